Source: an optimization exercise on an open RTL-to-GDS flow (aim: small area and a short achievable clock period). Production flows keep margins and buffers that such runs may drop.
Function was checked by simulation only, so behaviour that the tests miss may differ from the original.
Order is by start time. A run may have started before the one above it ended, and the first run may already hold edits.
Not every run is shown, and edits may drop behaviour that the tests do not exercise.
Power is estimated from default activity; no workload was simulated.

### flow/run.sh
#!/bin/bash
# synth_recipe.tcl (not shown) runs the flow's synth.tcl, then flattens the netlist and writes it again
# the make line also repeats each setting of config.mk as NAME=value (left out here)
make -C /OpenROAD-flow-scripts/flow DESIGN_CONFIG=/design/flow/config.mk WORK_HOME=/design/flow/orfs CLKGATE_MAP_FILE= SYNTH_SCRIPT=/design/flow/synth_recipe.tcl finish
### flow/design.v
module ALU(
    input [31:0] A,
    input [31:0] B,
    input [3:0] ALUOp,
    output reg [31:0] Result,
    output logic Zero,
    output logic negative
);
typedef enum logic[3:0] { ADD= 4'b0010,
                          SUB = 4'b0110,
                          SLT = 4'b0111,
                          XOR = 4'b1100,
                          AND_ = 4'b0000,
                          OR_ = 4'b0001,
                          SLL = 4'b1000,
                          SRL = 4'b1001,
                          SRA = 4'b1010   } operation;
assign Zero = A-B == 0;  
assign negative = Result[31];  
always @(*) begin
    case (ALUOp)
        ADD: Result = (A) + (B);  
        SUB: Result = $signed(A) - $signed(B);  
        SLT: Result = $signed(A) < $signed(B)?1'b1:1'b0;  
        XOR: Result = A ^ B;  
        AND_: Result = A & B;  
        OR_: Result = (A | B);  
        SLL: Result = A << B[4:0];  
        SRL: Result = A >> B[4:0];  
        SRA: Result = $signed(A) >>> B[4:0];  
        default: Result = 32'h00000000;  
    endcase
end
endmodule
module sign_extend(
    input [11:0] offset_load,input [11:0] offset_store,input [12:0] offset_branch, input [1:0] ctrl_sign_extend,
    output reg [31:0] out
);
    always @(*) begin
        case (ctrl_sign_extend)
            2'b00: out = {{20{offset_load[11]}}, offset_load};  
            2'b01: out = {{20{offset_store[11]}}, offset_store};  
            2'b10: out = {{19{offset_branch[12]}}, offset_branch};  
            default: out = 32'h00000000;  
        endcase
    end
endmodule
module Control_Unit(opcode,branch,mem_read,mem_to_register,ALU_op,mem_write,ALU_src,Reg_write,ctrl_sign_extend);
typedef enum logic[6:0] {R_format=7'h33,I_format_load=7'h03 ,S_format=7'h23,B_format=7'h63 ,I_format=7'h13 } op_code;
output reg Reg_write,mem_write,mem_read,mem_to_register,ALU_src,branch;
output reg [1:0] ALU_op, ctrl_sign_extend;
input [6:0] opcode;
always @(*) begin
    case (opcode)
        R_format:begin     
            ALU_src=0;
            mem_to_register=0;
            Reg_write=1;
            mem_read=0;
            mem_write=0;
            branch=0;
            ALU_op=2'b10;
            ctrl_sign_extend=2'b00;  
        end
        I_format:begin     
            ALU_src=1;
            mem_to_register=0;
            Reg_write=1;
            mem_read=0;
            mem_write=0;
            branch=0;
            ALU_op=2'b11;
            ctrl_sign_extend=2'b00;  
        end
        I_format_load:begin      
            ALU_src=1;
            mem_to_register=1;
            Reg_write=1;
            mem_read=1;
            mem_write=0;
            branch=0;
            ALU_op=2'b11;
            ctrl_sign_extend=2'b00;  
        end
        S_format:begin    
            ALU_src=1;
            mem_to_register=1'b0;
            Reg_write=0;
            mem_read=0;
            mem_write=1;
            branch=0;
            ALU_op=2'b00;
            ctrl_sign_extend=2'b01;  
        end
        B_format:begin   
            ALU_src=0;
            mem_to_register=1'b0;
            Reg_write=0;
            mem_read=0;
            mem_write=0;
            branch=1;
            ALU_op=2'b01;
            ctrl_sign_extend=2'b10;  
        end
        default:begin
            ALU_src=1'b0;
            mem_to_register=1'b0;
            Reg_write=1'b0;
            mem_read=1'b0;
            mem_write=1'b0;
            branch=1'b0;
            ALU_op=2'b00;
            ctrl_sign_extend=2'b00;
        end
    endcase
end
endmodule
module ALU_ctrl_unit (
    input  logic [1:0] alu_op,
    input  logic [2:0] funct3,
    input  logic [6:0] funct7,
    output logic [3:0] alu_ctrl_lines
);
    typedef enum logic [9:0] {
        ADD_R = 10'b0000000000,
        SUB_R = 10'b0100000000,
        SLL_R = 10'b0000000001,
        SLT_R = 10'b0000000010,
        XOR_R = 10'b0000000100,
        SRL_R = 10'b0000000101,
        SRA_R = 10'b0100000101,
        OR_R  = 10'b0000000110,
        AND_R = 10'b0000000111
    } R_format;
    typedef enum logic[2:0] { 
        ADD_I = 3'b000,
        SLL_I = 3'b001,
        SLT_I = 3'b010,
        SRA_I = 3'b011,
        XOR_I = 3'b100,
        SRL_I = 3'b101,
        OR_I  = 3'b110,
        AND_I = 3'b111
     } I_format;
    logic [9:0] funct_total;
    assign funct_total = {funct7, funct3};
    always_comb begin
        case (alu_op)
            2'b00: alu_ctrl_lines = 4'b0010;  
            2'b01: alu_ctrl_lines = 4'b0110;  
            2'b10: begin                      
                case (funct_total)
                    ADD_R: alu_ctrl_lines = 4'b0010;
                    SUB_R: alu_ctrl_lines = 4'b0110;
                    SLT_R: alu_ctrl_lines = 4'b0111;
                    XOR_R: alu_ctrl_lines = 4'b1100;
                    AND_R: alu_ctrl_lines = 4'b0000;
                    OR_R : alu_ctrl_lines = 4'b0001;
                    SLL_R: alu_ctrl_lines = 4'b1000;
                    SRL_R: alu_ctrl_lines = 4'b1001;
                    SRA_R: alu_ctrl_lines = 4'b1010;
                    default: alu_ctrl_lines = 4'b1111;  
                endcase
            end
            2'b11: begin
                case (funct3)
                    ADD_I: alu_ctrl_lines = 4'b0010;  
                    SLL_I: alu_ctrl_lines = 4'b1000;  
                    SLT_I: alu_ctrl_lines = 4'b0111;  
                    SRA_I: alu_ctrl_lines = 4'b1010;  
                    XOR_I: alu_ctrl_lines = 4'b1100;  
                    SRL_I: alu_ctrl_lines = (funct7[5]) ? 4'b1010 : 4'b1001;  
                    OR_I : alu_ctrl_lines = 4'b0001;  
                    AND_I: alu_ctrl_lines = 4'b0000;  
                    default: alu_ctrl_lines = 4'b1111;  
                endcase
            end
            default: alu_ctrl_lines = 4'b1111;
        endcase
    end
endmodule
module branch_control(
    input  logic B_format,
    input  logic Zero,
    input  logic negative,
    input logic [2:0] funct3,
    output logic branch
);
    always_comb begin
        case (funct3)
            3'b000: branch = B_format && Zero;  
            3'b001: branch = B_format && !Zero;  
            3'b100: branch = B_format && negative;  
            3'b101: branch = B_format && !negative;  
            default: branch = 1'b0;  
        endcase
    end
endmodule
module data_forwarding_unit(
    input logic [31:0] current_instruction,EX_MEM_instruction, MEM_WB_instruction,
    input logic Reg_write_EX_MEM, Reg_write_MEM_WB,
    output logic [1:0] ctrl_alu_src1, ctrl_alu_src2,
    output logic [1:0] sw_ctrl
);
    reg [4:0] rd_ex_mem, rd_mem_wb;
    reg [4:0] rs1, rs2;
    reg sw_flag;
    assign rs1 = current_instruction[19:15];  
    assign rs2 = current_instruction[24:20];  
    assign rd_ex_mem = EX_MEM_instruction[11:7];  
    assign rd_mem_wb = MEM_WB_instruction[11:7];  
    assign sw_flag = (current_instruction[6:0] == 7'b0100011);  
    always_comb begin
        if (Reg_write_EX_MEM && (rd_ex_mem != 0) && (rd_ex_mem == rs1)) begin
            ctrl_alu_src1 = 2'b01;  
        end else if (Reg_write_MEM_WB && (rd_mem_wb != 0) && (rd_mem_wb == rs1)) begin
            ctrl_alu_src1 = 2'b10;  
        end else begin
            ctrl_alu_src1 = 2'b00;  
        end
        if (Reg_write_EX_MEM && (rd_ex_mem != 0) && (rd_ex_mem == rs2)) begin
            ctrl_alu_src2 = 2'b01;  
        end else if (Reg_write_MEM_WB && (rd_mem_wb != 0) && (rd_mem_wb == rs2)) begin
            ctrl_alu_src2 = 2'b10;  
        end else begin
            ctrl_alu_src2 = 2'b00;  
        end
        if (sw_flag && (rd_ex_mem != 0) && EX_MEM_instruction[6:0]==7'b0000011) begin 
            sw_ctrl = 2'b11;  
        end else if (sw_flag && (rd_ex_mem != 0) && (rd_ex_mem == rs2)) begin
            sw_ctrl = 2'b01;  
        end else if (sw_flag && (rd_mem_wb != 0) && (rd_mem_wb == rs2)) begin
            sw_ctrl = 2'b10;  
        end else begin
            sw_ctrl = 2'b00;  
        end
    end
endmodule
module hazard_detection_unit(
    input logic [6:0] opcode,  
    input logic Mem_read_EX_MEM, 
    input logic [4:0] rd_ex_mem,
    input logic [4:0] rs1, rs2,
    output logic stall
);
    always_comb begin
        if (opcode == 7'b0100011) begin  
            stall = 1'b0;  
        end else if (Mem_read_EX_MEM  && ((rd_ex_mem == rs1) || (rd_ex_mem == rs2))) begin
            stall = 1'b1;  
        end else begin
            stall = 1'b0;  
        end
    end
endmodule
module branch_predictor(
    input logic branch,
    input logic Zero,
    output logic flush
);
    always_comb begin
        if (branch && Zero) begin
            flush = 1'b1;  
        end else begin
            flush = 1'b0;  
        end
    end
endmodule
module Register_file(
    input clk,
    input rst,
    input [4:0] read_reg1,
    input [4:0] read_reg2,
    input [4:0] write_reg,
    input [31:0] write_data,
    input reg_write,
    output reg [31:0] read_data1,
    output reg [31:0] read_data2
);
    reg [31:0] registers [31:0];  
    always @(posedge clk or posedge rst) begin
        if (rst) begin
            integer i;
            for (i = 0; i < 32; i = i + 1) begin
                registers[i] <= i;
            end
        end else if (reg_write && write_reg != 5'b00000) begin
            registers[write_reg] <= write_data;
        end
    end
    always @(*) begin
        read_data1 = (read_reg1 != 5'b00000) ? registers[read_reg1] : 32'h00000000;
        read_data2 = (read_reg2 != 5'b00000) ? registers[read_reg2] : 32'h00000000;
    end
endmodule
module PC_updater (
    input  logic        clk,
    input  logic        rst,
    input  logic        branch,
    input  logic        stall,
    input  logic [31:0] branch_offset,  
    output logic [31:0] PC
);
    reg [31:0] PC_4,PC_reg,PC_reg2,branched_PC,branched_PC_reg;
    assign PC_4=PC+ 32'h00000004;  
    assign branched_PC = PC_reg2 + branch_offset;  
    always_ff @(posedge clk or posedge rst) begin
        if (rst)
            PC <= 32'h00000000;
        else begin
                if (stall) begin
                    PC<=PC;
                end else if (branch) begin
                    PC <= branched_PC_reg;  
                end else begin
                    PC <= PC_4;  
                end
            end
    end
    always_ff @(posedge clk) begin
        PC_reg <= PC;  
        PC_reg2 <= PC_reg;  
        branched_PC_reg <= branched_PC;  
    end
endmodule
module Risc_V(
    input  logic        clk,
    input  logic        rst,
    output logic [31:0] imem_addr,
    input  logic [31:0] imem_data,
    output logic [31:0] dmem_addr,
    output logic [31:0] dmem_wdata,
    output logic        dmem_we,
    output logic        dmem_re,
    input  logic [31:0] dmem_rdata,
    output logic        wb_we,
    output logic [4:0]  wb_rd,
    output logic [31:0] wb_data
);
    wire branch, mem_read, ALU_src, mem_write;
    wire [31:0] address, instruction;
    wire [1:0] ctrl_sign_extend, ALUOp_ctrl;
    wire [4:0] read_reg1, read_reg2, write_reg;
    wire [31:0] write_data_reg, read_data1, read_data2;
    wire [31:0] A, B, Result;
    wire [3:0] ALUOp,ALU_opcode;
    wire Zero;
        wire [11:0] offset_load_Iformat, offset_store;
    wire [12:0] offset_branch;
    wire [31:0] sign_extended_out;
    reg [31:0] sign_extended_out2,read_data1_reg,read_data2_reg,read_data2_reg2;  
    reg branch1,branch2,branch3,Zero2;  
    reg negative1, negative2;  
    wire [31:0] write_data, read_data;
    reg [31:0] instruction_reg,instruction_reg2, instruction_reg3,instruction_reg4;  
    reg [4:0] write_reg1, write_reg2,write_reg3;  
    reg reg_write1, reg_write2, reg_write3, reg_write4;  
    reg mem_to_register1, mem_to_register2, mem_to_register3, mem_to_register4;  
    reg [1:0] ALUOp_ctrl1, ALUOp_ctrl2;  
    reg ALU_src1, ALU_src2;  
    reg [31:0] Result2, Result3,read_data_reg;  
    reg mem_read1,mem_read2,mem_read3, mem_write1,mem_write2,mem_write3;  
    wire [1:0] ctrl_alu_src1, ctrl_alu_src2;
    wire [1:0]sw_source_ctrl;
    wire stall,branch4;
    Control_Unit control_unit_inst (
        .opcode(instruction_reg[6:0]),
        .branch(branch1),
        .mem_read(mem_read1),
        .mem_to_register(mem_to_register1),
        .ALU_op(ALUOp_ctrl1),
        .mem_write(mem_write1),
        .ALU_src(ALU_src1),
        .Reg_write(reg_write1),
        .ctrl_sign_extend(ctrl_sign_extend)
    );
    wire [31:0] PC;
    PC_updater pc_updater_inst (
        .clk(clk),
        .rst(rst),
        .stall(stall),
        .branch(branch4),  
        .branch_offset(sign_extended_out2),  
        .PC(PC)
    );
    branch_control branch_control_inst (
        .B_format(branch3),  
        .Zero(Zero2),  
        .negative(negative2),  
        .funct3(instruction_reg3[14:12]),  
        .branch(branch4)  
    );
    assign imem_addr = PC;
    assign instruction = imem_data;
    assign read_reg1 = instruction_reg[19:15];  
    assign read_reg2 = instruction_reg[24:20];  
    assign write_reg = write_reg3;  
    assign write_data_reg =(mem_to_register4) ? read_data_reg : Result3 ;  
    Register_file reg_file_inst (
        .clk(clk),
        .rst(rst),
        .read_reg1(read_reg1),
        .read_reg2(read_reg2),
        .write_reg(write_reg),
        .write_data(write_data_reg),
        .reg_write(reg_write4), 
        .read_data1(read_data1),
        .read_data2(read_data2)
    );
    ALU_ctrl_unit alu_ctrl_unit_inst (
        .alu_op(ALUOp_ctrl2),  
        .funct3(instruction_reg2[14:12]),  
        .funct7(instruction_reg2[31:25]),  
        .alu_ctrl_lines(ALUOp)  
    );
    wire [31:0] B_stage1;
    assign A = (ctrl_alu_src1 == 2'b10) ? write_data_reg : (ctrl_alu_src1 == 2'b01) ? Result2 : read_data1_reg;  
    assign B_stage1 = (ctrl_alu_src2 == 2'b10) ? write_data_reg : (ctrl_alu_src2 == 2'b01) ? Result2 : read_data2_reg;
    assign B = (ALU_src2) ? sign_extended_out2 : B_stage1; 
    assign ALU_opcode = ALUOp;  
    ALU alu_inst (
        .A(A),
        .B(B),
        .ALUOp(ALU_opcode),
        .Result(Result),
        .Zero(Zero),
        .negative(negative1)  
    );
    assign offset_load_Iformat = instruction_reg[31:20];  
    assign offset_store = {instruction_reg[31:25],instruction_reg[11:7]};  
    assign offset_branch = {instruction_reg[31],instruction_reg[7],instruction_reg[30:25],instruction_reg[11:8],1'b0};  
    sign_extend sign_extend_inst (
        .offset_load(offset_load_Iformat),
        .offset_store(offset_store),
        .offset_branch(offset_branch),
        .ctrl_sign_extend(ctrl_sign_extend), 
        .out(sign_extended_out)
    );
    wire [31:0] sw_source_data;
    assign sw_source_data = (sw_source_ctrl == 2'b11)?read_data:(sw_source_ctrl == 2'b10) ? write_data_reg : 
                            (sw_source_ctrl == 2'b01) ? Result2 : read_data2_reg;
    assign write_data = read_data2_reg2;  
    assign address = Result2;  
    assign dmem_addr = address;
    assign dmem_wdata = write_data;
    assign dmem_we = mem_write3;
    assign dmem_re = mem_read3;
    assign read_data = dmem_rdata;
    assign wb_we = reg_write4;
    assign wb_rd = write_reg;
    assign wb_data = write_data_reg;
    data_forwarding_unit data_forwarding_unit_inst (
        .current_instruction(instruction_reg2),  
        .EX_MEM_instruction(instruction_reg3),  
        .MEM_WB_instruction(instruction_reg4),  
        .Reg_write_EX_MEM(reg_write3),  
        .Reg_write_MEM_WB(reg_write4),  
        .ctrl_alu_src1(ctrl_alu_src1),  
        .ctrl_alu_src2(ctrl_alu_src2),  
        .sw_ctrl(sw_source_ctrl)  
    );
    hazard_detection_unit hazard_detection_unit_inst (
        .opcode(instruction_reg[6:0]),  
        .Mem_read_EX_MEM(mem_read2),  
        .rd_ex_mem(instruction_reg2[11:7]),  
        .rs1(instruction_reg[19:15]),  
        .rs2(instruction_reg[24:20]),  
        .stall(stall)  
    );
    wire flush;
    branch_predictor branch_predictor_inst (
        .branch(branch3),  
        .Zero(Zero2),  
        .flush(flush)  
    );
    always @(posedge clk or posedge rst) begin
      if (rst) begin
        instruction_reg  <= 32'b0;
        reg_write2       <= 1'b0;
        mem_to_register2 <= 1'b0;
        ALUOp_ctrl2      <= 2'b00;
        ALU_src2         <= 1'b0;
        branch2          <= 1'b0;
        mem_read2        <= 1'b0;
        mem_write2       <= 1'b0;
      end else begin
        instruction_reg  <= (stall ) ? instruction_reg: (flush)? 0 : instruction;
        reg_write2       <= (stall || flush)? 0:reg_write1;  
        mem_to_register2 <= (stall ) ? mem_to_register2: (flush)? 0:mem_to_register1;  
        ALUOp_ctrl2      <= (stall ) ? ALUOp_ctrl2: (flush)? 0:ALUOp_ctrl1;  
        ALU_src2         <= (stall ) ? ALU_src2: (flush)? 0: ALU_src1;  
        branch2          <= (stall || flush)? 0: branch1;  
        mem_read2        <= (stall || flush)? 0:mem_read1;  
        mem_write2 <= (stall || flush)? 0:mem_write1;  
      end
    end
    always @(posedge clk or posedge rst) begin
      if (rst) begin
        instruction_reg2 <= 32'b0;
        reg_write3       <= 1'b0;
        mem_to_register3 <= 1'b0;
        branch3          <= 1'b0;
        mem_read3        <= 1'b0;
      end else begin
        instruction_reg2 <= flush ? 32'b0 : instruction_reg;  
        reg_write3 <= flush ? 0 : reg_write2;  
        mem_to_register3 <= flush ? 0 : mem_to_register2;  
        branch3 <= flush ? 0 : branch2;  
        mem_read3 <= flush ? 0 : mem_read2;  
      end
    end
    always @(posedge clk or posedge rst) begin
      if (rst) begin
        instruction_reg3 <= 32'b0;
        instruction_reg4 <= 32'b0;
        reg_write4       <= 1'b0;
        mem_to_register4 <= 1'b0;
        Zero2            <= 1'b0;
        negative2        <= 1'b0;
        mem_write3       <= 1'b0;
      end else begin
        instruction_reg3 <= instruction_reg2;  
        instruction_reg4 <= instruction_reg3;  
        reg_write4 <= reg_write3;  
        mem_to_register4 <= mem_to_register3;  
        Zero2 <= Zero;  
        negative2 <= negative1;  
        mem_write3 <= mem_write2;  
      end
    end
    always @(posedge clk) begin
        write_reg1 <= instruction_reg[11:7];  
        write_reg2 <= write_reg1;  
        write_reg3 <= write_reg2;  
        sign_extended_out2 <= sign_extended_out;  
        read_data1_reg <= read_data1;  
        read_data2_reg <= read_data2;  
        read_data2_reg2 <= sw_source_data;  
        read_data_reg<= read_data;  
        Result2 <= Result;  
        Result3 <= Result2;  
    end
endmodule
### flow/constraint.sdc
create_clock -name core_clock -period 8.0 [get_ports {clk}]
set_input_delay 1.6000 -clock core_clock [delete_from_list [all_inputs] [get_ports {clk}]]
set_output_delay 1.6000 -clock core_clock [all_outputs]
set_load 0.01 [all_outputs]
### flow/config.mk
export PLATFORM = sky130hd
export DESIGN_NAME = Risc_V
export DESIGN_NICKNAME = Risc_V
export VERILOG_FILES = /design/flow/design.v
export SDC_FILE = /design/flow/constraint.sdc
export NUM_CORES = 4
export LEC_CHECK = 0
export CAP_MARGIN = 20
export CORE_MARGIN = 2
export CORE_UTILIZATION = 40
export SLEW_MARGIN = 20
==> results of run 1 <==
logic make-up after synthesis:
group | Yosys count | share of synthesized area
DFF | 1441 | 0.483
muxes | 250 | 0.0362
xor gates and xnor gates | 101 | 0.0124
AOI/OAI and AO/OA | 2834 | 0.256
adders and majority gates | 133 | 0.0235
buffers and inverters | 833 | 0.0458
and+or+nand+nor | 2339 | 0.143
per-layer routing:
layer  vias to the layer above  GRT usage
met4                        29      0.271
met1                     33700      0.472
met5                         -     0.0161
met2                      5614      0.566
li1                      28700          -
met3                      1780      0.139
final cells by class:
type                    count  share of cell area
inverters                 154             0.00714
multi-input cells        5657               0.422
clock buffers             220              0.0564
clock inverters            72              0.0120
diodes                     18            0.000548
repair buffers            401              0.0453
well taps                2355              0.0359
flip-flops and latches   1441               0.421
critical path: cells and delay by family (launching register included):
family                     cells  cell delay (ns)
DFF                            1             0.44
buffers and inverters          1             0.14
adders and majority gates      2             0.87
AOI/OAI and AO/OA              6             2.49
and+or+nand+nor                9             2.80
stage by stage:
stage / power [W] / setup TNS (ns)
after floorplan: 0.00914 / -9838.35
after global placement: 0.0101 / 0
after detailed placement: 0.0101 / 0
after CTS: 0.0179 / 0
after global routing: 0.0184 / 0
final: 0.0179 / 0
power groups by stage:
stage,combinational [W],sequential (W),clock [W]
2_1_floorplan,0.00120,0.00794,0
3_3_place_gp,0.00201,0.00806,0
3_5_place_dp,0.00203,0.00807,0
4_1_cts,0.00204,0.00793,0.00793
5_1_grt,0.00221,0.00797,0.00823
6_report,0.00210,0.00795,0.00790
cell usage in the layout (no fill, tap or decap), types with 166 or more instances in the layout:
| cell type | synthesis | routed |
|---|---|---|
| nand3_1 | 187 | 186 |
| o21ai_0 | 709 | 709 |
| a22o_1 | 166 | 166 |
| dfrtp_1 | 1045 | 1044 |
| a21oi_1 | 756 | 756 |
| clkdlybuf4s50_1 | 0 | 201 |
| dfxtp_1 | 316 | 316 |
| nand2_1 | 824 | 813 |
| a221oi_1 | 175 | 175 |
| nor2_1 | 868 | 792 |
| a22oi_1 | 593 | 593 |
| buf_4 | 8 | 186 |
| mux2i_1 | 210 | 178 |
worst max path at each step:
stage                                    start             end
final                      instruction_reg3[7]           Zero2
after floorplan                            rst  ALUOp_ctrl2[0]
after global routing      instruction_reg4[11]       negative2
after detailed placement   instruction_reg3[7]           Zero2
after CTS                  instruction_reg3[7]           Zero2
after global placement     instruction_reg3[7]           Zero2
==> metrics.md, run 1 <==
| Metric | Value |
|---|---|
| Syn Std Cell Area | `0.0716 mm2` |
| CTS tree | `yes` |
| # fillers | `17,000` |
| First-iteration detailed-routing DRC count | `12,300` |
| Slowest stage cell, crit path | `a2111oi_0` |
| Worst R2R Start | `instruction_reg3[7]` |
| Fraction of layout instances using a drive strength above 1 | `0.0957` |
| Metal3 WL | `47.5 mm` |
| CORE AREA | `0.178 mm2` |
| Post-synthesis cell count | `7,931` |
| Vias in the first global route | `65,700` |
| Most frequent cells after synthesis | `dfrtp_1, nor2_1, nand2_1, a21oi_1, o21ai_0` |
| First drt pass iteration count | `13` |
| Fin Hold WS | `0.321 ns` |
| Reg power frac | `0.443` |
| Dominant cells by area after synthesis | `dfrtp_1, dfxtp_1, a22oi_1` |
| Highest metal used | `met5` |
| Max FFs per register | `992` |
| Max cap viols | `0` |
| Via count | `69,800` |
| Max incr delay on CP | `0.83 ns` |
| Final Hold Fails | `0` |
| Most frequent cell after synthesis | `dfrtp_1` |
| # setup viols final | `0` |
| Post-Place Cells | `10,000` |
| Synth Warn # | `19` |
| Post-route cell area | `0.0821 mm2` |
| Worst Hold Class | `reg2reg` |
| Clock insertion delay at the later pin of the skew report | `0.84 ns` |
| Setup Skew | `0.0576 ns` |
| Synth Register Bits | `1,441` |
| Post-synth top flop | `dfrtp_1` |
| Clock power share | `0.440` |
| Wire length on met1 | `131 mm` |
| Full die area | `0.182 mm2` |
| Largest fanout on the critical path | `13` |
| Worst R2R Path Depth | `18` |
| Area Growth Syn to Fin | `14.8%` |
| Nets | `8,009` |
| FF+latch area | `0.0346 mm2` |
| Power per Cell Area | `219 mW/mm2` |
| Final Non-Filler Cells | `10,300` |
| DR DRC count | `0` |
| Num CTS Buffers | `156` |
| Post-route ant nets | `0` |
| Worst-margin pin slew | `1.30 ns` |
| Slew HR | `0.134` |
| CP Cell Sequence | `or4_4 -> o211a_1 -> and3_2 -> o21ai_1 -> inv_1 -> ha_1 -> fa_1 -> nand2b_1 -> a221oi_1 -> o211ai_1 -> or4_1 -> a2111oi_0 -> nand4_1 -> nor3_1 -> nand4_1 -> a2111oi_0 -> nand4_1 -> nor4_1` |
| Min Tclk post-route | `6.84 ns` |
| Seq/Total Area, Yosys | `0.483` |
| Combinational share of power | `0.117` |
| Leakage | `34.6 nW` |
| RSZ-0062 raised after global routing | `false` |
| Startpoint types | `register` |
| Min-Delay Path Depth | `0` |
| CP arrival | `7.54 ns` |
| Switching Fraction | `0.278` |
| R2r endpoint | `Zero2` |
| Post-cts resize count | `0` |
| Root buf cell | `clkbuf_16` |
| Synth area leader | `dfrtp_1` |
| Syn_nets | `8,129` |
| Cts hold-fix bufs | `0` |
| Synth Area per Inst | `9.02 um2` |
| Chip Height | `427 um` |
| Die width | `427 um` |
| EDFF count, synth | `0` |
| Post-synth ARST share | `0.781` |
| First-pass GRT wire length | `502 mm` |
| Final worst slack | `1.16 ns` |
| # Post-CTS Setup Buffers | `0` |
| Clock Sink Count | `1,441` |
| Switch Pwr | `0.00498 W` |
| Fmax achieved | `0.146 GHz` |
| Req. time, crit path | `8.70 ns` |
| Finished Core Util | `0.461` |
| PortBufs | `201` |
| CTS max path bufs | `3` |
| WHS Endpoint | `pc_updater_inst.PC_reg2[11]` |
| Post-Place Worst Slack | `1.27 ns` |
| Hold Startpoint | `pc_updater_inst.PC_reg[11]` |
| Yosys cell types | `102` |
| Status | `complete, no violations` |
| CP Class | `reg2reg` |
| Clock transition at path regs | `0.06 ns` |
| CP Capture Type | `register` |
| Via density per instance | `6.77` |
| Yosys top cell area share | `0.365` |
| Metal2 WL | `152 mm` |
| Max Slew Vio Count | `0` |
| Mean routed wirelength per cell | `35.0 um` |
| Rows | `155` |
| Max VDD drop | `230 uV` |
| Total gr overflow | `0` |
| Total Routing Usage GR | `0.387` |
| Initial Util | `0.402` |
| Pint | `0.0130 W` |
| Crit path top cell by count | `nand4_1` |
| Placed Area | `0.0764 mm2` |
| Routability cong. | `1.03` |
| Largest net degree at the start of global routing | `149` |
| Placed wire-length estimate | `215 mm` |
| Initial antenna violation count | `21` |
| Area of the multi-input gates | `0.0346 mm2` |
| # IOs | `202` |
| Period utilization | `0.855` |
| Drt total wl | `361 mm` |
| Worst reg-to-reg setup slack | `1.16 ns` |
| CTS H-Tree Depth | `4` |
==> run 2: changes to the inputs <==
==> flow/design.v (replaced) <==
module ALU(
    input  logic [31:0] A,
    input  logic [31:0] B,
    input  logic [8:0]  op,
    input  logic        sub,       
    output logic [31:0] Result,
    output logic        Zero,
    output logic        negative
);
    logic [31:0] sum, shl, shr;
    logic        lt;
    assign sum = A + (B ^ {32{sub}}) + {31'b0, sub};
    assign lt  = (A[31] ^ B[31]) ? A[31] : sum[31];
    assign shl = A << B[4:0];
    assign shr = $signed({op[8] & A[31], A}) >>> B[4:0];
    assign Result = {32{op[0] | op[1]}} & sum
                  | {32{op[2]}}         & {31'b0, lt}
                  | {32{op[3]}}         & (A ^ B)
                  | {32{op[4]}}         & (A & B)
                  | {32{op[5]}}         & (A | B)
                  | {32{op[6]}}         & shl
                  | {32{op[7] | op[8]}} & shr;
    assign Zero     = (A == B);
    assign negative = Result[31];
endmodule
module Control_Unit(
    input  logic [6:0] opcode,
    output logic       branch,
    output logic       mem_read,
    output logic       mem_to_register,
    output logic [1:0] ALU_op,
    output logic       mem_write,
    output logic       ALU_src,
    output logic       Reg_write,
    output logic       is_store
);
    logic r, i, l, s, b;
    assign r = (opcode == 7'h33);
    assign i = (opcode == 7'h13);
    assign l = (opcode == 7'h03);
    assign s = (opcode == 7'h23);
    assign b = (opcode == 7'h63);
    assign branch          = b;
    assign mem_read        = l;
    assign mem_to_register = l;
    assign mem_write       = s;
    assign ALU_src         = i | l | s;
    assign Reg_write       = r | i | l;
    assign ALU_op          = {r | i | l, i | l | b};
    assign is_store        = s;
endmodule
module ALU_ctrl_unit (
    input  logic [1:0] alu_op,
    input  logic [2:0] funct3,
    input  logic [6:0] funct7,
    output logic [8:0] op
);
    always_comb begin
        op = 9'b0;
        case (alu_op)
            2'b00: op[0] = 1'b1;
            2'b01: op[1] = 1'b1;
            2'b10: begin
                if (funct7 == 7'h00)
                    case (funct3)
                        3'b000: op[0] = 1'b1;
                        3'b001: op[6] = 1'b1;
                        3'b010: op[2] = 1'b1;
                        3'b100: op[3] = 1'b1;
                        3'b101: op[7] = 1'b1;
                        3'b110: op[5] = 1'b1;
                        3'b111: op[4] = 1'b1;
                        default: ;
                    endcase
                else if (funct7 == 7'h20)
                    case (funct3)
                        3'b000: op[1] = 1'b1;
                        3'b101: op[8] = 1'b1;
                        default: ;
                    endcase
            end
            default: begin
                case (funct3)
                    3'b000: op[0] = 1'b1;
                    3'b001: op[6] = 1'b1;
                    3'b010: op[2] = 1'b1;
                    3'b011: op[8] = 1'b1;
                    3'b100: op[3] = 1'b1;
                    3'b101: if (funct7[5]) op[8] = 1'b1; else op[7] = 1'b1;
                    3'b110: op[5] = 1'b1;
                    3'b111: op[4] = 1'b1;
                endcase
            end
        endcase
    end
endmodule
module Register_file(
    input  logic        clk,
    input  logic        rst,
    input  logic [4:0]  read_reg1,
    input  logic [4:0]  read_reg2,
    input  logic [4:0]  write_reg,
    input  logic [31:0] write_data,
    input  logic        reg_write,
    output logic [31:0] read_data1,
    output logic [31:0] read_data2
);
    logic [31:0] t1 [1:31];
    logic [31:0] t2 [1:31];
    genvar g;
    generate
        for (g = 1; g < 32; g = g + 1) begin : r
            logic [31:0] q;
            logic        v;
            logic        s1, s2;
            always_ff @(posedge clk)
                if (reg_write && write_reg == g) q <= write_data;
            always_ff @(posedge clk or posedge rst)
                if (rst) v <= 1'b0;
                else if (reg_write && write_reg == g) v <= 1'b1;
            assign s1 = (read_reg1 == g);
            assign s2 = (read_reg2 == g);
            assign t1[g] = {32{s1 & v}} & q | {32{s1 & ~v}} & 32'(g);
            assign t2[g] = {32{s2 & v}} & q | {32{s2 & ~v}} & 32'(g);
        end
    endgenerate
    always_comb begin
        read_data1 = 32'b0;
        read_data2 = 32'b0;
        for (int i = 1; i < 32; i = i + 1) begin
            read_data1 = read_data1 | t1[i];
            read_data2 = read_data2 | t2[i];
        end
    end
endmodule
module Risc_V(
    input  logic        clk,
    input  logic        rst,
    output logic [31:0] imem_addr,
    input  logic [31:0] imem_data,
    output logic [31:0] dmem_addr,
    output logic [31:0] dmem_wdata,
    output logic        dmem_we,
    output logic        dmem_re,
    input  logic [31:0] dmem_rdata,
    output logic        wb_we,
    output logic [4:0]  wb_rd,
    output logic [31:0] wb_data
);
    logic [31:1] pc, pc_d1, pc_d2;
    logic [31:0] ir1;
    logic        rw2, mtr2, src2, br2, mr2, mw2, ld2;
    logic [1:0]  aluop2;
    logic [4:0]  rd2;
    logic [2:0]  f3_2;
    logic [8:0]  op2;
    logic        sub2;
    logic        fa_mem, fa_wb, fb_mem, fb_wb;
    logic [1:0]  sws2;
    logic [31:0] imm2, rs1v, rs2v;
    logic        rw3, mtr3, br3, mr3, mw3, z3, n3;
    logic [4:0]  rd3;
    logic [2:0]  f3_3;
    logic [31:0] res3, st3;
    logic [31:1] bpc;
    logic        rw4;
    logic [4:0]  rd4;
    logic [31:0] wd4;
    logic       br1, mr1, mtr1, mw1, src1, rw1, st1;
    logic [1:0] aluop1;
    Control_Unit control_unit_inst (
        .opcode(ir1[6:0]), .branch(br1), .mem_read(mr1), .mem_to_register(mtr1),
        .ALU_op(aluop1), .mem_write(mw1), .ALU_src(src1), .Reg_write(rw1),
        .is_store(st1)
    );
    logic [4:0] rs1, rs2, rd1;
    assign rs1 = ir1[19:15];
    assign rs2 = ir1[24:20];
    assign rd1 = ir1[11:7];
    logic [31:0] imm1;
    assign imm1 = st1 ? {{20{ir1[31]}}, ir1[31:25], ir1[11:7]} :
                  br1 ? {{19{ir1[31]}}, ir1[31], ir1[7], ir1[30:25], ir1[11:8], 1'b0} :
                        {{20{ir1[31]}}, ir1[31:20]};
    logic flush, stall, taken;
    assign flush = br3 & z3;
    assign stall = ~st1 & mr2 & ((rd2 == rs1) | (rd2 == rs2));
    logic [31:0] rf1, rf2;
    Register_file reg_file_inst (
        .clk(clk), .rst(rst),
        .read_reg1(rs1), .read_reg2(rs2),
        .write_reg(rd4), .write_data(wd4), .reg_write(rw4),
        .read_data1(rf1), .read_data2(rf2)
    );
    logic [1:0] aluop2_n;
    logic [8:0] op_n;
    assign aluop2_n = stall ? aluop2 : (flush ? 2'b00 : aluop1);
    ALU_ctrl_unit alu_ctrl_unit_inst (
        .alu_op(aluop2_n),
        .funct3(flush ? 3'b0 : ir1[14:12]),
        .funct7(flush ? 7'b0 : ir1[31:25]),
        .op(op_n)
    );
    logic w3, w4;                         
    assign w3 = rw2 & (rd2 != 5'd0);
    assign w4 = rw3 & (rd3 != 5'd0);
    logic fa_mem_n, fa_wb_n, fb_mem_n, fb_wb_n;
    assign fa_mem_n = ~flush & w3 & (rd2 == rs1);
    assign fa_wb_n  = ~flush & w4 & (rd3 == rs1);
    assign fb_mem_n = ~flush & w3 & (rd2 == rs2);
    assign fb_wb_n  = ~flush & w4 & (rd3 == rs2);
    logic [1:0] sws_n;
    always_comb begin
        if (flush | ~st1)                          sws_n = 2'b00;
        else if (ld2 & (rd2 != 5'd0))              sws_n = 2'b11;
        else if ((rd2 != 5'd0) & (rd2 == rs2))     sws_n = 2'b01;
        else if ((rd3 != 5'd0) & (rd3 == rs2))     sws_n = 2'b10;
        else                                       sws_n = 2'b00;
    end
    logic [31:0] A, B, Bf, result;
    logic        zero, negative;
    assign A  = fa_mem ? res3 : fa_wb ? wd4 : rs1v;
    assign Bf = fb_mem ? res3 : fb_wb ? wd4 : rs2v;
    assign B  = src2 ? imm2 : Bf;
    ALU alu_inst (
        .A(A), .B(B), .op(op2), .sub(sub2),
        .Result(result), .Zero(zero), .negative(negative)
    );
    logic [31:0] st_n;
    assign st_n = (sws2 == 2'b11) ? dmem_rdata :
                  (sws2 == 2'b10) ? wd4 :
                  (sws2 == 2'b01) ? res3 : rs2v;
    always_comb begin
        case (f3_3)
            3'b000:  taken = br3 & z3;
            3'b001:  taken = br3 & ~z3;
            3'b100:  taken = br3 & n3;
            3'b101:  taken = br3 & ~n3;
            default: taken = 1'b0;
        endcase
    end
    assign imem_addr  = {pc, 1'b0};
    assign dmem_addr  = res3;
    assign dmem_wdata = st3;
    assign dmem_we    = mw3;
    assign dmem_re    = mr3;
    assign wb_we      = rw4;
    assign wb_rd      = rd4;
    assign wb_data    = wd4;
    always_ff @(posedge clk or posedge rst) begin
        if (rst) pc <= 31'b0;
        else if (!stall) pc <= taken ? bpc : {pc[31:2] + 30'd1, pc[1]};
    end
    always_ff @(posedge clk) begin
        pc_d1 <= pc;
        pc_d2 <= pc_d1;
        bpc   <= pc_d2 + imm2[31:1];
        imm2  <= imm1;
        rs1v  <= rf1;
        rs2v  <= rf2;
        res3  <= result;
        st3   <= st_n;
        wd4   <= mtr3 ? dmem_rdata : res3;
    end
    always_ff @(posedge clk or posedge rst) begin
        if (rst) begin
            ir1 <= 32'b0;
            rw2 <= 1'b0; mtr2 <= 1'b0; src2 <= 1'b0; br2 <= 1'b0;
            mr2 <= 1'b0; mw2 <= 1'b0; ld2 <= 1'b0; aluop2 <= 2'b00;
            rd2 <= 5'd0; f3_2 <= 3'd0;
            op2 <= 9'b1; sub2 <= 1'b0;
            fa_mem <= 1'b0; fa_wb <= 1'b0; fb_mem <= 1'b0; fb_wb <= 1'b0;
            sws2 <= 2'b00;
            rw3 <= 1'b0; mtr3 <= 1'b0; br3 <= 1'b0; mr3 <= 1'b0; mw3 <= 1'b0;
            z3 <= 1'b0; n3 <= 1'b0; rd3 <= 5'd0; f3_3 <= 3'd0;
            rw4 <= 1'b0; rd4 <= 5'd0;
        end else begin
            if (!stall) ir1 <= flush ? 32'b0 : imem_data;
            rw2 <= ~stall & ~flush & rw1;
            br2 <= ~stall & ~flush & br1;
            mr2 <= ~stall & ~flush & mr1;
            mw2 <= ~stall & ~flush & mw1;
            if (!stall) begin
                mtr2 <= ~flush & mtr1;
                src2 <= ~flush & src1;
            end
            aluop2 <= aluop2_n;
            ld2  <= ~flush & mr1;
            rd2  <= flush ? 5'd0 : rd1;
            f3_2 <= flush ? 3'd0 : ir1[14:12];
            op2  <= op_n;
            sub2 <= op_n[1] | op_n[2];
            fa_mem <= fa_mem_n; fa_wb <= fa_wb_n;
            fb_mem <= fb_mem_n; fb_wb <= fb_wb_n;
            sws2 <= sws_n;
            rw3  <= ~flush & rw2;
            mtr3 <= ~flush & mtr2;
            br3  <= ~flush & br2;
            mr3  <= ~flush & mr2;
            mw3  <= mw2;
            z3   <= zero;
            n3   <= negative;
            rd3  <= rd2;
            f3_3 <= f3_2;
            rw4 <= rw3;
            rd4 <= rd3;
        end
    end
endmodule
==> metrics.md, run 2 <==
| Metric | Value |
|---|---|
| Yosys top cell area share | `0.463 (+0.0976)` |
| Placed Area | `0.0690 mm2 (-9.6%)` |
| Final Non-Filler Cells | `7,613 (-26%)` |
| First-pass GRT wire length | `414 mm (-17%)` |
| Initial antenna violation count | `11 (-48%)` |
| Post-synth top flop | `edfxtp_1` |
| CP arrival | `6.13 ns (-1.41 ns)` |
| # fillers | `14,400 (-15%)` |
| Most frequent cells in the layout | `edfxtp_1, nand2_1, a22oi_1, dfxtp_1, a221oi_1` |
| CTS max path bufs | `3 (unchanged)` |
| Mean routed wirelength per cell | `40.3 um (+15%)` |
| EDFF count, synth | `992 (+992)` |
| Die width | `405 um (-5.1%)` |
| Total Routing Usage GR | `0.364 (-0.0231)` |
| Largest Register | `reg_file_inst.r.q` |
| Most frequent cells after synthesis | `edfxtp_1, nand2_1, a22oi_1, clkbuf_1, dfxtp_1` |
| Met2 usage | `0.491 (-0.0752)` |
| Setup Skew | `0.0711 ns (+0.0135 ns)` |
| Total gr overflow | `0 (unchanged)` |
| Leakage | `28.3 nW (-18%)` |
| Clock insertion delay at the later pin of the skew report | `0.83 ns (about the same)` |
| Area Growth Syn to Fin | `15.0%` |
| Post-synthesis cell count | `5,242 (-34%)` |
| Commonest non-fill, non-tap cell in the layout | `edfxtp_1` |
| Clock transition at path regs | `0.07 ns (about the same)` |
| Syn_nets | `5,440 (-33%)` |
| CP Capture Type | `register` |
| Max FFs per register | `992 (unchanged)` |
| Post-route cell area | `0.0740 mm2 (-9.9%)` |
| Final Hold Fails | `0 (unchanged)` |
| Largest net degree at the start of global routing | `89 (-40%)` |
| First-iteration detailed-routing DRC count | `12,900 (+4.9%)` |
| Syn Std Cell Area | `0.0643 mm2 (-10%)` |
| RSZ-0062 raised after global routing | `false` |
| Fraction of layout instances using a drive strength above 1 | `0.113 (+0.0171)` |
| # Post-CTS Setup Buffers | `0 (unchanged)` |
| Num CTS Buffers | `146 (-6.4%)` |
| PortBufs | `200 (-0.50%)` |
| Max cap viols | `0 (unchanged)` |
| Power per Cell Area | `225 mW/mm2 (+3.1%)` |
| Largest fanout on the critical path | `56 (+43)` |
| Yosys cell types | `82 (-20%)` |
| Synth Warn # | `5 (-14)` |
| Met3 Use GR | `0.149 (+0.00947)` |
| Req. time, crit path | `8.72 ns (+0.02 ns)` |
| Post-Place Cells | `7,336 (-27%)` |
| Min Tclk post-route | `5.40 ns (-1.44 ns)` |
| Worst Hold Class | `reg2reg` |
| Synth Register Bits | `1,406 (-2.4%)` |
| Status | `complete, no violations` |
| Root buf cell | `clkbuf_16` |
| Nets | `5,523 (-31%)` |
| CTS H-Tree Depth | `4 (unchanged)` |
| Max VDD drop | `195 uV (-15%)` |
| Drt total wl | `307 mm (-15%)` |
| Worst-margin pin slew | `1.22 ns (-0.0784 ns)` |
| First drt pass iteration count | `13 (unchanged)` |
| Setup TNS Final | `0 ns (unchanged)` |
| Post-route ant nets | `0 (unchanged)` |
| Dominant cells by area after synthesis | `edfxtp_1, dfxtp_1, dfrtp_1` |
| Fmax achieved | `0.185 GHz (+27%)` |
| Via density per instance | `7.16 (+5.8%)` |
| Startpoint types | `register` |
| CORE AREA | `0.160 mm2 (-10%)` |
| Cts hold-fix bufs | `0 (unchanged)` |
| CTS tree | `yes` |
| Period utilization | `0.676 (-0.180)` |
| Synth area leader | `edfxtp_1` |
| Synth Area per Inst | `12.3 um2 (+36%)` |
| FF+latch area | `0.0388 mm2 (+12%)` |
| Routability cong. | `0.963 (-6.7%)` |
| Clock Sink Count | `1,406 (-2.4%)` |
| Initial Util | `0.402 (about the same)` |
| Most frequent cell after synthesis | `edfxtp_1` |
| Met1 usage | `0.482 (+0.0107)` |
| Post-synth ARST share | `0.105 (-0.675)` |
| Chip Height | `405 um (-5.1%)` |
| DR DRC count | `0 (unchanged)` |
| Rows | `147 (-5.2%)` |
| Layer with the highest usage | `met2` |
| CP Class | `reg2reg` |
| Max Slew Vio Count | `0 (unchanged)` |
| Slew HR | `0.186 (+0.0523)` |
| Full die area | `0.164 mm2 (-10%)` |
| Post-cts resize count | `0 (unchanged)` |
| Via count | `54,500 (-22%)` |
| # setup viols final | `0 (unchanged)` |
| Seq/Total Area, Yosys | `0.603 (+0.120)` |
| Placed wire-length estimate | `168 mm (-22%)` |
| # IOs | `202 (unchanged)` |
| Vias in the first global route | `51,700 (-21%)` |
| Area of the multi-input gates | `0.0241 mm2 (-31%)` |
==> run 2: cell count changes in the layout (fill, tap and decap cells not counted), sizes merged, moves of 79 or more <==
cell    change
edfxtp    +992
dfrtp     -898
nor2      -679
o21ai     -574
a21oi     -557
nand2     -406
a22oi     -264
dfstp      -79
==> run 2: path summary, 6_finish.rpt <==
| kind | slack (ns) | cells after the start | end | startpoint |
|---|---|---|---|---|
| max | 2.60 | 17 | res3[26] | fb_wb |
| min | 0.32 | 0 | pc_d2[14] | pc_d1[14] |
| max reg2reg | 2.60 | 17 | res3[26] | fb_wb |
| min reg2reg | 0.32 | 0 | pc_d2[14] | pc_d1[14] |
| max in group asynchronous | 5.12 | 3 | sub2 | rst |
| min in group asynchronous | 1.38 | 2 | ir1[16] | rst |
==> run 2: through the flow <==
step	hold slack [ns]	util	power, W	setup WS (ns)
6_report	0.317	0.462	0.0167	2.60
5_1_grt	0.329	0.462	0.0171	2.24
4_1_cts	0.320	0.462	0.0166	2.64
3_5_place_dp	0.312	0.431	0.00974	2.69
3_3_place_gp	0.310	0.431	0.00974	2.65
2_1_floorplan	0.310	-	0.00910	2.42
==> run 2: kinds of logic (layout without fill, tap and decap cells) <==
kind of cell / after synthesis / in the layout / synth area share
adder cells (fa/ha/maj): 132 / 132 / 0.0259
buffers and inverters: 499 / 702 / 0.0296
AO/OA/AOI/OAI: 1582 / 1582 / 0.185
AND/OR/NAND/NOR: 1252 / 1252 / 0.0936
XOR/XNOR: 106 / 106 / 0.0144
other: 1 / 9 / 0.0000583
flip-flops: 1406 / 1406 / 0.603
multiplexers: 264 / 264 / 0.0483
==> run 2: report_power, final <==
group | switching [W] | internal (W) | leakage [nW]
registers | 0.000176 | 0.00805 | 14.9
logic | 0.000899 | 0.000511 | 11.0
clock network | 0.00315 | 0.00388 | 2.39
==> run 2: cell type report <==
class | count | area share
clock buffers | 185 | 0.0536
diodes | 8 | 0.000271
inverters | 92 | 0.00474
clock inverters | 83 | 0.0132
well taps | 2160 | 0.0365
repair buffers | 342 | 0.0415
flip-flops and latches | 1406 | 0.525
multi-input cells | 3337 | 0.325
==> run 2: critical path, cell delays in order (launching register included) <==
cell and delay [ns]:
dfrtp_2 0.49, buf_4 0.47, nor2b_1 0.10, a211oi_1 0.24, o31a_2 0.17, buf_4 0.53, xnor2_1 0.15, ha_1 0.37
and3_1 0.17, a221oi_1 0.58, o21ai_0 0.36, a2111oi_0 0.51, buf_4 0.22, o31ai_1 0.20, a221oi_1 0.40, xnor2_1 0.16
nand2_1 0.08, nand4_1 0.09
==> run 2: per-layer routing <==
metal | wire [um] | share of wire
met5 | 86 | 0.00028
met2 | 119000 | 0.39
met4 | 23900 | 0.078
met3 | 51800 | 0.17
met1 | 112000 | 0.36
==> run 3: changes to the inputs <==
--- a/flow/design.v
+++ b/flow/design.v
@@ -149,3 +149,3 @@
 );
-    logic [31:1] pc, pc_d1, pc_d2;
+    logic [31:1] pc, pc_d1, bpc_x;
     logic [31:0] ir1;
@@ -157,5 +157,4 @@
     logic        sub2;
-    logic        fa_mem, fa_wb, fb_mem, fb_wb;
-    logic [1:0]  sws2;
-    logic [31:0] imm2, rs1v, rs2v;
+    logic        fa_mem, b_mem, sw_ld, sw_mem;
+    logic [31:0] aop, bop, sdat;
     logic        rw3, mtr3, br3, mr3, mw3, z3, n3;
@@ -211,2 +210,6 @@
     logic [1:0] sws_n;
+    logic       src2_n;
+    logic [31:0] wd_n;                    
+    assign src2_n = stall ? src2 : (~flush & src1);
+    assign wd_n   = mtr3 ? dmem_rdata : res3;
     always_comb begin
@@ -218,7 +221,6 @@
     end
-    logic [31:0] A, B, Bf, result;
+    logic [31:0] A, B, result;
     logic        zero, negative;
-    assign A  = fa_mem ? res3 : fa_wb ? wd4 : rs1v;
-    assign Bf = fb_mem ? res3 : fb_wb ? wd4 : rs2v;
-    assign B  = src2 ? imm2 : Bf;
+    assign A = fa_mem ? res3 : aop;
+    assign B = b_mem  ? res3 : bop;
     ALU alu_inst (
@@ -228,5 +230,3 @@
     logic [31:0] st_n;
-    assign st_n = (sws2 == 2'b11) ? dmem_rdata :
-                  (sws2 == 2'b10) ? wd4 :
-                  (sws2 == 2'b01) ? res3 : rs2v;
+    assign st_n = sw_ld ? dmem_rdata : sw_mem ? res3 : sdat;
     always_comb begin
@@ -254,10 +254,10 @@
         pc_d1 <= pc;
-        pc_d2 <= pc_d1;
-        bpc   <= pc_d2 + imm2[31:1];
-        imm2  <= imm1;
-        rs1v  <= rf1;
-        rs2v  <= rf2;
+        bpc_x <= pc_d1 + imm1[31:1];
+        bpc   <= bpc_x;
+        aop   <= fa_wb_n ? wd_n : rf1;
+        bop   <= src2_n ? imm1 : fb_wb_n ? wd_n : rf2;
+        sdat  <= (sws_n == 2'b10) ? wd_n : rf2;
         res3  <= result;
         st3   <= st_n;
-        wd4   <= mtr3 ? dmem_rdata : res3;
+        wd4   <= wd_n;
     end
@@ -270,4 +270,3 @@
             op2 <= 9'b1; sub2 <= 1'b0;
-            fa_mem <= 1'b0; fa_wb <= 1'b0; fb_mem <= 1'b0; fb_wb <= 1'b0;
-            sws2 <= 2'b00;
+            fa_mem <= 1'b0; b_mem <= 1'b0; sw_ld <= 1'b0; sw_mem <= 1'b0;
             rw3 <= 1'b0; mtr3 <= 1'b0; br3 <= 1'b0; mr3 <= 1'b0; mw3 <= 1'b0;
@@ -281,6 +280,4 @@
             mw2 <= ~stall & ~flush & mw1;
-            if (!stall) begin
-                mtr2 <= ~flush & mtr1;
-                src2 <= ~flush & src1;
-            end
+            if (!stall) mtr2 <= ~flush & mtr1;
+            src2 <= src2_n;
             aluop2 <= aluop2_n;
@@ -291,5 +288,6 @@
             sub2 <= op_n[1] | op_n[2];
-            fa_mem <= fa_mem_n; fa_wb <= fa_wb_n;
-            fb_mem <= fb_mem_n; fb_wb <= fb_wb_n;
-            sws2 <= sws_n;
+            fa_mem <= fa_mem_n;
+            b_mem  <= ~src2_n & fb_mem_n;
+            sw_ld  <= (sws_n == 2'b11);
+            sw_mem <= (sws_n == 2'b01);
             rw3  <= ~flush & rw2;
--- a/flow/config.mk
+++ b/flow/config.mk
@@ -10,2 +10,3 @@
 export CORE_UTILIZATION = 40
+export SETUP_SLACK_MARGIN = 4.5
 export SLEW_MARGIN = 20
==> metrics.md, run 3 <==
| Metric | Value |
|---|---|
| Status | `complete, no violations` |
| Switching Fraction | `0.258 (+0.00478)` |
| CP Capture Type | `register` |
| First-pass GRT wire length | `427 mm (+3.0%)` |
| Total gr overflow | `0 (unchanged)` |
| Setup Skew | `0.0371 ns (-0.0340 ns)` |
| Max cap viols | `0 (unchanged)` |
| Fraction of layout instances using a drive strength above 1 | `0.174 (+0.0612)` |
| Post-Synth Adder-Cell Area | `0.0256 (-0.000259)` |
| Area fraction in compound gates after synthesis | `0.192 (+0.00681)` |
| Total Routing Usage GR | `0.371 (+0.00745)` |
| RSZ-0062 raised after global routing | `true` |
| Synth Area per Inst | `11.9 um2 (-3.0%)` |
| Slew HR | `0.168 (-0.0177)` |
| Mean routed wirelength per cell | `39.9 um (-1.0%)` |
| CORE AREA | `0.161 mm2 (+0.46%)` |
| CP Class | `reg2reg` |
| Min Tclk post-route | `3.65 ns (-1.75 ns)` |
| Max FFs per register | `992 (unchanged)` |
| Largest fanout on the critical path | `53 (-5.4%)` |
| Chip Height | `407 um (+0.50%)` |
| Power per Cell Area | `227 mW/mm2 (+0.81%)` |
| Dominant cells by area after synthesis | `edfxtp_1, dfxtp_1, dfrtp_1` |
| Via density per instance | `7.16 (about the same)` |
| Clock Sink Count | `1,423 (+1.2%)` |
| Worst-margin pin slew | `1.21 ns (-0.00821 ns)` |
| Max incr delay on CP | `0.55 ns (-0.03 ns)` |
| Initial Util | `0.404 (+0.00221)` |
| WHS Endpoint | `bpc[11]` |
| Via count | `57,200 (+5.0%)` |
| Yosys cell types | `83 (+1.2%)` |
| Clock insertion delay at the later pin of the skew report | `0.83 ns (about the same)` |
| Crit path top cell by count | `buf_4` |
| Largest Register | `reg_file_inst.r.q` |
| Period utilization | `0.456 (-0.219)` |
| CP Buf/Inv Count | `4 (+1)` |
| Synth Warn # | `5 (unchanged)` |
| Finished Core Util | `0.487 (+0.0253)` |
| Most frequent cell after synthesis | `edfxtp_1` |
| Vias in the first global route | `53,200 (+3.0%)` |
| Min-Delay Path Depth | `0 (unchanged)` |
| CP arrival | `4.33 ns (-1.80 ns)` |
| Clock transition at path regs | `0.06 ns (about the same)` |
| PortBufs | `200 (unchanged)` |
| Leakage | `28.3 nW (about the same)` |
| Max Slew Vio Count | `0 (unchanged)` |
| Worst R2R Path Depth | `12 (-5)` |
| Nets | `5,898 (+6.8%)` |
| Startpoint types | `register` |
| Mux contribution to synthesized area | `0.0374 (-0.0109)` |
| Reg power frac | `0.480 (-0.014)` |
| Combinational share of power | `0.102 (+0.017)` |
| Post-route ant nets | `0 (unchanged)` |
| CTS H-Tree Depth | `4 (unchanged)` |
| Num CTS Buffers | `150 (+2.7%)` |
| Fmax achieved | `0.274 GHz (+48%)` |
| Drt total wl | `319 mm (+3.9%)` |
| Switch Pwr | `0.00460 W (+8.8%)` |
| Initial antenna violation count | `19 (+8)` |
| Simple-Gate Fraction of Synth Area | `0.0998 (+0.00617)` |
| Rows | `147 (unchanged)` |
| Synth area leader | `edfxtp_1` |
| Worst Hold Class | `reg2reg` |
| Slowest stage cell, crit path | `a2111oi_0` |
| Top delay family on crit path | `compound AO/OA/AOI/OAI gates` |
| Commonest non-fill, non-tap cell in the layout | `edfxtp_1` |
| DR DRC count | `0 (unchanged)` |
| First drt pass iteration count | `14 (+1)` |
| # IOs | `202 (unchanged)` |
| Pint | `0.0132 W (+6.1%)` |
| Final Hold Fails | `0 (unchanged)` |
| Routability cong. | `1.02 (+5.8%)` |
| R2r endpoint | `res3[25]` |
| Seq/Total Area, Yosys | `0.602 (-0.000958)` |
| XOR/XNOR share of the synthesized area | `0.0129 (-0.00149)` |
| Root buf cell | `clkbuf_16` |
| Largest net degree at the start of global routing | `147 (+65%)` |
| Post-synth top flop | `edfxtp_1` |
| CTS tree | `yes` |
| Most frequent cells in the layout | `edfxtp_1, nand2_1, a22oi_1, o21ai_0, dfxtp_1` |
| Yosys top cell area share | `0.458 (-0.00464)` |
| EDFF count, synth | `992 (unchanged)` |
| Max VDD drop | `162 uV (-17%)` |
| Post-synth ARST share | `0.103 (-0.00266)` |
| Placed wire-length estimate | `183 mm (+9.2%)` |
| Synth Register Bits | `1,423 (+1.2%)` |
| First-iteration detailed-routing DRC count | `12,800 (-0.51%)` |
| Main combinational cell family by area after synthesis | `compound AO/OA/AOI/OAI gates` |
| Worst R2R Start | `b_mem` |
| Syn Std Cell Area | `0.0650 mm2 (+1.0%)` |
| Setup TNS Final | `0 ns (unchanged)` |
| Die width | `407 um (+0.50%)` |
| Req. time, crit path | `8.69 ns (-0.03 ns)` |
| Cts hold-fix bufs | `0 (unchanged)` |
| Most frequent cells after synthesis | `edfxtp_1, nand2_1, a22oi_1, clkbuf_1, dfxtp_1` |
| Full die area | `0.166 mm2 (+1.0%)` |
| Clock power share | `0.418 (-0.004)` |
| Hold Startpoint | `bpc_x[11]` |
| Syn_nets | `5,657 (+4.0%)` |
| Post-synthesis cell count | `5,459 (+4.1%)` |
| CP Cell Sequence | `buf_4 -> buf_4 -> mux2i_4 -> buf_4 -> clkbuf_8 -> mux2_2 -> nor2_1 -> a21oi_1 -> o21ai_0 -> a21oi_1 -> a2111oi_0 -> o211ai_1` |
| Worst reg-to-reg setup slack | `4.35 ns (+1.75 ns)` |
| Area Growth Syn to Fin | `20.6%` |
| # setup viols final | `0 (unchanged)` |
| CTS max path bufs | `3 (unchanged)` |
-- run 3: cell types whose count changed after synthesis, sizes merged, moves of 33 or more --
cell	previous run	this run
a31oi	14	49
o22ai	56	17
a221oi	245	212
a22o	233	194
o21ai	171	269
a22oi	329	393
nor2	191	237
a21oi	199	247
o21a	54	12
-- run 3: power groups by stage --
stage	clock network (W)	logic [W]	registers, W
2_1_floorplan	0	0.000799	0.00864
3_3_place_gp	0	0.00154	0.00867
3_5_place_dp	0	0.00155	0.00867
4_1_cts	0.00744	0.00166	0.00853
5_1_grt	0.00773	0.00191	0.00856
6_report	0.00744	0.00181	0.00854
-- run 3: timing repair --
item / 4_1_cts / 5_1_grt
cloned: 9 / 3
gates resized for setup: 329 / 218
buffers inserted: 43 / 63
setup endpoints to repair: 207 / 119
pin swaps: 17 / 57
-- run 3: per-layer routing --
metal,GRT usage,vias up,part of all wire
li1,-,22100,-
met1,0.448,27700,0.34
met2,0.540,5759,0.42
met3,0.158,1636,0.16
met4,0.240,18,0.085
met5,0.0167,-,0.0016
-- run 3: worst register-to-register path, stage by stage (launching register included) --
cell	delay (ns)
dfrtp_2	0.42
buf_4	0.16
buf_4	0.16
mux2i_4	0.29
buf_4	0.20
clkbuf_8	0.39
mux2_2	0.47
nor2_1	0.09
a21oi_1	0.05
o21ai_0	0.33
a21oi_1	0.25
a2111oi_0	0.56
o211ai_1	0.17
-- run 3: logic make-up (layout without fill, tap and decap cells) --
family	Yosys count	count (layout)
AO/OA/AOI/OAI	1714	1714
XOR/XNOR	96	96
adder cells (fa/ha/maj)	132	132
buffers and inverters	512	881
flip-flops	1423	1423
multiplexers	235	235
other	1	7
AND/OR/NAND/NOR	1346	1347
-- run 3: area by class of cell --
class,instances,area (um2)
tap,2160,2700
timing repair buffer,494,4740
antenna,6,15.0
inverter,106,408
clock inverter,85,1130
fill,14100,82500
sequential,1423,39300
clock buffer,196,4100
multi-input combinational,3525,26000
-- run 3: worst max-delay path by stage --
stage | start | to | slack, ns | cells past startpoint
6_report | b_mem | res3[25] | 4.35 | 12
4_1_cts | fa_mem | res3[30] | 4.35 | 15
3_5_place_dp | b_mem | res3[30] | 3.22 | 15
3_3_place_gp | b_mem | res3[30] | 3.32 | 15
2_1_floorplan | fa_mem | n3 | 4.44 | 15
5_1_grt | b_mem | res3[25] | 4.17 | 12
-- run 3: per-stage QoR --
step,area [um2],total power [W],hold WS (ns),instances,setup slack (ns)
2_1_floorplan,65100,0.00944,0.310,5459,4.44
3_3_place_gp,70000,0.0102,0.311,7588,3.32
3_5_place_dp,70000,0.0102,0.312,7589,3.22
4_1_cts,76800,0.0176,0.324,7922,4.35
5_1_grt,78400,0.0182,0.328,7990,4.17
6_report,78400,0.0178,0.323,7995,4.35
==> run 4: changes to the inputs <==
--- a/flow/config.mk
+++ b/flow/config.mk
@@ -9,4 +9,5 @@
 export CORE_MARGIN = 2
-export CORE_UTILIZATION = 40
+export CORE_UTILIZATION = 60
 export SETUP_SLACK_MARGIN = 4.5
 export SLEW_MARGIN = 20
+export TNS_END_PERCENT = 10
==> metrics.md, run 4 <==
| Metric | Value |
|---|---|
| First-iteration detailed-routing DRC count | `14,900 (+16%)` |
| Max cap viols | `0 (unchanged)` |
| Initial antenna violation count | `14 (-5)` |
| Final worst slack | `4.09 ns (-0.258 ns)` |
| Max Slew Vio Count | `0 (unchanged)` |
| Clock transition at path regs | `0.06 ns (about the same)` |
| Final Hold Fails | `0 (unchanged)` |
| Vias in the first global route | `53,200 (+0.041%)` |
| DR DRC count | `0 (unchanged)` |
| RSZ-0062 raised after global routing | `true` |
| Setup TNS Final | `0 ns (unchanged)` |
| Initial Util | `0.606 (+0.202)` |
| Synth area leader | `edfxtp_1` |
| CTS H-Tree Depth | `4 (unchanged)` |
| Syn Std Cell Area | `0.0650 mm2 (unchanged)` |
| Yosys cell types | `83 (unchanged)` |
| Die width | `333 um (-18%)` |
| # IOs | `202 (unchanged)` |
| Leakage | `27.8 nW (-1.7%)` |
| Most frequent cells after synthesis | `edfxtp_1, nand2_1, a22oi_1, clkbuf_1, dfxtp_1` |
| Rows | `120 (-18%)` |
| Synth Area per Inst | `11.9 um2 (unchanged)` |
| Placed Area | `0.0688 mm2 (-1.6%)` |
| Slew HR | `0.160 (-0.00806)` |
| Dominant cells by area after synthesis | `edfxtp_1, dfxtp_1, dfrtp_1` |
| Post-synthesis cell count | `5,459 (unchanged)` |
| Startpoint types | `register` |
| Largest fanout on the critical path | `21 (-60%)` |
| CP arrival | `4.54 ns (+0.21 ns)` |
| Most frequent cell after synthesis | `edfxtp_1` |
| Post-route cell area | `0.0762 mm2 (-2.9%)` |
| Worst Hold Class | `reg2reg` |
| Post-synth ARST share | `0.103 (unchanged)` |
| Via count | `58,600 (+2.4%)` |
| Fmax achieved | `0.256 GHz (-6.6%)` |
| Largest net degree at the start of global routing | `72 (-51%)` |
| CP Class | `reg2reg` |
| Min Tclk post-route | `3.91 ns (+0.258 ns)` |
| Cts hold-fix bufs | `0 (unchanged)` |
| Req. time, crit path | `8.63 ns (-0.06 ns)` |
| # fillers | `7,454 (-47%)` |
| Syn_nets | `5,657 (unchanged)` |
| Largest Register | `reg_file_inst.r.q` |
| Simple-Gate Fraction of Synth Area | `0.0998 (unchanged)` |
| Fin Hold WS | `0.304 ns (-0.0187 ns)` |
| Mux contribution to synthesized area | `0.0374 (unchanged)` |
| Mean routed wirelength per cell | `42.3 um (+6.0%)` |
| CORE AREA | `0.107 mm2 (-33%)` |
| Area fraction in compound gates after synthesis | `0.192 (unchanged)` |
| PortBufs | `200 (unchanged)` |
| Post-Place Worst Slack | `3.50 ns (+0.287 ns)` |
| CTS max path bufs | `3 (unchanged)` |
| Synth Register Bits | `1,423 (unchanged)` |
| Max FFs per register | `992 (unchanged)` |
| Worst-margin pin slew | `1.26 ns (+0.0468 ns)` |
| Post-route ant nets | `0 (unchanged)` |
| Power per Cell Area | `229 mW/mm2 (+0.88%)` |
| Drt total wl | `303 mm (-4.9%)` |
| Fraction of layout instances using a drive strength above 1 | `0.146 (-0.0282)` |
| Seq/Total Area, Yosys | `0.602 (unchanged)` |
| First drt pass iteration count | `22 (+8)` |
| Placed wire-length estimate | `172 mm (-6.0%)` |
| Clock Sink Count | `1,423 (unchanged)` |
| # setup viols final | `0 (unchanged)` |
| Synth Warn # | `5 (unchanged)` |
| Via density per instance | `8.17 (+14%)` |
| Yosys top cell area share | `0.458 (unchanged)` |
| CP Capture Type | `register` |
| Post-Synth Adder-Cell Area | `0.0256 (unchanged)` |
| Max VDD drop | `286 uV (+77%)` |
| Area Growth Syn to Fin | `17.2%` |
| First-pass GRT wire length | `410 mm (-3.8%)` |
| Setup Skew | `0.0580 ns (+0.0209 ns)` |
| Total Routing Usage GR | `0.529 (+0.158)` |
| Status | `complete, no violations` |
| Commonest non-fill, non-tap cell in the layout | `edfxtp_1` |
| Clock insertion delay at the later pin of the skew report | `0.81 ns (-0.02 ns)` |
| Num CTS Buffers | `145 (-3.3%)` |
| CTS tree | `yes` |
| XOR/XNOR share of the synthesized area | `0.0129 (unchanged)` |
| Nets | `5,838 (-1.0%)` |
| Post-synth top flop | `edfxtp_1` |
| Full die area | `0.111 mm2 (-33%)` |
| Period utilization | `0.488 (+0.0322)` |
| Finished Core Util | `0.710 (+0.223)` |
| Routability cong. | `1.03 (+1.5%)` |
| Total gr overflow | `0 (unchanged)` |
| Main combinational cell family by area after synthesis | `compound AO/OA/AOI/OAI gates` |
| Root buf cell | `clkbuf_16` |
| EDFF count, synth | `992 (unchanged)` |
| Most frequent cells in the layout | `edfxtp_1, nand2_1, a22oi_1, dfxtp_1, o21ai_0` |
| Chip Height | `333 um (-18%)` |
## run 4: cell counts after synthesis
Identical to the previous run, type by type.
## run 4: per-stage QoR
stage / power (W) / instances
floorplan: 0.00943 / 5459
finish: 0.0174 / 7175
detailed placement: 0.0102 / 6813
global route: 0.0178 / 7168
global placement: 0.0101 / 6812
CTS: 0.0173 / 7139
## run 4: path summary, 6_finish.rpt
kind                               start  endpoint  slack (ns)  cells after the start
min in group asynchronous            rst    pc[13]        1.09                      2
worst max-delay path             ir1[17]    aop[7]        4.09                      8
worst min register to register  bpc_x[4]    bpc[4]        0.30                      0
worst max register to register   ir1[17]    aop[7]        4.09                      8
max in group asynchronous            rst   ir1[18]        5.55                      3
worst min-delay path            bpc_x[4]    bpc[4]        0.30                      0
## run 4: layout make-up
class,count,area (um2),area share
Multi-Input combinational cell,3524,25400,0.333
Clock buffer,181,3980,0.0523
Inverter,106,405,0.00532
Clock inverter,89,1070,0.0141
Antenna cell,9,22.5,0.000296
Tap cell,1403,1760,0.0231
Timing Repair Buffer,440,4290,0.0563
Sequential cell,1423,39200,0.515
## run 4: logic make-up after synthesis
logic type / Yosys count
simple gates: 1346
mux: 235
other cells: 1
compound gates: 1714
flops: 1423
fa+ha+maj: 132
xor+xnor: 96
buf+inv: 512
## run 4: metal layers
metal  vias to the layer above  part of all wire  track usage
met2                      6863              0.39        0.727
met4                        39             0.097        0.359
met1                     27600              0.31        0.633
met5                         -            0.0023       0.0165
li1                      22000                 -            -
met3                      2158              0.20        0.290
## run 4: timing repair
item | 4_1_cts | 5_1_grt
setup buffers | 43 | 24
gates cloned | 13 | 0
hold endpoints to repair | 0 | 0
endpoints found under the setup margin | 200 | 196
pin swaps | 35 | 29
gates resized for setup | 218 | 93
## run 4: worst max-delay path, stage by stage, from the launching register on
cell and delay [ns]:
dfrtp_2 0.56, nor2_1 0.63, and4_2 0.78, buf_4 0.67, a22oi_1 0.23, nand4_1 0.17
a2111oi_0 0.08, nand4_1 0.14, o22a_1 0.48
## run 4: where the power goes
part / total [W] / leakage, nW / internal, W / switching (W)
Combinational: 0.00169 / 11.9 / 0.000650 / 0.00104
Clock: 0.00717 / 2.46 / 0.00405 / 0.00312
Sequential: 0.00859 / 13.5 / 0.00825 / 0.000334
Total: 0.0174 / 27.8 / 0.0130 / 0.00449
==> run 5: changes to the inputs <==
--- a/flow/design.v
+++ b/flow/design.v
@@ -2,3 +2,3 @@
     input  logic [31:0] A,
-    input  logic [31:0] B,
+    input  logic [31:0] B,         
     input  logic [8:0]  op,
@@ -9,6 +9,26 @@
 );
-    logic [31:0] sum, shl, shr;
+    logic [31:0] bx, p0, g0, sum, shl, shr;
     logic        lt;
-    assign sum = A + (B ^ {32{sub}}) + {31'b0, sub};
-    assign lt  = (A[31] ^ B[31]) ? A[31] : sum[31];
+    assign bx = B;
+    assign p0 = A ^ bx;
+    assign g0 = A & bx;
+    logic [32*6-1:0] G, P;
+    assign G[31:0] = {g0[31:1], g0[0] | (p0[0] & sub)};
+    assign P[31:0] = p0;
+    genvar l, i;
+    generate
+        for (l = 0; l < 5; l = l + 1) begin : lvl
+            for (i = 0; i < 32; i = i + 1) begin : bit_
+                if (i >= (1 << l)) begin : op_
+                    assign G[32*(l+1)+i] = G[32*l+i] | (P[32*l+i] & G[32*l+i-(1<<l)]);
+                    assign P[32*(l+1)+i] = P[32*l+i] & P[32*l+i-(1<<l)];
+                end else begin : pass
+                    assign G[32*(l+1)+i] = G[32*l+i];
+                    assign P[32*(l+1)+i] = P[32*l+i];
+                end
+            end
+        end
+    endgenerate
+    assign sum = p0 ^ {G[32*5+30 -: 31], sub};
+    assign lt  = (A[31] ^ B[31] ^ sub) ? A[31] : sum[31];
     assign shl = A << B[4:0];
@@ -17,8 +37,8 @@
                   | {32{op[2]}}         & {31'b0, lt}
-                  | {32{op[3]}}         & (A ^ B)
-                  | {32{op[4]}}         & (A & B)
-                  | {32{op[5]}}         & (A | B)
+                  | {32{op[3]}}         & p0
+                  | {32{op[4]}}         & g0
+                  | {32{op[5]}}         & (p0 | g0)
                   | {32{op[6]}}         & shl
                   | {32{op[7] | op[8]}} & shr;
-    assign Zero     = (A == B);
+    assign Zero     = sub ? (&p0) : ~(|p0);
     assign negative = Result[31];
@@ -157,3 +177,3 @@
     logic        sub2;
-    logic        fa_mem, b_mem, sw_ld, sw_mem;
+    logic        sw_ld, sw_mem;
     logic [31:0] aop, bop, sdat;
@@ -180,3 +200,2 @@
     assign imm1 = st1 ? {{20{ir1[31]}}, ir1[31:25], ir1[11:7]} :
-                  br1 ? {{19{ir1[31]}}, ir1[31], ir1[7], ir1[30:25], ir1[11:8], 1'b0} :
                         {{20{ir1[31]}}, ir1[31:20]};
@@ -194,2 +213,4 @@
     logic [8:0] op_n;
+    logic       sub_n;
+    assign sub_n = op_n[1] | op_n[2];
     assign aluop2_n = stall ? aluop2 : (flush ? 2'b00 : aluop1);
@@ -223,4 +244,4 @@
     logic        zero, negative;
-    assign A = fa_mem ? res3 : aop;
-    assign B = b_mem  ? res3 : bop;
+    assign A = aop;
+    assign B = bop;
     ALU alu_inst (
@@ -254,6 +275,6 @@
         pc_d1 <= pc;
-        bpc_x <= pc_d1 + imm1[31:1];
+        bpc_x <= pc_d1 + {{19{ir1[31]}}, ir1[31], ir1[7], ir1[30:25], ir1[11:8]};
         bpc   <= bpc_x;
-        aop   <= fa_wb_n ? wd_n : rf1;
-        bop   <= src2_n ? imm1 : fb_wb_n ? wd_n : rf2;
+        aop   <= fa_mem_n ? result : fa_wb_n ? wd_n : rf1;
+        bop   <= (src2_n ? imm1 : fb_mem_n ? result : fb_wb_n ? wd_n : rf2) ^ {32{sub_n}};
         sdat  <= (sws_n == 2'b10) ? wd_n : rf2;
@@ -270,3 +291,3 @@
             op2 <= 9'b1; sub2 <= 1'b0;
-            fa_mem <= 1'b0; b_mem <= 1'b0; sw_ld <= 1'b0; sw_mem <= 1'b0;
+            sw_ld <= 1'b0; sw_mem <= 1'b0;
             rw3 <= 1'b0; mtr3 <= 1'b0; br3 <= 1'b0; mr3 <= 1'b0; mw3 <= 1'b0;
@@ -287,5 +308,3 @@
             op2  <= op_n;
-            sub2 <= op_n[1] | op_n[2];
-            fa_mem <= fa_mem_n;
-            b_mem  <= ~src2_n & fb_mem_n;
+            sub2 <= sub_n;
             sw_ld  <= (sws_n == 2'b11);
--- a/flow/config.mk
+++ b/flow/config.mk
@@ -9,5 +9,6 @@
 export CORE_MARGIN = 2
-export CORE_UTILIZATION = 60
-export SETUP_SLACK_MARGIN = 4.5
+export CORE_UTILIZATION = 50
+export CTS_CLUSTER_DIAMETER = 100
+export CTS_CLUSTER_SIZE = 20
+export SETUP_SLACK_MARGIN = 5
 export SLEW_MARGIN = 20
-export TNS_END_PERCENT = 10
==> metrics.md, run 5 <==
| Metric | Value |
|---|---|
| Largest net degree at the start of global routing | `145 (+100%)` |
| Met3 Use GR | `0.287 (-0.00275)` |
| Req. time, crit path | `8.62 ns (about the same)` |
| Post-Place Cells | `6,962 (+2.2%)` |
| PortBufs | `200 (unchanged)` |
| CORE AREA | `0.130 mm2 (+21%)` |
| Slew HR | `0.188 (+0.0281)` |
| Synth Warn # | `5 (unchanged)` |
| Largest fanout on the critical path | `5 (-76%)` |
| Worst Hold Class | `reg2reg` |
| Placed wire-length estimate | `173 mm (+0.44%)` |
| CTS tree | `yes` |
| Power per Cell Area | `186 mW/mm2 (-19%)` |
| Num CTS Buffers | `82 (-43%)` |
| Syn_nets | `5,475 (-3.2%)` |
| CTS max path bufs | `3 (unchanged)` |
| Final Power | `0.0154 W (-12%)` |
| Root buf cell | `clkbuf_16` |
| Initial Util | `0.504 (-0.102)` |
| First-iteration detailed-routing DRC count | `14,900 (+0.067%)` |
| Period utilization | `0.443 (-0.0454)` |
| Largest Register | `reg_file_inst.r.q` |
| Yosys cell types | `88 (+6.0%)` |
| # IOs | `202 (unchanged)` |
| Syn Std Cell Area | `0.0654 mm2 (+0.57%)` |
| Synth Register Bits | `1,421 (-0.14%)` |
| Fmax achieved | `0.282 GHz (+10%)` |
| Full die area | `0.134 mm2 (+20%)` |
| Final Hold Fails | `0 (unchanged)` |
| Max Slew Vio Count | `0 (unchanged)` |
| Mean routed wirelength per cell | `46.0 um (+8.8%)` |
| Setup TNS Final | `0 ns (unchanged)` |
| Synth Area per Inst | `12.3 um2 (+3.5%)` |
| Total Routing Usage GR | `0.514 (-0.0155)` |
| Post-synthesis cell count | `5,306 (-2.8%)` |
| Clock insertion delay at the later pin of the skew report | `0.80 ns (about the same)` |
| Placed Area | `0.0693 mm2 (+0.74%)` |
| Leakage | `29.8 nW (+7.0%)` |
| Clock transition at path regs | `0.09 ns (+0.03 ns)` |
| Layer with the highest usage | `met2` |
| Via density per instance | `8.02 (-1.8%)` |
| Area Growth Syn to Fin | `26.6%` |
| DR DRC count | `0 (unchanged)` |
| Die width | `366 um (+9.7%)` |
| Status | `complete, no violations` |
| Most frequent cells after synthesis | `edfxtp_1, a22oi_1, nand2_1, clkbuf_1, dfxtp_1` |
| Max FFs per register | `992 (unchanged)` |
| CP Capture Type | `register` |
| Final Non-Filler Cells | `7,762 (+8.2%)` |
| Fin Hold WS | `0.331 ns (+0.0273 ns)` |
| Most frequent cells in the layout | `edfxtp_1, buf_4, a22oi_1, nand2_1, a22o_1` |
| Max VDD drop | `216 uV (-24%)` |
| Post-route ant nets | `0 (unchanged)` |
| Setup Skew | `0.101 ns (+0.0431 ns)` |
| Worst-margin pin slew | `1.22 ns (-0.0421 ns)` |
| Via count | `62,300 (+6.3%)` |
| First drt pass iteration count | `16 (-27%)` |
| Rows | `132 (+10%)` |
| RSZ-0062 raised after global routing | `true` |
| Clock Sink Count | `1,421 (-0.14%)` |
| # setup viols final | `0 (unchanged)` |
| Dominant cells by area after synthesis | `edfxtp_1, dfxtp_1, dfrtp_1` |
| Fraction of layout instances using a drive strength above 1 | `0.284 (+0.138)` |
| Commonest non-fill, non-tap cell in the layout | `edfxtp_1` |
| Vias in the first global route | `55,500 (+4.2%)` |
| Initial antenna violation count | `32 (+18)` |
| CTS H-Tree Depth | `3 (-1)` |
| Seq/Total Area, Yosys | `0.598 (-0.00416)` |
| CP Class | `reg2reg` |
| Max cap viols | `0 (unchanged)` |
| Total gr overflow | `0 (unchanged)` |
| EDFF count, synth | `992 (unchanged)` |
| Post-synth ARST share | `0.101 (-0.00126)` |
| Min Tclk post-route | `3.54 ns (-0.363 ns)` |
| CP arrival | `4.16 ns (-0.38 ns)` |
| Yosys top cell area share | `0.456 (-0.00258)` |
| Nets | `6,088 (+4.3%)` |
| Startpoint types | `register` |
| First-pass GRT wire length | `465 mm (+13%)` |
| Met2 usage | `0.700 (-0.0274)` |
| Routability cong. | `0.991 (-4.2%)` |
| Synth area leader | `edfxtp_1` |
| Drt total wl | `357 mm (+18%)` |
| Post-route cell area | `0.0827 mm2 (+8.6%)` |
| Post-synth top flop | `edfxtp_1` |
| # fillers | `9,885 (+33%)` |
| Most frequent cell after synthesis | `edfxtp_1` |
| Met1 usage | `0.592 (-0.0408)` |
| Chip Height | `366 um (+9.7%)` |
==> run 5: cell families (layout without fill, tap and decap cells) <==
| group | Yosys count | after routing | share of synthesized area |
|---|---|---|---|
| adders and majority gates | 103 | 103 | 0.0201 |
| AOI/OAI and AO/OA | 1704 | 1704 | 0.193 |
| xor gates and xnor gates | 98 | 98 | 0.0131 |
| muxes | 228 | 228 | 0.0483 |
| other | 1 | 41 | 0.0000574 |
| and+or+nand+nor | 1172 | 1194 | 0.0901 |
| buffers and inverters | 579 | 1231 | 0.0367 |
| DFF | 1421 | 1421 | 0.598 |
==> run 5: path summary, 6_finish.rpt <==
kind / from / endpoint / slack, ns / cells after the start
min in group asynchronous: rst / pc[29] / 1.46 / 3
max in group asynchronous: rst / ir1[23] / 5.81 / 3
hold / removal: bpc_x[4] / bpc[4] / 0.33 / 0
setup / recovery: sub2 / bop[26] / 4.46 / 18
setup reg to reg: sub2 / bop[26] / 4.46 / 18
hold reg to reg: bpc_x[4] / bpc[4] / 0.33 / 0
==> run 5: repair_timing <==
action / CTS / global route
gates resized for setup: 1142 / 308
hold buffers: 0 / 0
hold endpoints to repair: 0 / 0
cloned: 64 / 12
setup endpoints to repair: 290 / 144
setup buffers: 385 / 154
pin swaps: 181 / 184
==> run 5: final cells by class <==
cell class / count / area, um2 / share of cell area
sequential: 1421 / 39400 / 0.476
multi-input combinational: 3328 / 27300 / 0.330
timing repair buffer: 929 / 10600 / 0.128
clock buffer: 135 / 2310 / 0.0280
tap: 1742 / 2180 / 0.0263
inverter: 154 / 629 / 0.00761
clock inverter: 10 / 171 / 0.00207
antenna: 40 / 100 / 0.00121
timing repair inverter: 3 / 28.8 / 0.000348
==> run 5: per-layer routing <==
layer	part of all wire	vias to the layer above
met5	0.0040	-
met4	0.11	50
met3	0.18	2619
met2	0.39	7344
met1	0.32	29800
li1	-	22500
==> run 5: power breakdown <==
group / internal [W] / switching, W / total (W) / leakage (nW)
registers: 0.00826 / 0.000201 / 0.00846 / 13.4
clock network: 0.00205 / 0.00259 / 0.00464 / 1.19
logic: 0.000955 / 0.00135 / 0.00230 / 15.2
total: 0.0113 / 0.00414 / 0.0154 / 29.8
==> run 5: stage by stage <==
| stage | setup slack [ns] | utilization |
|---|---|---|
| 6_report | 4.46 | 0.638 |
| 5_1_grt | 4.38 | 0.637 |
| 4_1_cts | 4.58 | 0.615 |
| 3_5_place_dp | 3.33 | 0.535 |
| 3_3_place_gp | 3.40 | 0.535 |
| 2_1_floorplan | 4.60 | - |
==> run 5: critical path, stage by stage, from the launching register on <==
cell and delay, ns:
dfrtp_2 0.45, fa_2 0.36, inv_2 0.08, fa_2 0.24
nor2b_4 0.06, o31ai_4 0.17, a211oi_2 0.09, buf_4 0.16
o211ai_1 0.42, buf_4 0.22, a21oi_4 0.08, buf_4 0.18
buf_6 0.11, buf_6 0.11, o31ai_4 0.15, o211ai_1 0.19
nand2_1 0.12, a31oi_1 0.10, xnor2_1 0.15
==> run 6: changes to the inputs <==
--- a/flow/config.mk
+++ b/flow/config.mk
@@ -9,6 +9,6 @@
 export CORE_MARGIN = 2
-export CORE_UTILIZATION = 50
+export CORE_UTILIZATION = 40
 export CTS_CLUSTER_DIAMETER = 100
 export CTS_CLUSTER_SIZE = 20
-export SETUP_SLACK_MARGIN = 5
+export SETUP_SLACK_MARGIN = 4.8
 export SLEW_MARGIN = 20
==> metrics.md, run 6 <==
| Metric | Value |
|---|---|
| Initial antenna violation count | `27 (-16%)` |
| Post-synthesis cell count | `5,306 (unchanged)` |
| PortBufs | `200 (unchanged)` |
| Seq/Total Area, Yosys | `0.598 (unchanged)` |
| DR DRC count | `0 (unchanged)` |
| First-pass GRT wire length | `443 mm (-4.7%)` |
| Placed Area | `0.0698 mm2 (+0.66%)` |
| Period utilization | `0.455 (+0.0121)` |
| CTS max path bufs | `3 (unchanged)` |
| Clock insertion delay at the later pin of the skew report | `0.79 ns (about the same)` |
| Synth Warn # | `5 (unchanged)` |
| Largest net degree at the start of global routing | `67 (-54%)` |
| Largest Register | `reg_file_inst.r.q` |
| Via density per instance | `7.46 (-7.0%)` |
| Post-route ant nets | `0 (unchanged)` |
| Switch Pwr | `0.00404 W (-2.2%)` |
| Post-synth top flop | `edfxtp_1` |
| Worst Hold Class | `reg2reg` |
| Synth area leader | `edfxtp_1` |
| Max FFs per register | `992 (unchanged)` |
| Placed wire-length estimate | `171 mm (-1.2%)` |
| Power per Cell Area | `191 mW/mm2 (+2.6%)` |
| Dominant cells by area after synthesis | `edfxtp_1, dfxtp_1, dfrtp_1` |
| CP arrival | `4.27 ns (+0.11 ns)` |
| Most frequent cell after synthesis | `edfxtp_1` |
| Status | `complete, no violations` |
| Largest fanout on the critical path | `17 (+12)` |
| Area Growth Syn to Fin | `21.1%` |
| Syn_nets | `5,475 (unchanged)` |
| Cts hold-fix bufs | `0 (unchanged)` |
| Initial Util | `0.402 (-0.102)` |
| Worst-margin pin slew | `1.24 ns (+0.0261 ns)` |
| Req. time, crit path | `8.63 ns (about the same)` |
| Commonest non-fill, non-tap cell in the layout | `edfxtp_1` |
| Slew HR | `0.171 (-0.0174)` |
| # IOs | `202 (unchanged)` |
| Pint | `0.0111 W (-1.7%)` |
| Via count | `59,100 (-5.1%)` |
| Routability cong. | `1.04 (+5.5%)` |
| Total Routing Usage GR | `0.381 (-0.132)` |
| Rows | `148 (+12%)` |
| Combinational share of power | `0.131 (-0.018)` |
| Reg power frac | `0.562 (+0.012)` |
| Max cap viols | `0 (unchanged)` |
| # setup viols final | `0 (unchanged)` |
| Yosys cell types | `88 (unchanged)` |
| CP Capture Type | `register` |
| First-iteration detailed-routing DRC count | `14,000 (-5.8%)` |
| CORE AREA | `0.163 mm2 (+25%)` |
| Yosys top cell area share | `0.456 (unchanged)` |
| Fmax achieved | `0.275 GHz (-2.7%)` |
| Num CTS Buffers | `83 (+1.2%)` |
| Synth Area per Inst | `12.3 um2 (unchanged)` |
| Max Slew Vio Count | `0 (unchanged)` |
| Final Non-Filler Cells | `7,925 (+2.1%)` |
| Synth Register Bits | `1,421 (unchanged)` |
| Switching Fraction | `0.268 (-0.000976)` |
| CTS H-Tree Depth | `3 (unchanged)` |
| First drt pass iteration count | `13 (-3)` |
| Chip Height | `408 um (+12%)` |
| Max VDD drop | `168 uV (-22%)` |
| Startpoint types | `register` |
| Mean routed wirelength per cell | `43.1 um (-6.4%)` |
| Drt total wl | `341 mm (-4.4%)` |
| Final Hold Fails | `0 (unchanged)` |
| Syn Std Cell Area | `0.0654 mm2 (unchanged)` |
| Most frequent cells in the layout | `edfxtp_1, a22oi_1, nand2_1, buf_4, a22o_1` |
| Max incr delay on CP | `0.94 ns (+0.49 ns)` |
| Clock Sink Count | `1,421 (unchanged)` |
| RSZ-0062 raised after global routing | `true` |
| Full die area | `0.167 mm2 (+25%)` |
| CP Cell Sequence | `buf_4 -> nor4bb_4 -> and2_4 -> a221oi_2 -> nand4_1 -> or4b_4 -> nor2_2 -> a211oi_1 -> o22ai_1 -> xnor2_1` |
| Die width | `408 um (+12%)` |
| CP Class | `reg2reg` |
| Min Tclk post-route | `3.64 ns (+0.0965 ns)` |
| Post-synth ARST share | `0.101 (unchanged)` |
| Leakage | `28.1 nW (-5.7%)` |
| Nets | `5,818 (-4.4%)` |
| Most frequent cells after synthesis | `edfxtp_1, a22oi_1, nand2_1, clkbuf_1, dfxtp_1` |
| Clock transition at path regs | `0.09 ns (about the same)` |
| EDFF count, synth | `992 (unchanged)` |
| Root buf cell | `clkbuf_16` |
| Slowest stage cell, crit path | `nor4bb_4` |
| Vias in the first global route | `53,500 (-3.5%)` |
| CTS tree | `yes` |
| Setup Skew | `0.0721 ns (-0.0290 ns)` |
| Setup TNS Final | `0 ns (unchanged)` |
| Post-Place Cells | `7,399 (+6.3%)` |
| Fraction of layout instances using a drive strength above 1 | `0.218 (-0.0659)` |
| Total gr overflow | `0 (unchanged)` |
| Clock power share | `0.306 (+0.005)` |
| Post-route cell area | `0.0792 mm2 (-4.3%)` |
| Fin Hold WS | `0.324 ns (-0.00782 ns)` |
[run 6: cell counts after synthesis]
Identical to the previous run, type by type.
[run 6: area by class of cell]
| cell class | count | area, um2 |
|---|---|---|
| sequential | 1421 | 39400 |
| clock buffer | 137 | 2280 |
| timing repair buffer | 671 | 7690 |
| multi-input combinational | 3317 | 26200 |
| clock inverter | 13 | 229 |
| timing repair inverter | 1 | 11.3 |
| antenna | 36 | 90.1 |
| fill | 14300 | 83400 |
| tap | 2175 | 2720 |
| inverter | 154 | 617 |
[run 6: cells by family (layout without fill, tap and decap cells)]
| group | Yosys count | count (layout) | share of synthesized area |
|---|---|---|---|
| XOR/XNOR | 98 | 98 | 0.0131 |
| flip-flops | 1421 | 1421 | 0.598 |
| AO/OA/AOI/OAI | 1704 | 1704 | 0.193 |
| other | 1 | 37 | 0.0000574 |
| multiplexers | 228 | 228 | 0.0483 |
| buffers and inverters | 579 | 976 | 0.0367 |
| adder cells (fa/ha/maj) | 103 | 103 | 0.0201 |
| AND/OR/NAND/NOR | 1172 | 1183 | 0.0901 |
[run 6: final timing paths]
check | startpoint | end | slack, ns | depth (start not counted)
setup / recovery | ir1[24] | bop[0] | 4.36 | 10
setup reg to reg | ir1[24] | bop[0] | 4.36 | 10
hold / removal | bpc_x[27] | bpc[27] | 0.32 | 0
hold reg to reg | bpc_x[27] | bpc[27] | 0.32 | 0
min in group asynchronous | rst | mr3 | 1.24 | 2
max in group asynchronous | rst | pc[29] | 5.46 | 3
[run 6: critical path, delay by kind of cell, from the launching register on]
kind            cells  cell delay [ns]
simple gates        5             2.03
compound gates      3             0.61
buf+inv             1             0.18
xor+xnor            1             0.15
flops               1             0.54
[run 6: power by group through the flow]
stage	combinational, W	sequential [W]	clock, W
finish	0.00198	0.00850	0.00463
detailed placement	0.00146	0.00872	0
global placement	0.00146	0.00872	0
floorplan	0.000775	0.00867	0
CTS	0.00184	0.00849	0.00461
global route	0.00206	0.00852	0.00488
[run 6: timing repair]
item,in CTS,in global routing
cloned,35,17
resized for setup,724,222
pin swaps,64,108
buffers inserted,204,84
setup endpoints to repair,279,90
[run 6: per-stage QoR]
| stage | power [W] | util | setup slack [ns] |
|---|---|---|---|
| floorplan | 0.00944 | - | 4.60 |
| global placement | 0.0102 | 0.429 | 2.93 |
| detailed placement | 0.0102 | 0.429 | 2.87 |
| CTS | 0.0149 | 0.473 | 4.60 |
| global route | 0.0155 | 0.487 | 4.40 |
| finish | 0.0151 | 0.487 | 4.36 |
[run 6: per-layer routing]
| layer | up-vias | track usage | share of wire |
|---|---|---|---|
| met5 | - | 0.0141 | 0.0018 |
| met2 | 6577 | 0.542 | 0.40 |
| met1 | 28500 | 0.443 | 0.32 |
| met4 | 20 | 0.290 | 0.11 |
| li1 | 21900 | - | - |
| met3 | 2142 | 0.180 | 0.17 |
==> run 7: changes to the inputs <==
--- a/flow/design.v
+++ b/flow/design.v
@@ -202,4 +202,8 @@
     logic flush, stall, taken;
-    assign flush = br3 & z3;
-    assign stall = ~st1 & mr2 & ((rd2 == rs1) | (rd2 == rs2));
+    logic flush_q, stall_q;
+    assign flush = flush_q;               
+    assign stall = stall_q;               
+    logic stall_n;
+    assign stall_n = ~stall & ~flush & mr1 & (imem_data[6:0] != 7'h23) &
+                     ((rd1 == imem_data[19:15]) | (rd1 == imem_data[24:20]));
     logic [31:0] rf1, rf2;
@@ -295,3 +299,6 @@
             rw4 <= 1'b0; rd4 <= 5'd0;
+            stall_q <= 1'b0; flush_q <= 1'b0;
         end else begin
+            stall_q <= stall_n;
+            flush_q <= ~flush & br2 & zero;
             if (!stall) ir1 <= flush ? 32'b0 : imem_data;
==> metrics.md, run 7 <==
| Metric | Value |
|---|---|
| Max VDD drop | `213 uV (+27%)` |
| # IOs | `202 (unchanged)` |
| Initial antenna violation count | `32 (+19%)` |
| Max FFs per register | `992 (unchanged)` |
| CTS max path bufs | `3 (unchanged)` |
| Leakage | `29.5 nW (+5.0%)` |
| RSZ-0062 raised after global routing | `true` |
| Final Non-Filler Cells | `8,024 (+1.2%)` |
| CP Capture Type | `register` |
| Worst-margin pin slew | `1.23 ns (-0.0133 ns)` |
| Syn Std Cell Area | `0.0655 mm2 (+0.15%)` |
| CP Class | `reg2reg` |
| Yosys cell types | `88 (unchanged)` |
| Seq/Total Area, Yosys | `0.598 (about the same)` |
| Placed wire-length estimate | `187 mm (+9.3%)` |
| Post-Place Cells | `7,473 (+1.0%)` |
| Full die area | `0.167 mm2 (+0.15%)` |
| CTS tree | `yes` |
| Mean routed wirelength per cell | `43.9 um (+2.1%)` |
| Yosys top cell area share | `0.455 (-0.000671)` |
| Routability cong. | `1.04 (-0.90%)` |
| Most frequent cells in the layout | `edfxtp_1, a22oi_1, nand2_1, buf_4, dfxtp_1` |
| Chip Height | `409 um (about the same)` |
| Status | `complete, no violations` |
| CTS H-Tree Depth | `3 (unchanged)` |
| Largest net degree at the start of global routing | `84 (+25%)` |
| Via density per instance | `7.44 (-0.22%)` |
| Fmax achieved | `0.287 GHz (+4.3%)` |
| Clock transition at path regs | `0.09 ns (about the same)` |
| Fraction of layout instances using a drive strength above 1 | `0.228 (+0.0101)` |
| Post-synthesis cell count | `5,342 (+0.68%)` |
| Synth Area per Inst | `12.3 um2 (-0.53%)` |
| Startpoint types | `register` |
| First-iteration detailed-routing DRC count | `14,200 (+1.5%)` |
| Clock Sink Count | `1,423 (+0.14%)` |
| Period utilization | `0.436 (-0.0188)` |
| Vias in the first global route | `53,500 (+0.036%)` |
| Synth Register Bits | `1,423 (+0.14%)` |
| CP arrival | `4.12 ns (-0.15 ns)` |
| Most frequent cells after synthesis | `edfxtp_1, a22oi_1, nand2_1, clkbuf_1, dfxtp_1` |
| Die width | `409 um (about the same)` |
| Final Hold Fails | `0 (unchanged)` |
| Num CTS Buffers | `83 (unchanged)` |
| Worst R2R Path Depth | `10 (unchanged)` |
| Min-Delay Path Depth | `0 (unchanged)` |
| Clock insertion delay at the later pin of the skew report | `0.79 ns (about the same)` |
| EDFF count, synth | `992 (unchanged)` |
| Total gr overflow | `0 (unchanged)` |
| Hold Startpoint | `bpc_x[26]` |
| Max Slew Vio Count | `0 (unchanged)` |
| CORE AREA | `0.163 mm2 (unchanged)` |
| # setup viols final | `0 (unchanged)` |
| Largest fanout on the critical path | `7 (-10)` |
| Placed Area | `0.0702 mm2 (+0.57%)` |
| Dominant cells by area after synthesis | `edfxtp_1, dfxtp_1, a22oi_1` |
| Post-route ant nets | `0 (unchanged)` |
| Slew HR | `0.180 (+0.00889)` |
| Final Power | `0.0152 W (+0.78%)` |
| Root buf cell | `clkbuf_16` |
| Power per Cell Area | `190 mW/mm2 (-0.30%)` |
| Worst Hold Class | `reg2reg` |
| Min Tclk post-route | `3.49 ns (-0.151 ns)` |
| Initial Util | `0.403 (+0.000593)` |
| Post-route cell area | `0.0800 mm2 (+1.1%)` |
| Synth area leader | `edfxtp_1` |
| Most frequent cell after synthesis | `edfxtp_1` |
| WHS Endpoint | `bpc[26]` |
| Largest Register | `reg_file_inst.r.q` |
| Setup TNS Final | `0 ns (unchanged)` |
| Post-synth top flop | `edfxtp_1` |
| Post-Place Worst Slack | `3.35 ns (+0.475 ns)` |
| Worst reg-to-reg setup slack | `4.51 ns (+0.15 ns)` |
| First drt pass iteration count | `13 (unchanged)` |
| Drt total wl | `353 mm (+3.3%)` |
| Commonest non-fill, non-tap cell in the layout | `edfxtp_1` |
| PortBufs | `200 (unchanged)` |
| Synth Warn # | `5 (unchanged)` |
| Final worst slack | `4.51 ns (+0.151 ns)` |
| Via count | `59,700 (+1.0%)` |
| Syn_nets | `5,511 (+0.66%)` |
| Total Routing Usage GR | `0.393 (+0.0114)` |
| Worst R2R Start | `reg_file_inst.r[12].v` |
| Req. time, crit path | `8.63 ns (about the same)` |
| R2r endpoint | `bop[2]` |
| Rows | `148 (unchanged)` |
| First-pass GRT wire length | `454 mm (+2.5%)` |
| DR DRC count | `0 (unchanged)` |
| Setup Skew | `0.0828 ns (+0.0107 ns)` |
| Area Growth Syn to Fin | `22.3%` |
| Max cap viols | `0 (unchanged)` |
| Post-synth ARST share | `0.103 (+0.00126)` |
| Nets | `5,914 (+1.7%)` |
run 7: cell count changes in the layout (fill, tap and decap cells not counted), moves of 26 or more:
cell | before | now
a22oi_1 | 347 | 522
buf_4 | 291 | 320
o22ai_1 | 50 | 24
a22o_1 | 266 | 170
o21ai_0 | 218 | 148
nand2_1 | 296 | 342
mux2_2 | 43 | 81
nor3_1 | 38 | 64
a221oi_1 | 232 | 117
run 7: worst max path at each step:
stage	slack [ns]	depth (start not counted)	endpoint	from
after CTS	4.57	11	bop[2]	ir1[23]
after global placement	3.35	11	bop[2]	ir1[21]
final	4.51	10	bop[2]	reg_file_inst.r[12].v
after detailed placement	3.35	11	bop[2]	ir1[21]
after floorplan	4.57	1	aluop2[0]	rst
after global routing	4.54	10	bop[2]	reg_file_inst.r[18].v
run 7: report_power, final:
group          switching (W)  leakage, nW  internal (W)
Clock                0.00263         1.17       0.00200
Combinational        0.00126         15.0      0.000841
Sequential          0.000243         13.3       0.00826
Total                0.00413         29.5        0.0111
run 7: kinds of logic after synthesis:
logic type	after synthesis	synth area share
adder cells (fa/ha/maj)	103	0.0200
multiplexers	252	0.0526
flip-flops	1423	0.598
AND/OR/NAND/NOR	1327	0.103
XOR/XNOR	108	0.0145
other	1	0.0000573
AO/OA/AOI/OAI	1595	0.180
buffers and inverters	533	0.0317
run 7: timing repair:
| item | 4_1_cts | 5_1_grt |
|---|---|---|
| gates cloned | 30 | 22 |
| hold buffers | 0 | 0 |
| pin swaps | 70 | 111 |
| buffers inserted | 135 | 175 |
| resized for setup | 749 | 341 |
| endpoints found under the setup margin | 264 | 99 |
run 7: cell type report:
cell class,instances,area (um2)
inverters,129,544
repair buffers,714,8260
repair inverters,1,8.76
well taps,2175,2720
fillers,14300,82600
flip-flops and latches,1423,39400
diodes,37,92.6
clock inverters,13,189
clock buffers,139,2290
multi-input cells,3393,26600
run 7: metal layers:
metal / track usage / share of wire
met1: 0.494 / 0.34
met2: 0.536 / 0.39
met3: 0.170 / 0.17
met4: 0.281 / 0.10
met5: 0.00316 / 0.00066
run 7: worst max-delay path: stages (launching register included):
cell       delay (ns)
dfrtp_1          0.78
mux2i_1          0.27
a32oi_4          0.33
o2111ai_2        0.17
or4_4            0.45
or4_4            0.60
nor2_2           0.10
nor3_1           0.06
a211oi_2         0.18
a21oi_2          0.09
xnor2_4          0.31
run 7: per-stage QoR:
step                hold slack (ns)  utilization
floorplan                     0.310            -
global placement              0.311        0.432
finish                        0.330        0.492
detailed placement            0.312        0.432
CTS                           0.321        0.471
global route                  0.325        0.492
==> run 8: changes to the inputs <==
--- a/flow/config.mk
+++ b/flow/config.mk
@@ -14 +14,2 @@
 export SLEW_MARGIN = 20
+export TNS_END_PERCENT = 0
==> metrics.md, run 8 <==
| Metric | Value |
|---|---|
| CP Buf/Inv Count | `2 (+2)` |
| CORE AREA | `0.163 mm2 (unchanged)` |
| Initial Util | `0.403 (unchanged)` |
| Chip Height | `409 um (unchanged)` |
| CP arrival | `4.25 ns (+0.13 ns)` |
| Root buf cell | `clkbuf_16` |
| CP Class | `reg2reg` |
| Syn Std Cell Area | `0.0655 mm2 (unchanged)` |
| Final Power | `0.0150 W (-1.5%)` |
| Clock Sink Count | `1,423 (unchanged)` |
| Startpoint types | `register` |
| Period utilization | `0.452 (+0.0155)` |
| Cts hold-fix bufs | `0 (unchanged)` |
| CP Capture Type | `register` |
| Min-Delay Path Depth | `0 (unchanged)` |
| CTS tree | `yes` |
| Hold Startpoint | `bpc_x[8]` |
| Mux contribution to synthesized area | `0.0526 (unchanged)` |
| Drt total wl | `332 mm (-6.0%)` |
| First drt pass iteration count | `11 (-2)` |
| Slew HR | `0.156 (-0.0232)` |
| Worst-margin pin slew | `1.27 ns (+0.0348 ns)` |
| Post-synth ARST share | `0.103 (unchanged)` |
| Synth area leader | `edfxtp_1` |
| CP Cell Sequence | `buf_4 -> nor3b_4 -> and3_4 -> buf_6 -> a22o_1 -> a221oi_1 -> nand4_1 -> nor3_1 -> nand4_1 -> o21ai_0 -> a21oi_1` |
| # setup viols final | `0 (unchanged)` |
| Commonest non-fill, non-tap cell in the layout | `edfxtp_1` |
| Post-route ant nets | `0 (unchanged)` |
| Req. time, crit path | `8.63 ns (about the same)` |
| XOR/XNOR share of the synthesized area | `0.0145 (unchanged)` |
| Placed wire-length estimate | `189 mm (+1.3%)` |
| Initial antenna violation count | `18 (-44%)` |
| EDFF count, synth | `992 (unchanged)` |
| DR DRC count | `0 (unchanged)` |
| CTS max path bufs | `3 (unchanged)` |
| Post-Place Cells | `7,483 (+0.13%)` |
| Via count | `57,100 (-4.3%)` |
| Synth Register Bits | `1,423 (unchanged)` |
| Largest Register | `reg_file_inst.r.q` |
| Clock transition at path regs | `0.09 ns (about the same)` |
| Syn_nets | `5,511 (unchanged)` |
| R2r endpoint | `aop[4]` |
| Total Routing Usage GR | `0.377 (-0.0153)` |
| Top delay family on crit path | `simple AND/OR/NAND/NOR gates` |
| Area fraction in compound gates after synthesis | `0.180 (unchanged)` |
| Max Slew Vio Count | `0 (unchanged)` |
| Clock insertion delay at the later pin of the skew report | `0.78 ns (about the same)` |
| Slowest stage cell, crit path | `dfrtp_4` |
| Rows | `148 (unchanged)` |
| Worst reg-to-reg setup slack | `4.39 ns (-0.12 ns)` |
| Routability cong. | `1.04 (+0.77%)` |
| Max FFs per register | `992 (unchanged)` |
| Most frequent cells in the layout | `edfxtp_1, a22oi_1, nand2_1, dfxtp_1, nor2_1` |
| Synth Area per Inst | `12.3 um2 (unchanged)` |
| Power per Cell Area | `199 mW/mm2 (+4.5%)` |
| Dominant cells by area after synthesis | `edfxtp_1, dfxtp_1, a22oi_1` |
| WHS Endpoint | `bpc[8]` |
| Full die area | `0.167 mm2 (unchanged)` |
| Max cap viols | `0 (unchanged)` |
| Worst Hold Class | `reg2reg` |
| Max incr delay on CP | `0.60 ns (-0.18 ns)` |
| Seq/Total Area, Yosys | `0.598 (unchanged)` |
| First-iteration detailed-routing DRC count | `13,700 (-3.6%)` |
| Mean routed wirelength per cell | `42.8 um (-2.5%)` |
| Largest net degree at the start of global routing | `97 (+15%)` |
| Vias in the first global route | `52,600 (-1.7%)` |
| Crit path top cell by count | `nand4_1` |
| Post-synthesis cell count | `5,342 (unchanged)` |
| Post-synth top flop | `edfxtp_1` |
| Yosys top cell area share | `0.455 (unchanged)` |
| Num CTS Buffers | `83 (unchanged)` |
| Total gr overflow | `0 (unchanged)` |
| Leakage | `26.9 nW (-8.7%)` |
| Most frequent cell after synthesis | `edfxtp_1` |
| Setup TNS Final | `0 ns (unchanged)` |
| Most frequent cells after synthesis | `edfxtp_1, a22oi_1, nand2_1, clkbuf_1, dfxtp_1` |
| Max VDD drop | `151 uV (-29%)` |
| Nets | `5,654 (-4.4%)` |
| CTS H-Tree Depth | `3 (unchanged)` |
| Fmax achieved | `0.277 GHz (-3.4%)` |
| # IOs | `202 (unchanged)` |
| First-pass GRT wire length | `438 mm (-3.6%)` |
| # fillers | `14,700 (+2.5%)` |
| Fraction of layout instances using a drive strength above 1 | `0.158 (-0.0705)` |
| Largest fanout on the critical path | `24 (+17)` |
| Worst R2R Path Depth | `11 (+1)` |
| Setup Skew | `0.0912 ns (+0.00840 ns)` |
| Final Hold Fails | `0 (unchanged)` |
| Worst R2R Start | `ir1[19]` |
| Die width | `409 um (unchanged)` |
| RSZ-0062 raised after global routing | `true` |
| Post-Synth Adder-Cell Area | `0.0200 (unchanged)` |
| Synth Warn # | `5 (unchanged)` |
| Post-route cell area | `0.0754 mm2 (-5.8%)` |
| Status | `complete, no violations` |
| Placed Area | `0.0702 mm2 (about the same)` |
| Final Non-Filler Cells | `7,738 (-3.6%)` |
| Min Tclk post-route | `3.61 ns (+0.124 ns)` |
| Finished Core Util | `0.464 (-0.0283)` |
| Main combinational cell family by area after synthesis | `compound AO/OA/AOI/OAI gates` |
| Yosys cell types | `88 (unchanged)` |
| PortBufs | `200 (unchanged)` |
| Simple-Gate Fraction of Synth Area | `0.103 (unchanged)` |
| Area Growth Syn to Fin | `15.2%` |
| Via density per instance | `7.38 (-0.76%)` |
run 8: report_power, final:
group | internal [W] | total, W | switching [W]
logic | 0.000700 | 0.00184 | 0.00114
clock network | 0.00205 | 0.00464 | 0.00259
registers | 0.00826 | 0.00854 | 0.000280
total | 0.0110 | 0.0150 | 0.00401
run 8: worst max-delay path by stage:
| stage | slack [ns] | cells past startpoint | from | endpoint |
|---|---|---|---|---|
| floorplan | 4.57 | 1 | rst | aluop2[0] |
| global placement | 3.22 | 12 | bop[4] | aop[30] |
| detailed placement | 3.11 | 12 | bop[4] | aop[30] |
| CTS | 4.53 | 11 | ir1[21] | bop[10] |
| global route | 4.47 | 13 | bop[3] | bop[28] |
| finish | 4.39 | 11 | ir1[19] | aop[4] |
run 8: metal layers:
metal  vias up  GRT usage  wire length (um)
met4        13      0.244             30700
met1     27800      0.494            117000
met3      1748      0.145             55100
met2      6159      0.519            129000
met5         -    0.00546               179
li1      21500          -                 -
run 8: metrics by stage:
stage | worst slack [ns] | hold WS, ns
floorplan | 4.57 | 0.310
global placement | 3.22 | 0.310
detailed placement | 3.11 | 0.314
CTS | 4.53 | 0.334
global route | 4.47 | 0.337
finish | 4.39 | 0.331
run 8: area by class of cell:
type | count | area, um2 | share of cell area
Antenna cell | 11 | 27.5 | 0.000365
Clock buffer | 141 | 2350 | 0.0311
Clock inverter | 11 | 168 | 0.00222
Inverter | 129 | 515 | 0.00683
Multi-Input combinational cell | 3390 | 25600 | 0.339
Sequential cell | 1423 | 39300 | 0.521
Tap cell | 2175 | 2720 | 0.0361
Timing Repair Buffer | 458 | 4800 | 0.0636
run 8: cell families (layout without fill, tap and decap cells):
group	Yosys count	in the layout
multiplexers	252	252
flip-flops	1423	1423
buffers and inverters	533	739
adder cells (fa/ha/maj)	103	103
AO/OA/AOI/OAI	1595	1595
other	1	12
AND/OR/NAND/NOR	1327	1331
XOR/XNOR	108	108
run 8: worst register-to-register path, stage by stage, from the launching register on:
cell,delay (ns)
dfrtp_4,0.60
buf_4,0.19
nor3b_4,0.54
and3_4,0.51
buf_6,0.52
a22o_1,0.23
a221oi_1,0.06
nand4_1,0.13
nor3_1,0.06
nand4_1,0.22
o21ai_0,0.23
a21oi_1,0.20
run 8: timing repair:
| action | CTS | global route |
|---|---|---|
| cloned | 6 | 9 |
| buffers inserted | 26 | 50 |
| endpoints found under the setup margin | 259 | 233 |
| gates resized for setup | 322 | 200 |
| pin swaps | 22 | 46 |
==> run 9: changes to the inputs <==
--- a/flow/design.v
+++ b/flow/design.v
@@ -119,4 +119,6 @@
     input  logic        rst,
-    input  logic [4:0]  read_reg1,
-    input  logic [4:0]  read_reg2,
+    input  logic [3:0]  read_hi1,
+    input  logic [7:0]  read_lo1,
+    input  logic [3:0]  read_hi2,
+    input  logic [7:0]  read_lo2,
     input  logic [4:0]  write_reg,
@@ -140,4 +142,4 @@
                 else if (reg_write && write_reg == g) v <= 1'b1;
-            assign s1 = (read_reg1 == g);
-            assign s2 = (read_reg2 == g);
+            assign s1 = read_hi1[g / 8] & read_lo1[g % 8];
+            assign s2 = read_hi2[g / 8] & read_lo2[g % 8];
             assign t1[g] = {32{s1 & v}} & q | {32{s1 & ~v}} & 32'(g);
@@ -171,2 +173,4 @@
     logic [31:0] ir1;
+    logic [3:0]  r1hi, r2hi;              
+    logic [7:0]  r1lo, r2lo;
     logic        rw2, mtr2, src2, br2, mr2, mw2, ld2;
@@ -211,3 +215,3 @@
         .clk(clk), .rst(rst),
-        .read_reg1(rs1), .read_reg2(rs2),
+        .read_hi1(r1hi), .read_lo1(r1lo), .read_hi2(r2hi), .read_lo2(r2lo),
         .write_reg(rd4), .write_data(wd4), .reg_write(rw4),
@@ -291,2 +295,4 @@
             ir1 <= 32'b0;
+            r1hi <= 4'b0001; r1lo <= 8'b00000001;
+            r2hi <= 4'b0001; r2lo <= 8'b00000001;
             rw2 <= 1'b0; mtr2 <= 1'b0; src2 <= 1'b0; br2 <= 1'b0;
@@ -303,3 +309,9 @@
             flush_q <= ~flush & br2 & zero;
-            if (!stall) ir1 <= flush ? 32'b0 : imem_data;
+            if (!stall) begin
+                ir1  <= flush ? 32'b0 : imem_data;
+                r1hi <= flush ? 4'b0001 : 4'b0001 << imem_data[19:18];
+                r1lo <= flush ? 8'b00000001 : 8'b00000001 << imem_data[17:15];
+                r2hi <= flush ? 4'b0001 : 4'b0001 << imem_data[24:23];
+                r2lo <= flush ? 8'b00000001 : 8'b00000001 << imem_data[22:20];
+            end
             rw2 <= ~stall & ~flush & rw1;
==> metrics.md, run 9 <==
| Metric | Value |
|---|---|
| First-pass GRT wire length | `422 mm (-3.6%)` |
| Routability cong. | `1.02 (-2.5%)` |
| Setup Skew | `0.0462 ns (-0.0449 ns)` |
| Synth Register Bits | `1,447 (+1.7%)` |
| Total Routing Usage GR | `0.358 (-0.0196)` |
| Synth Warn # | `5 (unchanged)` |
| Post-route cell area | `0.0744 mm2 (-1.4%)` |
| Commonest non-fill, non-tap cell in the layout | `edfxtp_1` |
| Leakage | `26.0 nW (-3.4%)` |
| Dominant cells by area after synthesis | `edfxtp_1, dfxtp_1, dfrtp_1` |
| Post-synthesis cell count | `5,323 (-0.36%)` |
| Area fraction in compound gates after synthesis | `0.189 (+0.00874)` |
| CORE AREA | `0.165 mm2 (+1.2%)` |
| First drt pass iteration count | `10 (-1)` |
| Syn Std Cell Area | `0.0661 mm2 (+1.0%)` |
| Seq/Total Area, Yosys | `0.601 (+0.00317)` |
| Largest Register | `reg_file_inst.r.q` |
| Cts hold-fix bufs | `0 (unchanged)` |
| Fraction of layout instances using a drive strength above 1 | `0.121 (-0.0364)` |
| RSZ-0062 raised after global routing | `true` |
| Clock transition at path regs | `0.08 ns (about the same)` |
| Most frequent cells in the layout | `edfxtp_1, a22oi_1, dfxtp_1, nand2_1, a22o_1` |
| Placed Area | `0.0709 mm2 (+0.91%)` |
| Most frequent cell after synthesis | `edfxtp_1` |
| Synth area leader | `edfxtp_1` |
| Power per Cell Area | `204 mW/mm2 (+2.7%)` |
| Synth Area per Inst | `12.4 um2 (+1.4%)` |
| Worst R2R Start | `r1hi[2]` |
| Worst-margin pin slew | `1.20 ns (-0.0673 ns)` |
| CTS max path bufs | `3 (unchanged)` |
| Post-Place Cells | `7,469 (-0.19%)` |
| Via count | `55,700 (-2.6%)` |
| Most frequent cells after synthesis | `edfxtp_1, a22oi_1, clkbuf_1, dfxtp_1, nand2_1` |
| Simple-Gate Fraction of Synth Area | `0.0910 (-0.0117)` |
| Full die area | `0.169 mm2 (+1.0%)` |
| Rows | `149 (+0.68%)` |
| Min Tclk post-route | `3.92 ns (+0.303 ns)` |
| Finished Core Util | `0.452 (-0.0120)` |
| Drt total wl | `313 mm (-5.6%)` |
| CP arrival | `4.50 ns (+0.25 ns)` |
| CP startpoint | `r1hi[2]` |
| # IOs | `202 (unchanged)` |
| Die width | `411 um (+0.50%)` |
| PortBufs | `200 (unchanged)` |
| Setup TNS Final | `0 ns (unchanged)` |
| Final Power | `0.0152 W (+1.3%)` |
| Req. time, crit path | `8.58 ns (-0.05 ns)` |
| Max cap viols | `0 (unchanged)` |
| Via density per instance | `7.26 (-1.7%)` |
| Slew HR | `0.201 (+0.0448)` |
| Vias in the first global route | `52,000 (-1.2%)` |
| Hold Startpoint | `bpc_x[8]` |
| Yosys cell types | `92 (+4.5%)` |
| Placed wire-length estimate | `180 mm (-4.8%)` |
| Largest fanout on the critical path | `27 (+13%)` |
| CTS tree | `yes` |
| First-iteration detailed-routing DRC count | `12,100 (-12%)` |
| Post-Synth Adder-Cell Area | `0.0198 (-0.000201)` |
| Final Hold Fails | `0 (unchanged)` |
| Max FFs per register | `992 (unchanged)` |
| Startpoint types | `register` |
| Final Non-Filler Cells | `7,666 (-0.93%)` |
| Post-synth top flop | `edfxtp_1` |
| Mux contribution to synthesized area | `0.0542 (+0.00161)` |
| Syn_nets | `5,492 (-0.34%)` |
| Post-route ant nets | `0 (unchanged)` |
| Status | `complete, no violations` |
| DR DRC count | `0 (unchanged)` |
| Fmax achieved | `0.255 GHz (-7.7%)` |
| Largest net degree at the start of global routing | `86 (-11%)` |
| Yosys top cell area share | `0.451 (-0.00456)` |
| Mean routed wirelength per cell | `40.8 um (-4.8%)` |
| Root buf cell | `clkbuf_16` |
| Initial Util | `0.402 (-0.000945)` |
| Nets | `5,567 (-1.5%)` |
| Worst Hold Class | `reg2reg` |
| Post-synth ARST share | `0.117 (+0.0149)` |
| Total gr overflow | `0 (unchanged)` |
| Period utilization | `0.490 (+0.0379)` |
| Main combinational cell family by area after synthesis | `compound AO/OA/AOI/OAI gates` |
| Area Growth Syn to Fin | `12.5%` |
| Max VDD drop | `183 uV (+21%)` |
| Clock Sink Count | `1,447 (+1.7%)` |
| CP Class | `reg2reg` |
| Initial antenna violation count | `16 (-2)` |
| CTS H-Tree Depth | `3 (unchanged)` |
| CP Capture Type | `register` |
| XOR/XNOR share of the synthesized area | `0.0121 (-0.00240)` |
| Num CTS Buffers | `85 (+2.4%)` |
| Max Slew Vio Count | `0 (unchanged)` |
| # setup viols final | `0 (unchanged)` |
| EDFF count, synth | `992 (unchanged)` |
| Chip Height | `411 um (+0.50%)` |
| Clock insertion delay at the later pin of the skew report | `0.75 ns (-0.03 ns)` |
[run 9: cell types whose count changed in the layout (fill, tap and decap cells not counted), moves of 31 or more]
cell,before,now
nand4_1,91,139
dfrtp_1,114,156
a22oi_1,529,482
a221oi_1,146,213
nand2_1,345,255
a22o_1,171,233
o21ai_0,176,207
and3_1,64,26
[run 9: metal layers]
| metal | GRT usage | vias to the layer above | part of all wire |
|---|---|---|---|
| met4 | 0.219 | 16 | 0.080 |
| met2 | 0.528 | 5575 | 0.42 |
| met1 | 0.433 | 27100 | 0.34 |
| met3 | 0.153 | 1617 | 0.16 |
| met5 | 0 | - | 0.00039 |
| li1 | - | 21300 | - |
[run 9: path summary, 6_finish.rpt]
check,slack [ns],to,depth (start not counted)
min,0.33,bpc[8],0
max in group asynchronous,5.28,r2hi[2],3
min in group asynchronous,1.40,pc[12],2
max,4.08,aop[3],9
min reg2reg,0.33,bpc[8],0
max reg2reg,4.08,aop[3],9
[run 9: area by class of cell]
type                       instances  area, um2
multi-input combinational       3327      25000
fill                           14800      90200
timing repair buffer             391       3690
clock buffer                     142       2350
inverter                         145        557
sequential                      1447      39800
clock inverter                    16        236
tap                             2189       2740
antenna                            8       20.0
timing repair inverter             1       7.51
[run 9: report_power, final]
| part | leakage [nW] | internal [W] | switching, W |
|---|---|---|---|
| clock network | 1.22 | 0.00207 | 0.00269 |
| logic | 11.1 | 0.000665 | 0.00108 |
| registers | 13.7 | 0.00840 | 0.000299 |
[run 9: metrics by stage]
step	setup WS, ns	hold WS (ns)
after global placement	3.26	0.311
after global routing	4.15	0.337
after CTS	4.46	0.329
after detailed placement	3.31	0.312
after floorplan	4.24	0.310
final	4.08	0.332
[run 9: critical path: stages, from the launching register on]
cell and delay [ns]:
dfrtp_1 0.76, inv_1 0.22, nor3_4 0.67, buf_4 0.78, nand2_1 0.22, nand2_1 0.11
a221oi_1 0.09, nand4_1 0.28, o32ai_2 0.20, a21oi_1 0.42
[run 9: what timing repair did]
action / 4_1_cts / 5_1_grt
setup endpoints to repair: 273 / 263
resized for setup: 158 / 16
gates cloned: 4 / 0
pin swaps: 7 / 11
hold endpoints to repair: 0 / 0
buffers inserted: 15 / 12
[run 9: cells by family (layout without fill, tap and decap cells)]
family,after synthesis,in the layout
XOR/XNOR,91,91
multiplexers,251,251
buffers and inverters,549,695
flip-flops,1447,1447
AND/OR/NAND/NOR,1194,1194
AO/OA/AOI/OAI,1687,1687
adder cells (fa/ha/maj),103,103
other,1,9
==> run 10: changes to the inputs <==
--- a/flow/design.v
+++ b/flow/design.v
@@ -45,4 +45,11 @@
 endmodule
-module Control_Unit(
+module Opcode_decode(
     input  logic [6:0] opcode,
+    output logic [4:0] cls        
+);
+    assign cls = {opcode == 7'h63, opcode == 7'h23, opcode == 7'h03,
+                  opcode == 7'h13, opcode == 7'h33};
+endmodule
+module Control_Unit(
+    input  logic [4:0] cls,
     output logic       branch,
@@ -57,7 +64,3 @@
     logic r, i, l, s, b;
-    assign r = (opcode == 7'h33);
-    assign i = (opcode == 7'h13);
-    assign l = (opcode == 7'h03);
-    assign s = (opcode == 7'h23);
-    assign b = (opcode == 7'h63);
+    assign {b, s, l, i, r} = cls;
     assign branch          = b;
@@ -175,2 +178,3 @@
     logic [7:0]  r1lo, r2lo;
+    logic [4:0]  cls1;                    
     logic        rw2, mtr2, src2, br2, mr2, mw2, ld2;
@@ -191,2 +195,4 @@
     logic [31:0] wd4;
+    logic [4:0] cls0;
+    Opcode_decode opcode_decode_inst (.opcode(imem_data[6:0]), .cls(cls0));
     logic       br1, mr1, mtr1, mw1, src1, rw1, st1;
@@ -194,3 +200,3 @@
     Control_Unit control_unit_inst (
-        .opcode(ir1[6:0]), .branch(br1), .mem_read(mr1), .mem_to_register(mtr1),
+        .cls(cls1), .branch(br1), .mem_read(mr1), .mem_to_register(mtr1),
         .ALU_op(aluop1), .mem_write(mw1), .ALU_src(src1), .Reg_write(rw1),
@@ -210,3 +216,3 @@
     logic stall_n;
-    assign stall_n = ~stall & ~flush & mr1 & (imem_data[6:0] != 7'h23) &
+    assign stall_n = ~stall & ~flush & mr1 & ~cls0[3] &
                      ((rd1 == imem_data[19:15]) | (rd1 == imem_data[24:20]));
@@ -295,2 +301,3 @@
             ir1 <= 32'b0;
+            cls1 <= 5'b0;
             r1hi <= 4'b0001; r1lo <= 8'b00000001;
@@ -311,2 +318,3 @@
                 ir1  <= flush ? 32'b0 : imem_data;
+                cls1 <= flush ? 5'b0 : cls0;
                 r1hi <= flush ? 4'b0001 : 4'b0001 << imem_data[19:18];
--- a/flow/config.mk
+++ b/flow/config.mk
@@ -14,2 +14 @@
 export SLEW_MARGIN = 20
-export TNS_END_PERCENT = 0
==> metrics.md, run 10 <==
| Metric | Value |
|---|---|
| EDFF count, synth | `992 (unchanged)` |
| Yosys top cell area share | `0.450 (-0.000766)` |
| CTS H-Tree Depth | `3 (unchanged)` |
| Synth area leader | `edfxtp_1` |
| Yosys cell types | `99 (+7.6%)` |
| Via count | `57,900 (+4.1%)` |
| RSZ-0062 raised after global routing | `true` |
| Max Slew Vio Count | `0 (unchanged)` |
| Clock transition at path regs | `0.10 ns (+0.02 ns)` |
| Dominant cells by area after synthesis | `edfxtp_1, dfxtp_1, dfrtp_1` |
| Post-synth ARST share | `0.116 (-0.00122)` |
| Max incr delay on CP | `0.74 ns (-0.04 ns)` |
| First-pass GRT wire length | `431 mm (+2.2%)` |
| Finished Core Util | `0.471 (+0.0194)` |
| Vias in the first global route | `53,100 (+2.2%)` |
| Die width | `411 um (about the same)` |
| Power per Cell Area | `202 mW/mm2 (-0.94%)` |
| Top delay family on crit path | `simple AND/OR/NAND/NOR gates` |
| Most frequent cells after synthesis | `edfxtp_1, a22oi_1, clkbuf_1, nand2_1, dfxtp_1` |
| Worst R2R Start | `reg_file_inst.r[6].v` |
| CP Cell Sequence | `and3_4 -> buf_4 -> a22oi_1 -> nand4_1 -> or4_1 -> nor2_1 -> a211oi_2 -> a21o_1` |
| CP arrival | `4.14 ns (-0.36 ns)` |
| Rows | `149 (unchanged)` |
| Largest net degree at the start of global routing | `154 (+79%)` |
| First drt pass iteration count | `11 (+1)` |
| Initial Util | `0.402 (+0.000684)` |
| Post-route ant nets | `0 (unchanged)` |
| CTS tree | `yes` |
| Seq/Total Area, Yosys | `0.600 (-0.00178)` |
| Root buf cell | `clkbuf_16` |
| Syn_nets | `5,548 (+1.0%)` |
| CP Capture Type | `register` |
| CP Class | `reg2reg` |
| FF+latch area | `0.0400 mm2 (+0.45%)` |
| Synth Register Bits | `1,445 (-0.14%)` |
| Setup TNS Final | `0 ns (unchanged)` |
| Setup Skew | `0.0516 ns (+0.00540 ns)` |
| Req. time, crit path | `8.71 ns (+0.13 ns)` |
| Final worst slack | `4.58 ns (+0.493 ns)` |
| Status | `complete, no violations` |
| DR DRC count | `0 (unchanged)` |
| Post-route cell area | `0.0776 mm2 (+4.3%)` |
| Clock Sink Count | `1,445 (-0.14%)` |
| Largest fanout on the critical path | `21 (-22%)` |
| Via density per instance | `7.35 (+1.2%)` |
| Slew HR | `0.154 (-0.0470)` |
| Worst Hold Class | `reg2reg` |
| CTS max path bufs | `3 (unchanged)` |
| Placed wire-length estimate | `182 mm (+1.2%)` |
| # setup viols final | `0 (unchanged)` |
| Fraction of layout instances using a drive strength above 1 | `0.179 (+0.0575)` |
| Leakage | `27.7 nW (+6.4%)` |
| Area of the multi-input gates | `0.0258 mm2 (+3.1%)` |
| R2r endpoint | `aop[30]` |
| Commonest non-fill, non-tap cell in the layout | `edfxtp_1` |
| Drt total wl | `327 mm (+4.5%)` |
| Placed Area | `0.0710 mm2 (+0.13%)` |
| PortBufs | `200 (unchanged)` |
| First-iteration detailed-routing DRC count | `12,700 (+4.8%)` |
| Syn Std Cell Area | `0.0662 mm2 (+0.17%)` |
| Area Growth Syn to Fin | `17.2%` |
| Worst reg-to-reg setup slack | `4.58 ns (+0.49 ns)` |
| Routability cong. | `0.978 (-3.9%)` |
| Most frequent cell after synthesis | `edfxtp_1` |
| Crit path depth | `8 (-1)` |
| Post-synthesis cell count | `5,379 (+1.1%)` |
| Final Hold Fails | `0 (unchanged)` |
| Mean routed wirelength per cell | `41.5 um (+1.6%)` |
| Total Routing Usage GR | `0.365 (+0.00724)` |
| Post-synth top flop | `edfxtp_1` |
| CP startpoint | `reg_file_inst.r[6].v` |
| Most frequent cells in the layout | `edfxtp_1, a22oi_1, nand2_1, buf_4, a22o_1` |
| WHS Endpoint | `bpc[10]` |
| Initial antenna violation count | `13 (-3)` |
| Clock insertion delay at the later pin of the skew report | `0.77 ns (+0.02 ns)` |
| Max cap viols | `0 (unchanged)` |
| Num CTS Buffers | `84 (-1.2%)` |
| CORE AREA | `0.165 mm2 (unchanged)` |
| Fmax achieved | `0.292 GHz (+14%)` |
| # IOs | `202 (unchanged)` |
| Min-Delay Path Depth | `0 (unchanged)` |
| Largest Register | `reg_file_inst.r.q` |
| CP Buf/Inv Count | `1 (-1)` |
| Hold Startpoint | `bpc_x[10]` |
| Total gr overflow | `0 (unchanged)` |
| Startpoint types | `register` |
| # fillers | `14,700 (-0.90%)` |
| Full die area | `0.169 mm2 (+0.17%)` |
| Nets | `5,779 (+3.8%)` |
| Post-Place Worst Slack | `3.18 ns (-0.131 ns)` |
| Synth Warn # | `5 (unchanged)` |
| Max FFs per register | `992 (unchanged)` |
| Synth Area per Inst | `12.3 um2 (-0.87%)` |
| Chip Height | `411 um (about the same)` |
| Min Tclk post-route | `3.42 ns (-0.493 ns)` |
| Max VDD drop | `206 uV (+13%)` |
| Worst R2R Path Depth | `8 (-1)` |
| Period utilization | `0.428 (-0.0616)` |
| Slowest stage cell, crit path | `dfrtp_1` |
| Worst-margin pin slew | `1.26 ns (+0.0590 ns)` |
[run 10: cell types whose count changed in the layout (fill, tap and decap cells not counted), moves of 34 or more]
cell             previous run  this run
buf_12                      7        45
buf_4                     157       240
clkdlybuf4s50_1           183        67
dfrtp_1                   156       116
dfrtp_2                     8        42
dfxtp_1                   274       211
dfxtp_4                     8        44
dlygate4sd2_1              17       109
mux2_2                     74        26
nand2_1                   255       308
nor2_1                    217       177
[run 10: area by class of cell]
class                   count  share of cell area
clock buffers             139              0.0298
diodes                     17            0.000548
repair inverters            1            0.000210
repair buffers            558              0.0749
well taps                2189              0.0353
inverters                 163             0.00842
clock inverters            15             0.00361
multi-input cells        3357               0.332
flip-flops and latches   1445               0.515
[run 10: repair_timing]
item	CTS	global route
endpoints found under the setup margin	270	84
resized for setup	589	169
cloned	13	15
pin swaps	34	62
buffers inserted	88	91
hold buffers	0	0
[run 10: logic make-up (layout without fill, tap and decap cells)]
| kind of cell | Yosys count | count (layout) | synth area share |
|---|---|---|---|
| multiplexers | 206 | 206 | 0.0448 |
| adder cells (fa/ha/maj) | 103 | 103 | 0.0198 |
| other | 1 | 18 | 0.0000566 |
| flip-flops | 1445 | 1445 | 0.600 |
| buffers and inverters | 583 | 876 | 0.0351 |
| XOR/XNOR | 97 | 97 | 0.0128 |
| AO/OA/AOI/OAI | 1705 | 1705 | 0.193 |
| AND/OR/NAND/NOR | 1239 | 1245 | 0.0946 |
[run 10: layer usage]
layer / global-route usage / part of all wire
met1: 0.442 / 0.33
met3: 0.155 / 0.17
met4: 0.231 / 0.088
met2: 0.534 / 0.41
met5: 0.00650 / 0.0016
[run 10: how the worst max path moves through the flow]
| stage | endpoint | slack, ns |
|---|---|---|
| detailed placement | bop[12] | 3.18 |
| floorplan | aluop2[0] | 4.26 |
| finish | aop[30] | 4.58 |
| global route | bop[28] | 4.60 |
| global placement | bop[12] | 3.17 |
| CTS | aop[28] | 4.65 |
[run 10: per-stage QoR]
stage          power, W  instances  hold slack, ns
2_1_floorplan   0.00978       5379           0.310
3_3_place_gp     0.0106       7506           0.310
3_5_place_dp     0.0106       7506           0.312
4_1_cts          0.0155       7761           0.327
5_1_grt          0.0160       7870           0.333
6_report         0.0157       7884           0.320
[run 10: report_power, final]
| part | total [W] | leakage, nW | internal (W) | switching (W) |
|---|---|---|---|---|
| sequential | 0.00874 | 13.6 | 0.00844 | 0.000294 |
| combinational | 0.00218 | 12.8 | 0.000870 | 0.00131 |
| clock | 0.00479 | 1.22 | 0.00210 | 0.00270 |
[run 10: worst register-to-register path: cells and delay by family (launching register included)]
family,cells,cell delay [ns]
AND/OR/NAND/NOR,4,1.20
AO/OA/AOI/OAI,3,0.80
flip-flops,1,0.74
buffers and inverters,1,0.66
==> run 11: changes to the inputs <==
--- a/flow/config.mk
+++ b/flow/config.mk
@@ -14 +14,2 @@
 export SLEW_MARGIN = 20
+export TNS_END_PERCENT = 25
==> metrics.md, run 11 <==
| Metric | Value |
|---|---|
| Setup Skew | `0.0601 ns (+0.00851 ns)` |
| Synth Warn # | `5 (unchanged)` |
| First-iteration detailed-routing DRC count | `12,400 (-2.2%)` |
| EDFF count, synth | `992 (unchanged)` |
| # setup viols final | `0 (unchanged)` |
| Post-synth top flop | `edfxtp_1` |
| Dominant cells by area after synthesis | `edfxtp_1, dfxtp_1, dfrtp_1` |
| Largest Register | `reg_file_inst.r.q` |
| Worst reg-to-reg setup slack | `4.57 ns (about the same)` |
| Initial Util | `0.402 (unchanged)` |
| CP startpoint | `wd4[20]` |
| Max VDD drop | `176 uV (-14%)` |
| Die width | `411 um (unchanged)` |
| Synth Register Bits | `1,445 (unchanged)` |
| Setup TNS Final | `0 ns (unchanged)` |
| RSZ-0062 raised after global routing | `true` |
| CTS tree | `yes` |
| Fmax achieved | `0.289 GHz (-1.0%)` |
| Placed wire-length estimate | `185 mm (+1.7%)` |
| CTS H-Tree Depth | `3 (unchanged)` |
| Clock transition at path regs | `0.09 ns (about the same)` |
| Max cap viols | `0 (unchanged)` |
| Vias in the first global route | `53,500 (+0.75%)` |
| Syn Std Cell Area | `0.0662 mm2 (unchanged)` |
| Worst Hold Class | `reg2reg` |
| CORE AREA | `0.165 mm2 (unchanged)` |
| Req. time, crit path | `6.40 ns (-2.31 ns)` |
| Most frequent cell after synthesis | `edfxtp_1` |
| Worst-margin pin slew | `1.19 ns (-0.0672 ns)` |
| First-pass GRT wire length | `433 mm (+0.45%)` |
| CP Class | `reg2out` |
| Syn_nets | `5,548 (unchanged)` |
| CP endpoint | `wb_data[20]` |
| Startpoint types | `register` |
| First drt pass iteration count | `14 (+3)` |
| Largest fanout on the critical path | `32 (+52%)` |
| Leakage | `27.1 nW (-2.0%)` |
| Via density per instance | `7.31 (-0.57%)` |
| Initial antenna violation count | `16 (+3)` |
| Routability cong. | `1.02 (+4.7%)` |
| R2r endpoint | `bop[28]` |
| Rows | `149 (unchanged)` |
| Most frequent cells in the layout | `edfxtp_1, a22oi_1, nand2_1, a22o_1, dfxtp_1` |
| Clock Sink Count | `1,445 (unchanged)` |
| CTS max path bufs | `3 (unchanged)` |
| Max FFs per register | `992 (unchanged)` |
| CP Cell Sequence | `buf_4 -> clkdlybuf4s15_2` |
| Period utilization | `0.432 (+0.00432)` |
| Post-synthesis cell count | `5,379 (unchanged)` |
| Drt total wl | `323 mm (-1.1%)` |
| DR DRC count | `0 (unchanged)` |
| Slew HR | `0.207 (+0.0525)` |
| Crit path depth | `2 (-6)` |
| Final worst slack | `4.54 ns (-0.0346 ns)` |
| Final Hold Fails | `0 (unchanged)` |
| Seq/Total Area, Yosys | `0.600 (unchanged)` |
| Top delay family on crit path | `buffers and inverters` |
| Worst R2R Start | `r2lo[2]` |
| Area Growth Syn to Fin | `15.3%` |
| Post-route cell area | `0.0764 mm2 (-1.6%)` |
| Power per Cell Area | `205 mW/mm2 (+1.2%)` |
| Root buf cell | `clkbuf_16` |
| Min Tclk post-route | `3.46 ns (+0.0346 ns)` |
| Chip Height | `411 um (unchanged)` |
| Placed Area | `0.0710 mm2 (about the same)` |
| Yosys cell types | `99 (unchanged)` |
| Synth area leader | `edfxtp_1` |
| Mean routed wirelength per cell | `41.6 um (+0.26%)` |
| # IOs | `202 (unchanged)` |
| CP Buf/Inv Count | `2 (+1)` |
| Synth Area per Inst | `12.3 um2 (unchanged)` |
| Via count | `56,800 (-1.9%)` |
| Post-synth ARST share | `0.116 (unchanged)` |
| Num CTS Buffers | `85 (+1.2%)` |
| CP arrival | `1.86 ns (-2.28 ns)` |
| Yosys top cell area share | `0.450 (unchanged)` |
| Total gr overflow | `0 (unchanged)` |
| Most frequent cells after synthesis | `edfxtp_1, a22oi_1, clkbuf_1, nand2_1, dfxtp_1` |
| Clock insertion delay at the later pin of the skew report | `0.78 ns (about the same)` |
| Post-Place Worst Slack | `3.47 ns (+0.291 ns)` |
| Max incr delay on CP | `0.38 ns (-0.36 ns)` |
| Post-route ant nets | `0 (unchanged)` |
| Fraction of layout instances using a drive strength above 1 | `0.153 (-0.0258)` |
| CP Capture Type | `output port` |
| Commonest non-fill, non-tap cell in the layout | `edfxtp_1` |
| Max Slew Vio Count | `0 (unchanged)` |
| Total Routing Usage GR | `0.366 (+0.00127)` |
| PortBufs | `200 (unchanged)` |
| Full die area | `0.169 mm2 (unchanged)` |
| Worst R2R Path Depth | `10 (+2)` |
| Nets | `5,687 (-1.6%)` |
| Status | `complete, no violations` |
| Slowest stage cell, crit path | `clkdlybuf4s15_2` |
| Largest net degree at the start of global routing | `169 (+9.7%)` |
[run 11: cell counts after synthesis]
Identical to the previous run, type by type.
[run 11: report_power, final]
group,total [W],switching [W],internal [W]
Combinational,0.00212,0.00126,0.000860
Clock,0.00477,0.00269,0.00208
Sequential,0.00875,0.000307,0.00844
Total,0.0156,0.00426,0.0114
[run 11: how the worst min path moves through the flow]
stage	from	to	slack [ns]	cells after the start
floorplan	bpc_x[10]	bpc[10]	0.31	0
global placement	bpc_x[7]	bpc[7]	0.31	0
detailed placement	bpc_x[7]	bpc[7]	0.31	0
CTS	bpc_x[7]	bpc[7]	0.33	0
global route	bpc_x[4]	bpc[4]	0.34	0
finish	bpc_x[16]	bpc[16]	0.33	0
[run 11: final cells by class]
type                       instances  area, um2
tap                             2189       2740
multi-input combinational       3355      25500
antenna                            5       12.5
sequential                      1445      39900
fill                           14700      88300
clock inverter                    14        243
clock buffer                     138       2360
timing repair buffer             468       4990
inverter                         163        641
[run 11: worst reg2reg max path: cells and delay by family, from the launching register on]
family	cells	cell delay, ns
buf+inv	2	0.64
compound gates	4	1.16
flops	1	0.38
simple gates	3	1.03
xor+xnor	1	0.15
[run 11: cell families after synthesis]
group / count (synthesis) / share of synthesized area
AND/OR/NAND/NOR: 1239 / 0.0946
buffers and inverters: 583 / 0.0351
adder cells (fa/ha/maj): 103 / 0.0198
multiplexers: 206 / 0.0448
other: 1 / 0.0000566
XOR/XNOR: 97 / 0.0128
AO/OA/AOI/OAI: 1705 / 0.193
flip-flops: 1445 / 0.600
[run 11: repair_timing]
action,CTS,global route
hold buffers,0,0
cloned,12,8
endpoints found under the setup margin,269,203
hold endpoints to repair,0,0
buffers inserted,49,38
pin swaps,27,26
resized for setup,369,160
[run 11: per-layer routing]
metal  vias up  share of wire  global-route usage
met2      5865           0.42               0.540
li1      21600              -                   -
met4        22          0.084               0.224
met5         -        0.00062             0.00509
met3      1753           0.17               0.154
met1     27600           0.33               0.444
[run 11: stage by stage]
| stage | utilization | hold WS, ns | cells | power, W |
|---|---|---|---|---|
| 5_1_grt | 0.464 | 0.339 | 7772 | 0.0160 |
| 2_1_floorplan | - | 0.310 | 5379 | 0.00977 |
| 6_report | 0.464 | 0.332 | 7777 | 0.0156 |
| 3_3_place_gp | 0.431 | 0.310 | 7511 | 0.0106 |
| 4_1_cts | 0.458 | 0.333 | 7726 | 0.0154 |
| 3_5_place_dp | 0.431 | 0.312 | 7513 | 0.0106 |
==> run 12: changes to the inputs <==
--- a/flow/config.mk
+++ b/flow/config.mk
@@ -14,2 +14,2 @@
 export SLEW_MARGIN = 20
-export TNS_END_PERCENT = 25
+export TNS_END_PERCENT = 0
==> metrics.md, run 12 <==
| Metric | Value |
|---|---|
| First-pass GRT wire length | `429 mm (-0.82%)` |
| Synth Register Bits | `1,445 (unchanged)` |
| Largest net degree at the start of global routing | `169 (unchanged)` |
| Top delay family on crit path | `simple AND/OR/NAND/NOR gates` |
| Via density per instance | `7.30 (-0.17%)` |
| Clock transition at path regs | `0.09 ns (about the same)` |
| Switching Fraction | `0.271 (-0.00161)` |
| Most frequent cells in the layout | `edfxtp_1, a22oi_1, nand2_1, dfxtp_1, a22o_1` |
| Initial Util | `0.402 (unchanged)` |
| Min Tclk post-route | `3.60 ns (+0.144 ns)` |
| Syn_nets | `5,548 (unchanged)` |
| Initial antenna violation count | `11 (-5)` |
| Period utilization | `0.450 (+0.0180)` |
| # fillers | `14,800 (+0.70%)` |
| Num CTS Buffers | `85 (unchanged)` |
| Post-synth ARST share | `0.116 (unchanged)` |
| Dominant cells by area after synthesis | `edfxtp_1, dfxtp_1, dfrtp_1` |
| Combinational share of power | `0.124 (-0.012)` |
| Total Routing Usage GR | `0.363 (-0.00300)` |
| Largest fanout on the critical path | `19 (-41%)` |
| Syn Std Cell Area | `0.0662 mm2 (unchanged)` |
| First-iteration detailed-routing DRC count | `12,300 (-1.2%)` |
| Full die area | `0.169 mm2 (unchanged)` |
| # setup viols final | `0 (unchanged)` |
| Clock insertion delay at the later pin of the skew report | `0.77 ns (about the same)` |
| Synth Warn # | `5 (unchanged)` |
| Max VDD drop | `177 uV (+0.18%)` |
| DR DRC count | `0 (unchanged)` |
| Post-synth top flop | `edfxtp_1` |
| Total gr overflow | `0 (unchanged)` |
| Pint | `0.0113 W (-0.80%)` |
| Post-Place Worst Slack | `3.47 ns (unchanged)` |
| Placed wire-length estimate | `185 mm (unchanged)` |
| Yosys top cell area share | `0.450 (unchanged)` |
| PortBufs | `200 (unchanged)` |
| Clock power share | `0.308 (+0.003)` |
| Most frequent cell after synthesis | `edfxtp_1` |
| Chip Height | `411 um (unchanged)` |
| Req. time, crit path | `8.62 ns (+2.22 ns)` |
| CTS tree | `yes` |
| Die width | `411 um (unchanged)` |
| Rows | `149 (unchanged)` |
| CTS max path bufs | `3 (unchanged)` |
| Setup Skew | `0.0565 ns (-0.00359 ns)` |
| # IOs | `202 (unchanged)` |
| Commonest non-fill, non-tap cell in the layout | `edfxtp_1` |
| EDFF count, synth | `992 (unchanged)` |
| Max Slew Vio Count | `0 (unchanged)` |
| Synth area leader | `edfxtp_1` |
| Crit path top cell by count | `o21ai_0` |
| Final worst slack | `4.40 ns (-0.144 ns)` |
| Max incr delay on CP | `0.65 ns (+0.27 ns)` |
| Slowest stage cell, crit path | `nor3_1` |
| Post-synthesis cell count | `5,379 (unchanged)` |
| Area Growth Syn to Fin | `13.2%` |
| Leakage | `26.3 nW (-3.1%)` |
| Worst reg-to-reg setup slack | `4.40 ns (-0.17 ns)` |
| CTS H-Tree Depth | `3 (unchanged)` |
| Startpoint types | `register` |
| Routability cong. | `1.02 (unchanged)` |
| Switch Pwr | `0.00419 W (-1.6%)` |
| Post-route ant nets | `0 (unchanged)` |
| Slew HR | `0.207 (+0.000641)` |
| Drt total wl | `318 mm (-1.6%)` |
| Status | `complete, no violations` |
| CP Class | `reg2reg` |
| Largest Register | `reg_file_inst.r.q` |
| Worst Hold Class | `reg2reg` |
| CP Capture Type | `register` |
| Via count | `56,300 (-0.93%)` |
| Final Hold Fails | `0 (unchanged)` |
| Max FFs per register | `992 (unchanged)` |
| Most frequent cells after synthesis | `edfxtp_1, a22oi_1, clkbuf_1, nand2_1, dfxtp_1` |
| CP arrival | `4.23 ns (+2.37 ns)` |
| CP Buf/Inv Count | `1 (-1)` |
| Max cap viols | `0 (unchanged)` |
| First drt pass iteration count | `17 (+3)` |
| Power per Cell Area | `206 mW/mm2 (+0.78%)` |
| Fraction of layout instances using a drive strength above 1 | `0.127 (-0.0262)` |
| Vias in the first global route | `53,000 (-1.1%)` |
| Root buf cell | `clkbuf_16` |
| Seq/Total Area, Yosys | `0.600 (unchanged)` |
| CORE AREA | `0.165 mm2 (unchanged)` |
| Setup TNS Final | `0 ns (unchanged)` |
| Mean routed wirelength per cell | `41.2 um (-0.84%)` |
| Cts hold-fix bufs | `0 (unchanged)` |
| Yosys cell types | `99 (unchanged)` |
| Synth Area per Inst | `12.3 um2 (unchanged)` |
| RSZ-0062 raised after global routing | `true` |
| CP Cell Sequence | `and3_2 -> buf_4 -> a222oi_1 -> nand3_1 -> nor3_1 -> nand2_1 -> o21ai_0 -> o21ai_0` |
| Reg power frac | `0.567 (+0.008)` |
| Clock Sink Count | `1,445 (unchanged)` |
| Worst-margin pin slew | `1.19 ns (-0.000962 ns)` |
| Fmax achieved | `0.278 GHz (-4.0%)` |
| Nets | `5,624 (-1.1%)` |
run 12: cell counts after synthesis:
Identical to the previous run, type by type.
run 12: worst paths after layout:
path,depth (start not counted),start,to
setup / recovery,8,r1hi[2],aop[18]
hold / removal,0,bpc_x[16],bpc[16]
setup reg to reg,8,r1hi[2],aop[18]
hold reg to reg,0,bpc_x[16],bpc[16]
max in group asynchronous,3,rst,pc[25]
min in group asynchronous,3,rst,reg_file_inst.r[11].v
run 12: area by class of cell:
| type | instances | area (um2) | area share |
|---|---|---|---|
| antenna | 9 | 22.5 | 0.000300 |
| clock buffer | 138 | 2360 | 0.0314 |
| inverter | 163 | 626 | 0.00834 |
| timing repair buffer | 407 | 4100 | 0.0546 |
| clock inverter | 14 | 243 | 0.00324 |
| tap | 2189 | 2740 | 0.0365 |
| sequential | 1445 | 39800 | 0.531 |
| multi-input combinational | 3353 | 25100 | 0.334 |
run 12: repair_timing:
item                       in CTS  in global routing
gates cloned                    9                  2
gates resized for setup       219                 73
pin swaps                       9                 15
setup endpoints to repair     269                234
setup buffers                  21                 12
run 12: power by group through the flow:
stage / clock [W] / combinational, W / sequential, W
2_1_floorplan: 0 / 0.000886 / 0.00888
3_3_place_gp: 0 / 0.00167 / 0.00893
3_5_place_dp: 0 / 0.00168 / 0.00894
4_1_cts: 0.00476 / 0.00183 / 0.00878
5_1_grt: 0.00502 / 0.00202 / 0.00881
6_report: 0.00477 / 0.00192 / 0.00878
run 12: metal layers:
layer  up-vias  global-route usage  routed length, um
met5         -             0.00170                168
met4        16               0.220              25400
met3      1626               0.151              51300
met2      5664               0.538             134000
met1     27500               0.441             107000
li1      21500                   -                  -
run 12: cell families (layout without fill, tap and decap cells):
family | after synthesis | count (layout) | synth area share
AO/OA/AOI/OAI | 1705 | 1705 | 0.193
flip-flops | 1445 | 1445 | 0.600
multiplexers | 206 | 206 | 0.0448
buffers and inverters | 583 | 722 | 0.0351
adder cells (fa/ha/maj) | 103 | 103 | 0.0198
AND/OR/NAND/NOR | 1239 | 1241 | 0.0946
other | 1 | 10 | 0.0000566
XOR/XNOR | 97 | 97 | 0.0128
run 12: worst reg2reg max path: stages (launching register included):
cell and delay, ns:
dfrtp_1 0.63, and3_2 0.64, buf_4 0.46, a222oi_1 0.55
nand3_1 0.13, nor3_1 0.65, nand2_1 0.12, o21ai_0 0.16
o21ai_0 0.14
run 12: stage by stage:
step | std cells | hold slack (ns) | utilization | area, um2 | power, W
4_1_cts | 7695 | 0.333 | 0.453 | 74600 | 0.0154
3_5_place_dp | 7513 | 0.312 | 0.431 | 71000 | 0.0106
6_report | 7718 | 0.331 | 0.456 | 75000 | 0.0155
2_1_floorplan | 5379 | 0.310 | - | 66200 | 0.00977
5_1_grt | 7709 | 0.339 | 0.455 | 75000 | 0.0159
3_3_place_gp | 7511 | 0.310 | 0.431 | 70900 | 0.0106
==> run 13: changes to the inputs <==
--- a/flow/config.mk
+++ b/flow/config.mk
@@ -10,6 +10,5 @@
 export CORE_UTILIZATION = 40
-export CTS_CLUSTER_DIAMETER = 100
-export CTS_CLUSTER_SIZE = 20
+export CTS_CLUSTER_DIAMETER = 120
+export CTS_CLUSTER_SIZE = 25
 export SETUP_SLACK_MARGIN = 4.8
 export SLEW_MARGIN = 20
-export TNS_END_PERCENT = 0
==> metrics.md, run 13 <==
| Metric | Value |
|---|---|
| Rows | `149 (unchanged)` |
| Area Growth Syn to Fin | `15.7%` |
| Period utilization | `0.420 (-0.0303)` |
| Fmax achieved | `0.298 GHz (+7.2%)` |
| Fin Hold WS | `0.320 ns (-0.0103 ns)` |
| Syn Std Cell Area | `0.0662 mm2 (unchanged)` |
| Via count | `57,600 (+2.3%)` |
| Post-route ant nets | `0 (unchanged)` |
| Syn_nets | `5,548 (unchanged)` |
| Routability cong. | `0.978 (-4.5%)` |
| Max incr delay on CP | `0.58 ns (-0.07 ns)` |
| Yosys cell types | `99 (unchanged)` |
| Min Tclk post-route | `3.36 ns (-0.243 ns)` |
| Largest fanout on the critical path | `23 (+4)` |
| PortBufs | `200 (unchanged)` |
| Most frequent cell after synthesis | `edfxtp_1` |
| Vias in the first global route | `53,000 (-0.036%)` |
| Setup Skew | `0.0523 ns (-0.00422 ns)` |
| Post-synth top flop | `edfxtp_1` |
| Slowest stage cell, crit path | `dfstp_4` |
| Dominant cells by area after synthesis | `edfxtp_1, dfxtp_1, dfrtp_1` |
| Max VDD drop | `150 uV (-15%)` |
| Seq/Total Area, Yosys | `0.600 (unchanged)` |
| Placed wire-length estimate | `182 mm (-1.7%)` |
| Num CTS Buffers | `69 (-19%)` |
| RSZ-0062 raised after global routing | `true` |
| Largest net degree at the start of global routing | `154 (-8.9%)` |
| Synth area leader | `edfxtp_1` |
| Max FFs per register | `992 (unchanged)` |
| Synth Register Bits | `1,445 (unchanged)` |
| Chip Height | `411 um (unchanged)` |
| Clock transition at path regs | `0.12 ns (+0.03 ns)` |
| Post-synthesis cell count | `5,379 (unchanged)` |
| # setup viols final | `0 (unchanged)` |
| Initial Util | `0.402 (unchanged)` |
| Mean routed wirelength per cell | `41.5 um (+0.61%)` |
| Final Hold Fails | `0 (unchanged)` |
| Yosys top cell area share | `0.450 (unchanged)` |
| DR DRC count | `0 (unchanged)` |
| Drt total wl | `324 mm (+1.8%)` |
| Largest Register | `reg_file_inst.r.q` |
| Leakage | `27.2 nW (+3.6%)` |
| # IOs | `202 (unchanged)` |
| Post-synth ARST share | `0.116 (unchanged)` |
| Synth Warn # | `5 (unchanged)` |
| Max Slew Vio Count | `0 (unchanged)` |
| Via density per instance | `7.38 (+1.1%)` |
| First-pass GRT wire length | `429 mm (about the same)` |
| CP Cell Sequence | `buf_4 -> and3_4 -> buf_12 -> a22o_1 -> a221oi_1 -> nand3_1 -> or4_4 -> o211ai_1 -> a31oi_1 -> xnor2_1` |
| Power per Cell Area | `198 mW/mm2 (-4.1%)` |
| Slew HR | `0.156 (-0.0516)` |
| Nets | `5,732 (+1.9%)` |
| CTS H-Tree Depth | `3 (unchanged)` |
| First drt pass iteration count | `12 (-5)` |
| Full die area | `0.169 mm2 (unchanged)` |
| Clock Sink Count | `1,445 (unchanged)` |
| Setup TNS Final | `0 ns (unchanged)` |
| Total gr overflow | `0 (unchanged)` |
| Max cap viols | `0 (unchanged)` |
| Most frequent cells after synthesis | `edfxtp_1, a22oi_1, clkbuf_1, nand2_1, dfxtp_1` |
| CORE AREA | `0.165 mm2 (unchanged)` |
| Worst Hold Class | `reg2reg` |
| Total Routing Usage GR | `0.363 (about the same)` |
| CP Class | `reg2reg` |
| Final Power | `0.0152 W (-2.1%)` |
| Die width | `411 um (unchanged)` |
| Commonest non-fill, non-tap cell in the layout | `edfxtp_1` |
| CP Buf/Inv Count | `2 (+1)` |
| Clock insertion delay at the later pin of the skew report | `0.76 ns (about the same)` |
| Root buf cell | `clkbuf_16` |
| Initial antenna violation count | `12 (+1)` |
| Most frequent cells in the layout | `edfxtp_1, a22oi_1, nand2_1, a22o_1, buf_4` |
| CTS tree | `yes` |
| Status | `complete, no violations` |
| EDFF count, synth | `992 (unchanged)` |
| Req. time, crit path | `8.60 ns (-0.02 ns)` |
| Startpoint types | `register` |
| Fraction of layout instances using a drive strength above 1 | `0.171 (+0.0439)` |
| CTS max path bufs | `3 (unchanged)` |
| CP arrival | `3.96 ns (-0.27 ns)` |
| Cts hold-fix bufs | `0 (unchanged)` |
| Synth Area per Inst | `12.3 um2 (unchanged)` |
| First-iteration detailed-routing DRC count | `12,300 (+0.42%)` |
| Worst-margin pin slew | `1.25 ns (+0.0659 ns)` |
| CP Capture Type | `register` |
| Top delay family on crit path | `compound AO/OA/AOI/OAI gates` |
-- run 13: cell counts after synthesis --
Identical to the previous run, type by type.
-- run 13: final timing paths --
| kind | startpoint | endpoint | slack, ns | cells past startpoint |
|---|---|---|---|---|
| worst min-delay path | bpc_x[13] | bpc[13] | 0.32 | 0 |
| worst max-delay path | r2hi[0] | bop[10] | 4.64 | 10 |
| worst min register to register | bpc_x[13] | bpc[13] | 0.32 | 0 |
| max in group asynchronous | rst | pc[9] | 5.45 | 3 |
| worst max register to register | r2hi[0] | bop[10] | 4.64 | 10 |
| min in group asynchronous | rst | reg_file_inst.r[19].v | 1.24 | 2 |
-- run 13: repair_timing --
item | in CTS | in global routing
endpoints found under the setup margin | 268 | 83
buffers inserted | 84 | 68
resized for setup | 580 | 156
cloned | 13 | 10
pin swaps | 35 | 65
-- run 13: kinds of logic (layout without fill, tap and decap cells) --
| group | count (synthesis) | count (layout) | share of synthesized area |
|---|---|---|---|
| xor gates and xnor gates | 97 | 97 | 0.0128 |
| muxes | 206 | 206 | 0.0448 |
| DFF | 1445 | 1445 | 0.600 |
| adders and majority gates | 103 | 103 | 0.0198 |
| other | 1 | 9 | 0.0000566 |
| buffers and inverters | 583 | 810 | 0.0351 |
| AOI/OAI and AO/OA | 1705 | 1705 | 0.193 |
| and+or+nand+nor | 1239 | 1245 | 0.0946 |
-- run 13: area by class of cell --
cell class / count / area (um2)
fillers: 14700 / 88000
flip-flops and latches: 1445 / 40000
multi-input cells: 3357 / 25700
repair buffers: 526 / 5400
well taps: 2189 / 2740
clock buffers: 109 / 1900
inverters: 163 / 653
clock inverters: 11 / 208
diodes: 8 / 20.0
repair inverters: 1 / 16.3
-- run 13: report_power, final --
part,switching [W],internal [W],leakage (nW)
Combinational,0.00129,0.000852,12.6
Clock,0.00257,0.00170,0.998
Sequential,0.000289,0.00845,13.6
Total,0.00415,0.0110,27.2
-- run 13: routing by layer --
layer  part of all wire  track usage  vias up
li1                   -            -    21700
met1               0.33        0.444    28000
met2               0.41        0.531     6037
met3               0.17        0.150     1806
met4              0.088        0.228       22
met5            0.00097      0.00678        -
-- run 13: metrics by stage --
stage,cells,util,worst slack [ns],cell area [um2]
finish,7809,0.465,4.64,76600
global placement,7506,0.431,3.17,71000
detailed placement,7506,0.431,3.18,71000
CTS,7723,0.458,4.65,75300
global route,7801,0.465,4.57,76600
floorplan,5379,-,4.26,66300
==> run 14: changes to the inputs <==
--- a/flow/config.mk
+++ b/flow/config.mk
@@ -14 +14,2 @@
 export SLEW_MARGIN = 20
+export TNS_END_PERCENT = 25
==> metrics.md, run 14 <==
| Metric | Value |
|---|---|
| Status | `complete, no violations` |
| Worst R2R Path Depth | `6 (-4)` |
| DR DRC count | `0 (unchanged)` |
| Most frequent cell after synthesis | `edfxtp_1` |
| Chip Height | `411 um (unchanged)` |
| Largest Register | `reg_file_inst.r.q` |
| Max VDD drop | `169 uV (+13%)` |
| Post-synth ARST share | `0.116 (unchanged)` |
| Root buf cell | `clkbuf_16` |
| Worst Hold Class | `reg2reg` |
| Initial antenna violation count | `17 (+5)` |
| Syn_nets | `5,548 (unchanged)` |
| Leakage | `27.0 nW (-0.99%)` |
| Area of the multi-input gates | `0.0256 mm2 (-0.53%)` |
| Most frequent cells in the layout | `edfxtp_1, a22oi_1, nand2_1, a22o_1, dfxtp_1` |
| Synth Register Bits | `1,445 (unchanged)` |
| Startpoint types | `register` |
| EDFF count, synth | `992 (unchanged)` |
| Clock insertion delay at the later pin of the skew report | `0.76 ns (about the same)` |
| Finished Core Util | `0.463 (-0.00261)` |
| Most frequent cells after synthesis | `edfxtp_1, a22oi_1, clkbuf_1, nand2_1, dfxtp_1` |
| Area Growth Syn to Fin | `15.0%` |
| Final Non-Filler Cells | `7,784 (-0.32%)` |
| Post-Place Worst Slack | `3.47 ns (+0.291 ns)` |
| Placed wire-length estimate | `185 mm (+1.7%)` |
| Min-Delay Path Depth | `0 (unchanged)` |
| Post-Place Cells | `7,513 (+0.093%)` |
| Via density per instance | `7.34 (-0.50%)` |
| Max cap viols | `0 (unchanged)` |
| Mean routed wirelength per cell | `41.5 um (+0.14%)` |
| CTS H-Tree Depth | `3 (unchanged)` |
| RSZ-0062 raised after global routing | `true` |
| Largest net degree at the start of global routing | `169 (+9.7%)` |
| Routability cong. | `1.02 (+4.7%)` |
| Post-route ant nets | `0 (unchanged)` |
| CORE AREA | `0.165 mm2 (unchanged)` |
| Max incr delay on CP | `0.38 ns (-0.20 ns)` |
| Max Slew Vio Count | `0 (unchanged)` |
| Setup Skew | `0.0433 ns (-0.00901 ns)` |
| Final worst slack | `4.54 ns (-0.0957 ns)` |
| Period utilization | `0.432 (+0.0120)` |
| Top delay family on crit path | `buffers and inverters` |
| Clock transition at path regs | `0.11 ns (about the same)` |
| Slew HR | `0.186 (+0.0305)` |
| CP Class | `reg2out` |
| Req. time, crit path | `6.40 ns (-2.20 ns)` |
| Nets | `5,687 (-0.79%)` |
| First-pass GRT wire length | `432 mm (+0.74%)` |
| Min Tclk post-route | `3.46 ns (+0.0957 ns)` |
| Fraction of layout instances using a drive strength above 1 | `0.153 (-0.0182)` |
| CP Cell Sequence | `buf_4 -> clkdlybuf4s15_2` |
| Synth area leader | `edfxtp_1` |
| Commonest non-fill, non-tap cell in the layout | `edfxtp_1` |
| Synth Warn # | `5 (unchanged)` |
| Rows | `149 (unchanged)` |
| Drt total wl | `323 mm (-0.18%)` |
| CP arrival | `1.86 ns (-2.10 ns)` |
| Total Routing Usage GR | `0.366 (+0.00274)` |
| First-iteration detailed-routing DRC count | `12,400 (+0.96%)` |
| Dominant cells by area after synthesis | `edfxtp_1, dfxtp_1, dfrtp_1` |
| Clock Sink Count | `1,445 (unchanged)` |
| Yosys cell types | `99 (unchanged)` |
| Fmax achieved | `0.289 GHz (-2.8%)` |
| Largest fanout on the critical path | `32 (+39%)` |
| CTS tree | `yes` |
| Post-synth top flop | `edfxtp_1` |
| Die width | `411 um (unchanged)` |
| # IOs | `202 (unchanged)` |
| Final Power | `0.0151 W (-0.22%)` |
| Final Hold Fails | `0 (unchanged)` |
| Power per Cell Area | `199 mW/mm2 (+0.35%)` |
| Full die area | `0.169 mm2 (unchanged)` |
| Crit path depth | `2 (-8)` |
| Seq/Total Area, Yosys | `0.600 (unchanged)` |
| FF+latch area | `0.0399 mm2 (-0.20%)` |
| Setup TNS Final | `0 ns (unchanged)` |
| Yosys top cell area share | `0.450 (unchanged)` |
| Vias in the first global route | `53,200 (+0.44%)` |
| Via count | `57,200 (-0.82%)` |
| Total gr overflow | `0 (unchanged)` |
| # fillers | `14,700 (-0.088%)` |
| PortBufs | `200 (unchanged)` |
| First drt pass iteration count | `13 (+1)` |
| Post-synthesis cell count | `5,379 (unchanged)` |
| CP Capture Type | `output port` |
| Slowest stage cell, crit path | `clkdlybuf4s15_2` |
| Syn Std Cell Area | `0.0662 mm2 (unchanged)` |
| CTS max path bufs | `3 (unchanged)` |
| Num CTS Buffers | `69 (unchanged)` |
| Initial Util | `0.402 (unchanged)` |
| Max FFs per register | `992 (unchanged)` |
| Synth Area per Inst | `12.3 um2 (unchanged)` |
| CP Buf/Inv Count | `2 (unchanged)` |
| Worst-margin pin slew | `1.22 ns (-0.0341 ns)` |
| # setup viols final | `0 (unchanged)` |
-- run 14: routing by layer --
| layer | share of wire | up-vias | GRT usage |
|---|---|---|---|
| li1 | - | 21700 | - |
| met1 | 0.33 | 27900 | 0.440 |
| met2 | 0.42 | 5832 | 0.539 |
| met3 | 0.16 | 1707 | 0.156 |
| met4 | 0.084 | 22 | 0.229 |
| met5 | 0.0012 | - | 0.0113 |
-- run 14: power breakdown --
group,internal (W),switching (W)
clock,0.00170,0.00256
sequential,0.00844,0.000309
combinational,0.000862,0.00125
-- run 14: kinds of logic (layout without fill, tap and decap cells) --
| group | count (synthesis) | count (layout) | share of synthesized area |
|---|---|---|---|
| xor gates and xnor gates | 97 | 97 | 0.0128 |
| other | 1 | 22 | 0.0000566 |
| adders and majority gates | 103 | 103 | 0.0198 |
| DFF | 1445 | 1445 | 0.600 |
| buffers and inverters | 583 | 774 | 0.0351 |
| muxes | 206 | 206 | 0.0448 |
| AOI/OAI and AO/OA | 1705 | 1705 | 0.193 |
| and+or+nand+nor | 1239 | 1243 | 0.0946 |
-- run 14: final cells by class --
cell class                      count  area share
Clock buffer                      117      0.0252
Timing Repair Buffer              484      0.0684
Inverter                          163     0.00839
Sequential cell                  1445       0.524
Tap cell                         2189      0.0360
Multi-Input combinational cell   3355       0.335
Antenna cell                       21    0.000690
Clock inverter                     10     0.00215
-- run 14: repair_timing --
item,CTS,global route
gates cloned,13,6
resized for setup,364,168
pin swaps,36,31
endpoints found under the setup margin,264,202
hold buffers,0,0
setup buffers,57,47
-- run 14: worst paths after layout --
check,from,endpoint,slack (ns)
worst max-delay path,wd4[20],wb_data[20],4.54
min in group asynchronous,rst,reg_file_inst.r[1].v,1.43
max in group asynchronous,rst,pc[17],5.67
worst max register to register,flush_q,aop[16],4.59
worst min register to register,bpc_x[31],bpc[31],0.33
worst min-delay path,bpc_x[31],bpc[31],0.33
-- run 14: stage by stage --
step	area, um2	hold WS (ns)
after detailed placement	71000	0.312
final	76200	0.328
after floorplan	66200	0.310
after CTS	75000	0.336
after global routing	76100	0.344
after global placement	70900	0.310
==> run 15: changes to the inputs <==
--- a/flow/config.mk
+++ b/flow/config.mk
@@ -14,2 +14,2 @@
 export SLEW_MARGIN = 20
-export TNS_END_PERCENT = 25
+export TNS_END_PERCENT = 50
==> metrics.md, run 15 <==
| Metric | Value |
|---|---|
| Routability cong. | `1.02 (unchanged)` |
| Fraction of layout instances using a drive strength above 1 | `0.175 (+0.0219)` |
| Synth Register Bits | `1,445 (unchanged)` |
| CP arrival | `4.04 ns (+2.18 ns)` |
| Nets | `5,768 (+1.4%)` |
| Max cap viols | `0 (unchanged)` |
| Slew HR | `0.197 (+0.0103)` |
| First-pass GRT wire length | `433 mm (+0.25%)` |
| Post-route cell area | `0.0775 mm2 (+1.7%)` |
| Via count | `57,800 (+1.0%)` |
| CP Class | `reg2reg` |
| Power per Cell Area | `196 mW/mm2 (-1.1%)` |
| Req. time, crit path | `8.63 ns (+2.23 ns)` |
| Slowest stage cell, crit path | `or4_4` |
| CP startpoint | `r2lo[4]` |
| Startpoint types | `register` |
| CP Buf/Inv Count | `1 (-1)` |
| Clock Sink Count | `1,445 (unchanged)` |
| Mean routed wirelength per cell | `41.6 um (+0.18%)` |
| CTS max path bufs | `3 (unchanged)` |
| Fmax achieved | `0.293 GHz (+1.1%)` |
| Clock insertion delay at the later pin of the skew report | `0.76 ns (about the same)` |
| First-iteration detailed-routing DRC count | `12,600 (+1.7%)` |
| First drt pass iteration count | `14 (+1)` |
| Yosys cell types | `99 (unchanged)` |
| Crit path top cell by count | `o211ai_1` |
| Max VDD drop | `169 uV (about the same)` |
| Min-Delay Path Depth | `0 (unchanged)` |
| FF+latch area | `0.0400 mm2 (+0.15%)` |
| Synth area leader | `edfxtp_1` |
| Max FFs per register | `992 (unchanged)` |
| CP Capture Type | `register` |
| Clock transition at path regs | `0.11 ns (about the same)` |
| Seq/Total Area, Yosys | `0.600 (unchanged)` |
| # IOs | `202 (unchanged)` |
| Worst R2R Start | `r2lo[4]` |
| Period utilization | `0.427 (-0.00476)` |
| R2r endpoint | `bop[13]` |
| Largest fanout on the critical path | `29 (-9.4%)` |
| Status | `complete, no violations` |
| Cts hold-fix bufs | `0 (unchanged)` |
| Top delay family on crit path | `simple AND/OR/NAND/NOR gates` |
| Vias in the first global route | `53,300 (+0.12%)` |
| Synth Warn # | `5 (unchanged)` |
| Initial antenna violation count | `13 (-4)` |
| Synth Area per Inst | `12.3 um2 (unchanged)` |
| CTS tree | `yes` |
| Area of the multi-input gates | `0.0258 mm2 (+0.82%)` |
| Total Routing Usage GR | `0.367 (+0.00106)` |
| # setup viols final | `0 (unchanged)` |
| Largest Register | `reg_file_inst.r.q` |
| Min Tclk post-route | `3.42 ns (-0.0381 ns)` |
| Initial Util | `0.402 (unchanged)` |
| Total gr overflow | `0 (unchanged)` |
| Commonest non-fill, non-tap cell in the layout | `edfxtp_1` |
| # fillers | `14,500 (-1.0%)` |
| CORE AREA | `0.165 mm2 (unchanged)` |
| PortBufs | `200 (unchanged)` |
| Most frequent cells after synthesis | `edfxtp_1, a22oi_1, clkbuf_1, nand2_1, dfxtp_1` |
| Placed Area | `0.0710 mm2 (unchanged)` |
| Post-synth top flop | `edfxtp_1` |
| Worst R2R Path Depth | `10 (+4)` |
| RSZ-0062 raised after global routing | `true` |
| Leakage | `27.9 nW (+3.4%)` |
| Syn_nets | `5,548 (unchanged)` |
| Most frequent cell after synthesis | `edfxtp_1` |
| DR DRC count | `0 (unchanged)` |
| Root buf cell | `clkbuf_16` |
| Max incr delay on CP | `0.69 ns (+0.31 ns)` |
| Syn Std Cell Area | `0.0662 mm2 (unchanged)` |
| Yosys top cell area share | `0.450 (unchanged)` |
| Num CTS Buffers | `69 (unchanged)` |
| Post-route ant nets | `0 (unchanged)` |
| Die width | `411 um (unchanged)` |
| Area Growth Syn to Fin | `17.0%` |
| Worst reg-to-reg setup slack | `4.58 ns (about the same)` |
| Largest net degree at the start of global routing | `169 (unchanged)` |
| Worst Hold Class | `reg2reg` |
| Hold Startpoint | `bpc_x[31]` |
| Most frequent cells in the layout | `edfxtp_1, a22oi_1, nand2_1, buf_4, a22o_1` |
| Rows | `149 (unchanged)` |
| EDFF count, synth | `992 (unchanged)` |
| Full die area | `0.169 mm2 (unchanged)` |
| Via density per instance | `7.35 (about the same)` |
| Post-synthesis cell count | `5,379 (unchanged)` |
| Setup TNS Final | `0 ns (unchanged)` |
| Chip Height | `411 um (unchanged)` |
| CP Cell Sequence | `and3_2 -> buf_6 -> a22o_1 -> a221oi_1 -> nand3_1 -> or4_4 -> o211ai_1 -> o211ai_1 -> a21oi_1 -> a31oi_1` |
| Max Slew Vio Count | `0 (unchanged)` |
| Setup Skew | `0.0440 ns (+0.000657 ns)` |
| CTS H-Tree Depth | `3 (unchanged)` |
| Worst-margin pin slew | `1.20 ns (-0.0167 ns)` |
| Placed wire-length estimate | `185 mm (unchanged)` |
| Drt total wl | `327 mm (+1.2%)` |
| Crit path depth | `10 (+8)` |
| Final Hold Fails | `0 (unchanged)` |
| Dominant cells by area after synthesis | `edfxtp_1, dfxtp_1, dfrtp_1` |
| WHS Endpoint | `bpc[31]` |
| Post-synth ARST share | `0.116 (unchanged)` |
[run 15: cell counts after synthesis]
No cell type changed its count.
[run 15: worst max path at each step]
stage / to / slack [ns]
2_1_floorplan: aluop2[0] / 4.26
3_3_place_gp: bop[27] / 3.49
3_5_place_dp: bop[27] / 3.47
4_1_cts: dmem_addr[0] / 4.52
5_1_grt: bop[28] / 4.61
6_report: bop[13] / 4.58
[run 15: stage by stage]
step	std cells	hold WS, ns	power [W]	util	worst slack, ns
6_report	7860	0.327	0.0152	0.471	4.58
2_1_floorplan	5379	0.310	0.00977	-	4.26
3_3_place_gp	7511	0.310	0.0106	0.431	3.49
4_1_cts	7719	0.336	0.0150	0.458	4.52
5_1_grt	7845	0.344	0.0156	0.470	4.61
3_5_place_dp	7513	0.312	0.0106	0.431	3.47
[run 15: power breakdown]
group / switching, W / internal [W] / total, W
clock: 0.00256 / 0.00170 / 0.00426
combinational: 0.00128 / 0.000918 / 0.00220
sequential: 0.000298 / 0.00845 / 0.00874
total: 0.00414 / 0.0111 / 0.0152
[run 15: cell families (layout without fill, tap and decap cells)]
logic type | Yosys count | after routing | share of synthesized area
AO/OA/AOI/OAI | 1705 | 1705 | 0.193
AND/OR/NAND/NOR | 1239 | 1244 | 0.0946
adder cells (fa/ha/maj) | 103 | 103 | 0.0198
buffers and inverters | 583 | 854 | 0.0351
other | 1 | 17 | 0.0000566
multiplexers | 206 | 206 | 0.0448
XOR/XNOR | 97 | 97 | 0.0128
flip-flops | 1445 | 1445 | 0.600
[run 15: timing repair]
action	in CTS	in global routing
buffers inserted	61	114
cloned	18	11
gates resized for setup	457	260
pin swaps	36	67
endpoints found under the hold margin	0	0
endpoints found under the setup margin	264	180
[run 15: cell type report]
cell class,instances,share of cell area
well taps,2189,0.0353
multi-input cells,3356,0.332
clock buffers,117,0.0247
clock inverters,10,0.00212
diodes,16,0.000517
inverters,163,0.00833
flip-flops and latches,1445,0.516
repair buffers,564,0.0807
[run 15: metal layers]
metal / wire, um / track usage / up-vias
met5: 223 / 0.00226 / -
met3: 53700 / 0.157 / 1772
li1: - / - / 21800
met2: 137000 / 0.540 / 6054
met4: 28200 / 0.231 / 17
met1: 108000 / 0.442 / 28100

## separate check: timing with driven ports
No port has a modelled driver above. Below, the same layouts with a new extraction and two added sets of constraints.
Step 1, drivers: a clkbuf_16 drives clk and a buf_2 each remaining input, both assumed.
Step 2, shift: input delay + t, output delay - t, t = (earliest + latest rising clock arrival at the registers) / 2. This alone moves slack from input paths to output paths.
a / b / c = no drivers / after step 1 / after step 2; a / b = the first two.
| run | t, ns | slack for setup (ns) | worst setup path at the end | clock arrival spread, ns |
|---|---|---|---|---|
| run 1 | 0.901 | 1.158 / 1.158 / 1.158 | register to register | 0.059 / 0.058 |
| run 2 | 0.885 | 2.596 / 2.596 / 2.596 | register to register | 0.080 / 0.079 |
| run 3 | 0.896 | 4.350 / 4.339 / 4.132 | input to register | 0.042 / 0.042 |
| run 4 | 0.861 | 4.093 / 4.093 / 4.093 | register to register | 0.064 / 0.065 |
| run 5 | 0.837 | 4.456 / 4.456 / 4.030 | input to register | 0.103 / 0.103 |
| run 6 | 0.840 | 4.359 / 4.359 / 4.200 | input to register | 0.072 / 0.072 |
| run 7 | 0.826 | 4.510 / 4.510 / 4.364 | input to register | 0.085 / 0.085 |
| run 8 | 0.812 | 4.386 / 4.386 / 3.989 | input to register | 0.095 / 0.096 |
| run 9 | 0.820 | 4.083 / 4.083 / 4.083 | register to register | 0.065 / 0.066 |
| run 10 | 0.835 | 4.576 / 4.576 / 4.273 | input to register | 0.071 / 0.071 |
| run 11 | 0.838 | 4.541 / 4.457 / 4.185 | input to register | 0.071 / 0.071 |
| run 12 | 0.832 | 4.398 / 4.398 / 4.132 | input to register | 0.070 / 0.070 |
| run 13 | 0.823 | 4.640 / 4.640 / 4.265 | input to register | 0.070 / 0.070 |
| run 14 | 0.824 | 4.544 / 4.457 / 4.064 | input to register | 0.049 / 0.049 |
| run 15 | 0.826 | 4.583 / 4.583 / 4.126 | input to register | 0.049 / 0.049 |
After both steps setup and hold are still met in every run listed. The setup slack of run 14, which loses most, moves by -0.087 ns with the drivers and by -0.480 ns with both steps.
